Context: an optimization exercise on an open-source flow, tuned for small area, a short achievable clock period and few clock cycles per item. The choices shown serve that exercise and are no tape-out recipe. In this exercise RTL edits were held to simulation tests only and were not proved equivalent to the original. Runs are listed by start time; runs that overlapped did not see each other's results, and the first one shown may already differ from the original design. Not every run is shown, and edits may drop behaviour that the tests do not exercise. Power is estimated from default activity; no workload was simulated.

$ cat run.sh
#!/bin/bash
# synth_recipe.tcl (not shown) runs the flow's synth.tcl, then flattens the netlist and writes it again
# the make line also repeats each setting of config.mk as NAME=value (left out here)
make -C /OpenROAD-flow-scripts/flow DESIGN_CONFIG=/design/flow/config.mk WORK_HOME=/design/flow/orfs CLKGATE_MAP_FILE= SYNTH_SCRIPT=/design/flow/synth_recipe.tcl finish
$ cat config.mk
export PLATFORM = sky130hd
export DESIGN_NAME = speck_rc4_keygen
export DESIGN_NICKNAME = speck_rc4_keygen
export VERILOG_FILES = /design/flow/design.v
export SDC_FILE = /design/flow/constraint.sdc
export NUM_CORES = 4
export LEC_CHECK = 0
export CAP_MARGIN = 20
export CORE_MARGIN = 2
export CORE_UTILIZATION = 40
export SLEW_MARGIN = 20
$ cat constraint.sdc
create_clock -name core_clock -period 7.0 [get_ports {clk}]
set_input_delay 1.4000 -clock core_clock [delete_from_list [all_inputs] [get_ports {clk}]]
set_output_delay 1.4000 -clock core_clock [all_outputs]
set_load 0.01 [all_outputs]
$ cat design.v
`timescale 1ns / 1ps
module adder_speck(ain1,
             ain2,
             add_out
    );
    input [63:0] ain1;
    input [63:0] ain2;
    output [63:0] add_out;
    assign add_out = ain1+ain2;
endmodule
`timescale 1ns / 1ps
module shift_right_speck(in,
                   out
    );
    input[63:0] in;
    output[63:0] out;
    assign out = (in>>7);
endmodule
`timescale 1ns / 1ps
module shift_left_speck(in,
                  out
    );
    input[63:0] in;
    output[63:0] out;
    assign out = (in<<2);
endmodule
`timescale 1ns / 1ps
module adder_rc4(input [3:0] in1,in2,
             output [4:0] out
    );
        assign out = in1+in2;
endmodule
`timescale 1ns / 1ps
module mod16_rc4(input  [4:0] in,
              output [3:0] out
    );
    assign out = (in % 16);
endmodule
`timescale 1ns / 1ps
module speck_rc4_keygen (
    input             clk,
    input             rst,
    input             start,
    input      [63:0] X,
    input      [63:0] Y1,
    input      [63:0] K1,
    input      [63:0] H1,
    input      [3:0]  add_to_read,
    output            ready,
    output     [3:0]  out,
    output     [31:0] final_out
);
    localparam ST_IDLE  = 3'd0,
               ST_SPECK = 3'd1,
               ST_HLOAD = 3'd2,
               ST_HASH  = 3'd3,
               ST_KSA   = 3'd4,
               ST_PRGA  = 3'd5;
    reg [2:0]  state;
    reg [3:0]  cnt;      
    reg [1:0]  ph;       
    reg [3:0]  j;
    reg [3:0]  n;        
    reg [63:0] xr, yr, kr, h1r, hr;
    reg [3:0]  S  [0:15];
    reg [3:0]  ks [0:15];
    wire [63:0] x_shr, x_add, x_new, y_shl, y_new;
    shift_right_speck sr  (.in(xr), .out(x_shr));              
    adder_speck       add (.ain1(x_shr), .ain2(yr), .add_out(x_add));
    assign x_new = x_add ^ kr;
    shift_left_speck  sl  (.in(yr), .out(y_shl));              
    assign y_new = x_new ^ y_shl;
    wire [63:0] h_shr, h_shl, h_add, h_new;
    shift_right_speck sr1  (.in(hr), .out(h_shr));
    shift_left_speck  sl1  (.in(hr), .out(h_shl));
    adder_speck       add1 (.ain1(h_shr), .ain2(kr), .add_out(h_add));
    assign h_new = h_add ^ h_shl;
    wire [3:0] key_i = hr[63 - 4*cnt -: 4];
    wire [3:0] s_i   = S[cnt];
    wire [4:0] a1, a2, a3, a4;
    wire [3:0] j_ksa, i_next, j_prga, t_idx;
    adder_rc4 ad1 (.in1(s_i), .in2(key_i), .out(a1));
    adder_rc4 ad2 (.in1(a1[3:0]), .in2(j), .out(a2));
    mod16_rc4 m1  (.in(a2), .out(j_ksa));
    assign i_next = cnt + 4'd1;
    adder_rc4 ad3 (.in1(j), .in2(S[i_next]), .out(a3));
    mod16_rc4 m2  (.in(a3), .out(j_prga));
    adder_rc4 ad4 (.in1(S[cnt]), .in2(S[j]), .out(a4));
    mod16_rc4 m3  (.in(a4), .out(t_idx));
    integer q;
    always @(posedge clk) begin
        if (rst) begin
            state <= ST_IDLE;
        end else begin
            case (state)
            ST_IDLE: begin
                if (start) begin
                    xr    <= X;
                    yr    <= Y1;
                    kr    <= K1;
                    h1r   <= H1;
                    cnt   <= 4'd0;
                    state <= ST_SPECK;
                end
            end
            ST_SPECK: begin
                xr  <= x_new;
                yr  <= y_new;
                cnt <= cnt + 4'd1;
                if (cnt == 4'd7)
                    state <= ST_HLOAD;
            end
            ST_HLOAD: begin
                hr    <= xr ^ yr ^ h1r;
                cnt   <= 4'd0;
                state <= ST_HASH;
            end
            ST_HASH: begin
                hr  <= h_new;
                cnt <= cnt + 4'd1;
                if (cnt == 4'd7) begin
                    cnt   <= 4'd0;
                    j     <= 4'd0;
                    ph    <= 2'd0;
                    for (q = 0; q < 16; q = q + 1)
                        S[q] <= q[3:0];
                    state <= ST_KSA;
                end
            end
            ST_KSA: begin
                if (ph == 2'd0) begin
                    j  <= j_ksa;
                    ph <= 2'd1;
                end else begin
                    S[cnt] <= S[j];
                    S[j]   <= S[cnt];
                    ph     <= 2'd0;
                    cnt    <= cnt + 4'd1;
                    if (cnt == 4'd15) begin
                        cnt   <= 4'd0;
                        j     <= 4'd0;
                        n     <= 4'd0;
                        state <= ST_PRGA;
                    end
                end
            end
            ST_PRGA: begin
                if (ph == 2'd0) begin
                    cnt <= i_next;
                    j   <= j_prga;
                    ph  <= 2'd1;
                end else if (ph == 2'd1) begin
                    S[cnt] <= S[j];
                    S[j]   <= S[cnt];
                    ph     <= 2'd2;
                end else begin
                    ks[n] <= S[t_idx];
                    n     <= n + 4'd1;
                    ph    <= 2'd0;
                    if (n == 4'd15)
                        state <= ST_IDLE;
                end
            end
            default: state <= ST_IDLE;
            endcase
        end
    end
    assign ready = (state == ST_IDLE);
    assign out   = ks[add_to_read];
    assign final_out = {ks[0] ^ ks[2],  ks[1] ^ ks[3],
                        ks[4] ^ ks[6],  ks[5] ^ ks[7],
                        ks[8] ^ ks[10], ks[9] ^ ks[11],
                        ks[12] ^ ks[14], ks[13] ^ ks[15]};
endmodule
==> flow_metrics.env, run 1 <==
export IMPL_run_status="timing/DRC/antenna clean"
export IMPL_p_clk_share_pct=28.3
export IMPL_tns_ns=0
export IMPL_maxCapViolations=0
export IMPL_die_y_um=282
export IMPL_cts_buffers=52
export IMPL_hold_violations=0
export IMPL_required_ns=5.60
export IMPL_worstHoldPathCells=1
export IMPL_area_growth_pct=18.8
export IMPL_slew_headroom_pct=34.0
export IMPL_period_needed_ns=5.14
export IMPL_cts_path_max_buffers=3
export IMPL_finalSetupViolCount=0
export IMPL_routed_via_density=5.72
export IMPL_post_cts_buffers=0
export IMPL_netSwitchingPower_uw=3320
export IMPL_syn_num_nets=3204
export IMPL_arrival_ns=3.74
export IMPL_ys_types=84
export IMPL_hpwlAfterDp_um=73900
export IMPL_antenna_found_initial=5
export IMPL_r2r_worst_path_cells=19
export IMPL_seq_area_mm2=0.0141
export IMPL_drt_wl_total_um=96400
export IMPL_first_pass_iters=6
export IMPL_hold_buffers=0
export IMPL_clock_sinks=473
export IMPL_cts_htree_levels=2
export IMPL_portBuffers=299
export IMPL_routed_via_count=23700
export IMPL_endpoint_kind="primary output"
export IMPL_seq_power_share_pct=38.3
export IMPL_dp_cells=4038
export IMPL_grt_usage_pct=24.0
export IMPL_place_congestion=0.965
export IMPL_final_nets=3453
export IMPL_avgRoutedWirePerCell_um=23.3
export IMPL_synth_avg_cell_area_um2=11.0
export IMPL_pwr_share_comb_pct=33.4
export IMPL_ios=300
export IMPL_multiInputGateArea_mm2=0.0162
export IMPL_ir_worst_vdd_uv=180
export IMPL_rows=102
export IMPL_coreArea_mm2=0.0771
export IMPL_min_path_type="flip-flop to flip-flop"
export IMPL_synthArstFlopShare_pct=0
export IMPL_cp_max_fo=16
export IMPL_cts_resized=0
export IMPL_die_area_mm2=0.0797
export IMPL_rsz0062_at_grt="false"
export IMPL_overflow=0
export IMPL_fill_cells=7098
export IMPL_drive_gt1_share_pct=8.89
export IMPL_stdcell_count=4136
export IMPL_clk_latency_ns=0.64
export IMPL_clock_root_buffer="clkbuf_16"
export IMPL_drt_iter0_drc=2290
export IMPL_worstSetupPathType="input pin to primary output"
export IMPL_drv_slew=0
export IMPL_worstMarginPinSlew_ns=0.987
export IMPL_cts_tree="yes"
export IMPL_leakage_uw=0.0132
export IMPL_synth_edf_count=462
export IMPL_fin_skew_ns=0.0317
export IMPL_start_kind="input pin"
export IMPL_swShare_pct=33.9
export IMPL_die_x_um=282
export IMPL_drc_errors=0
export IMPL_fin_crit_sh_pct=73.4
export IMPL_clk_pin_slew_worst_paths_ns=0.06
export IMPL_ys_seq_area_share_pct=45.5
export IMPL_grt_max_degree=232
export IMPL_synth_main_ff_cell="edfxtp_1"
export IMPL_start_util_pct=40.2
export IMPL_power_report_internal_total_uw=6460
export IMPL_grt_pass1_vias=24300
export IMPL_ys_seq_elements=473
export IMPL_yosysWarningCount=1
export IMPL_netlist_area_mm2=0.0310
export IMPL_powerDensity_mw_per_mm2=266
export IMPL_fmax_ghz=0.195
export IMPL_grt_first_pass_wirelength_um=147000
export IMPL_postRouteAntennaNets=0
export IMPL_synthCells=2804
[registers in the layout, summed over array words and instances, names as in the netlist, named ones only]
register and flops:
yr 64, kr 64, xr 64, n 4, ks 64, S 64, cnt 4, state 3
ph 2, hr 64, h1r 64, j 4
[cells in the mapped netlist (30+ instances only)]
library cell	n	share of area, %
ha_1	129	5.2
edfxtp_1	462	45
nor3_1	35	0.57
o21ai_0	235	3.8
mux4_2	100	7.3
clkbuf_1	123	1.5
nand3_1	46	0.74
a22oi_1	30	0.73
o22ai_1	32	0.65
nand2_1	322	3.9
nor2_1	140	1.7
a21o_1	82	2.0
a21oi_1	134	2.2
xnor2_1	322	9.1
inv_1	55	0.67
xor2_1	157	4.4
[stage by stage]
step / area, um^2 / setup slack [ns] / power [uW] / util, % / hold WS (ns)
final: 36800 / 1.86 / 9770 / 47.7 / 0.655
after global routing: 36800 / 1.56 / 10300 / 47.7 / 0.700
after CTS: 36800 / 1.41 / 9810 / 47.7 / 0.664
after detailed placement: 35100 / 1.41 / 7030 / 45.5 / 0.656
after floorplan: 31000 / 1.34 / 6010 / - / 0.608
after global placement: 35100 / 1.41 / 6990 / 45.5 / 0.635
[cell families (layout without fill, tap and decap cells)]
kind of cell,after synthesis,count (layout),share of synthesized area (%)
buf+inv,194,484,2.36
simple gates,678,678,9.76
other cells,0,2,0
fa+ha+maj,137,137,5.73
xor+xnor,482,482,13.8
mux,138,138,8.57
flops,473,473,45.5
compound gates,702,702,14.3
[power by group through the flow]
stage,Combinational (uW),Clock [uW],Sequential [uW]
after floorplan,2320,0,3700
after global placement,3190,0,3800
after detailed placement,3230,0,3800
after CTS,3260,2810,3740
after global routing,3600,2910,3760
final,3270,2770,3740
[worst max-delay path: stages]
cell and delay [ns]:
clkdlybuf4s50_1 0.95, mux4_2 0.42, mux4_2 0.47, clkdlybuf4s50_1 0.49
[placed cells by master, fill, tap and decap left out, types with 46 or more instances in the layout]
| master | instances |
|---|---|
| a21o_1 | 82 |
| a21oi_1 | 134 |
| clkbuf_16 | 52 |
| clkdlybuf4s50_1 | 298 |
| edfxtp_1 | 462 |
| ha_1 | 129 |
| inv_1 | 55 |
| mux4_2 | 100 |
| nand2_1 | 322 |
| nand3_1 | 46 |
| nor2_1 | 140 |
| o21ai_0 | 235 |
| xnor2_1 | 321 |
| xor2_1 | 157 |
[path summary, 6_finish.rpt]
kind                  start        end  slack, ns
max          add_to_read[1]     out[0]       1.86
min                    n[0]       n[0]       0.65
max reg2reg          cnt[1]  flip-flop       2.07
min reg2reg            n[0]       n[0]       0.65
[layout make-up]
| type | instances | share of cell area, % |
|---|---|---|
| Antenna cell | 2 | 0.0136 |
| Timing Repair Buffer | 334 | 8.95 |
| Clock buffer | 61 | 3.63 |
| Inverter | 55 | 0.561 |
| Sequential cell | 473 | 38.3 |
| Clock inverter | 34 | 0.979 |
| Multi-Input combinational cell | 2137 | 44.0 |
| Tap cell | 1040 | 3.54 |
[per-layer routing]
layer / part of all wire, % / wire, um / vias to the layer above / global-route usage [%]
li1: - / - / 10900 / -
met1: 43 / 41600 / 11500 / 33.0
met2: 47 / 45200 / 995 / 39.4
met3: 6.9 / 6640 / 176 / 3.58
met4: 3.0 / 2850 / 6 / 7.12
met5: 0.033 / 32 / - / 0
Testbench counts, summed over its fixed seeds: cycles 31,360, items 320.
==> inputs of run 2 (changes only) <==
==> design.v (replaced) <==
`timescale 1ns / 1ps
module adder_speck(ain1,
             ain2,
             add_out
    );
    input [63:0] ain1;
    input [63:0] ain2;
    output [63:0] add_out;
    assign add_out = ain1+ain2;
endmodule
`timescale 1ns / 1ps
module shift_right_speck(in,
                   out
    );
    input[63:0] in;
    output[63:0] out;
    assign out = (in>>7);
endmodule
`timescale 1ns / 1ps
module shift_left_speck(in,
                  out
    );
    input[63:0] in;
    output[63:0] out;
    assign out = (in<<2);
endmodule
`timescale 1ns / 1ps
module adder_rc4(input [3:0] in1,in2,
             output [4:0] out
    );
        assign out = in1+in2;
endmodule
`timescale 1ns / 1ps
module mod16_rc4(input  [4:0] in,
              output [3:0] out
    );
    assign out = (in % 16);
endmodule
`timescale 1ns / 1ps
module speck_rc4_keygen (
    input             clk,
    input             rst,
    input             start,
    input      [63:0] X,
    input      [63:0] Y1,
    input      [63:0] K1,
    input      [63:0] H1,
    input      [3:0]  add_to_read,
    output            ready,
    output     [3:0]  out,
    output     [31:0] final_out
);
    localparam ST_IDLE  = 3'd0,
               ST_SPECK = 3'd1,
               ST_HASH  = 3'd2,
               ST_KSA   = 3'd3,
               ST_PRGA  = 3'd4;
    reg [2:0]  state;
    reg [3:0]  cnt;
    reg [3:0]  j;
    reg [63:0] A, B, K, C;
    wire        is_hash = (state == ST_HASH);
    wire [63:0] sum     = (A >> 7) + (is_hash ? K : B);
    wire [63:0] r_new   = sum ^ (is_hash ? (A << 2) : K);   
    wire [63:0] y_new   = r_new ^ (B << 2);
    wire [63:0] h0      = (y_new << 2) ^ C;                 
    wire [3:0] S [0:15];
    genvar gi;
    generate
        for (gi = 0; gi < 16; gi = gi + 1) begin : g_s
            assign S[gi] = B[4*gi +: 4];
        end
    endgenerate
    wire [3:0] key = A[63:60];
    wire [3:0] si  = S[cnt];
    wire [3:0] jn  = j + si + ((state == ST_KSA) ? key : 4'd0);
    wire [3:0] sj  = S[jn];
    wire [3:0] t   = si + sj;
    wire [3:0] ks  = (t == cnt) ? sj : (t == jn) ? si : S[t];
    reg [63:0] B_swap;
    integer p;
    always @* begin
        for (p = 0; p < 16; p = p + 1)
            B_swap[4*p +: 4] = (p[3:0] == jn) ? si :
                               (p[3:0] == cnt) ? sj : S[p];
    end
    reg [63:0] S_init;
    always @* begin
        for (p = 0; p < 16; p = p + 1)
            S_init[4*p +: 4] = p[3:0];
    end
    always @(posedge clk) begin
        if (rst) begin
            state <= ST_IDLE;
        end else begin
            case (state)
            ST_IDLE: begin
                if (start) begin
                    cnt   <= 4'd0;
                    state <= ST_SPECK;
                end
            end
            ST_SPECK: begin
                cnt <= cnt + 4'd1;
                if (cnt == 4'd6) begin
                    cnt   <= 4'd0;
                    state <= ST_HASH;
                end
            end
            ST_HASH: begin
                cnt <= cnt + 4'd1;
                j   <= 4'd0;
                if (cnt == 4'd7) begin
                    cnt   <= 4'd0;
                    state <= ST_KSA;
                end
            end
            ST_KSA: begin
                cnt <= cnt + 4'd1;
                j   <= jn;
                if (cnt == 4'd15) begin
                    cnt   <= 4'd1;
                    j     <= 4'd0;
                    state <= ST_PRGA;
                end
            end
            ST_PRGA: begin
                cnt <= cnt + 4'd1;
                j   <= jn;
                if (cnt == 4'd0)
                    state <= ST_IDLE;
            end
            default: state <= ST_IDLE;
            endcase
        end
    end
    always @(posedge clk) begin
        case (state)
        ST_IDLE: begin
            if (start)
                A <= X;
            B <= Y1;
            K <= K1;
            C <= H1;
        end
        ST_SPECK: begin
            A <= (cnt == 4'd6) ? h0 : r_new;
            B <= y_new;
        end
        ST_HASH: begin
            A <= r_new;
            B <= S_init;
        end
        default: begin    
            A <= {A[59:0], ks};
            B <= B_swap;
        end
        endcase
    end
    assign ready = (state == ST_IDLE);
    wire [3:0] KS [0:15];
    generate
        for (gi = 0; gi < 16; gi = gi + 1) begin : g_ks
            assign KS[gi] = A[63 - 4*gi -: 4];
        end
    endgenerate
    assign out       = KS[add_to_read];
    assign final_out = {KS[0] ^ KS[2],  KS[1] ^ KS[3],
                        KS[4] ^ KS[6],  KS[5] ^ KS[7],
                        KS[8] ^ KS[10], KS[9] ^ KS[11],
                        KS[12] ^ KS[14], KS[13] ^ KS[15]};
endmodule
==> run 2 against run 1 <==
Compared with the run above: now fails the layout checks on setup timing; first-iteration DRC count up 24%; utilization up 4.0 points; via count down 2.2%; worst setup slack worse by 2.0 ns; critical endpoint is now A[0].
==> flow_metrics.env, run 2 <==
export IMPL_clock_root_buffer="clkbuf_16"
export IMPL_cts_buffers=36
export IMPL_synthArstFlopShare_pct=0
export IMPL_yosysMostFrequentCell="nand2_1"
export IMPL_ys_seq_elements=267
export IMPL_postRouteAntennaNets=0
export IMPL_hpwlAfterDp_um=90300
export IMPL_run_status="complete, but fails checks"
export IMPL_worstHoldPathCells=1
export IMPL_synthTopCellsByArea="edfxtp_1 (36%), xnor2_1 (8.0%), nand2_1 (6.3%), mux2i_1 (5.7%), xor2_1 (4.8%)"
export IMPL_synth_main_ff_cell="edfxtp_1"
export IMPL_overflow=0
export IMPL_synthAdderAreaFrac_pct=4.20
export IMPL_finalSetupViolCount=4
export IMPL_drt_iter0_drc=2836
export IMPL_area_growth_pct=28.2
export IMPL_path_depth=30
export IMPL_start_kind="flip-flop"
export IMPL_start_util_pct=40.4
export IMPL_grt_first_pass_wirelength_um=164000
export IMPL_hold_buffers=0
export IMPL_min_path_type="flip-flop to flip-flop"
export IMPL_final_common_cell="nand2_1"
export IMPL_clk_pin_slew_worst_paths_ns=0.06
export IMPL_synthDominantCellAreaShare_pct=35.7
export IMPL_ys_seq_area_share_pct=36.0
export IMPL_drc_errors=0
export IMPL_stdcell_count=3612
export IMPL_crit_family="compound AO/OA/AOI/OAI gates"
export IMPL_avgRoutedWirePerCell_um=32.5
export IMPL_fin_crit_sh_pct=102
export IMPL_drt_wl_total_um=118000
export IMPL_grt_pass1_vias=22200
export IMPL_synth_top_family_by_area="compound AO/OA/AOI/OAI gates"
export IMPL_synth_edf_count=264
export IMPL_dp_cells=3544
export IMPL_rsz0062_at_grt="true"
export IMPL_final_cell_mix="nand2_1 (368), clkdlybuf4s50_1 (299), edfxtp_1 (264)"
export IMPL_place_congestion=1.05
export IMPL_routed_via_density=6.41
export IMPL_slowest_delay_ns=0.54
export IMPL_netlist_area_mm2=0.0222
export IMPL_grt_usage_pct=40.2
export IMPL_cp_max_fo=19
export IMPL_cp_num_buf_inv=6
export IMPL_worstMarginPinSlew_ns=1.22
export IMPL_syn_num_nets=2798
export IMPL_hold_violations=0
export IMPL_ys_types=83
export IMPL_slowest_stage="mux4_2"
export IMPL_fmax_ghz=0.141
export IMPL_yosys_area_share_simple_pct=13.8
export IMPL_die_y_um=240
export IMPL_cts_path_max_buffers=3
export IMPL_ios=300
export IMPL_r2r_worst_path_cells=30
export IMPL_endpoint_kind="flip-flop"
export IMPL_drv_slew=0
export IMPL_arrival_ns=7.35
export IMPL_routed_via_count=23200
export IMPL_synthCells=2464
export IMPL_fin_ws_ns=-0.114
export IMPL_synthTopCellsByCount="nand2_1 (372), edfxtp_1 (264), xnor2_1 (202)"
export IMPL_fin_util_pct=51.7
export IMPL_yosysWarningCount=1
export IMPL_so_violations="setup timing"
export IMPL_grt_max_degree=125
export IMPL_cts_htree_levels=2
export IMPL_rows=86
export IMPL_diodes=0
export IMPL_clk_latency_ns=0.57
export IMPL_final_nets=3175
export IMPL_synth_mux_area_fraction_pct=7.20
export IMPL_antenna_found_initial=7
export IMPL_slew_headroom_pct=18.4
export IMPL_portBuffers=299
export IMPL_coreArea_mm2=0.0550
export IMPL_maxCapViolations=0
export IMPL_die_x_um=240
export IMPL_fill_cells=5188
export IMPL_drive_gt1_share_pct=11.6
export IMPL_first_pass_iters=6
export IMPL_required_ns=7.24
export IMPL_die_area_mm2=0.0574
export IMPL_synth_top_area_cell="edfxtp_1"
export IMPL_period_needed_ns=7.11
export IMPL_synth_xor_area_share_pct=13.3
export IMPL_synth_avg_cell_area_um2=9.01
export IMPL_fin_skew_ns=0.0246
export IMPL_clock_sinks=267
export IMPL_worstSetupPathType="flip-flop to flip-flop"
export IMPL_synth_compound_area_share_pct=21.8
export IMPL_cts_tree="yes"
[run 2: metal layers]
| metal | vias up | track usage [%] | share of wire (%) |
|---|---|---|---|
| met1 | 11300 | 53.1 | 40 |
| li1 | 9865 | - | - |
| met4 | 10 | 21.9 | 6.3 |
| met5 | - | 0 | 0.059 |
| met2 | 1687 | 61.3 | 43 |
| met3 | 343 | 8.59 | 11 |
[run 2: through the flow]
step	setup WS (ns)	hold slack (ns)	setup TNS, ns	area, um^2
4_1_cts	0.00179	0.602	0	28400
2_1_floorplan	-0.0230	0.554	-0.0511	22300
6_report	-0.114	0.599	-0.155	28400
3_3_place_gp	-0.0870	0.585	-0.300	27100
3_5_place_dp	-0.106	0.572	-0.402	27200
5_1_grt	-0.374	0.613	-1.34	28400
[run 2: worst register-to-register path, delay by kind of cell, from the launching register on]
kind	cells	cell delay [ns]
compound gates	8	1.56
xor+xnor	4	0.76
fa+ha+maj	5	1.51
buf+inv	6	0.68
flops	1	0.48
mux	3	1.34
simple gates	4	0.46
[run 2: final timing paths]
path,slack [ns],start,endpoint
worst max-delay path,-0.11,cnt[0],A[0]
worst min register to register,0.60,C[48],A[48]
worst max register to register,-0.11,cnt[0],A[0]
worst min-delay path,0.60,C[48],A[48]
[run 2: cell families (layout without fill, tap and decap cells)]
group	after synthesis	in the layout
compound gates	730	730
fa+ha+maj	71	71
mux	149	149
xor+xnor	329	329
buf+inv	208	608
flops	267	267
simple gates	710	710
[run 2: timing repair]
action                                  4_1_cts  5_1_grt
setup buffers                                 5        2
resized for setup                             6       15
pin swaps                                     5       10
endpoints found under the setup margin        4        4
[run 2: layout make-up]
class,instances,area [um^2],area share [%]
tap,748,936,3.29
inverter,46,179,0.629
multi-input combinational,1989,13600,47.8
clock inverter,20,204,0.717
clock buffer,41,941,3.31
sequential,267,7990,28.1
timing repair buffer,501,4600,16.2
Testbench counts for the RTL of run 2, summed over its fixed seeds: cycles 15,360, items 320.
Power of run 2 is not shown: the default activity estimate is doubtful for this run.
==> inputs of run 3 (changes only) <==
==> design.v (replaced) <==
`timescale 1ns / 1ps
module adder_speck(ain1,
             ain2,
             add_out
    );
    input [63:0] ain1;
    input [63:0] ain2;
    output [63:0] add_out;
    assign add_out = ain1+ain2;
endmodule
`timescale 1ns / 1ps
module shift_right_speck(in,
                   out
    );
    input[63:0] in;
    output[63:0] out;
    assign out = (in>>7);
endmodule
`timescale 1ns / 1ps
module shift_left_speck(in,
                  out
    );
    input[63:0] in;
    output[63:0] out;
    assign out = (in<<2);
endmodule
`timescale 1ns / 1ps
module adder_rc4(input [3:0] in1,in2,
             output [4:0] out
    );
        assign out = in1+in2;
endmodule
`timescale 1ns / 1ps
module mod16_rc4(input  [4:0] in,
              output [3:0] out
    );
    assign out = (in % 16);
endmodule
`timescale 1ns / 1ps
module speck_rc4_keygen (
    input             clk,
    input             rst,
    input             start,
    input      [63:0] X,
    input      [63:0] Y1,
    input      [63:0] K1,
    input      [63:0] H1,
    input      [3:0]  add_to_read,
    output            ready,
    output     [3:0]  out,
    output     [31:0] final_out
);
    reg        idle, speck, hash, ksa, prga, flush;
    reg [3:0]  cnt;
    reg [3:0]  jsa;
    reg [3:0]  sa, sb;
    reg [3:0]  tAr, tBr, aval;
    reg        asel;
    reg [63:0] A, B, K, C;
    wire [63:0] sum   = (A >> 7) + B;
    wire [63:0] r_new = sum ^ (hash ? (A << 2) : K);    
    wire [63:0] y_new = r_new ^ (B << 2);
    wire [63:0] h0    = (y_new << 2) ^ C;               
    function [3:0] rd(input [63:0] s, input [3:0] idx);
        rd = s[4*idx +: 4];
    endfunction
    wire [3:0] i0 = cnt;
    wire [3:0] i1 = cnt + 4'd1;
    wire [3:0] ka = A[63:60];         
    wire [3:0] kb = A[59:56];         
    wire [3:0] jA  = jsa + ka;
    wire [3:0] sjA = rd(B, jA);
    wire       c1  = (jA == i1);
    wire [3:0] sbA = c1 ? sa : sb;
    wire [3:0] jkk = jsa + ka + kb;
    wire [3:0] jB  = c1 ? jkk + sa : jkk + sb;
    wire [3:0] sjB = (jB == jA) ? sa : (jB == i0) ? sjA : rd(B, jB);
    wire [3:0] tA  = sa + sjA;
    wire [3:0] tB  = sbA + sjB;
    reg [63:0] B_rc4;
    integer p;
    always @* begin
        for (p = 0; p < 16; p = p + 1)
            B_rc4[4*p +: 4] = (p[3:0] == jB) ? sbA :
                              (p[3:0] == i1) ? sjB :
                              (p[3:0] == jA) ? sa  :
                              (p[3:0] == i0) ? sjA : B[4*p +: 4];
    end
    wire       ksa_last = ksa && (cnt == 4'd14);
    wire [3:0] n0 = ksa_last ? 4'd1 : cnt + 4'd2;
    wire [3:0] n1 = ksa_last ? 4'd2 : cnt + 4'd3;
    wire [3:0] sa_nx = (n0 == jB) ? sbA : (n0 == jA) ? sa : rd(B, n0);
    wire [3:0] sb_nx = (n1 == jB) ? sbA : (n1 == jA) ? sa : rd(B, n1);
    wire [3:0] ksA = asel ? aval : rd(B, tAr);
    wire [3:0] ksB = rd(B, tBr);
    reg [63:0] S_init;
    always @* begin
        for (p = 0; p < 16; p = p + 1)
            S_init[4*p +: 4] = p[3:0];
    end
    always @(posedge clk) begin
        if (rst) begin
            idle  <= 1'b1;
            speck <= 1'b0;
            hash  <= 1'b0;
            ksa   <= 1'b0;
            prga  <= 1'b0;
            flush <= 1'b0;
        end else begin
            if (idle && start) begin
                idle  <= 1'b0;
                speck <= 1'b1;
            end
            if (speck && cnt == 4'd6) begin
                speck <= 1'b0;
                hash  <= 1'b1;
            end
            if (hash && cnt == 4'd7) begin
                hash <= 1'b0;
                ksa  <= 1'b1;
            end
            if (ksa_last) begin
                ksa  <= 1'b0;
                prga <= 1'b1;
            end
            if (prga && cnt == 4'd15) begin
                prga  <= 1'b0;
                flush <= 1'b1;
            end
            if (flush) begin
                flush <= 1'b0;
                idle  <= 1'b1;
            end
        end
    end
    always @(posedge clk) begin
        if (idle || flush) begin
            cnt <= 4'd0;
        end else if (speck) begin
            cnt <= (cnt == 4'd6) ? 4'd0 : cnt + 4'd1;
        end else if (hash) begin
            cnt <= (cnt == 4'd7) ? 4'd0 : cnt + 4'd1;
            jsa <= 4'd0;
            sa  <= 4'd0;
            sb  <= 4'd1;
        end else begin
            cnt  <= n0;
            jsa  <= (ksa_last ? 4'd0 : jB) + sa_nx;
            sa   <= sa_nx;
            sb   <= sb_nx;
            tAr  <= tA;
            tBr  <= tB;
            asel <= (tA == i1) || (tA == jB);
            aval <= (tA == i1) ? sbA : sjB;
        end
    end
    always @(posedge clk) begin
        if (idle) begin
            if (start)
                A <= X;
            B <= Y1;
            K <= K1;
            C <= H1;
        end else if (speck) begin
            A <= (cnt == 4'd6) ? h0 : r_new;
            B <= (cnt == 4'd6) ? K : y_new;
        end else if (hash) begin
            A <= r_new;
            if (cnt == 4'd7)
                B <= S_init;
        end else begin    
            A <= {A[55:0], (ksa ? 8'd0 : {ksA, ksB})};
            B <= B_rc4;
        end
    end
    assign ready = idle;
    wire [3:0] KS [0:15];
    genvar gi;
    generate
        for (gi = 0; gi < 16; gi = gi + 1) begin : g_ks
            assign KS[gi] = A[63 - 4*gi -: 4];
        end
    endgenerate
    assign out       = KS[add_to_read];
    assign final_out = {KS[0] ^ KS[2],  KS[1] ^ KS[3],
                        KS[4] ^ KS[6],  KS[5] ^ KS[7],
                        KS[8] ^ KS[10], KS[9] ^ KS[11],
                        KS[12] ^ KS[14], KS[13] ^ KS[15]};
endmodule
--- a/config.mk
+++ b/config.mk
@@ -5,7 +5,9 @@
 export SDC_FILE = /design/flow/constraint.sdc
 export NUM_CORES = 4
 export LEC_CHECK = 0
+export ABC_CLOCK_PERIOD_IN_PS = 4000
 export CAP_MARGIN = 20
 export CORE_MARGIN = 2
 export CORE_UTILIZATION = 40
+export SETUP_SLACK_MARGIN = 2.5
 export SLEW_MARGIN = 20
==> run 3 against run 2 <==
Compared with the run above: hold slack worse by 0.13 ns; worst setup slack improved by 1.7 ns; highest routed layer unchanged; now clean on timing, DRC and antenna; clock skew is 0.0027 ns higher; final cell count is 18% higher; synthesized area increased by 23%; synthesized cell count increased by 21%; critical path depth decreased by 6; utilization up 1.7 points; largest cell class unchanged.
==> flow_metrics.env, run 3 <==
export IMPL_synth_top_area_cell="edfxtp_1"
export IMPL_synth_xor_area_share_pct=11.8
export IMPL_hpwlAfterDp_um=114000
export IMPL_drv_slew=0
export IMPL_cts_path_max_buffers=3
export IMPL_area_growth_pct=31.9
export IMPL_postRouteAntennaNets=0
export IMPL_netlist_area_mm2=0.0274
export IMPL_path_depth=24
export IMPL_hold_buffers=0
export IMPL_drt_wl_total_um=155000
export IMPL_maxCapViolations=0
export IMPL_synth_top_family_by_area="compound AO/OA/AOI/OAI gates"
export IMPL_avgRoutedWirePerCell_um=36.5
export IMPL_r2r_worst_path_cells=24
export IMPL_grt_max_degree=72
export IMPL_clock_sinks=291
export IMPL_drt_iter0_drc=4261
export IMPL_ios=300
export IMPL_min_path_type="flip-flop to flip-flop"
export IMPL_clk_latency_ns=0.59
export IMPL_die_area_mm2=0.0705
export IMPL_portBuffers=299
export IMPL_yosys_area_share_simple_pct=13.2
export IMPL_slew_headroom_pct=14.9
export IMPL_hold_violations=0
export IMPL_cts_htree_levels=2
export IMPL_drc_errors=0
export IMPL_clk_pin_slew_worst_paths_ns=0.06
export IMPL_slowest_stage="fa_2"
export IMPL_run_status="timing/DRC/antenna clean"
export IMPL_arrival_ns=5.72
export IMPL_grt_usage_pct=42.8
export IMPL_synth_main_ff_cell="edfxtp_1"
export IMPL_cp_max_fo=6
export IMPL_synthTopCellsByCount="nand2_1 (299), edfxtp_1 (281), nor2_1 (197)"
export IMPL_fmax_ghz=0.185
export IMPL_worstHoldPathCells=1
export IMPL_cts_buffers=38
export IMPL_synthCells=2975
export IMPL_synth_edf_count=281
export IMPL_grt_first_pass_wirelength_um=215000
export IMPL_period_needed_ns=5.41
export IMPL_worstSetupPathType="flip-flop to flip-flop"
export IMPL_synthArstFlopShare_pct=0
export IMPL_ys_seq_elements=291
export IMPL_required_ns=7.32
export IMPL_routed_via_density=6.87
export IMPL_synthTopCellsByArea="edfxtp_1 (31%), xnor2_1 (5.8%), mux2i_1 (5.1%), mux4_2 (4.9%), xor2_1 (4.4%)"
export IMPL_drive_gt1_share_pct=21.1
export IMPL_fin_crit_sh_pct=77.3
export IMPL_die_x_um=266
export IMPL_cp_common_cell="ha_4"
export IMPL_worstMarginPinSlew_ns=1.27
export IMPL_synthAdderAreaFrac_pct=4.07
export IMPL_die_y_um=266
export IMPL_first_pass_iters=7
export IMPL_cp_num_buf_inv=2
export IMPL_endpoint_kind="flip-flop"
export IMPL_antenna_found_initial=3
export IMPL_yosysMostFrequentCell="nand2_1"
export IMPL_slowest_delay_ns=0.62
export IMPL_clock_root_buffer="clkbuf_16"
export IMPL_cts_tree="yes"
export IMPL_tns_ns=0
export IMPL_overflow=0
export IMPL_rows=95
export IMPL_final_common_cell="clkdlybuf4s50_1"
export IMPL_finalSetupViolCount=0
export IMPL_start_kind="flip-flop"
export IMPL_fin_skew_ns=0.0273
export IMPL_crit_family="adder cells"
export IMPL_crit_chain="ha_4 -> fa_2 -> xor2_2 -> nor3_4 -> and2_4 -> mux2_4 -> ha_4 -> nand2_4 -> a221oi_4 -> a21oi_4 -> and2_4 -> xnor3_2 -> xnor2_2 -> nand4_1 -> buf_6 -> nor2_4 -> a21oi_4 -> inv_2 -> ha_4 -> a21o_1 -> a21oi_2 -> xnor2_2 -> xnor2_1 -> nor2_1"
export IMPL_ys_types=98
export IMPL_syn_num_nets=3324
export IMPL_grt_pass1_vias=28500
export IMPL_yosysWarningCount=1
export IMPL_synth_mux_area_fraction_pct=11.8
export IMPL_routed_via_count=29300
export IMPL_synth_compound_area_share_pct=23.5
export IMPL_synth_avg_cell_area_um2=9.20
export IMPL_synthDominantCellAreaShare_pct=30.8
export IMPL_place_congestion=1.05
export IMPL_ys_seq_area_share_pct=31.6
export IMPL_start_util_pct=40.5
export IMPL_rsz0062_at_grt="true"
export IMPL_final_cell_mix="clkdlybuf4s50_1 (291), nand2_1 (290), edfxtp_1 (281)"
export IMPL_coreArea_mm2=0.0675
export IMPL_final_nets=3710
==> run 3: cell types whose count changed in the layout (fill, tap and decap cells not counted), moves of 20 or more <==
cell / delta
a211oi_1: +41
mux4_2: +53
a21o_1: +39
nor2_4: +23
o211ai_1: +39
xnor2_1: -34
buf_6: +37
a22oi_1: -24
buf_4: +20
nand2_1: -78
mux2_2: +22
a222oi_1: -20
==> run 3: layout make-up <==
cell class              count  area, um^2
inverters                  54         208
flip-flops and latches    291        8650
clock buffers              44         973
fillers                  6130       31400
clock inverters            21         174
multi-input cells        2395       19300
repair buffers            581        5650
diodes                      2        5.00
well taps                 873        1090
==> run 3: cells by family after synthesis <==
family,after synthesis
AO/OA/AOI/OAI,941
adder cells (fa/ha/maj),86
multiplexers,242
flip-flops,291
AND/OR/NAND/NOR,788
XOR/XNOR,338
buffers and inverters,289
==> run 3: worst paths after layout <==
check | from | to | slack [ns]
worst max-delay path | A[60] | jsa[3] | 1.59
worst min-delay path | prga | prga | 0.47
worst max register to register | A[60] | jsa[3] | 1.59
worst min register to register | prga | prga | 0.47
==> run 3: metrics by stage <==
step	cell area (um^2)	util, %	setup WS (ns)	hold slack, ns	cells
final	36100	53.5	1.59	0.473	4261
after CTS	34900	51.7	1.73	0.467	4198
after floorplan	27900	-	1.59	0.423	2975
after global placement	32000	47.4	1.12	0.445	4044
after detailed placement	32000	47.4	1.08	0.455	4044
after global routing	36100	53.5	1.54	0.492	4259
==> run 3: routing by layer <==
metal / vias up / share of wire (%) / global-route usage (%)
li1: 12100 / - / -
met1: 14300 / 38 / 56.1
met2: 2337 / 42 / 63.3
met3: 524 / 13 / 12.3
met4: 2 / 7.1 / 24.1
met5: - / 0.0084 / 0
==> run 3: worst reg2reg max path, cell delays in order (launching register included) <==
cell,delay (ns)
edfxtp_1,0.46
ha_4,0.21
fa_2,0.62
xor2_2,0.11
nor3_4,0.30
and2_4,0.26
mux2_4,0.33
ha_4,0.32
nand2_4,0.08
a221oi_4,0.26
a21oi_4,0.06
and2_4,0.15
xnor3_2,0.29
xnor2_2,0.16
nand4_1,0.12
buf_6,0.17
nor2_4,0.12
a21oi_4,0.05
inv_2,0.08
ha_4,0.19
a21o_1,0.21
a21oi_2,0.21
xnor2_2,0.15
xnor2_1,0.17
nor2_1,0.07
==> run 3: what timing repair did <==
action                                  4_1_cts  5_1_grt
resized for setup                           230      151
gates cloned                                  6        0
buffers inserted                             83       61
endpoints found under the setup margin      180      171
pin swaps                                    74       68
Testbench counts for the RTL of run 3, summed over its fixed seeds: cycles 10,560, items 320.
Power of run 3 is not shown: default switching activity piles up to over one toggle a cycle in this logic, so the estimate is an artifact.
==> inputs of run 4 (changes only) <==
--- a/design.v
+++ b/design.v
@@ -51,10 +51,10 @@
     output     [31:0] final_out
 );
     reg        idle, speck, hash, ksa, prga, flush;
-    reg [3:0]  cnt;
-    reg [3:0]  jsa;
-    reg [3:0]  sa, sb;
-    reg [3:0]  tAr, tBr, aval;
+    reg        first;           
+    reg [3:0]  cnt;             
+    reg [3:0]  jAq, r2, r3;     
+    reg [3:0]  tAr, tBr, aval;  
     reg        asel;
     reg [63:0] A, B, K, C;
     wire [63:0] sum   = (A >> 7) + B;
@@ -64,33 +64,43 @@
     function [3:0] rd(input [63:0] s, input [3:0] idx);
         rd = s[4*idx +: 4];
     endfunction
-    wire [3:0] i0 = cnt;
-    wire [3:0] i1 = cnt + 4'd1;
-    wire [3:0] ka = A[63:60];         
-    wire [3:0] kb = A[59:56];         
-    wire [3:0] jA  = jsa + ka;
-    wire [3:0] sjA = rd(B, jA);
-    wire       c1  = (jA == i1);
+    wire [3:0] o0 = {3'd0, prga};           
+    wire [3:0] o1 = {2'd0, prga, ~prga};    
+    wire [3:0] ka = A[63:60];               
+    wire [3:0] kb = A[59:56];               
+    wire [3:0] sa = prga ? B[7:4]  : B[3:0];
+    wire [3:0] sb = prga ? B[11:8] : B[7:4];
+    wire [3:0] jAr = first ? ka : jAq;
+    wire [3:0] sjA = rd(B, jAr);
+    wire       c1  = (jAr == o1);
     wire [3:0] sbA = c1 ? sa : sb;
-    wire [3:0] jkk = jsa + ka + kb;
-    wire [3:0] jB  = c1 ? jkk + sa : jkk + sb;
-    wire [3:0] sjB = (jB == jA) ? sa : (jB == i0) ? sjA : rd(B, jB);
-    wire [3:0] tA  = sa + sjA;
-    wire [3:0] tB  = sbA + sjB;
-    reg [63:0] B_rc4;
+    wire [3:0] kab = ka + kb;
+    wire [3:0] jBr = first ? (c1 ? kab : kab + 4'd1) : (c1 ? r3 : r2);
+    wire [3:0] sjB = (jBr == jAr) ? sa : (jBr == o0) ? sjA : rd(B, jBr);
+    reg [63:0] Bn;
     integer p;
     always @* begin
         for (p = 0; p < 16; p = p + 1)
-            B_rc4[4*p +: 4] = (p[3:0] == jB) ? sbA :
-                              (p[3:0] == i1) ? sjB :
-                              (p[3:0] == jA) ? sa  :
-                              (p[3:0] == i0) ? sjA : B[4*p +: 4];
+            Bn[4*p +: 4] = (p[3:0] == jBr) ? sbA :
+                           (p[3:0] == o1)  ? sjB :
+                           (p[3:0] == jAr) ? sa  :
+                           (p[3:0] == o0)  ? sjA : B[4*p +: 4];
     end
+    wire [3:0] nb2 = 4'd14 - cnt;                   
+    wire [3:0] tA  = sa + sjA;
+    wire [3:0] tB  = sbA + sjB;
+    wire [3:0] tAs = tA - cnt;                      
+    wire [3:0] tAn = tA + nb2;                      
+    wire [3:0] tBn = tB + nb2;
     wire       ksa_last = ksa && (cnt == 4'd14);
-    wire [3:0] n0 = ksa_last ? 4'd1 : cnt + 4'd2;
-    wire [3:0] n1 = ksa_last ? 4'd2 : cnt + 4'd3;
-    wire [3:0] sa_nx = (n0 == jB) ? sbA : (n0 == jA) ? sa : rd(B, n0);
-    wire [3:0] sb_nx = (n1 == jB) ? sbA : (n1 == jA) ? sa : rd(B, n1);
+    wire       prga_nx  = prga || ksa_last;
+    wire [3:0] sa_nx = prga_nx ? Bn[15:12] : Bn[11:8];
+    wire [3:0] sb_nx = prga_nx ? Bn[19:16] : Bn[15:12];
+    wire [3:0] j_nx  = ksa_last ? 4'd0 : jBr - 4'd2;
+    wire [3:0] kab_nx = A[55:52] + A[51:48];
+    wire [3:0] jA_nx = j_nx + sa_nx + A[55:52];
+    wire [3:0] r2_nx = j_nx + sa_nx + sb_nx + kab_nx;
+    wire [3:0] r3_nx = j_nx + {sa_nx[2:0], 1'b0} + kab_nx;
     wire [3:0] ksA = asel ? aval : rd(B, tAr);
     wire [3:0] ksB = rd(B, tBr);
     reg [63:0] S_init;
@@ -123,7 +133,7 @@
                 ksa  <= 1'b0;
                 prga <= 1'b1;
             end
-            if (prga && cnt == 4'd15) begin
+            if (prga && cnt == 4'd14) begin
                 prga  <= 1'b0;
                 flush <= 1'b1;
             end
@@ -139,19 +149,18 @@
         end else if (speck) begin
             cnt <= (cnt == 4'd6) ? 4'd0 : cnt + 4'd1;
         end else if (hash) begin
-            cnt <= (cnt == 4'd7) ? 4'd0 : cnt + 4'd1;
-            jsa <= 4'd0;
-            sa  <= 4'd0;
-            sb  <= 4'd1;
+            cnt   <= (cnt == 4'd7) ? 4'd0 : cnt + 4'd1;
+            first <= (cnt == 4'd7);
         end else begin
-            cnt  <= n0;
-            jsa  <= (ksa_last ? 4'd0 : jB) + sa_nx;
-            sa   <= sa_nx;
-            sb   <= sb_nx;
-            tAr  <= tA;
-            tBr  <= tB;
-            asel <= (tA == i1) || (tA == jB);
-            aval <= (tA == i1) ? sbA : sjB;
+            cnt   <= cnt + 4'd2;
+            first <= 1'b0;
+            jAq   <= jA_nx;
+            r2    <= r2_nx;
+            r3    <= r3_nx;
+            tAr   <= tAn;
+            tBr   <= tBn;
+            asel  <= (tAs == o1) || (tAs == jBr);
+            aval  <= (tAs == o1) ? sbA : sjB;
         end
     end
     always @(posedge clk) begin
@@ -170,7 +179,7 @@
                 B <= S_init;
         end else begin    
             A <= {A[55:0], (ksa ? 8'd0 : {ksA, ksB})};
-            B <= B_rc4;
+            B <= {Bn[7:0], Bn[63:8]};
         end
     end
     assign ready = idle;
--- a/config.mk
+++ b/config.mk
@@ -9,5 +9,5 @@
 export CAP_MARGIN = 20
 export CORE_MARGIN = 2
 export CORE_UTILIZATION = 40
-export SETUP_SLACK_MARGIN = 2.5
+export SETUP_SLACK_MARGIN = 1.5
 export SLEW_MARGIN = 20
==> run 4 against run 3 <==
Compared with the run above: still clean on timing, DRC and antenna; worst setup slack lost 0.028 ns; utilization shrank 4.0 points; non-clock buffer count shrank 152; die area shrank 5.0%; cell area shrank 12%; fmax shrank 0.51%; critical path depth shrank 2; synthesized cell count shrank 6.4%; count of clock-buffer cells in the layout grew 6; sequential cell count grew 1; final cell count shrank 7.4%; critical path type unchanged.
==> flow_metrics.env, run 4 <==
export IMPL_fin_crit_sh_pct=77.7
export IMPL_slew_headroom_pct=19.3
export IMPL_crit_chain="buf_4 -> fa_2 -> ha_1 -> o21ai_2 -> xor2_2 -> a21oi_4 -> inv_2 -> o21ai_4 -> nor2_4 -> mux2i_4 -> nor2_1 -> a21oi_2 -> ha_4 -> xor2_2 -> fa_1 -> ha_1 -> inv_1 -> fa_1 -> xor2_1 -> xnor2_1 -> xnor2_1 -> xnor2_1"
export IMPL_synth_avg_cell_area_um2=9.33
export IMPL_cts_path_max_buffers=3
export IMPL_grt_pass1_vias=25100
export IMPL_ios=300
export IMPL_syn_num_nets=3153
export IMPL_dr_wl_met2_um=58300
export IMPL_placed_area_mm2=0.0300
export IMPL_worstMarginPinSlew_ns=1.21
export IMPL_antenna_found_initial=10
export IMPL_hold_violations=0
export IMPL_clk_latency_ns=0.58
export IMPL_finalSetupViolCount=0
export IMPL_ys_types=106
export IMPL_hpwlAfterDp_um=101000
export IMPL_drive_gt1_share_pct=11.8
export IMPL_r2r_end="r2[3]"
export IMPL_period_needed_ns=5.44
export IMPL_reg2reg_from="A[61]"
export IMPL_drt_iter0_drc=3640
export IMPL_worstHoldPathCells=2
export IMPL_synth_main_ff_cell="edfxtp_1"
export IMPL_final_common_cell="nand2_1"
export IMPL_clock_sinks=292
export IMPL_cp_common_cell="xnor2_1"
export IMPL_required_ns=7.30
export IMPL_rrSetupSlack_ns=1.56
export IMPL_final_cell_mix="nand2_1 (297), clkdlybuf4s50_1 (296), edfxtp_1 (282)"
export IMPL_synthTopCellsByArea="edfxtp_1 (33%), xnor2_1 (6.3%), mux2i_1 (5.4%), nand2_1 (4.4%), ha_1 (4.2%)"
export IMPL_die_y_um=259
export IMPL_cts_htree_levels=2
export IMPL_fin_skew_ns=0.0277
export IMPL_clk_pin_slew_worst_paths_ns=0.06
export IMPL_r2r_worst_path_cells=22
export IMPL_tns_ns=0
export IMPL_die_area_mm2=0.0670
export IMPL_yosysWarningCount=1
export IMPL_grt_max_degree=77
export IMPL_design_area_mm2=0.0318
export IMPL_ys_seq_area_share_pct=33.4
export IMPL_routed_via_density=6.54
export IMPL_grt_first_pass_wirelength_um=187000
export IMPL_maxCapViolations=0
export IMPL_slowest_stage="fa_2"
export IMPL_min_to="idle"
export IMPL_synthDominantCellAreaShare_pct=32.6
export IMPL_hold_buffers=0
export IMPL_fmax_ghz=0.184
export IMPL_overflow=0
export IMPL_final_nets=3431
export IMPL_coreArea_mm2=0.0643
export IMPL_endpoint_kind="flip-flop"
export IMPL_cp_max_fo=8
export IMPL_stdcell_count=3945
export IMPL_yosysMostFrequentCell="nand2_1"
export IMPL_powerDensity_mw_per_mm2=416
export IMPL_place_congestion=1.04
export IMPL_die_x_um=259
export IMPL_drt_met1_wl_um=53900
export IMPL_slowest_delay_ns=0.55
export IMPL_first_pass_iters=7
export IMPL_leakage_uw=0.0118
export IMPL_total_power_uw=13200
export IMPL_arrival_ns=5.74
export IMPL_cts_buffers=36
export IMPL_min_path_type="flip-flop to flip-flop"
export IMPL_dr_wl_met3_um=14800
export IMPL_synth_top_area_cell="edfxtp_1"
export IMPL_area_growth_pct=22.4
export IMPL_start_util_pct=40.4
export IMPL_postRouteAntennaNets=0
export IMPL_hold_ws_ns=0.611
export IMPL_netlist_area_mm2=0.0260
export IMPL_rsz0062_at_grt="true"
export IMPL_avgRoutedWirePerCell_um=34.1
export IMPL_cts_tree="yes"
export IMPL_top_layer_used="met5"
export IMPL_drt_wl_total_um=134000
export IMPL_portBuffers=299
export IMPL_rows=93
export IMPL_run_status="timing/DRC/antenna clean"
export IMPL_synthArstFlopShare_pct=0
export IMPL_synth_edf_count=282
export IMPL_drc_errors=0
export IMPL_start_kind="flip-flop"
export IMPL_synthCells=2784
export IMPL_dp_cells=3835
export IMPL_synthTopCellsByCount="nand2_1 (303), edfxtp_1 (282), a21oi_1 (219)"
export IMPL_clock_root_buffer="clkbuf_16"
export IMPL_drv_slew=0
export IMPL_routed_via_count=25800
export IMPL_worstSetupPathType="flip-flop to flip-flop"
export IMPL_ir_worst_vdd_uv=300
export IMPL_min_delay_start="flush"
export IMPL_ys_seq_elements=292
export IMPL_grt_usage_pct=38.9
[run 4: cell types whose count changed in the layout (fill, tap and decap cells not counted), sizes merged, moves of 25 or more]
cell,before,now
buf,283,130
a21o,77,40
a21oi,188,220
a211oi,63,33
nor3,60,32
inv,56,81
[run 4: per-layer routing]
layer,global-route usage [%],up-vias
li1,-,10900
met1,52.9,12600
met2,59.4,1858
met3,7.99,389
met4,18.1,10
met5,0,-
[run 4: cells by family (layout without fill, tap and decap cells)]
logic type	count (synthesis)	after routing	synth area share, %
other	0	3	0
buffers and inverters	273	575	4.35
adder cells (fa/ha/maj)	106	106	5.63
multiplexers	216	216	10.7
AND/OR/NAND/NOR	742	742	12.8
flip-flops	292	292	33.4
AO/OA/AOI/OAI	830	831	21.3
XOR/XNOR	325	325	11.8
[run 4: stage by stage]
step | util (%) | setup WS (ns)
2_1_floorplan | - | 1.69
3_3_place_gp | 46.5 | 0.865
3_5_place_dp | 46.5 | 0.897
4_1_cts | 48.6 | 1.46
5_1_grt | 49.4 | 1.43
6_report | 49.4 | 1.56
[run 4: worst max path at each step]
stage / start / end / slack (ns) / cells after the start
2_1_floorplan: A[56] / r2[3] / 1.69 / 22
3_3_place_gp: add_to_read[0] / out[2] / 0.87 / 7
3_5_place_dp: first / r2[3] / 0.90 / 19
4_1_cts: jAq[1] / r2[3] / 1.46 / 19
5_1_grt: A[61] / r2[3] / 1.43 / 20
6_report: A[61] / r2[3] / 1.56 / 22
[run 4: cell type report]
class / count / area [um^2]
inverter: 83 / 317
clock buffer: 50 / 996
timing repair buffer: 429 / 4030
antenna: 3 / 7.51
fill: 5992 / 32500
sequential: 292 / 8680
multi-input combinational: 2220 / 16600
tap: 855 / 1070
clock inverter: 13 / 153
[run 4: critical path: cells and delay by family (launching register included)]
family / cells / cell delay (ns)
buffers and inverters: 3 / 0.35
AO/OA/AOI/OAI: 4 / 0.64
AND/OR/NAND/NOR: 2 / 0.31
flip-flops: 1 / 0.52
adder cells (fa/ha/maj): 6 / 2.05
XOR/XNOR: 6 / 1.01
multiplexers: 1 / 0.28
[run 4: power by group]
| part | internal (uW) | switching, uW | leakage [uW] |
|---|---|---|---|
| Sequential | 2400 | 624 | 0.00293 |
| Clock | 1110 | 823 | 0.000554 |
| Combinational | 3420 | 4880 | 0.00827 |
[run 4: repair_timing]
action / 4_1_cts / 5_1_grt
buffers inserted: 14 / 29
endpoints found under the setup margin: 8 / 10
pin swaps: 2 / 13
resized for setup: 22 / 52
cloned: 0 / 1
Testbench counts for the RTL of run 4, summed over its fixed seeds: cycles 10,560, items 320.
==> inputs of run 5 (changes only) <==
==> flow/run.sh (new file) <==
#!/bin/bash
# Standard ORFS flow (standard.sh, standard synthesis unchanged);
# the only change is the cell used to buffer the ports: buf_1 instead of
# the default clkdlybuf4s50_1 (every port still gets its own buffer).
set -o pipefail
bash standard.sh BUFFER_PORTS_ARGS="-buffer_cell sky130_fd_sc_hd__buf_1" finish > flow_make.log 2>&1
==> standard.sh (new file) <==
#!/bin/bash
# synth_recipe.tcl (not shown) runs the flow's synth.tcl, then flattens the netlist and writes it again
# the make line also repeats each setting of config.mk as NAME=value (left out here)
make -C /OpenROAD-flow-scripts/flow DESIGN_CONFIG=/design/flow/config.mk WORK_HOME=/design/flow/orfs CLKGATE_MAP_FILE= SYNTH_SCRIPT=/design/flow/synth_recipe.tcl "${@:-finish}"
removed: run.sh
==> run 5 against run 4 <==
Compared with the run above: critical endpoint is now aval[1]; non-clock buffer count shrank 13; sequential cell count is the same; still clean; sequential share of layout area grew 1.8 points.
==> flow_metrics.env, run 5 <==
export IMPL_run_status="timing/DRC/antenna clean"
export IMPL_routed_via_density=6.48
export IMPL_ios=300
export IMPL_drive_gt1_share_pct=11.5
export IMPL_pwr_share_comb_pct=62.0
export IMPL_drt_wl_total_um=128000
export IMPL_period_needed_ns=5.37
export IMPL_final_nets=3418
export IMPL_seq_area_mm2=0.00868
export IMPL_tns_ns=0
export IMPL_first_pass_iters=5
export IMPL_routed_via_count=25500
export IMPL_netlist_area_mm2=0.0260
export IMPL_ys_types=106
export IMPL_hpwlAfterDp_um=96400
export IMPL_start_kind="flip-flop"
export IMPL_finalSetupViolCount=0
export IMPL_clock_root_buffer="clkbuf_16"
export IMPL_portBuffers=299
export IMPL_cts_path_max_buffers=3
export IMPL_fin_crit_sh_pct=76.6
export IMPL_rows=93
export IMPL_powerDensity_mw_per_mm2=435
export IMPL_final_common_cell="buf_1"
export IMPL_coreArea_mm2=0.0643
export IMPL_synth_main_ff_cell="edfxtp_1"
export IMPL_place_congestion=1.03
export IMPL_die_y_um=259
export IMPL_stdcell_count=3937
export IMPL_placed_area_mm2=0.0280
export IMPL_clock_sinks=292
export IMPL_synthTopCellsByArea="edfxtp_1 (33%), xnor2_1 (6.3%), mux2i_1 (5.4%), nand2_1 (4.4%), ha_1 (4.2%)"
export IMPL_slew_headroom_pct=18.4
export IMPL_ys_seq_area_share_pct=33.4
export IMPL_yosysMostFrequentCell="nand2_1"
export IMPL_hold_buffers=0
export IMPL_cts_htree_levels=2
export IMPL_swShare_pct=48.4
export IMPL_overflow=0
export IMPL_rsz0062_at_grt="true"
export IMPL_grt_first_pass_wirelength_um=180000
export IMPL_min_path_type="flip-flop to flip-flop"
export IMPL_final_cell_mix="buf_1 (298), nand2_1 (297), edfxtp_1 (282)"
export IMPL_grt_max_degree=132
export IMPL_synth_avg_cell_area_um2=9.33
export IMPL_leakage_uw=0.0109
export IMPL_postRouteAntennaNets=0
export IMPL_drc_errors=0
export IMPL_arrival_ns=5.69
export IMPL_die_x_um=259
export IMPL_fmax_ghz=0.186
export IMPL_cts_buffers=37
export IMPL_cp_max_fo=32
export IMPL_required_ns=7.32
export IMPL_drv_slew=0
export IMPL_fin_ws_ns=1.63
export IMPL_design_area_mm2=0.0298
export IMPL_worstMarginPinSlew_ns=1.22
export IMPL_synthArstFlopShare_pct=0
export IMPL_synthCells=2784
export IMPL_ys_seq_elements=292
export IMPL_syn_num_nets=3153
export IMPL_ir_worst_vdd_uv=217
export IMPL_synth_top_area_cell="edfxtp_1"
export IMPL_dp_cells=3825
export IMPL_cts_tree="yes"
export IMPL_synthDominantCellAreaShare_pct=32.6
export IMPL_seq_power_share_pct=23.3
export IMPL_drt_iter0_drc=3627
export IMPL_grt_pass1_vias=24600
export IMPL_post_place_ws_ns=0.889
export IMPL_avgRoutedWirePerCell_um=32.6
export IMPL_synthTopCellsByCount="nand2_1 (303), edfxtp_1 (282), a21oi_1 (219)"
export IMPL_fin_skew_ns=0.0360
export IMPL_clk_pin_slew_worst_paths_ns=0.06
export IMPL_yosysWarningCount=1
export IMPL_antenna_found_initial=6
export IMPL_endpoint_kind="flip-flop"
export IMPL_area_growth_pct=14.8
export IMPL_p_clk_share_pct=14.6
export IMPL_multiInputGateArea_mm2=0.0165
export IMPL_power_report_internal_total_uw=6680
export IMPL_maxCapViolations=0
export IMPL_netSwitchingPower_uw=6280
export IMPL_fill_cells=6161
export IMPL_grt_usage_pct=37.2
export IMPL_clk_latency_ns=0.60
export IMPL_hold_violations=0
export IMPL_total_power_uw=13000
export IMPL_start_util_pct=40.4
export IMPL_die_area_mm2=0.0670
export IMPL_synth_edf_count=282
export IMPL_worstSetupPathType="flip-flop to flip-flop"
==> run 5: cell type report <==
cell class | count | share of cell area, %
inverter | 83 | 1.07
clock buffer | 47 | 3.34
clock inverter | 21 | 0.550
timing repair buffer | 416 | 6.91
sequential | 292 | 29.1
multi-input combinational | 2219 | 55.4
antenna | 4 | 0.0336
tap | 855 | 3.59
==> run 5: critical path, stage by stage (launching register included) <==
cell and delay [ns]:
edfxtp_1 0.42, buf_6 0.23, nor2b_1 0.29, a21o_1 0.73
nand3_1 0.16, a21oi_1 0.36, nor4_2 0.10, buf_4 0.18
ha_1 0.23, fa_1 0.67, ha_1 0.28, a21o_1 0.16
a21oi_1 0.17, xor2_1 0.22, xnor2_1 0.22, nand3_1 0.32
mux2_2 0.38
==> run 5: power groups by stage <==
stage          registers (uW)  clock network (uW)  logic, uW
6_report                 3020                1900       8040
2_1_floorplan            2660                   0       5280
5_1_grt                  3030                1980       8500
4_1_cts                  3000                1920       7540
3_3_place_gp             3040                   0       7400
3_5_place_dp             3040                   0       7400
==> run 5: metal layers <==
metal	vias to the layer above	track usage (%)	wire [um]
met2	1748	58.1	57400
met3	330	7.23	13200
met5	-	0	75
li1	10900	-	-
met1	12500	50.4	51800
met4	10	15.2	5750
==> run 5: cells by family after synthesis <==
family	synth area share, %
AND/OR/NAND/NOR	12.8
adder cells (fa/ha/maj)	5.63
multiplexers	10.7
XOR/XNOR	11.8
AO/OA/AOI/OAI	21.3
flip-flops	33.4
buffers and inverters	4.35
==> run 5: final timing paths <==
kind / cells past startpoint / slack (ns) / to / start
worst min-delay path: 2 / 0.60 / idle / flush
worst min register to register: 2 / 0.60 / idle / flush
worst max register to register: 16 / 1.63 / aval[1] / first
worst max-delay path: 16 / 1.63 / aval[1] / first
==> run 5: through the flow <==
| stage | utilization, % | hold WS (ns) |
|---|---|---|
| after detailed placement | 43.5 | 0.589 |
| final | 46.3 | 0.596 |
| after global routing | 46.3 | 0.632 |
| after global placement | 43.5 | 0.586 |
| after floorplan | - | 0.464 |
| after CTS | 45.6 | 0.594 |
==> run 5: what timing repair did <==
action                                  in CTS  in global routing
resized for setup                           22                 47
endpoints found under the setup margin       4                  2
setup buffers                               10                 30
pin swaps                                    2                 14
==> inputs of run 6 (changes only) <==
--- a/design.v
+++ b/design.v
@@ -50,7 +50,7 @@
     output     [3:0]  out,
     output     [31:0] final_out
 );
-    reg        idle, speck, hash, ksa, prga, flush;
+    reg        idle, speck, hash, ksa, prga;
     reg        first;           
     reg [3:0]  cnt;             
     reg [3:0]  jAq, r2, r3;     
@@ -74,8 +74,9 @@
     wire [3:0] sjA = rd(B, jAr);
     wire       c1  = (jAr == o1);
     wire [3:0] sbA = c1 ? sa : sb;
-    wire [3:0] kab = ka + kb;
-    wire [3:0] jBr = first ? (c1 ? kab : kab + 4'd1) : (c1 ? r3 : r2);
+    wire [3:0] kab  = ka + kb;
+    wire [3:0] kab1 = ka + kb + 4'd1;
+    wire [3:0] jBr  = first ? (c1 ? kab : kab1) : (c1 ? r3 : r2);
     wire [3:0] sjB = (jBr == jAr) ? sa : (jBr == o0) ? sjA : rd(B, jBr);
     reg [63:0] Bn;
     integer p;
@@ -86,21 +87,27 @@
                            (p[3:0] == jAr) ? sa  :
                            (p[3:0] == o0)  ? sjA : B[4*p +: 4];
     end
-    wire [3:0] nb2 = 4'd14 - cnt;                   
-    wire [3:0] tA  = sa + sjA;
-    wire [3:0] tB  = sbA + sjB;
-    wire [3:0] tAs = tA - cnt;                      
-    wire [3:0] tAn = tA + nb2;                      
-    wire [3:0] tBn = tB + nb2;
+    wire [3:0] nb2  = 4'd14 - cnt;                  
+    wire [3:0] sa_n = sa + nb2;
+    wire [3:0] sb_n = sb + nb2;
+    wire [3:0] tAs  = (sa - cnt) + sjA;             
+    wire [3:0] tAn  = sa_n + sjA;                   
+    wire [3:0] tBn  = (c1 ? sa_n : sb_n) + sjB;     
     wire       ksa_last = ksa && (cnt == 4'd14);
     wire       prga_nx  = prga || ksa_last;
     wire [3:0] sa_nx = prga_nx ? Bn[15:12] : Bn[11:8];
     wire [3:0] sb_nx = prga_nx ? Bn[19:16] : Bn[15:12];
-    wire [3:0] j_nx  = ksa_last ? 4'd0 : jBr - 4'd2;
-    wire [3:0] kab_nx = A[55:52] + A[51:48];
-    wire [3:0] jA_nx = j_nx + sa_nx + A[55:52];
-    wire [3:0] r2_nx = j_nx + sa_nx + sb_nx + kab_nx;
-    wire [3:0] r3_nx = j_nx + {sa_nx[2:0], 1'b0} + kab_nx;
+    wire [3:0] kn2  = A[55:52] - 4'd2;
+    wire [3:0] kkn2 = A[55:52] + A[51:48] - 4'd2;
+    wire [3:0] qa   = first ? (c1 ? kab + kn2  : kab1 + kn2)
+                            : (c1 ? r3 + kn2   : r2 + kn2);
+    wire [3:0] qk   = first ? (c1 ? kab + kkn2 : kab1 + kkn2)
+                            : (c1 ? r3 + kkn2  : r2 + kkn2);
+    wire [3:0] qam  = ksa_last ? 4'd0 : qa;       
+    wire [3:0] qkm  = ksa_last ? 4'd0 : qk;       
+    wire [3:0] jA_nx = qam + sa_nx;
+    wire [3:0] r2_nx = qkm + sa_nx + sb_nx;
+    wire [3:0] r3_nx = qkm + {sa_nx[2:0], 1'b0};
     wire [3:0] ksA = asel ? aval : rd(B, tAr);
     wire [3:0] ksB = rd(B, tBr);
     reg [63:0] S_init;
@@ -115,7 +122,6 @@
             hash  <= 1'b0;
             ksa   <= 1'b0;
             prga  <= 1'b0;
-            flush <= 1'b0;
         end else begin
             if (idle && start) begin
                 idle  <= 1'b0;
@@ -134,17 +140,13 @@
                 prga <= 1'b1;
             end
             if (prga && cnt == 4'd14) begin
-                prga  <= 1'b0;
-                flush <= 1'b1;
-            end
-            if (flush) begin
-                flush <= 1'b0;
-                idle  <= 1'b1;
+                prga <= 1'b0;
+                idle <= 1'b1;
             end
         end
     end
     always @(posedge clk) begin
-        if (idle || flush) begin
+        if (idle) begin
             cnt <= 4'd0;
         end else if (speck) begin
             cnt <= (cnt == 4'd6) ? 4'd0 : cnt + 4'd1;
@@ -165,9 +167,10 @@
     end
     always @(posedge clk) begin
         if (idle) begin
-            if (start)
+            if (start) begin
                 A <= X;
-            B <= Y1;
+                B <= Y1;
+            end
             K <= K1;
             C <= H1;
         end else if (speck) begin
@@ -187,9 +190,13 @@
     genvar gi;
     generate
         for (gi = 0; gi < 16; gi = gi + 1) begin : g_ks
-            assign KS[gi] = A[63 - 4*gi -: 4];
+            if (gi < 14) begin : g_a
+                assign KS[gi] = A[55 - 4*gi -: 4];
+            end
         end
     endgenerate
+    assign KS[14] = ksA;
+    assign KS[15] = ksB;
     assign out       = KS[add_to_read];
     assign final_out = {KS[0] ^ KS[2],  KS[1] ^ KS[3],
                         KS[4] ^ KS[6],  KS[5] ^ KS[7],
--- a/config.mk
+++ b/config.mk
@@ -9,5 +9,5 @@
 export CAP_MARGIN = 20
 export CORE_MARGIN = 2
 export CORE_UTILIZATION = 40
-export SETUP_SLACK_MARGIN = 1.5
+export SETUP_SLACK_MARGIN = 2.2
 export SLEW_MARGIN = 20
==> run 6 against run 5 <==
Compared with the run above: clock skew is 0.016 ns lower; highest routed layer unchanged; final cell count hardly changed; sequential cell count is 1 lower; clock power hardly changed; fmax is 3.9% lower; hold slack worse by 0.0019 ns; utilization is 0.96 points higher; wire length is 1.0% lower; critical endpoint is now r2[3]; sequential share of layout area is 0.19 points lower; largest power group unchanged; still clean.
==> flow_metrics.env, run 6 <==
export IMPL_run_status="timing/DRC/antenna clean"
export IMPL_cts_htree_levels=2
export IMPL_final_cell_mix="buf_1 (295), nand2_1 (290), edfxtp_1 (282)"
export IMPL_start_util_pct=40.6
export IMPL_drt_iter0_drc=3737
export IMPL_synth_main_ff_cell="edfxtp_1"
export IMPL_cts_buffers=36
export IMPL_grt_max_degree=174
export IMPL_synth_top_area_cell="edfxtp_1"
export IMPL_yosysWarningCount=1
export IMPL_synthCells=2777
export IMPL_grt_pass1_vias=24800
export IMPL_synth_mux_area_fraction_pct=9.40
export IMPL_worstHoldPathCells=2
export IMPL_p_clk_share_pct=15.0
export IMPL_period_needed_ns=5.59
export IMPL_final_common_cell="buf_1"
export IMPL_power_report_internal_total_uw=6670
export IMPL_leakage_uw=0.0110
export IMPL_die_x_um=257
export IMPL_r2r_worst_path_cells=23
export IMPL_clock_root_buffer="clkbuf_16"
export IMPL_tns_ns=0
export IMPL_synthAdderAreaFrac_pct=5.96
export IMPL_fmax_ghz=0.179
export IMPL_grt_usage_pct=37.2
export IMPL_rrSetupSlack_ns=1.41
export IMPL_clk_latency_ns=0.57
export IMPL_area_growth_pct=16.5
export IMPL_synth_top_family_by_area="compound AO/OA/AOI/OAI gates"
export IMPL_cts_tree="yes"
export IMPL_routed_via_count=25700
export IMPL_design_area_mm2=0.0299
export IMPL_avgRoutedWirePerCell_um=32.2
export IMPL_rsz0062_at_grt="true"
export IMPL_synth_edf_count=282
export IMPL_endpoint_kind="flip-flop"
export IMPL_drt_wl_total_um=127000
export IMPL_post_place_ws_ns=0.734
export IMPL_cts_path_max_buffers=3
export IMPL_slew_headroom_pct=13.9
export IMPL_ys_seq_elements=291
export IMPL_swShare_pct=48.0
export IMPL_ys_types=90
export IMPL_worstMarginPinSlew_ns=1.29
export IMPL_netSwitchingPower_uw=6160
export IMPL_first_pass_iters=6
export IMPL_routed_via_density=6.52
export IMPL_synthTopCellsByCount="nand2_1 (294), edfxtp_1 (282), o21ai_0 (216)"
export IMPL_hold_buffers=0
export IMPL_synthArstFlopShare_pct=0
export IMPL_fin_ws_ns=1.41
export IMPL_placed_area_mm2=0.0279
export IMPL_start_kind="flip-flop"
export IMPL_yosysMostFrequentCell="nand2_1"
export IMPL_dp_cells=3810
export IMPL_overflow=0
export IMPL_fin_skew_ns=0.0204
export IMPL_powerDensity_mw_per_mm2=428
export IMPL_yosys_area_share_simple_pct=11.9
export IMPL_required_ns=7.31
export IMPL_grt_first_pass_wirelength_um=179000
export IMPL_die_y_um=257
export IMPL_place_congestion=1.04
export IMPL_syn_num_nets=3152
export IMPL_stdcell_count=3940
export IMPL_netlist_area_mm2=0.0257
export IMPL_hpwlAfterDp_um=95400
export IMPL_coreArea_mm2=0.0633
export IMPL_synthTopCellsByArea="edfxtp_1 (33%), xnor2_1 (6.9%), ha_1 (4.7%), mux2i_1 (4.5%), nand2_1 (4.3%)"
export IMPL_clock_sinks=291
export IMPL_synth_avg_cell_area_um2=9.25
export IMPL_finalSetupViolCount=0
export IMPL_final_nets=3442
export IMPL_drive_gt1_share_pct=11.6
export IMPL_ir_worst_vdd_uv=233
export IMPL_postRouteAntennaNets=0
export IMPL_antenna_found_initial=4
export IMPL_clk_pin_slew_worst_paths_ns=0.06
export IMPL_cp_max_fo=9
export IMPL_synthDominantCellAreaShare_pct=33.0
export IMPL_synth_compound_area_share_pct=23.0
export IMPL_drc_errors=0
export IMPL_seq_power_share_pct=22.9
export IMPL_worstSetupPathType="flip-flop to flip-flop"
export IMPL_maxCapViolations=0
export IMPL_min_path_type="flip-flop to flip-flop"
export IMPL_die_area_mm2=0.0663
export IMPL_ios=300
export IMPL_arrival_ns=5.89
export IMPL_rows=92
export IMPL_hold_violations=0
export IMPL_ys_seq_area_share_pct=33.7
export IMPL_synth_xor_area_share_pct=12.0
export IMPL_drv_slew=0
export IMPL_pwr_share_comb_pct=62.1
export IMPL_fin_crit_sh_pct=79.8
export IMPL_portBuffers=299
-- run 6: cell count changes after synthesis, moves of 14 or more --
cell      change
mux2i_1      -23
clkbuf_1     +30
nor2_1       -34
a21o_1       +31
buf_2        -14
o21ai_0      +44
o21a_1       +14
-- run 6: stage by stage --
step                      hold slack [ns]  util (%)  power [uW]
after detailed placement            0.585      44.0       10100
after global routing                0.626      47.3       13300
after floorplan                     0.515         -        7580
after CTS                           0.594      46.8       12400
after global placement              0.565      44.0       10100
final                               0.595      47.3       12800
-- run 6: worst max-delay path: stages, from the launching register on --
cell and delay (ns):
edfxtp_1 0.49, buf_4 0.19, nor2b_4 0.12, mux4_2 0.59, nand2_1 0.21, mux2i_4 0.34
o22ai_1 0.11, buf_4 0.19, nand2_2 0.22, o22ai_1 0.17, nor4_4 0.36, o22ai_2 0.15
a31oi_2 0.24, nor2_1 0.06, or2_1 0.27, fa_1 0.43, inv_1 0.07, ha_1 0.13
inv_1 0.05, fa_2 0.35, xnor2_2 0.15, xnor2_1 0.13, xnor2_1 0.16, xnor2_1 0.13
-- run 6: per-layer routing --
layer | vias to the layer above | GRT usage, % | share of wire (%) | wire (um)
met5 | - | 0 | 0.039 | 49
met4 | 8 | 17.2 | 5.3 | 6730
met3 | 358 | 7.67 | 11 | 13900
met2 | 1783 | 58.3 | 45 | 56900
met1 | 12500 | 49.2 | 39 | 49300
li1 | 11000 | - | - | -
-- run 6: final timing paths --
check           to  start
max          r2[3]  A[60]
min            ksa    ksa
max reg2reg  r2[3]  A[60]
min reg2reg    ksa    ksa
-- run 6: kinds of logic (layout without fill, tap and decap cells) --
kind of cell             count (synthesis)  count (layout)
XOR/XNOR                               330             330
buffers and inverters                  274             590
flip-flops                             291             291
other                                    0               1
AO/OA/AOI/OAI                          902             902
multiplexers                           182             182
AND/OR/NAND/NOR                        685             685
adder cells (fa/ha/maj)                113             113
-- run 6: final cells by class --
cell class / count / area (um^2)
Tap cell: 846 / 1060
Sequential cell: 291 / 8660
Inverter: 87 / 342
Timing Repair Buffer: 439 / 2240
Antenna cell: 1 / 2.50
Clock inverter: 21 / 211
Clock buffer: 43 / 948
Multi-Input combinational cell: 2212 / 16500
Fill cell: 6215 / 33400
-- run 6: power by group through the flow --
stage / registers [uW] / clock network, uW / logic, uW
finish: 2940 / 1920 / 7960
global placement: 3000 / 0 / 7120
floorplan: 2610 / 0 / 4970
CTS: 2930 / 1940 / 7560
global route: 2940 / 2010 / 8350
detailed placement: 3000 / 0 / 7140
-- run 6: repair_timing --
item | 4_1_cts | 5_1_grt
pin swaps | 16 | 5
buffers inserted | 47 | 18
resized for setup | 60 | 46
cloned | 0 | 0
setup endpoints to repair | 50 | 50
Testbench counts for the RTL of run 6, summed over its fixed seeds: cycles 10,240, items 320.
==> inputs of run 7 (changes only) <==
--- a/design.v
+++ b/design.v
@@ -1,12 +1,34 @@
 `timescale 1ns / 1ps
 module adder_speck(ain1,
              ain2,
-             add_out
+             add_out,
+             c56
     );
     input [63:0] ain1;
     input [63:0] ain2;
     output [63:0] add_out;
-    assign add_out = ain1+ain2;
+    output c56;                  
+    wire [63:0] G [0:6];
+    wire [63:0] P [0:6];
+    assign G[0] = ain1 & ain2;
+    assign P[0] = ain1 ^ ain2;
+    genvar l, i;
+    generate
+        for (l = 0; l < 6; l = l + 1) begin : lv
+            for (i = 0; i < 64; i = i + 1) begin : bt
+                if (i & (1 << l)) begin : c
+                    localparam integer J = ((i >> l) << l) - 1;
+                    assign G[l+1][i] = G[l][i] | (P[l][i] & G[l][J]);
+                    assign P[l+1][i] = P[l][i] & P[l][J];
+                end else begin : p
+                    assign G[l+1][i] = G[l][i];
+                    assign P[l+1][i] = P[l][i];
+                end
+            end
+        end
+    endgenerate
+    assign add_out = P[0] ^ {G[6][62:0], 1'b0};
+    assign c56 = G[6][55];
 endmodule
 `timescale 1ns / 1ps
 module shift_right_speck(in,
@@ -51,16 +73,26 @@
     output     [31:0] final_out
 );
     reg        idle, speck, hash, ksa, prga;
-    reg        first;           
     reg [3:0]  cnt;             
     reg [3:0]  jAq, r2, r3;     
     reg [3:0]  tAr, tBr, aval;  
     reg        asel;
     reg [63:0] A, B, K, C;
-    wire [63:0] sum   = (A >> 7) + B;
-    wire [63:0] r_new = sum ^ (hash ? (A << 2) : K);    
-    wire [63:0] y_new = r_new ^ (B << 2);
-    wire [63:0] h0    = (y_new << 2) ^ C;               
+    wire [63:0] sum;
+    wire        c56;
+    adder_speck add (.ain1(A >> 7), .ain2(B), .add_out(sum), .c56(c56));
+    wire [63:0] r_new = sum ^ (hash ? (A << 2) : K);           
+    wire [63:0] ky    = K ^ (B << 2);
+    wire [63:0] y_new = sum ^ ky;
+    wire [63:0] h0    = (sum << 2) ^ ((ky << 2) ^ C);          
+    wire [7:0] htop0 = ({7'd0, A[63]} + B[63:56])        ^ A[61:54];
+    wire [7:0] htop1 = ({7'd0, A[63]} + B[63:56] + 8'd1) ^ A[61:54];
+    wire [7:0] htop  = c56 ? htop1 : htop0;
+    wire [3:0] k0_0  = htop0[7:4];
+    wire [3:0] k0_1  = htop1[7:4];
+    wire [3:0] kk_0  = htop0[7:4] + htop0[3:0];
+    wire [3:0] kk_1  = htop1[7:4] + htop1[3:0];
+    wire [3:0] kk    = c56 ? kk_1 : kk_0;
     function [3:0] rd(input [63:0] s, input [3:0] idx);
         rd = s[4*idx +: 4];
     endfunction
@@ -70,13 +102,11 @@
     wire [3:0] kb = A[59:56];               
     wire [3:0] sa = prga ? B[7:4]  : B[3:0];
     wire [3:0] sb = prga ? B[11:8] : B[7:4];
-    wire [3:0] jAr = first ? ka : jAq;
+    wire [3:0] jAr = jAq;
     wire [3:0] sjA = rd(B, jAr);
     wire       c1  = (jAr == o1);
     wire [3:0] sbA = c1 ? sa : sb;
-    wire [3:0] kab  = ka + kb;
-    wire [3:0] kab1 = ka + kb + 4'd1;
-    wire [3:0] jBr  = first ? (c1 ? kab : kab1) : (c1 ? r3 : r2);
+    wire [3:0] jBr = c1 ? r3 : r2;
     wire [3:0] sjB = (jBr == jAr) ? sa : (jBr == o0) ? sjA : rd(B, jBr);
     reg [63:0] Bn;
     integer p;
@@ -99,10 +129,8 @@
     wire [3:0] sb_nx = prga_nx ? Bn[19:16] : Bn[15:12];
     wire [3:0] kn2  = A[55:52] - 4'd2;
     wire [3:0] kkn2 = A[55:52] + A[51:48] - 4'd2;
-    wire [3:0] qa   = first ? (c1 ? kab + kn2  : kab1 + kn2)
-                            : (c1 ? r3 + kn2   : r2 + kn2);
-    wire [3:0] qk   = first ? (c1 ? kab + kkn2 : kab1 + kkn2)
-                            : (c1 ? r3 + kkn2  : r2 + kkn2);
+    wire [3:0] qa   = c1 ? r3 + kn2  : r2 + kn2;
+    wire [3:0] qk   = c1 ? r3 + kkn2 : r2 + kkn2;
     wire [3:0] qam  = ksa_last ? 4'd0 : qa;       
     wire [3:0] qkm  = ksa_last ? 4'd0 : qk;       
     wire [3:0] jA_nx = qam + sa_nx;
@@ -152,10 +180,11 @@
             cnt <= (cnt == 4'd6) ? 4'd0 : cnt + 4'd1;
         end else if (hash) begin
             cnt   <= (cnt == 4'd7) ? 4'd0 : cnt + 4'd1;
-            first <= (cnt == 4'd7);
+            jAq <= c56 ? k0_1 : k0_0;      
+            r2  <= kk + 4'd1;              
+            r3  <= kk;                     
         end else begin
             cnt   <= cnt + 4'd2;
-            first <= 1'b0;
             jAq   <= jA_nx;
             r2    <= r2_nx;
             r3    <= r3_nx;
==> run 7 against run 6 <==
Compared with the run above: still clean; non-clock buffer count fell by 32; sequential cell count down 1; first-iteration DRC count down 12%; critical path type unchanged.
==> flow_metrics.env, run 7 <==
export IMPL_syn_num_nets=3052
export IMPL_place_congestion=1.01
export IMPL_synthTopCellsByCount="edfxtp_1 (281), xnor2_1 (260), nand2_1 (253)"
export IMPL_portBuffers=299
export IMPL_clk_latency_ns=0.58
export IMPL_required_ns=7.31
export IMPL_cp_max_fo=24
export IMPL_fin_crit_sh_pct=71.8
export IMPL_start_kind="flip-flop"
export IMPL_maxCapViolations=0
export IMPL_synth_top_area_cell="edfxtp_1"
export IMPL_cts_path_max_buffers=3
export IMPL_powerDensity_mw_per_mm2=485
export IMPL_clock_root_buffer="clkbuf_16"
export IMPL_clk_pin_slew_worst_paths_ns=0.06
export IMPL_overflow=0
export IMPL_drv_slew=0
export IMPL_fmax_ghz=0.199
export IMPL_synth_edf_count=281
export IMPL_ir_worst_vdd_uv=218
export IMPL_grt_pass1_vias=23700
export IMPL_slowest_delay_ns=0.65
export IMPL_die_area_mm2=0.0671
export IMPL_drc_errors=0
export IMPL_period_needed_ns=5.02
export IMPL_drive_gt1_share_pct=10.9
export IMPL_yosysMostFrequentCell="edfxtp_1"
export IMPL_min_path_type="flip-flop to flip-flop"
export IMPL_antenna_found_initial=2
export IMPL_cts_buffers=39
export IMPL_worstMarginPinSlew_ns=1.21
export IMPL_startpoint="jAq[1]"
export IMPL_synthDominantCellAreaShare_pct=32.5
export IMPL_finalSetupViolCount=0
export IMPL_ios=300
export IMPL_path_depth=19
export IMPL_placed_area_mm2=0.0282
export IMPL_clock_sinks=290
export IMPL_worstSetupPathType="flip-flop to flip-flop"
export IMPL_ys_types=86
export IMPL_routed_via_count=24300
export IMPL_cp_common_cell="xnor2_1"
export IMPL_synth_avg_cell_area_um2=9.76
export IMPL_crit_chain="buf_4 -> buf_4 -> mux4_2 -> mux4_2 -> o21ai_1 -> o22ai_4 -> o211a_1 -> or3_4 -> o21ai_4 -> fa_1 -> inv_1 -> ha_2 -> fa_2 -> xor2_1 -> xnor2_1 -> xnor2_1 -> xnor2_1 -> nor2_1 -> a21oi_1"
export IMPL_tns_ns=0
export IMPL_start_util_pct=40.4
export IMPL_grt_usage_pct=34.4
export IMPL_die_x_um=259
export IMPL_first_pass_iters=6
export IMPL_slowest_stage="mux4_2"
export IMPL_ys_seq_elements=290
export IMPL_avgRoutedWirePerCell_um=30.8
export IMPL_routed_via_density=6.32
export IMPL_synthArstFlopShare_pct=0
export IMPL_yosysWarningCount=2
export IMPL_leakage_uw=0.0110
export IMPL_final_common_cell="buf_1"
export IMPL_endpoint_kind="flip-flop"
export IMPL_rsz0062_at_grt="true"
export IMPL_drt_iter0_drc=3292
export IMPL_grtUsageMet2_pct=54.3
export IMPL_arrival_ns=5.33
export IMPL_total_power_uw=14600
export IMPL_grt_max_degree=72
export IMPL_r2r_worst_path_cells=19
export IMPL_run_status="timing/DRC/antenna clean"
export IMPL_reg2reg_from="jAq[1]"
export IMPL_cts_htree_levels=2
export IMPL_fin_skew_ns=0.0244
export IMPL_synthCells=2663
export IMPL_synthTopCellsByArea="edfxtp_1 (32%), xnor2_1 (8.8%), xor2_1 (5.4%), mux4_2 (5.2%), ha_1 (4.9%)"
export IMPL_grt_first_pass_wirelength_um=167000
export IMPL_ys_seq_area_share_pct=33.1
export IMPL_min_delay_start="cnt[1]"
export IMPL_cts_tree="yes"
export IMPL_coreArea_mm2=0.0643
export IMPL_use_met1_pct=45.4
export IMPL_area_growth_pct=15.8
export IMPL_final_nets=3342
export IMPL_postRouteAntennaNets=0
export IMPL_cp_num_buf_inv=3
export IMPL_slew_headroom_pct=19.4
export IMPL_die_y_um=259
export IMPL_hold_buffers=0
export IMPL_grt_use_met3_pct=6.76
export IMPL_hpwlAfterDp_um=88600
export IMPL_crit_family="multiplexers"
export IMPL_final_cell_mix="buf_1 (297), edfxtp_1 (281), xnor2_1 (260)"
export IMPL_drt_wl_total_um=118000
export IMPL_rows=93
export IMPL_netlist_area_mm2=0.0260
export IMPL_synth_main_ff_cell="edfxtp_1"
export IMPL_worstHoldPathCells=1
export IMPL_busiest_layer="met2"
export IMPL_design_area_mm2=0.0301
export IMPL_hold_violations=0
-- run 7: stage by stage --
step	utilization, %	cells	setup WS (ns)	hold slack [ns]
floorplan	-	2663	2.21	0.513
global placement	43.8	3735	1.34	0.535
detailed placement	43.9	3735	1.30	0.556
CTS	46.6	3830	1.96	0.570
global route	46.8	3837	1.74	0.623
finish	46.8	3838	1.98	0.565
-- run 7: logic make-up (layout without fill, tap and decap cells) --
logic type      count (synthesis)  count (layout)  share of synthesized area (%)
buf+inv                       243             562                           3.59
simple gates                  666             666                           11.5
mux                           209             209                           11.0
other cells                     0               1                              0
xor+xnor                      444             444                           16.2
fa+ha+maj                     126             126                           6.76
flops                         290             290                           33.1
compound gates                685             685                           17.8
-- run 7: cell type report --
cell class                      count  area, um^2
Timing Repair Buffer              407        2030
Antenna cell                        1        2.50
Tap cell                          855        1070
Inverter                           85         323
Clock inverter                     26         297
Clock buffer                       44        1040
Fill cell                        6101       34200
Sequential cell                   290        8630
Multi-Input combinational cell   2130       16700
-- run 7: what timing repair did --
item	CTS	global route
setup buffers	25	7
setup endpoints to repair	30	30
gates cloned	0	0
pin swaps	14	10
endpoints found under the hold margin	0	0
resized for setup	47	18
-- run 7: routing by layer --
layer  part of all wire (%)  vias to the layer above
met5                      0                        -
met4                    5.2                        0
met3                     10                      302
met2                     45                     1648
met1                     39                    11800
li1                       -                    10500
-- run 7: worst register-to-register path, delay by kind of cell, from the launching register on --
kind,cells,cell delay [ns]
XOR/XNOR,4,0.60
buffers and inverters,3,0.59
flip-flops,1,0.54
AO/OA/AOI/OAI,5,0.76
adder cells (fa/ha/maj),3,0.79
AND/OR/NAND/NOR,2,0.46
multiplexers,2,1.03
-- run 7: power breakdown --
part | internal [uW] | switching, uW
Clock | 1290 | 864
Sequential | 2400 | 578
Combinational | 3940 | 5530
Total | 7640 | 6970
-- run 7: path summary, 6_finish.rpt --
path                                to  slack (ns)
worst max-delay path             r2[3]        1.98
worst min register to register  cnt[1]        0.56
worst min-delay path            cnt[1]        0.56
worst max register to register   r2[3]        1.98
Testbench counts for the RTL of run 7, summed over its fixed seeds: cycles 10,240, items 320.
==> inputs of run 8 (changes only) <==
--- a/config.mk
+++ b/config.mk
@@ -8,6 +8,7 @@
 export ABC_CLOCK_PERIOD_IN_PS = 4000
 export CAP_MARGIN = 20
 export CORE_MARGIN = 2
-export CORE_UTILIZATION = 40
+export CORE_UTILIZATION = 52
+export CTS_BUF_LIST = sky130_fd_sc_hd__clkbuf_4 sky130_fd_sc_hd__clkbuf_8
 export SETUP_SLACK_MARGIN = 2.2
 export SLEW_MARGIN = 20
==> run 8 against run 7 <==
Compared with the run above: wire length down 5.9%; count of clock-buffer cells in the layout is 28 higher; sequential share of layout area up 0.31 points; global-route usage increased by 8.2 points; power decreased by 2.6%; utilization increased by 14 points; fmax down 0.45%; clock skew increased by 0.021 ns; final cell count fell by 4.2%; register-to-register slack got worse by 0.02 ns; combinational power shrank 1%; synthesized area stayed put; largest cell class unchanged.
==> flow_metrics.env, run 8 <==
export IMPL_final_common_cell="buf_1"
export IMPL_coreArea_mm2=0.0492
export IMPL_netlist_area_mm2=0.0260
export IMPL_crit_family="buffers and inverters"
export IMPL_slowest_delay_ns=0.44
export IMPL_endpoint_kind="flip-flop"
export IMPL_die_area_mm2=0.0518
export IMPL_postRouteAntennaNets=0
export IMPL_grt_max_degree=164
export IMPL_power_report_internal_total_uw=7440
export IMPL_min_to="cnt[1]"
export IMPL_slowest_stage="edfxtp_1"
export IMPL_final_cell_mix="buf_1 (296), edfxtp_1 (281), xnor2_1 (260)"
export IMPL_yosysMostFrequentCell="edfxtp_1"
export IMPL_post_place_ws_ns=0.971
export IMPL_synthArstFlopShare_pct=0
export IMPL_fmax_ghz=0.198
export IMPL_period_needed_ns=5.05
export IMPL_busiest_layer="met2"
export IMPL_drv_slew=0
export IMPL_worstSetupPathType="flip-flop to flip-flop"
export IMPL_reg2reg_from="jAq[0]"
export IMPL_synthDominantCellAreaShare_pct=32.5
export IMPL_drt_iter0_drc=3794
export IMPL_fin_ws_ns=1.95
export IMPL_drt_wl_total_um=111000
export IMPL_tns_ns=0
export IMPL_rsz0062_at_grt="true"
export IMPL_p_clk_share_pct=13.2
export IMPL_cts_htree_levels=2
export IMPL_cp_common_cell="buf_4"
export IMPL_synth_main_ff_cell="edfxtp_1"
export IMPL_overflow=0
export IMPL_fin_skew_ns=0.0459
export IMPL_drive_gt1_share_pct=11.5
export IMPL_r2r_worst_path_cells=23
export IMPL_routed_via_density=6.72
export IMPL_synthCells=2663
export IMPL_routed_via_count=24700
export IMPL_ys_types=86
export IMPL_cp_num_buf_inv=6
export IMPL_ios=300
export IMPL_clk_pin_slew_worst_paths_ns=0.07
export IMPL_fin_crit_sh_pct=72.1
export IMPL_avgRoutedWirePerCell_um=30.3
export IMPL_leakage_uw=0.0111
export IMPL_use_met1_pct=57.2
export IMPL_hold_violations=0
export IMPL_yosysWarningCount=2
export IMPL_grt_usage_pct=42.5
export IMPL_min_delay_start="cnt[1]"
export IMPL_portBuffers=299
export IMPL_ys_seq_area_share_pct=33.1
export IMPL_start_kind="flip-flop"
export IMPL_seq_power_share_pct=21.2
export IMPL_r2r_end="r2[3]"
export IMPL_crit_chain="buf_4 -> buf_4 -> nor3b_2 -> o21ai_4 -> buf_4 -> buf_4 -> mux2_2 -> a222oi_1 -> buf_4 -> o22ai_4 -> o211a_1 -> or3_4 -> o21ai_4 -> fa_1 -> inv_1 -> ha_2 -> fa_2 -> xor2_1 -> xnor2_1 -> xnor2_1 -> xnor2_1 -> nor2_1 -> a21oi_1"
export IMPL_cts_tree="yes"
export IMPL_worstHoldPathCells=1
export IMPL_antenna_found_initial=5
export IMPL_synthTopCellsByCount="edfxtp_1 (281), xnor2_1 (260), nand2_1 (253)"
export IMPL_clock_root_buffer="clkbuf_8"
export IMPL_synth_avg_cell_area_um2=9.76
export IMPL_clk_latency_ns=0.71
export IMPL_synth_top_area_cell="edfxtp_1"
export IMPL_grt_first_pass_wirelength_um=158000
export IMPL_clock_sinks=290
export IMPL_synth_edf_count=281
export IMPL_rrSetupSlack_ns=1.95
export IMPL_place_congestion=1.05
export IMPL_drc_errors=0
export IMPL_worstMarginPinSlew_ns=1.23
export IMPL_hold_buffers=0
export IMPL_synthTopCellsByArea="edfxtp_1 (32%), xnor2_1 (8.8%), xor2_1 (5.4%), mux4_2 (5.2%), ha_1 (4.9%)"
export IMPL_grt_use_met3_pct=9.46
export IMPL_grt_pass1_vias=23800
export IMPL_finalSetupViolCount=0
export IMPL_cts_buffers=55
export IMPL_die_y_um=228
export IMPL_grtUsageMet2_pct=63.4
export IMPL_required_ns=7.39
export IMPL_pwr_share_comb_pct=65.6
export IMPL_start_util_pct=52.9
export IMPL_area_growth_pct=14.6
export IMPL_powerDensity_mw_per_mm2=477
export IMPL_min_path_type="flip-flop to flip-flop"
export IMPL_final_nets=3359
export IMPL_arrival_ns=5.43
export IMPL_netSwitchingPower_uw=6790
export IMPL_ir_worst_vdd_uv=338
export IMPL_cts_path_max_buffers=3
export IMPL_maxCapViolations=0
export IMPL_swShare_pct=47.7
export IMPL_first_pass_iters=6
export IMPL_cp_max_fo=17
export IMPL_ys_seq_elements=290
export IMPL_die_x_um=228
export IMPL_syn_num_nets=3052
export IMPL_slew_headroom_pct=17.6
export IMPL_run_status="timing/DRC/antenna clean"
export IMPL_rows=81
export IMPL_hpwlAfterDp_um=80900
run 8: layout make-up:
| cell class | count | area, um^2 |
|---|---|---|
| Fill cell | 4271 | 19400 |
| Multi-Input combinational cell | 2130 | 16700 |
| Sequential cell | 290 | 8630 |
| Timing Repair Buffer | 408 | 2120 |
| Clock buffer | 72 | 910 |
| Tap cell | 664 | 831 |
| Inverter | 85 | 322 |
| Clock inverter | 28 | 270 |
| Antenna cell | 1 | 2.50 |
run 8: metrics by stage:
stage	power, uW	std cells	util (%)	hold slack (ns)	cell area [um^2]
2_1_floorplan	8830	2663	-	0.513	26000
3_3_place_gp	11400	3529	56.7	0.536	27900
3_5_place_dp	11500	3529	56.7	0.551	27900
4_1_cts	13900	3675	60.4	0.563	29700
5_1_grt	14800	3677	60.6	0.573	29800
6_report	14200	3678	60.6	0.558	29800
run 8: cells by family after synthesis:
kind of cell	Yosys count	synth area share, %
xor gates and xnor gates	444	16.2
muxes	209	11.0
AOI/OAI and AO/OA	685	17.8
buffers and inverters	243	3.59
and+or+nand+nor	666	11.5
adders and majority gates	126	6.76
DFF	290	33.1
run 8: routing by layer:
metal  part of all wire, %  wire length (um)  vias to the layer above
li1                      -                 -                    10500
met1                    38             42600                    11900
met2                    43             48200                     1884
met5                 0.038                42                        -
met3                    12             13700                      370
met4                   6.2              6930                        6
run 8: how the worst max path moves through the flow:
| stage | start | endpoint | slack, ns | depth (start not counted) |
|---|---|---|---|---|
| floorplan | jAq[0] | r2[3] | 2.21 | 23 |
| global placement | prga | r2[3] | 1.03 | 22 |
| detailed placement | prga | r2[3] | 0.97 | 22 |
| CTS | jAq[1] | r2[3] | 1.95 | 23 |
| global route | jAq[0] | r2[3] | 1.75 | 23 |
| finish | jAq[0] | r2[3] | 1.95 | 23 |
run 8: timing repair:
action	CTS	global route
endpoints found under the setup margin	35	18
cloned	2	0
resized for setup	48	22
pin swaps	15	7
setup buffers	44	2
run 8: power groups by stage:
stage / logic, uW / clock network, uW / registers [uW]
5_1_grt: 9870 / 1950 / 3020
6_report: 9330 / 1880 / 3020
3_5_place_dp: 8410 / 0 / 3080
3_3_place_gp: 8350 / 0 / 3080
4_1_cts: 9010 / 1870 / 2980
2_1_floorplan: 6160 / 0 / 2670
==> inputs of run 9 (changes only) <==
--- a/design.v
+++ b/design.v
@@ -125,8 +125,11 @@
     wire [3:0] tBn  = (c1 ? sa_n : sb_n) + sjB;     
     wire       ksa_last = ksa && (cnt == 4'd14);
     wire       prga_nx  = prga || ksa_last;
-    wire [3:0] sa_nx = prga_nx ? Bn[15:12] : Bn[11:8];
-    wire [3:0] sb_nx = prga_nx ? Bn[19:16] : Bn[15:12];
+    wire [3:0] s2_nx = (jBr == 4'd2) ? sbA : (jAr == 4'd2) ? sa : B[11:8];
+    wire [3:0] s3_nx = (jBr == 4'd3) ? sbA : (jAr == 4'd3) ? sa : B[15:12];
+    wire [3:0] s4_nx = (jBr == 4'd4) ? sbA : (jAr == 4'd4) ? sa : B[19:16];
+    wire [3:0] sa_nx = prga_nx ? s3_nx : s2_nx;
+    wire [3:0] sb_nx = prga_nx ? s4_nx : s3_nx;
     wire [3:0] kn2  = A[55:52] - 4'd2;
     wire [3:0] kkn2 = A[55:52] + A[51:48] - 4'd2;
     wire [3:0] qa   = c1 ? r3 + kn2  : r2 + kn2;
--- a/config.mk
+++ b/config.mk
@@ -8,7 +8,6 @@
 export ABC_CLOCK_PERIOD_IN_PS = 4000
 export CAP_MARGIN = 20
 export CORE_MARGIN = 2
-export CORE_UTILIZATION = 52
-export CTS_BUF_LIST = sky130_fd_sc_hd__clkbuf_4 sky130_fd_sc_hd__clkbuf_8
-export SETUP_SLACK_MARGIN = 2.2
+export CORE_UTILIZATION = 40
+export SETUP_SLACK_MARGIN = 2.6
 export SLEW_MARGIN = 20
==> run 9 against run 8 <==
Compared with the run above: critical endpoint is now out[0]; cell area is 4.1% higher; synthesized area fell by 0.29%; sequential cell count did not move; non-clock buffer count increased by 96; global-route usage shrank 6.5 points; synthesized cell count decreased by 2.5%; clock power is 7% higher.
==> flow_metrics.env, run 9 <==
export IMPL_synth_top_area_cell="edfxtp_1"
export IMPL_drc_errors=0
export IMPL_total_power_uw=15100
export IMPL_synthDominantCellAreaShare_pct=32.5
export IMPL_area_growth_pct=19.7
export IMPL_yosysMostFrequentCell="edfxtp_1"
export IMPL_clock_sinks=290
export IMPL_fill_cells=6106
export IMPL_hold_violations=0
export IMPL_die_x_um=259
export IMPL_antenna_found_initial=5
export IMPL_min_path_type="flip-flop to flip-flop"
export IMPL_clk_pin_slew_worst_paths_ns=0.06
export IMPL_place_congestion=1.02
export IMPL_leakage_uw=0.0116
export IMPL_drv_slew=0
export IMPL_rsz0062_at_grt="true"
export IMPL_grt_pass1_vias=23700
export IMPL_slew_headroom_pct=22.1
export IMPL_routed_via_density=6.43
export IMPL_start_kind="flip-flop"
export IMPL_postRouteAntennaNets=0
export IMPL_ys_types=95
export IMPL_routed_via_count=24900
export IMPL_final_common_cell="buf_1"
export IMPL_cts_buffers=38
export IMPL_grt_usage_pct=36.0
export IMPL_yosysWarningCount=2
export IMPL_overflow=0
export IMPL_netlist_area_mm2=0.0259
export IMPL_cts_htree_levels=2
export IMPL_tns_ns=0
export IMPL_run_status="timing/DRC/antenna clean"
export IMPL_synthCells=2597
export IMPL_final_nets=3369
export IMPL_seq_power_share_pct=19.0
export IMPL_hold_buffers=0
export IMPL_power_report_internal_total_uw=7820
export IMPL_slowest_stage="mux4_2"
export IMPL_final_cell_mix="buf_1 (288), edfxtp_1 (281), xnor2_1 (251)"
export IMPL_ys_seq_area_share_pct=33.2
export IMPL_ios=300
export IMPL_drive_gt1_share_pct=15.7
export IMPL_maxCapViolations=0
export IMPL_arrival_ns=3.68
export IMPL_netSwitchingPower_uw=7290
export IMPL_finalSetupViolCount=0
export IMPL_slowest_delay_ns=0.56
export IMPL_placed_area_mm2=0.0281
export IMPL_die_y_um=259
export IMPL_clock_root_buffer="clkbuf_16"
export IMPL_fin_crit_sh_pct=72.5
export IMPL_synthArstFlopShare_pct=0
export IMPL_ys_seq_elements=290
export IMPL_hpwlAfterDp_um=89200
export IMPL_cp_common_cell="mux4_2"
export IMPL_seq_area_mm2=0.00863
export IMPL_design_area_mm2=0.0310
export IMPL_crit_chain="mux4_2 -> mux4_2 -> mux2_4 -> mux4_2 -> mux4_2 -> buf_6"
export IMPL_ir_worst_vdd_uv=222
export IMPL_multiInputGateArea_mm2=0.0168
export IMPL_worstSetupPathType="flip-flop to primary output"
export IMPL_worstMarginPinSlew_ns=1.17
export IMPL_syn_num_nets=2985
export IMPL_period_needed_ns=5.08
export IMPL_cts_path_max_buffers=3
export IMPL_endpoint_kind="primary output"
export IMPL_cts_tree="yes"
export IMPL_cp_max_fo=3
export IMPL_first_pass_iters=6
export IMPL_required_ns=5.60
export IMPL_clk_latency_ns=0.59
export IMPL_grt_first_pass_wirelength_um=173000
export IMPL_coreArea_mm2=0.0642
export IMPL_fmax_ghz=0.197
export IMPL_synth_main_ff_cell="edfxtp_1"
export IMPL_drt_iter0_drc=3682
export IMPL_portBuffers=299
export IMPL_synth_avg_cell_area_um2=9.98
export IMPL_drt_wl_total_um=124000
export IMPL_rows=93
export IMPL_die_area_mm2=0.0669
export IMPL_powerDensity_mw_per_mm2=487
export IMPL_rrSetupSlack_ns=2.39
export IMPL_synthTopCellsByCount="edfxtp_1 (281), xnor2_1 (258), nand2_1 (234)"
export IMPL_start_util_pct=40.4
export IMPL_pwr_share_comb_pct=67.7
export IMPL_avgRoutedWirePerCell_um=32.1
export IMPL_synthTopCellsByArea="edfxtp_1 (33%), xnor2_1 (8.7%), xor2_1 (5.9%), mux4_2 (5.9%), ha_1 (4.9%)"
export IMPL_swShare_pct=48.2
export IMPL_grt_max_degree=94
export IMPL_fin_skew_ns=0.0347
export IMPL_synth_edf_count=281
export IMPL_p_clk_share_pct=13.3
## run 9: changes by cell type after synthesis, moves of 14 or more
cell and delta:
a211oi_1 -29, o21ai_1 +18, mux2i_1 -16, o21ai_0 -30
nand2_1 -19, a21oi_1 +16, nor2_1 -15, xor2_1 +14
## run 9: metal layers
layer / global-route usage (%) / routed length [um] / vias up
met4: 14.4 / 5790 / 4
met2: 52.8 / 52500 / 1874
met1: 49.7 / 48800 / 12200
met5: 0 / 27 / -
li1: - / - / 10400
met3: 10.8 / 17000 / 333
## run 9: layout make-up
type | count | share of cell area (%)
Antenna cell | 3 | 0.0242
Clock buffer | 43 | 3.13
Clock inverter | 25 | 0.815
Inverter | 86 | 1.14
Multi-Input combinational cell | 2059 | 54.2
Sequential cell | 290 | 27.8
Tap cell | 855 | 3.45
Timing Repair Buffer | 504 | 9.36
Timing Repair inverter | 2 | 0.0403
## run 9: stage by stage
| stage | setup WS [ns] | utilization (%) | std cells | hold WS, ns |
|---|---|---|---|---|
| 2_1_floorplan | 2.46 | - | 2597 | 0.575 |
| 3_3_place_gp | 1.68 | 43.7 | 3661 | 0.625 |
| 3_5_place_dp | 1.59 | 43.8 | 3663 | 0.640 |
| 4_1_cts | 1.97 | 47.8 | 3848 | 0.647 |
| 5_1_grt | 1.92 | 48.3 | 3865 | 0.672 |
| 6_report | 1.92 | 48.3 | 3867 | 0.644 |
## run 9: kinds of logic after synthesis
group,after synthesis,synth area share [%]
buffers and inverters,249,3.86
DFF,290,33.2
xor gates and xnor gates,453,16.4
and+or+nand+nor,612,10.4
AOI/OAI and AO/OA,659,17.3
adders and majority gates,125,6.73
muxes,209,12.1
## run 9: timing repair
action | CTS | global route
endpoints found under the hold margin | 0 | 0
endpoints found under the setup margin | 47 | 51
pin swaps | 12 | 14
cloned | 5 | 0
gates resized for setup | 87 | 36
setup buffers | 112 | 16
## run 9: power by group through the flow
stage               Sequential, uW  Clock (uW)  Combinational [uW]
floorplan                     2670           0                6170
CTS                           2840        2010                9660
global route                  2870        2080               10700
global placement              3070           0                8630
detailed placement            3070           0                8660
finish                        2870        2010               10200
## run 9: final timing paths
| path | start | endpoint | cells after the start |
|---|---|---|---|
| setup reg to reg | prga | r2[3] | 16 |
| setup / recovery | B[16] | out[0] | 6 |
| hold / removal | cnt[0] | cnt[0] | 2 |
| hold reg to reg | cnt[0] | cnt[0] | 2 |
## run 9: critical path: cells and delay by family (launching register included)
family,cells,cell delay (ns)
buf+inv,1,0.16
flops,1,0.55
mux,5,2.37
Testbench counts for the RTL of run 9, summed over its fixed seeds: cycles 10,240, items 320.
==> inputs of run 10 (changes only) <==
--- a/design.v
+++ b/design.v
@@ -72,7 +72,7 @@
     output     [3:0]  out,
     output     [31:0] final_out
 );
-    reg        idle, speck, hash, ksa, prga;
+    reg        idle, speck, hash, ksa, prga, flush;
     reg [3:0]  cnt;             
     reg [3:0]  jAq, r2, r3;     
     reg [3:0]  tAr, tBr, aval;  
@@ -153,6 +153,7 @@
             hash  <= 1'b0;
             ksa   <= 1'b0;
             prga  <= 1'b0;
+            flush <= 1'b0;
         end else begin
             if (idle && start) begin
                 idle  <= 1'b0;
@@ -171,13 +172,17 @@
                 prga <= 1'b1;
             end
             if (prga && cnt == 4'd14) begin
-                prga <= 1'b0;
-                idle <= 1'b1;
+                prga  <= 1'b0;
+                flush <= 1'b1;
+            end
+            if (flush) begin
+                flush <= 1'b0;
+                idle  <= 1'b1;
             end
         end
     end
     always @(posedge clk) begin
-        if (idle) begin
+        if (idle || flush) begin
             cnt <= 4'd0;
         end else if (speck) begin
             cnt <= (cnt == 4'd6) ? 4'd0 : cnt + 4'd1;
@@ -199,10 +204,9 @@
     end
     always @(posedge clk) begin
         if (idle) begin
-            if (start) begin
+            if (start)
                 A <= X;
-                B <= Y1;
-            end
+            B <= Y1;
             K <= K1;
             C <= H1;
         end else if (speck) begin
@@ -222,13 +226,9 @@
     genvar gi;
     generate
         for (gi = 0; gi < 16; gi = gi + 1) begin : g_ks
-            if (gi < 14) begin : g_a
-                assign KS[gi] = A[55 - 4*gi -: 4];
-            end
+            assign KS[gi] = A[63 - 4*gi -: 4];
         end
     endgenerate
-    assign KS[14] = ksA;
-    assign KS[15] = ksB;
     assign out       = KS[add_to_read];
     assign final_out = {KS[0] ^ KS[2],  KS[1] ^ KS[3],
                         KS[4] ^ KS[6],  KS[5] ^ KS[7],
==> run 10 against run 9 <==
Compared with the run above: cell area shrank 1.1%; non-clock buffer count shrank 47; hold slack lost 0.011 ns; first-iteration DRC count shrank 12%; combinational power is essentially flat; power grew 3.3%; clock power grew 5%; clock skew grew 0.0020 ns; worst setup slack gained 0.70 ns; register-to-register slack gained 0.24 ns; count of clock-buffer cells in the layout shrank 1; critical path type is now flip-flop to flip-flop; largest power group unchanged; highest routed layer unchanged.
==> flow_metrics.env, run 10 <==
export IMPL_die_area_mm2=0.0673
export IMPL_synth_edf_count=281
export IMPL_slew_headroom_pct=25.8
export IMPL_place_congestion=1.03
export IMPL_ys_seq_elements=291
export IMPL_crit_family="compound AO/OA/AOI/OAI gates"
export IMPL_worstHoldPathCells=2
export IMPL_final_nets=3363
export IMPL_ys_seq_area_share_pct=33.1
export IMPL_endpoint_kind="flip-flop"
export IMPL_synthTopCellsByArea="edfxtp_1 (32%), xnor2_1 (8.4%), mux4_2 (5.7%), xor2_1 (5.5%), ha_1 (4.8%)"
export IMPL_worstMarginPinSlew_ns=1.11
export IMPL_ys_types=97
export IMPL_netlist_area_mm2=0.0261
export IMPL_final_cell_mix="buf_1 (294), edfxtp_1 (281), xnor2_1 (249)"
export IMPL_arrival_ns=4.69
export IMPL_drt_iter0_drc=3246
export IMPL_design_area_mm2=0.0307
export IMPL_cp_num_buf_inv=0
export IMPL_synth_avg_cell_area_um2=9.89
export IMPL_cts_buffers=38
export IMPL_portBuffers=299
export IMPL_synthCells=2638
export IMPL_synth_top_area_cell="edfxtp_1"
export IMPL_placed_area_mm2=0.0282
export IMPL_start_kind="flip-flop"
export IMPL_synth_top_family_by_area="compound AO/OA/AOI/OAI gates"
export IMPL_yosysMostFrequentCell="edfxtp_1"
export IMPL_worstSetupPathType="flip-flop to flip-flop"
export IMPL_min_path_type="flip-flop to flip-flop"
export IMPL_tns_ns=0
export IMPL_min_delay_start="cnt[0]"
export IMPL_cts_htree_levels=2
export IMPL_r2r_worst_path_cells=11
export IMPL_seq_area_mm2=0.00865
export IMPL_slowest_delay_ns=0.64
export IMPL_die_x_um=259
export IMPL_clk_pin_slew_worst_paths_ns=0.06
export IMPL_area_growth_pct=17.5
export IMPL_yosysWarningCount=2
export IMPL_period_needed_ns=4.37
export IMPL_maxCapViolations=0
export IMPL_cp_max_fo=8
export IMPL_overflow=0
export IMPL_rsz0062_at_grt="true"
export IMPL_routed_via_count=24300
export IMPL_fmax_ghz=0.229
export IMPL_run_status="timing/DRC/antenna clean"
export IMPL_path_depth=11
export IMPL_die_y_um=259
export IMPL_ios=300
export IMPL_reg2reg_from="B[34]"
export IMPL_clock_sinks=291
export IMPL_clock_root_buffer="clkbuf_16"
export IMPL_drv_slew=0
export IMPL_synthArstFlopShare_pct=0
export IMPL_grt_max_degree=83
export IMPL_synth_main_ff_cell="edfxtp_1"
export IMPL_synthTopCellsByCount="edfxtp_1 (281), xnor2_1 (250), nand2_1 (228)"
export IMPL_crit_chain="ha_1 -> nand4_1 -> or4_4 -> nor3_4 -> a41oi_4 -> a2111o_4 -> a31oi_4 -> nor2_2 -> xnor3_1 -> and3_1 -> o41a_1"
export IMPL_coreArea_mm2=0.0645
export IMPL_multiInputGateArea_mm2=0.0168
export IMPL_grt_pass1_vias=23400
export IMPL_finalSetupViolCount=0
export IMPL_synth_mux_area_fraction_pct=11.5
export IMPL_synthDominantCellAreaShare_pct=32.3
export IMPL_synth_compound_area_share_pct=17.7
export IMPL_fin_crit_sh_pct=62.5
export IMPL_drc_errors=0
export IMPL_yosys_area_share_simple_pct=10.9
export IMPL_fin_skew_ns=0.0367
export IMPL_avgRoutedWirePerCell_um=29.8
export IMPL_powerDensity_mw_per_mm2=509
export IMPL_synth_xor_area_share_pct=16.4
export IMPL_antenna_found_initial=6
export IMPL_min_to="cnt[0]"
export IMPL_slowest_stage="a2111o_4"
export IMPL_post_place_ws_ns=1.64
export IMPL_first_pass_iters=6
export IMPL_drt_wl_total_um=115000
export IMPL_start_util_pct=40.5
export IMPL_rows=93
export IMPL_hpwlAfterDp_um=84100
export IMPL_drive_gt1_share_pct=13.3
export IMPL_grt_usage_pct=33.1
export IMPL_grt_first_pass_wirelength_um=163000
export IMPL_synthAdderAreaFrac_pct=6.68
export IMPL_fill_cells=6120
export IMPL_syn_num_nets=3026
export IMPL_routed_via_density=6.30
export IMPL_ir_worst_vdd_uv=253
export IMPL_r2r_end="A[59]"
export IMPL_cts_path_max_buffers=3
export IMPL_postRouteAntennaNets=0
export IMPL_fin_ws_ns=2.63
export IMPL_rrSetupSlack_ns=2.63
export IMPL_cts_tree="yes"
export IMPL_final_common_cell="buf_1"
export IMPL_clk_latency_ns=0.60
export IMPL_hold_violations=0
export IMPL_required_ns=7.32
export IMPL_leakage_uw=0.0116
run 10: tightest hold or removal path: stages (launching register included):
cell,delay [ns]
dfxtp_1,0.42
nand2_1,0.10
o31ai_1,0.06
run 10: cells by family (layout without fill, tap and decap cells):
logic type               Yosys count  count (layout)
AO/OA/AOI/OAI                    682             682
XOR/XNOR                         442             442
adder cells (fa/ha/maj)          125             125
buffers and inverters            257             623
flip-flops                       291             291
multiplexers                     212             212
other                              0               3
AND/OR/NAND/NOR                  629             629
run 10: worst max-delay path by stage:
stage / start / to / slack, ns
after floorplan: jAq[1] / r2[3] / 2.64
after global placement: jAq[2] / r2[3] / 1.77
after detailed placement: jAq[2] / r2[3] / 1.64
after CTS: jAq[0] / aval[2] / 2.52
after global routing: jAq[1] / r2[3] / 2.55
final: B[34] / A[59] / 2.63
run 10: power breakdown:
group          internal (uW)  total [uW]  leakage (uW)  switching [uW]
Combinational           4580       10400       0.00801            5790
Clock                   1260        2110      0.000636             850
Sequential              2450        3140       0.00293             691
run 10: cell type report:
type | count | area share [%]
antenna | 3 | 0.0245
multi-input combinational | 2090 | 54.7
clock inverter | 27 | 1.06
sequential | 291 | 28.2
clock buffer | 42 | 3.15
timing repair buffer | 457 | 8.17
inverter | 97 | 1.21
tap | 855 | 3.49
run 10: through the flow:
step / hold WS, ns / total power, uW / cells / utilization (%)
after floorplan: 0.463 / 9740 / 2638 / -
after global placement: 0.631 / 12500 / 3687 / 43.7
after detailed placement: 0.629 / 12600 / 3687 / 43.7
after CTS: 0.639 / 14900 / 3782 / 46.2
after global routing: 0.686 / 16400 / 3859 / 47.6
final: 0.633 / 15600 / 3862 / 47.6
run 10: timing repair:
action / 4_1_cts / 5_1_grt
endpoints found under the setup margin: 52 / 44
buffers inserted: 25 / 72
hold buffers: 0 / 0
gates cloned: 1 / 3
gates resized for setup: 49 / 52
pin swaps: 5 / 20
run 10: routing by layer:
metal / part of all wire, % / track usage, % / up-vias
li1: - / - / 10500
met1: 38 / 43.1 / 12000
met2: 46 / 52.6 / 1570
met3: 10 / 5.95 / 328
met4: 5.5 / 17.1 / 8
met5: 0.054 / 0 / -
Testbench counts for the RTL of run 10, summed over its fixed seeds: cycles 10,560, items 320.
==> inputs of run 11 (changes only) <==
==> flow/run.sh (replaced) <==
#!/bin/bash
# Standard ORFS flow (standard.sh, standard synthesis unchanged) with
# two layout settings changed:
#  - ports are buffered with buf_1 instead of clkdlybuf4s50_1 (every port
#    still gets its own buffer);
#  - timing repair may resize a cell to any footprint (MATCH_CELL_FOOTPRINT=0),
#    not only to cells of the same width.
set -o pipefail
bash standard.sh BUFFER_PORTS_ARGS="-buffer_cell sky130_fd_sc_hd__buf_1" MATCH_CELL_FOOTPRINT=0 finish > flow_make.log 2>&1
==> run 11 against run 10 <==
Compared with the run above: still clean; first-iteration DRC count fell by 9.7%; clock power is 11% lower; sequential power barely moved; synthesized cell count unchanged; worst setup slack worse by 0.043 ns; largest power group unchanged.
==> flow_metrics.env, run 11 <==
export IMPL_powerDensity_mw_per_mm2=504
export IMPL_ys_seq_elements=291
export IMPL_die_y_um=259
export IMPL_hold_buffers=0
export IMPL_worstMarginPinSlew_ns=1.06
export IMPL_postRouteAntennaNets=0
export IMPL_cts_path_max_buffers=3
export IMPL_area_growth_pct=17.6
export IMPL_die_x_um=259
export IMPL_endpoint_kind="primary output"
export IMPL_fin_skew_ns=0.0152
export IMPL_dp_cells=3685
export IMPL_seq_power_share_pct=20.3
export IMPL_startpoint="add_to_read[0]"
export IMPL_maxCapViolations=0
export IMPL_run_status="timing/DRC/antenna clean"
export IMPL_diodes=0
export IMPL_start_util_pct=40.5
export IMPL_rows=93
export IMPL_cts_buffers=36
export IMPL_finalSetupViolCount=0
export IMPL_period_needed_ns=4.42
export IMPL_synthCells=2638
export IMPL_start_kind="input pin"
export IMPL_syn_num_nets=3026
export IMPL_seq_area_mm2=0.00865
export IMPL_rsz0062_at_grt="true"
export IMPL_netlist_area_mm2=0.0261
export IMPL_p_clk_share_pct=12.1
export IMPL_antenna_found_initial=2
export IMPL_clk_pin_slew_worst_paths_ns=0.06
export IMPL_netSwitchingPower_uw=7360
export IMPL_synthTopCellsByArea="edfxtp_1 (32%), xnor2_1 (8.4%), mux4_2 (5.7%), xor2_1 (5.5%), ha_1 (4.8%)"
export IMPL_yosysMostFrequentCell="edfxtp_1"
export IMPL_drive_gt1_share_pct=14.2
export IMPL_first_pass_iters=8
export IMPL_overflow=0
export IMPL_r2r_worst_path_cells=12
export IMPL_crit_end="out[2]"
export IMPL_ys_seq_area_share_pct=33.1
export IMPL_die_area_mm2=0.0673
export IMPL_drt_iter0_drc=2932
export IMPL_pwr_share_comb_pct=67.5
export IMPL_design_area_mm2=0.0307
export IMPL_place_congestion=1.02
export IMPL_yosysWarningCount=2
export IMPL_final_common_cell="buf_1"
export IMPL_ir_worst_vdd_uv=286
export IMPL_swShare_pct=47.5
export IMPL_clock_root_buffer="clkbuf_16"
export IMPL_routed_via_count=24400
export IMPL_fin_util_pct=47.6
export IMPL_cts_htree_levels=2
export IMPL_synthDominantCellAreaShare_pct=32.3
export IMPL_routed_via_density=6.28
export IMPL_cts_tree="yes"
export IMPL_min_path_type="flip-flop to flip-flop"
export IMPL_drv_slew=0
export IMPL_grt_first_pass_wirelength_um=162000
export IMPL_placed_area_mm2=0.0282
export IMPL_reg2reg_from="B[17]"
export IMPL_stdcell_count=3877
export IMPL_synth_main_ff_cell="edfxtp_1"
export IMPL_fill_cells=6116
export IMPL_coreArea_mm2=0.0645
export IMPL_synthTopCellsByCount="edfxtp_1 (281), xnor2_1 (250), nand2_1 (228)"
export IMPL_synth_avg_cell_area_um2=9.89
export IMPL_fmax_ghz=0.226
export IMPL_grt_max_degree=75
export IMPL_cp_max_fo=14
export IMPL_multiInputGateArea_mm2=0.0168
export IMPL_worstSetupPathType="input pin to primary output"
export IMPL_synth_edf_count=281
export IMPL_final_cell_mix="buf_1 (294), edfxtp_1 (281), xnor2_1 (249)"
export IMPL_required_ns=5.60
export IMPL_avgRoutedWirePerCell_um=29.9
export IMPL_drt_wl_total_um=116000
export IMPL_arrival_ns=3.02
export IMPL_ys_types=97
export IMPL_clk_latency_ns=0.56
export IMPL_power_report_internal_total_uw=8120
export IMPL_r2r_end="B[43]"
export IMPL_grt_usage_pct=33.1
export IMPL_synthArstFlopShare_pct=0
export IMPL_ios=300
export IMPL_clock_sinks=291
export IMPL_leakage_uw=0.0116
export IMPL_fin_crit_sh_pct=63.1
export IMPL_hold_violations=0
export IMPL_final_nets=3386
export IMPL_portBuffers=299
export IMPL_tns_ns=0
export IMPL_grt_pass1_vias=23400
export IMPL_hpwlAfterDp_um=84300
export IMPL_synth_top_area_cell="edfxtp_1"
export IMPL_rrSetupSlack_ns=2.63
export IMPL_drc_errors=0
export IMPL_slew_headroom_pct=29.2
## run 11: cell counts after synthesis
Identical to the previous run, type by type.
## run 11: how the worst min path moves through the flow
stage / start / slack, ns / to / cells past startpoint
6_report: flush / 0.61 / idle / 2
5_1_grt: flush / 0.64 / idle / 2
4_1_cts: flush / 0.59 / idle / 2
3_5_place_dp: flush / 0.58 / idle / 2
3_3_place_gp: flush / 0.57 / idle / 2
2_1_floorplan: flush / 0.46 / idle / 2
## run 11: power by group through the flow
stage                     Sequential, uW  Clock [uW]  Combinational (uW)
final                               3150        1880               10500
after global routing                3150        1970               11100
after CTS                           3230        1900                9670
after detailed placement            3320           0                9330
after global placement              3320           0                9280
after floorplan                     2760           0                6990
## run 11: cell families after synthesis
logic type,count (synthesis),share of synthesized area [%]
flip-flops,291,33.1
multiplexers,212,11.5
AO/OA/AOI/OAI,682,17.7
XOR/XNOR,442,16.4
AND/OR/NAND/NOR,629,10.9
buffers and inverters,257,3.75
adder cells (fa/ha/maj),125,6.68
## run 11: critical path: stages
cell,delay [ns]
clkbuf_4,0.19
buf_12,0.18
mux2i_2,0.40
o221ai_1,0.25
o21ai_0,0.13
o221ai_1,0.15
o21a_1,0.17
buf_1,0.14
## run 11: final cells by class
type,count,area share (%)
multi-input cells,2090,54.9
flip-flops and latches,291,28.2
repair buffers,482,8.61
well taps,855,3.48
clock buffers,43,3.09
inverters,97,1.21
clock inverters,19,0.583
## run 11: timing repair
action                     in CTS  in global routing
buffers inserted               26                 99
cloned                          2                  2
pin swaps                       3                 16
hold endpoints to repair        0                  0
setup endpoints to repair      56                 50
resized for setup              41                 63
## run 11: metrics by stage
step | worst slack (ns) | hold slack, ns | total power, uW
3_5_place_dp | 1.66 | 0.580 | 12700
4_1_cts | 2.54 | 0.594 | 14800
3_3_place_gp | 1.75 | 0.571 | 12600
5_1_grt | 2.53 | 0.640 | 16200
6_report | 2.58 | 0.608 | 15500
2_1_floorplan | 2.64 | 0.463 | 9740
## run 11: metal layers
layer / up-vias / routed length (um) / global-route usage (%)
met3: 314 / 11200 / 5.94
li1: 10500 / - / -
met2: 1586 / 53400 / 53.1
met4: 2 / 6580 / 16.8
met1: 11900 / 44700 / 42.9
met5: - / 12 / 0
==> inputs of run 12 (changes only) <==
==> flow/run.sh (replaced) <==
#!/bin/bash
# Standard ORFS flow (standard.sh, standard synthesis unchanged);
# the only change is the cell used to buffer the ports: buf_1 instead of
# the default clkdlybuf4s50_1 (every port still gets its own buffer).
set -o pipefail
bash standard.sh BUFFER_PORTS_ARGS="-buffer_cell sky130_fd_sc_hd__buf_1" finish > flow_make.log 2>&1
--- a/config.mk
+++ b/config.mk
@@ -9,5 +9,7 @@
 export CAP_MARGIN = 20
 export CORE_MARGIN = 2
 export CORE_UTILIZATION = 40
+export CTS_CLUSTER_DIAMETER = 100
+export CTS_CLUSTER_SIZE = 16
 export SETUP_SLACK_MARGIN = 2.6
 export SLEW_MARGIN = 20
==> run 12 against run 11 <==
Compared with the run above: still clean on timing, DRC and antenna; sequential cell count did not move; fmax grew 0.31%; die area is the same; non-clock buffer count shrank 38; sequential share of layout area grew 0.69 points; clock power is 23% lower; synthesized cell count did not move; critical endpoint is now A[42].
==> flow_metrics.env, run 12 <==
export IMPL_fill_cells=6194
export IMPL_grt_use_met3_pct=4.48
export IMPL_synthArstFlopShare_pct=0
export IMPL_worstSetupPathType="flip-flop to flip-flop"
export IMPL_grt_max_degree=83
export IMPL_ios=300
export IMPL_cp_num_buf_inv=4
export IMPL_swShare_pct=48.6
export IMPL_seq_power_share_pct=21.1
export IMPL_fin_skew_ns=0.0393
export IMPL_area_growth_pct=14.8
export IMPL_final_cell_mix="buf_1 (294), edfxtp_1 (281), xnor2_1 (247)"
export IMPL_place_congestion=1.03
export IMPL_rsz0062_at_grt="true"
export IMPL_yosysMostFrequentCell="edfxtp_1"
export IMPL_synthCells=2638
export IMPL_run_status="timing/DRC/antenna clean"
export IMPL_total_power_uw=14800
export IMPL_avgRoutedWirePerCell_um=30.1
export IMPL_synthAdderAreaFrac_pct=6.68
export IMPL_die_area_mm2=0.0673
export IMPL_drc_errors=0
export IMPL_clock_sinks=291
export IMPL_post_place_ws_ns=1.64
export IMPL_yosys_area_share_simple_pct=10.9
export IMPL_die_y_um=259
export IMPL_antenna_found_initial=4
export IMPL_final_nets=3336
export IMPL_powerDensity_mw_per_mm2=495
export IMPL_hold_buffers=0
export IMPL_slew_headroom_pct=22.3
export IMPL_diodes=0
export IMPL_portBuffers=299
export IMPL_tns_ns=0
export IMPL_synthTopCellsByCount="edfxtp_1 (281), xnor2_1 (250), nand2_1 (228)"
export IMPL_synth_compound_area_share_pct=17.7
export IMPL_coreArea_mm2=0.0645
export IMPL_syn_num_nets=3026
export IMPL_start_kind="flip-flop"
export IMPL_drive_gt1_share_pct=12.1
export IMPL_use_met1_pct=43.5
export IMPL_grt_usage_pct=32.9
export IMPL_clk_pin_slew_worst_paths_ns=0.07
export IMPL_overflow=0
export IMPL_crit_family="simple AND/OR/NAND/NOR gates"
export IMPL_synth_main_ff_cell="edfxtp_1"
export IMPL_fin_crit_sh_pct=62.9
export IMPL_die_x_um=259
export IMPL_period_needed_ns=4.40
export IMPL_rrSetupSlack_ns=2.60
export IMPL_synth_mux_area_fraction_pct=11.5
export IMPL_netlist_area_mm2=0.0261
export IMPL_synthTopCellsByArea="edfxtp_1 (32%), xnor2_1 (8.4%), mux4_2 (5.7%), xor2_1 (5.5%), ha_1 (4.8%)"
export IMPL_synth_top_area_cell="edfxtp_1"
export IMPL_postRouteAntennaNets=0
export IMPL_synth_avg_cell_area_um2=9.89
export IMPL_cts_path_max_buffers=3
export IMPL_clock_root_buffer="clkbuf_16"
export IMPL_maxCapViolations=0
export IMPL_leakage_uw=0.0112
export IMPL_cp_max_fo=38
export IMPL_fmax_ghz=0.227
export IMPL_clk_latency_ns=0.61
export IMPL_cts_tree="yes"
export IMPL_drt_wl_total_um=115000
export IMPL_rows=93
export IMPL_synthDominantCellAreaShare_pct=32.3
export IMPL_slowest_delay_ns=0.90
export IMPL_ir_worst_vdd_uv=226
export IMPL_busiest_layer="met2"
export IMPL_netSwitchingPower_uw=7210
export IMPL_routed_via_density=6.32
export IMPL_start_util_pct=40.5
export IMPL_ys_types=97
export IMPL_power_report_internal_total_uw=7630
export IMPL_arrival_ns=4.82
export IMPL_endpoint_kind="flip-flop"
export IMPL_drt_iter0_drc=3180
export IMPL_hpwlAfterDp_um=84100
export IMPL_cts_htree_levels=1
export IMPL_required_ns=7.42
export IMPL_worstMarginPinSlew_ns=1.16
export IMPL_drv_slew=0
export IMPL_grt_pass1_vias=23200
export IMPL_grtUsageMet2_pct=52.5
export IMPL_fin_ws_ns=2.60
export IMPL_crit_chain="inv_1 -> ha_1 -> nand2_1 -> nor2_2 -> buf_4 -> nand2_1 -> buf_4 -> nand2_1 -> buf_4 -> nor2_1 -> a22oi_1 -> o21ai_0"
export IMPL_routed_via_count=24100
export IMPL_multiInputGateArea_mm2=0.0168
export IMPL_p_clk_share_pct=9.8
export IMPL_synth_top_family_by_area="compound AO/OA/AOI/OAI gates"
export IMPL_synth_edf_count=281
export IMPL_hold_ws_ns=0.642
export IMPL_pwr_share_comb_pct=69.1
export IMPL_finalSetupViolCount=0
export IMPL_seq_area_mm2=0.00865
export IMPL_hold_violations=0
export IMPL_yosysWarningCount=2
export IMPL_ys_seq_elements=291
export IMPL_grt_first_pass_wirelength_um=162000
export IMPL_cts_buffers=24
export IMPL_final_common_cell="buf_1"
export IMPL_first_pass_iters=8
export IMPL_synth_xor_area_share_pct=16.4
export IMPL_ys_seq_area_share_pct=33.1
export IMPL_min_path_type="flip-flop to flip-flop"
export IMPL_slowest_stage="nand2_1"
[run 12: cell counts after synthesis]
Identical to the previous run, type by type.
[run 12: layout make-up]
class | count | share of cell area (%)
clock buffers | 33 | 2.22
repair buffers | 444 | 7.86
clock inverters | 7 | 0.280
flip-flops and latches | 291 | 28.9
multi-input cells | 2090 | 56.0
well taps | 855 | 3.57
inverters | 97 | 1.24
[run 12: final timing paths]
path,startpoint,endpoint,depth (start not counted)
worst min-delay path,cnt[0],cnt[0],2
worst max register to register,cnt[0],A[42],12
worst max-delay path,cnt[0],A[42],12
worst min register to register,cnt[0],cnt[0],2
[run 12: cell families after synthesis]
group,Yosys count
AO/OA/AOI/OAI,682
XOR/XNOR,442
adder cells (fa/ha/maj),125
buffers and inverters,257
flip-flops,291
multiplexers,212
AND/OR/NAND/NOR,629
[run 12: worst min-delay path: stages (launching register included)]
cell	delay, ns
dfxtp_1	0.43
nand2_1	0.10
o31ai_1	0.06
[run 12: per-layer routing]
metal | routed length [um] | share of wire (%) | vias up
met5 | 33 | 0.029 | -
met4 | 6610 | 5.8 | 4
met3 | 11200 | 9.7 | 307
met2 | 52700 | 46 | 1584
met1 | 44200 | 39 | 11900
li1 | - | - | 10400
[run 12: power by group through the flow]
stage | Clock [uW] | Sequential [uW] | Combinational, uW
3_5_place_dp | 0 | 3290 | 9280
2_1_floorplan | 0 | 2760 | 6990
3_3_place_gp | 0 | 3280 | 9230
5_1_grt | 1520 | 3150 | 10900
6_report | 1450 | 3130 | 10300
4_1_cts | 1460 | 3200 | 9590
[run 12: per-stage QoR]
step                      std cells  utilization, %  instance area, um^2
after detailed placement       3687            43.7                28200
final                          3817            46.5                30000
after CTS                      3747            45.3                29200
after global routing           3817            46.5                30000
after floorplan                2638               -                26100
after global placement         3687            43.7                28200
[run 12: what timing repair did]
item                       4_1_cts  5_1_grt
gates cloned                     0        3
pin swaps                        4       13
setup endpoints to repair       56       45
resized for setup               49       46
setup buffers                   20       65
==> inputs of run 13 (changes only) <==
--- a/config.mk
+++ b/config.mk
@@ -13,3 +13,4 @@
 export CTS_CLUSTER_SIZE = 16
 export SETUP_SLACK_MARGIN = 2.6
 export SLEW_MARGIN = 20
+export TNS_END_PERCENT = 10
==> run 13 against run 12 <==
Compared with the run above: still clean on timing, DRC and antenna; register-to-register slack hardly changed; final cell count grew 0.73%; count of clock-buffer cells in the layout fell by 1; sequential share of layout area decreased by 0.14 points; combinational power about the same; sequential power about the same; largest power group unchanged.
==> flow_metrics.env, run 13 <==
export IMPL_total_power_uw=14900
export IMPL_cts_path_max_buffers=3
export IMPL_final_cell_mix="buf_1 (296), edfxtp_1 (281), xnor2_1 (248)"
export IMPL_grt_first_pass_wirelength_um=160000
export IMPL_crit_chain="buf_1 -> buf_6 -> inv_1 -> nor2_1 -> a31oi_1 -> o221ai_1 -> o21ai_0 -> a21oi_1 -> buf_1"
export IMPL_worstMarginPinSlew_ns=1.19
export IMPL_slowest_delay_ns=0.36
export IMPL_synth_main_ff_cell="edfxtp_1"
export IMPL_cp_common_cell="buf_1"
export IMPL_ios=300
export IMPL_avgRoutedWirePerCell_um=29.6
export IMPL_fmax_ghz=0.222
export IMPL_synthDominantCellAreaShare_pct=32.3
export IMPL_clock_root_buffer="clkbuf_16"
export IMPL_yosysWarningCount=2
export IMPL_place_congestion=0.990
export IMPL_netlist_area_mm2=0.0261
export IMPL_slew_headroom_pct=20.5
export IMPL_hold_ws_ns=0.651
export IMPL_fill_cells=6208
export IMPL_synthTopCellsByArea="edfxtp_1 (32%), xnor2_1 (8.4%), mux4_2 (5.7%), xor2_1 (5.5%), ha_1 (4.8%)"
export IMPL_overflow=0
export IMPL_first_pass_iters=6
export IMPL_arrival_ns=3.11
export IMPL_fin_ws_ns=2.49
export IMPL_hold_violations=0
export IMPL_crit_family="buffers and inverters"
export IMPL_ys_seq_area_share_pct=33.1
export IMPL_coreArea_mm2=0.0645
export IMPL_area_growth_pct=15.4
export IMPL_ys_types=97
export IMPL_run_status="timing/DRC/antenna clean"
export IMPL_routed_via_density=6.25
export IMPL_synthCells=2638
export IMPL_ys_seq_elements=291
export IMPL_leakage_uw=0.0113
export IMPL_placed_area_mm2=0.0281
export IMPL_design_area_mm2=0.0301
export IMPL_grt_usage_pct=32.7
export IMPL_cp_max_fo=28
export IMPL_start_kind="input pin"
export IMPL_routed_via_count=24000
export IMPL_cts_tree="yes"
export IMPL_syn_num_nets=3026
export IMPL_cp_num_buf_inv=4
export IMPL_tns_ns=0
export IMPL_required_ns=5.60
export IMPL_fin_crit_sh_pct=64.5
export IMPL_die_y_um=259
export IMPL_synthTopCellsByCount="edfxtp_1 (281), xnor2_1 (250), nand2_1 (228)"
export IMPL_postRouteAntennaNets=0
export IMPL_period_needed_ns=4.51
export IMPL_drv_slew=0
export IMPL_die_area_mm2=0.0673
export IMPL_synth_top_area_cell="edfxtp_1"
export IMPL_synthArstFlopShare_pct=0
export IMPL_synth_edf_count=281
export IMPL_worstSetupPathType="input pin to primary output"
export IMPL_final_common_cell="buf_1"
export IMPL_hpwlAfterDp_um=83300
export IMPL_hold_buffers=0
export IMPL_post_place_ws_ns=1.45
export IMPL_clock_sinks=291
export IMPL_slowest_stage="a21oi_1"
export IMPL_start_util_pct=40.5
export IMPL_clk_pin_slew_worst_paths_ns=0.07
export IMPL_die_x_um=259
export IMPL_drc_errors=0
export IMPL_endpoint_kind="primary output"
export IMPL_maxCapViolations=0
export IMPL_grt_max_degree=76
export IMPL_cts_buffers=24
export IMPL_drt_iter0_drc=3012
export IMPL_final_nets=3362
export IMPL_rows=93
export IMPL_rsz0062_at_grt="true"
export IMPL_grt_pass1_vias=23200
export IMPL_clk_latency_ns=0.61
export IMPL_yosysMostFrequentCell="edfxtp_1"
export IMPL_drive_gt1_share_pct=12.6
export IMPL_finalSetupViolCount=0
export IMPL_fin_skew_ns=0.0402
export IMPL_drt_wl_total_um=114000
export IMPL_antenna_found_initial=4
export IMPL_cts_htree_levels=1
export IMPL_powerDensity_mw_per_mm2=495
export IMPL_min_path_type="flip-flop to flip-flop"
export IMPL_portBuffers=299
export IMPL_ir_worst_vdd_uv=296
export IMPL_synth_avg_cell_area_um2=9.89
-- run 13: cell type report --
| class | count | area (um^2) | area share [%] |
|---|---|---|---|
| diodes | 2 | 5.00 | 0.0166 |
| clock buffers | 32 | 652 | 2.16 |
| clock inverters | 8 | 61.3 | 0.204 |
| inverters | 97 | 378 | 1.25 |
| multi-input cells | 2090 | 16800 | 55.7 |
| flip-flops and latches | 291 | 8650 | 28.7 |
| well taps | 855 | 1070 | 3.55 |
| repair buffers | 470 | 2520 | 8.37 |
-- run 13: logic make-up after synthesis --
group / count (synthesis) / share of synthesized area [%]
buffers and inverters: 257 / 3.75
AOI/OAI and AO/OA: 682 / 17.7
and+or+nand+nor: 629 / 10.9
muxes: 212 / 11.5
DFF: 291 / 33.1
xor gates and xnor gates: 442 / 16.4
adders and majority gates: 125 / 6.68
-- run 13: where the power goes --
part / leakage (uW) / switching (uW) / internal [uW] / total [uW]
logic: 0.00805 / 5790 / 4590 / 10400
clock network: 0.000345 / 732 / 661 / 1390
registers: 0.00293 / 689 / 2440 / 3130
-- run 13: worst min-delay path: stages, from the launching register on --
cell	delay (ns)
dfxtp_1	0.44
nand2_1	0.11
o31ai_1	0.06
-- run 13: final timing paths --
kind	startpoint	to	slack [ns]	cells after the start
max	add_to_read[0]	out[1]	2.49	9
min	cnt[0]	cnt[0]	0.65	2
max reg2reg	B[34]	A[59]	2.61	11
min reg2reg	cnt[0]	cnt[0]	0.65	2
-- run 13: timing repair --
action	CTS	global route
setup endpoints to repair	74	62
hold endpoints to repair	0	0
pin swaps	3	17
gates resized for setup	45	40
cloned	2	0
buffers inserted	27	89
-- run 13: through the flow --
stage,cells,util (%)
6_report,3845,46.7
5_1_grt,3844,46.7
4_1_cts,3754,45.4
3_5_place_dp,3685,43.6
3_3_place_gp,3684,43.6
2_1_floorplan,2638,-
-- run 13: layer usage --
metal	part of all wire (%)	wire, um	track usage (%)	up-vias
li1	-	-	-	10500
met4	5.6	6410	16.0	6
met2	46	52200	52.5	1473
met5	0.031	35	0	-
met1	39	44600	43.0	11800
met3	9.2	10500	5.17	305
==> inputs of run 14 (changes only) <==
--- a/design.v
+++ b/design.v
@@ -125,17 +125,19 @@
     wire [3:0] tBn  = (c1 ? sa_n : sb_n) + sjB;     
     wire       ksa_last = ksa && (cnt == 4'd14);
     wire       prga_nx  = prga || ksa_last;
+    reg        nxp;        
+    reg        nlast;      
     wire [3:0] s2_nx = (jBr == 4'd2) ? sbA : (jAr == 4'd2) ? sa : B[11:8];
     wire [3:0] s3_nx = (jBr == 4'd3) ? sbA : (jAr == 4'd3) ? sa : B[15:12];
     wire [3:0] s4_nx = (jBr == 4'd4) ? sbA : (jAr == 4'd4) ? sa : B[19:16];
-    wire [3:0] sa_nx = prga_nx ? s3_nx : s2_nx;
-    wire [3:0] sb_nx = prga_nx ? s4_nx : s3_nx;
+    wire [3:0] sa_nx = nxp ? s3_nx : s2_nx;
+    wire [3:0] sb_nx = nxp ? s4_nx : s3_nx;
     wire [3:0] kn2  = A[55:52] - 4'd2;
     wire [3:0] kkn2 = A[55:52] + A[51:48] - 4'd2;
     wire [3:0] qa   = c1 ? r3 + kn2  : r2 + kn2;
     wire [3:0] qk   = c1 ? r3 + kkn2 : r2 + kkn2;
-    wire [3:0] qam  = ksa_last ? 4'd0 : qa;       
-    wire [3:0] qkm  = ksa_last ? 4'd0 : qk;       
+    wire [3:0] qam  = nlast ? 4'd0 : qa;          
+    wire [3:0] qkm  = nlast ? 4'd0 : qk;          
     wire [3:0] jA_nx = qam + sa_nx;
     wire [3:0] r2_nx = qkm + sa_nx + sb_nx;
     wire [3:0] r3_nx = qkm + {sa_nx[2:0], 1'b0};
@@ -182,25 +184,24 @@
         end
     end
     always @(posedge clk) begin
+        nxp   <= prga || ksa_last || (ksa && cnt == 4'd12);
+        nlast <= ksa && (cnt == 4'd12);
         if (idle || flush) begin
             cnt <= 4'd0;
         end else if (speck) begin
             cnt <= (cnt == 4'd6) ? 4'd0 : cnt + 4'd1;
         end else if (hash) begin
             cnt   <= (cnt == 4'd7) ? 4'd0 : cnt + 4'd1;
-            jAq <= c56 ? k0_1 : k0_0;      
-            r2  <= kk + 4'd1;              
-            r3  <= kk;                     
         end else begin
             cnt   <= cnt + 4'd2;
-            jAq   <= jA_nx;
-            r2    <= r2_nx;
-            r3    <= r3_nx;
-            tAr   <= tAn;
-            tBr   <= tBn;
-            asel  <= (tAs == o1) || (tAs == jBr);
-            aval  <= (tAs == o1) ? sbA : sjB;
-        end
+        end
+        jAq  <= hash ? (c56 ? k0_1 : k0_0) : jA_nx;     
+        r2   <= hash ? kk + 4'd1 : r2_nx;               
+        r3   <= hash ? kk : r3_nx;                      
+        tAr  <= tAn;
+        tBr  <= tBn;
+        asel <= (tAs == o1) || (tAs == jBr);
+        aval <= (tAs == o1) ? sbA : sjB;
     end
     always @(posedge clk) begin
         if (idle) begin
@@ -214,8 +215,7 @@
             B <= (cnt == 4'd6) ? K : y_new;
         end else if (hash) begin
             A <= r_new;
-            if (cnt == 4'd7)
-                B <= S_init;
+            B <= (cnt == 4'd7) ? S_init : K;
         end else begin    
             A <= {A[55:0], (ksa ? 8'd0 : {ksA, ksB})};
             B <= {Bn[7:0], Bn[63:8]};
--- a/config.mk
+++ b/config.mk
@@ -13,4 +13,3 @@
 export CTS_CLUSTER_SIZE = 16
 export SETUP_SLACK_MARGIN = 2.6
 export SLEW_MARGIN = 20
-export TNS_END_PERCENT = 10
==> run 14 against run 13 <==
Compared with the run above: utilization decreased by 0.17 points; count of clock-buffer cells in the layout grew 5; sequential share of layout area shrank 1.4 points; synthesized area down 5.0%; die area decreased by 4.9%; final cell count is 3.9% lower; global-route usage rose by 2.7 points; register-to-register slack worse by 0.04 ns; synthesized cell count down 1.5%; fmax increased by 1.8%; largest cell class unchanged.
==> flow_metrics.env, run 14 <==
export IMPL_run_status="timing/DRC/antenna clean"
export IMPL_place_congestion=0.975
export IMPL_slew_headroom_pct=28.6
export IMPL_r2r_end="r2[3]"
export IMPL_hpwlAfterDp_um=86200
export IMPL_fin_ws_ns=2.57
export IMPL_start_kind="flip-flop"
export IMPL_r2r_worst_path_cells=21
export IMPL_final_nets=3273
export IMPL_netlist_area_mm2=0.0248
export IMPL_total_power_uw=13700
export IMPL_rows=91
export IMPL_dr_wl_met2_um=52100
export IMPL_design_area_mm2=0.0286
export IMPL_first_pass_iters=9
export IMPL_crit_end="r2[3]"
export IMPL_ios=300
export IMPL_synthDominantCellAreaShare_pct=23.2
export IMPL_fin_skew_ns=0.0277
export IMPL_synth_edf_count=192
export IMPL_grt_pass1_vias=23100
export IMPL_ys_types=86
export IMPL_endpoint_kind="flip-flop"
export IMPL_fin_crit_sh_pct=63.4
export IMPL_die_x_um=253
export IMPL_cts_buffers=26
export IMPL_yosysMostFrequentCell="xnor2_1"
export IMPL_clock_root_buffer="clkbuf_16"
export IMPL_cp_max_fo=14
export IMPL_drt_met1_wl_um=45300
export IMPL_avgRoutedWirePerCell_um=31.5
export IMPL_min_path_type="flip-flop to flip-flop"
export IMPL_synthTopCellsByCount="xnor2_1 (253), nand2_1 (237), edfxtp_1 (192)"
export IMPL_cts_path_max_buffers=3
export IMPL_final_common_cell="buf_1"
export IMPL_rsz0062_at_grt="true"
export IMPL_routed_via_density=6.47
export IMPL_overflow=0
export IMPL_synthTopCellsByArea="edfxtp_1 (23%), xnor2_1 (8.9%), dfxtp_1 (8.2%), mux4_2 (5.8%), xor2_1 (5.5%)"
export IMPL_synth_main_ff_cell="edfxtp_1"
export IMPL_die_area_mm2=0.0640
export IMPL_coreArea_mm2=0.0615
export IMPL_rrSetupSlack_ns=2.57
export IMPL_maxCapViolations=0
export IMPL_grt_usage_pct=35.4
export IMPL_drt_iter0_drc=3035
export IMPL_fmax_ghz=0.226
export IMPL_hold_buffers=0
export IMPL_required_ns=7.53
export IMPL_cts_htree_levels=1
export IMPL_leakage_uw=0.0104
export IMPL_worstMarginPinSlew_ns=1.07
export IMPL_hold_violations=0
export IMPL_ys_seq_elements=293
export IMPL_portBuffers=299
export IMPL_top_layer_used="met5"
export IMPL_area_growth_pct=15.4
export IMPL_fin_util_pct=46.5
export IMPL_clock_sinks=293
export IMPL_syn_num_nets=2988
export IMPL_final_cell_mix="buf_1 (293), xnor2_1 (248), nand2_1 (236)"
export IMPL_routed_via_count=23900
export IMPL_die_y_um=253
export IMPL_synth_top_area_cell="edfxtp_1"
export IMPL_finalSetupViolCount=0
export IMPL_start_util_pct=40.3
export IMPL_drt_wl_total_um=116000
export IMPL_powerDensity_mw_per_mm2=479
export IMPL_startpoint="jAq[0]"
export IMPL_drc_errors=0
export IMPL_tns_ns=0
export IMPL_drv_slew=0
export IMPL_slowest_delay_ns=0.45
export IMPL_clk_pin_slew_worst_paths_ns=0.08
export IMPL_placed_area_mm2=0.0269
export IMPL_cts_tree="yes"
export IMPL_grt_first_pass_wirelength_um=163000
export IMPL_period_needed_ns=4.43
export IMPL_dr_wl_met3_um=11700
export IMPL_drive_gt1_share_pct=12.3
export IMPL_worstSetupPathType="flip-flop to flip-flop"
export IMPL_grt_max_degree=94
export IMPL_post_place_ws_ns=1.65
export IMPL_crit_chain="buf_12 -> nor3b_4 -> o21ai_4 -> buf_12 -> mux2i_4 -> buf_6 -> inv_1 -> buf_6 -> ha_1 -> inv_1 -> fa_1 -> nor2_2 -> fa_1 -> ha_1 -> fa_1 -> xor2_1 -> xnor2_1 -> xnor2_1 -> xnor2_1 -> nor2_1 -> a21oi_1"
export IMPL_fill_cells=5875
export IMPL_reg2reg_from="jAq[0]"
export IMPL_antenna_found_initial=9
export IMPL_synthCells=2599
export IMPL_ir_worst_vdd_uv=281
export IMPL_yosysWarningCount=2
export IMPL_slowest_stage="fa_1"
export IMPL_synthArstFlopShare_pct=0
export IMPL_ys_seq_area_share_pct=31.4
export IMPL_synth_avg_cell_area_um2=9.54
export IMPL_clk_latency_ns=0.60
export IMPL_postRouteAntennaNets=0
export IMPL_arrival_ns=4.96
[run 14: through the flow]
step                      instances  hold slack (ns)
after floorplan                2599            0.483
after global placement         3593            0.550
after detailed placement       3593            0.569
after CTS                      3661            0.578
after global routing           3693            0.602
final                          3695            0.601
[run 14: worst min-delay path by stage]
stage	cells after the start	start	endpoint	slack, ns
after floorplan	1	flush	cnt[0]	0.48
after global placement	1	flush	cnt[0]	0.55
after detailed placement	1	flush	cnt[0]	0.57
after CTS	1	flush	cnt[0]	0.58
after global routing	2	flush	idle	0.60
final	2	flush	idle	0.60
[run 14: power by group]
group / total (uW) / internal, uW / switching, uW
combinational: 9250 / 3900 / 5340
sequential: 2930 / 2210 / 723
clock: 1530 / 765 / 764
[run 14: area by class of cell]
cell class | instances | area [um^2] | area share (%)
repair buffers | 417 | 2240 | 7.84
multi-input cells | 2063 | 16400 | 57.4
well taps | 790 | 988 | 3.45
clock inverters | 10 | 118 | 0.411
inverters | 83 | 314 | 1.10
diodes | 2 | 5.00 | 0.0175
clock buffers | 37 | 713 | 2.49
flip-flops and latches | 293 | 7820 | 27.3
[run 14: repair_timing]
| action | in CTS | in global routing |
|---|---|---|
| pin swaps | 7 | 10 |
| cloned | 4 | 2 |
| resized for setup | 60 | 54 |
| buffers inserted | 17 | 29 |
| setup endpoints to repair | 42 | 34 |
[run 14: critical path: cells and delay by family (launching register included)]
kind / cells / cell delay, ns
compound gates: 2 / 0.22
mux: 1 / 0.18
flops: 1 / 0.39
xor+xnor: 4 / 0.64
buf+inv: 6 / 0.74
fa+ha+maj: 5 / 1.69
simple gates: 3 / 0.49
[run 14: kinds of logic after synthesis]
| logic type | synth area share [%] |
|---|---|
| AO/OA/AOI/OAI | 20.2 |
| buffers and inverters | 3.85 |
| adder cells (fa/ha/maj) | 7.08 |
| multiplexers | 11.4 |
| XOR/XNOR | 15.6 |
| flip-flops | 31.4 |
| AND/OR/NAND/NOR | 10.5 |
[run 14: routing by layer]
layer	vias to the layer above	track usage (%)
li1	10200	-
met1	11800	46.4
met2	1591	55.6
met3	365	6.32
met4	10	18.9
met5	-	0
Testbench counts for the RTL of run 14, summed over its fixed seeds: cycles 10,560, items 320.
==> inputs of run 15 (changes only) <==
--- a/config.mk
+++ b/config.mk
@@ -11,5 +11,5 @@
 export CORE_UTILIZATION = 40
 export CTS_CLUSTER_DIAMETER = 100
 export CTS_CLUSTER_SIZE = 16
-export SETUP_SLACK_MARGIN = 2.6
+export SETUP_SLACK_MARGIN = 2.4
 export SLEW_MARGIN = 20
==> run 15 against run 14 <==
Compared with the run above: worst setup slack got worse by 0.13 ns; sequential power about the same; utilization shrank 1.1 points; sequential cell count stayed put; critical path type is now input pin to primary output; highest routed layer unchanged.
==> flow_metrics.env, run 15 <==
export IMPL_hold_buffers=0
export IMPL_clk_latency_ns=0.58
export IMPL_synth_top_area_cell="edfxtp_1"
export IMPL_fin_skew_ns=0.0249
export IMPL_portBuffers=299
export IMPL_grt_pass1_vias=22800
export IMPL_fin_crit_sh_pct=65.3
export IMPL_maxCapViolations=0
export IMPL_grt_usage_pct=33.9
export IMPL_area_growth_pct=12.5
export IMPL_drv_slew=0
export IMPL_final_nets=3227
export IMPL_design_area_mm2=0.0279
export IMPL_synth_avg_cell_area_um2=9.54
export IMPL_clk_pin_slew_worst_paths_ns=0.07
export IMPL_overflow=0
export IMPL_rsz0062_at_grt="true"
export IMPL_hpwlAfterDp_um=84200
export IMPL_worstSetupPathType="input pin to primary output"
export IMPL_powerDensity_mw_per_mm2=478
export IMPL_final_cell_mix="buf_1 (297), xnor2_1 (249), nand2_1 (236)"
export IMPL_start_util_pct=40.3
export IMPL_clock_sinks=293
export IMPL_run_status="timing/DRC/antenna clean"
export IMPL_rows=91
export IMPL_die_x_um=253
export IMPL_start_kind="input pin"
export IMPL_cts_tree="yes"
export IMPL_netlist_area_mm2=0.0248
export IMPL_synth_main_ff_cell="edfxtp_1"
export IMPL_cts_htree_levels=1
export IMPL_fmax_ghz=0.219
export IMPL_stdcell_count=3647
export IMPL_die_y_um=253
export IMPL_drive_gt1_share_pct=9.98
export IMPL_leakage_uw=0.0100
export IMPL_synthCells=2599
export IMPL_endpoint_kind="primary output"
export IMPL_postRouteAntennaNets=0
export IMPL_ys_seq_area_share_pct=31.4
export IMPL_drt_wl_total_um=112000
export IMPL_syn_num_nets=2988
export IMPL_drt_iter0_drc=2830
export IMPL_tns_ns=0
export IMPL_antenna_found_initial=3
export IMPL_ys_types=86
export IMPL_ir_worst_vdd_uv=258
export IMPL_synthTopCellsByArea="edfxtp_1 (23%), xnor2_1 (8.9%), dfxtp_1 (8.2%), mux4_2 (5.8%), xor2_1 (5.5%)"
export IMPL_period_needed_ns=4.57
export IMPL_hold_violations=0
export IMPL_first_pass_iters=7
export IMPL_worstMarginPinSlew_ns=1.07
export IMPL_cp_max_fo=23
export IMPL_cts_buffers=24
export IMPL_arrival_ns=3.17
export IMPL_ios=300
export IMPL_finalSetupViolCount=0
export IMPL_grt_first_pass_wirelength_um=158000
export IMPL_final_common_cell="buf_1"
export IMPL_min_path_type="flip-flop to flip-flop"
export IMPL_grt_max_degree=99
export IMPL_slew_headroom_pct=28.4
export IMPL_synthTopCellsByCount="xnor2_1 (253), nand2_1 (237), edfxtp_1 (192)"
export IMPL_yosysMostFrequentCell="xnor2_1"
export IMPL_die_area_mm2=0.0640
export IMPL_cts_path_max_buffers=3
export IMPL_place_congestion=0.976
export IMPL_placed_area_mm2=0.0268
export IMPL_routed_via_count=23400
export IMPL_fin_util_pct=45.4
export IMPL_drc_errors=0
export IMPL_clock_root_buffer="clkbuf_16"
export IMPL_synthArstFlopShare_pct=0
export IMPL_dp_cells=3594
export IMPL_coreArea_mm2=0.0615
export IMPL_ys_seq_elements=293
export IMPL_avgRoutedWirePerCell_um=30.6
export IMPL_routed_via_density=6.42
export IMPL_yosysWarningCount=2
export IMPL_synthDominantCellAreaShare_pct=23.2
export IMPL_synth_edf_count=192
export IMPL_required_ns=5.60
run 15: cell types whose count changed in the layout (fill, tap and decap cells not counted), sizes merged:
cell,change
inv,-2
buf,-37
diode,-1
bufbuf,-2
clkbuf,-5
clkinv,-1
run 15: path summary, 6_finish.rpt:
| check | endpoint | slack [ns] | cells after the start | startpoint |
|---|---|---|---|---|
| hold / removal | cnt[0] | 0.57 | 1 | flush |
| setup / recovery | out[2] | 2.43 | 8 | add_to_read[1] |
| hold reg to reg | cnt[0] | 0.57 | 1 | flush |
| setup reg to reg | r2[3] | 2.44 | 20 | jAq[1] |
run 15: cells by family after synthesis:
logic type | synth area share [%]
fa+ha+maj | 7.08
compound gates | 20.2
flops | 31.4
mux | 11.4
simple gates | 10.5
buf+inv | 3.85
xor+xnor | 15.6
run 15: stage by stage:
step	setup slack, ns	hold WS [ns]	power [uW]
2_1_floorplan	2.42	0.483	8780
3_3_place_gp	1.59	0.540	11500
3_5_place_dp	1.53	0.548	11500
4_1_cts	2.33	0.559	13000
5_1_grt	2.24	0.590	14000
6_report	2.43	0.567	13300
run 15: where the power goes:
group	internal (uW)	total [uW]	switching (uW)
logic	3750	8990	5230
clock network	717	1440	723
registers	2210	2910	701
run 15: area by class of cell:
| cell class | instances | area [um^2] |
|---|---|---|
| Inverter | 83 | 317 |
| Multi-Input combinational cell | 2063 | 16300 |
| Timing Repair Buffer | 373 | 1750 |
| Clock buffer | 37 | 681 |
| Clock inverter | 7 | 77.6 |
| Sequential cell | 293 | 7800 |
| Tap cell | 790 | 988 |
| Fill cell | 5962 | 33600 |
| Antenna cell | 1 | 2.50 |
run 15: critical path: stages:
cell	delay [ns]
buf_2	0.19
buf_8	0.20
nor2_1	0.30
nand2_1	0.11
o22ai_1	0.28
a222oi_1	0.19
a31oi_2	0.29
buf_1	0.19
run 15: per-layer routing:
layer	wire length (um)	global-route usage, %	vias to the layer above
met4	5380	14.0	4
met5	27	0	-
met2	51900	55.2	1497
met3	10700	6.26	273
met1	43700	44.2	11500
li1	-	-	10100
run 15: repair_timing:
| item | CTS | global route |
|---|---|---|
| setup endpoints to repair | 18 | 21 |
| setup buffers | 4 | 3 |
| pin swaps | 3 | 2 |
| cloned | 1 | 0 |
| gates resized for setup | 27 | 39 |
==> inputs of run 16 (changes only) <==
--- a/config.mk
+++ b/config.mk
@@ -11,5 +11,5 @@
 export CORE_UTILIZATION = 40
 export CTS_CLUSTER_DIAMETER = 100
 export CTS_CLUSTER_SIZE = 16
-export SETUP_SLACK_MARGIN = 2.4
+export SETUP_SLACK_MARGIN = 2.8
 export SLEW_MARGIN = 20
==> run 16 against run 15 <==
Compared with the run above: critical endpoint unchanged; register-to-register slack improved by 0.30 ns; utilization is 1.9 points higher; critical path type unchanged; non-clock buffer count rose by 80; power rose by 3.8%; largest power group unchanged.
==> flow_metrics.env, run 16 <==
export IMPL_run_status="timing/DRC/antenna clean"
export IMPL_final_common_cell="buf_1"
export IMPL_overflow=0
export IMPL_slew_headroom_pct=24.3
export IMPL_drive_gt1_share_pct=14.4
export IMPL_powerDensity_mw_per_mm2=477
export IMPL_synthDominantCellAreaShare_pct=23.2
export IMPL_place_congestion=1.00
export IMPL_cts_buffers=24
export IMPL_required_ns=5.60
export IMPL_die_y_um=253
export IMPL_avgRoutedWirePerCell_um=30.0
export IMPL_ys_seq_elements=293
export IMPL_ios=300
export IMPL_cts_path_max_buffers=3
export IMPL_drc_errors=0
export IMPL_cts_tree="yes"
export IMPL_grt_max_degree=93
export IMPL_multiInputGateArea_mm2=0.0166
export IMPL_final_nets=3309
export IMPL_yosysWarningCount=2
export IMPL_fin_skew_ns=0.0299
export IMPL_tns_ns=0
export IMPL_first_pass_iters=6
export IMPL_routed_via_count=23800
export IMPL_synthArstFlopShare_pct=0
export IMPL_grt_first_pass_wirelength_um=158000
export IMPL_portBuffers=299
export IMPL_die_area_mm2=0.0640
export IMPL_clock_root_buffer="clkbuf_16"
export IMPL_fin_crit_sh_pct=63.0
export IMPL_grt_usage_pct=33.6
export IMPL_synth_avg_cell_area_um2=9.54
export IMPL_drt_iter0_drc=3057
export IMPL_coreArea_mm2=0.0615
export IMPL_postRouteAntennaNets=0
export IMPL_drt_wl_total_um=112000
export IMPL_worstSetupPathType="input pin to primary output"
export IMPL_start_kind="input pin"
export IMPL_fill_cells=5821
export IMPL_synthCells=2599
export IMPL_synth_top_area_cell="edfxtp_1"
export IMPL_maxCapViolations=0
export IMPL_rsz0062_at_grt="true"
export IMPL_synthTopCellsByCount="xnor2_1 (253), nand2_1 (237), edfxtp_1 (192)"
export IMPL_ys_types=86
export IMPL_worstMarginPinSlew_ns=1.14
export IMPL_syn_num_nets=2988
export IMPL_synthTopCellsByArea="edfxtp_1 (23%), xnor2_1 (8.9%), dfxtp_1 (8.2%), mux4_2 (5.8%), xor2_1 (5.5%)"
export IMPL_routed_via_density=6.37
export IMPL_design_area_mm2=0.0291
export IMPL_clk_pin_slew_worst_paths_ns=0.08
export IMPL_synth_edf_count=192
export IMPL_ir_worst_vdd_uv=252
export IMPL_antenna_found_initial=3
export IMPL_endpoint_kind="primary output"
export IMPL_clk_latency_ns=0.59
export IMPL_cts_htree_levels=1
export IMPL_hpwlAfterDp_um=80800
export IMPL_netlist_area_mm2=0.0248
export IMPL_ys_seq_area_share_pct=31.4
export IMPL_yosysMostFrequentCell="xnor2_1"
export IMPL_cp_max_fo=8
export IMPL_area_growth_pct=17.2
export IMPL_finalSetupViolCount=0
export IMPL_seq_area_mm2=0.00783
export IMPL_placed_area_mm2=0.0268
export IMPL_die_x_um=253
export IMPL_drv_slew=0
export IMPL_fin_ws_ns=2.59
export IMPL_start_util_pct=40.3
export IMPL_post_place_ws_ns=1.58
export IMPL_synth_main_ff_cell="edfxtp_1"
export IMPL_hold_violations=0
export IMPL_final_cell_mix="buf_1 (291), xnor2_1 (247), nand2_1 (234)"
export IMPL_rows=91
export IMPL_leakage_uw=0.0106
export IMPL_min_path_type="flip-flop to flip-flop"
export IMPL_fmax_ghz=0.227
export IMPL_clock_sinks=293
export IMPL_grt_pass1_vias=22900
export IMPL_hold_buffers=0
export IMPL_period_needed_ns=4.41
export IMPL_arrival_ns=3.01
[run 16: cell counts after synthesis]
Identical to the previous run, type by type.
[run 16: path summary, 6_finish.rpt]
path                  startpoint  slack, ns  depth (start not counted)  endpoint
setup reg to reg          jAq[1]       2.74                         19     r2[3]
hold reg to reg            flush       0.60                          1    cnt[0]
hold / removal             flush       0.60                          1    cnt[0]
setup / recovery  add_to_read[0]       2.59                          9    out[2]
[run 16: critical path, stage by stage]
cell and delay (ns):
buf_12 0.11, buf_12 0.13, nor2b_4 0.14, nand2_1 0.06, nor2_1 0.04, a311o_1 0.28
a222oi_1 0.45, a31oi_2 0.20, buf_2 0.18
[run 16: per-stage QoR]
stage	utilization [%]	std cells	power (uW)	hold WS (ns)
2_1_floorplan	-	2599	8830	0.483
3_3_place_gp	43.6	3586	11400	0.546
3_5_place_dp	43.6	3586	11400	0.566
4_1_cts	46.1	3682	13200	0.578
5_1_grt	47.3	3728	14500	0.604
6_report	47.3	3729	13800	0.597
[run 16: layout make-up]
type,instances,area share [%]
antenna,1,0.00861
multi-input combinational,2064,57.0
timing repair buffer,453,8.93
sequential,293,27.0
inverter,83,1.11
clock buffer,38,2.39
tap,790,3.40
timing repair inverter,1,0.0172
clock inverter,6,0.177
[run 16: repair_timing]
item | in CTS | in global routing
buffers inserted | 49 | 40
gates resized for setup | 77 | 82
pin swaps | 15 | 19
gates cloned | 3 | 6
endpoints found under the setup margin | 68 | 44
[run 16: cells by family after synthesis]
| logic type | synth area share (%) |
|---|---|
| flip-flops | 31.4 |
| adder cells (fa/ha/maj) | 7.08 |
| XOR/XNOR | 15.6 |
| buffers and inverters | 3.85 |
| AND/OR/NAND/NOR | 10.5 |
| multiplexers | 11.4 |
| AO/OA/AOI/OAI | 20.2 |
[run 16: metal layers]
metal | track usage (%) | up-vias | share of wire [%]
met4 | 18.1 | 6 | 6.2
met5 | 0 | - | 0.038
met3 | 6.20 | 368 | 9.7
li1 | - | 10300 | -
met1 | 43.3 | 11600 | 39
met2 | 53.3 | 1517 | 45
[run 16: where the power goes]
group	internal, uW	total [uW]	switching [uW]
logic	4090	9560	5470
clock network	695	1420	726
registers	2210	2870	656
==> inputs of run 17 (changes only) <==
--- a/config.mk
+++ b/config.mk
@@ -11,5 +11,6 @@
 export CORE_UTILIZATION = 40
 export CTS_CLUSTER_DIAMETER = 100
 export CTS_CLUSTER_SIZE = 16
-export SETUP_SLACK_MARGIN = 2.8
+export PLACE_DENSITY = 0.75
+export SETUP_SLACK_MARGIN = 2.6
 export SLEW_MARGIN = 20
==> run 17 against run 16 <==
Compared with the run above: synthesized area did not move; clock skew barely moved; sequential cell count did not move; critical path type unchanged; highest routed layer unchanged.
==> flow_metrics.env, run 17 <==
export IMPL_cp_num_buf_inv=3
export IMPL_grt_use_met3_pct=8.66
export IMPL_synthCells=2599
export IMPL_rsz0062_at_grt="true"
export IMPL_start_kind="input pin"
export IMPL_ir_worst_vdd_uv=272
export IMPL_grt_max_degree=70
export IMPL_worstSetupPathType="input pin to primary output"
export IMPL_crit_family="compound AO/OA/AOI/OAI gates"
export IMPL_rrSetupSlack_ns=2.67
export IMPL_crit_end="out[2]"
export IMPL_hpwlAfterDp_um=80300
export IMPL_syn_num_nets=2988
export IMPL_grt_usage_pct=33.6
export IMPL_first_pass_iters=9
export IMPL_leakage_uw=0.0105
export IMPL_final_nets=3304
export IMPL_portBuffers=299
export IMPL_grt_pass1_vias=22700
export IMPL_ios=300
export IMPL_die_x_um=253
export IMPL_arrival_ns=3.03
export IMPL_clock_sinks=293
export IMPL_busiest_layer="met2"
export IMPL_yosysMostFrequentCell="xnor2_1"
export IMPL_clk_pin_slew_worst_paths_ns=0.08
export IMPL_slowest_delay_ns=0.41
export IMPL_reg2reg_from="B[38]"
export IMPL_slew_headroom_pct=30.3
export IMPL_drt_iter0_drc=3783
export IMPL_fmax_ghz=0.226
export IMPL_startpoint="add_to_read[0]"
export IMPL_synth_main_ff_cell="edfxtp_1"
export IMPL_overflow=0
export IMPL_hold_ws_ns=0.619
export IMPL_clock_root_buffer="clkbuf_16"
export IMPL_die_area_mm2=0.0640
export IMPL_area_growth_pct=16.2
export IMPL_grt_first_pass_wirelength_um=157000
export IMPL_rows=91
export IMPL_r2r_worst_path_cells=13
export IMPL_synthDominantCellAreaShare_pct=23.2
export IMPL_min_path_type="flip-flop to flip-flop"
export IMPL_routed_via_count=24300
export IMPL_grtUsageMet2_pct=50.6
export IMPL_cp_max_fo=5
export IMPL_path_depth=9
export IMPL_ys_types=86
export IMPL_r2r_end="A[56]"
export IMPL_synthTopCellsByCount="xnor2_1 (253), nand2_1 (237), edfxtp_1 (192)"
export IMPL_clk_latency_ns=0.59
export IMPL_drive_gt1_share_pct=13.5
export IMPL_netlist_area_mm2=0.0248
export IMPL_run_status="timing/DRC/antenna clean"
export IMPL_drv_slew=0
export IMPL_ys_seq_area_share_pct=31.4
export IMPL_crit_chain="buf_12 -> buf_12 -> nor2b_4 -> nand2_2 -> nor2_2 -> a311o_1 -> a222oi_1 -> a31oi_2 -> buf_2"
export IMPL_start_util_pct=40.3
export IMPL_avgRoutedWirePerCell_um=30.1
export IMPL_tns_ns=0
export IMPL_fin_skew_ns=0.0303
export IMPL_slowest_stage="a222oi_1"
export IMPL_place_congestion=1.06
export IMPL_maxCapViolations=0
export IMPL_cts_path_max_buffers=3
export IMPL_cts_htree_levels=1
export IMPL_fill_cells=5816
export IMPL_worstMarginPinSlew_ns=1.04
export IMPL_antenna_found_initial=4
export IMPL_cts_tree="yes"
export IMPL_drc_errors=0
export IMPL_hold_buffers=0
export IMPL_final_cell_mix="buf_1 (293), xnor2_1 (246), nand2_1 (233)"
export IMPL_period_needed_ns=4.43
export IMPL_synth_avg_cell_area_um2=9.54
export IMPL_drt_wl_total_um=112000
export IMPL_die_y_um=253
export IMPL_routed_via_density=6.53
export IMPL_postRouteAntennaNets=0
export IMPL_use_met1_pct=42.6
export IMPL_yosysWarningCount=2
export IMPL_final_common_cell="buf_1"
export IMPL_synthArstFlopShare_pct=0
export IMPL_endpoint_kind="primary output"
export IMPL_synth_edf_count=192
export IMPL_coreArea_mm2=0.0615
export IMPL_powerDensity_mw_per_mm2=475
export IMPL_synth_top_area_cell="edfxtp_1"
export IMPL_synthTopCellsByArea="edfxtp_1 (23%), xnor2_1 (8.9%), dfxtp_1 (8.2%), mux4_2 (5.8%), xor2_1 (5.5%)"
export IMPL_fin_crit_sh_pct=63.2
export IMPL_required_ns=5.60
export IMPL_ys_seq_elements=293
export IMPL_finalSetupViolCount=0
export IMPL_cts_buffers=22
export IMPL_cp_common_cell="buf_12"
export IMPL_hold_violations=0
-- run 17: timing repair --
item / in CTS / in global routing
buffers inserted: 22 / 55
gates cloned: 3 / 6
gates resized for setup: 63 / 76
setup endpoints to repair: 34 / 26
pin swaps: 7 / 19
-- run 17: worst min-delay path by stage --
stage,from,to,depth (start not counted)
finish,ksa,ksa,2
global route,ksa,ksa,2
CTS,ksa,ksa,2
detailed placement,ksa,ksa,2
global placement,ksa,ksa,2
floorplan,flush,cnt[0],1
-- run 17: through the flow --
stage	util [%]	total power (uW)	area (um^2)	instances	worst slack [ns]
finish	46.9	13700	28800	3722	2.57
global route	46.8	14200	28800	3720	2.53
CTS	45.6	12900	28000	3659	2.52
detailed placement	43.7	11300	26800	3595	1.47
global placement	43.7	11300	26800	3595	1.53
floorplan	-	8790	24800	2599	2.64
-- run 17: layout make-up --
class                           instances  area [um^2]  share of cell area [%]
Timing Repair Buffer                  450         2500                    8.69
Tap cell                              790          988                    3.43
Timing Repair inverter                  1         5.00                  0.0174
Multi-Input combinational cell       2064        16500                    57.4
Sequential cell                       293         7820                    27.1
Antenna cell                            2         5.00                  0.0174
Clock buffer                           37          628                    2.18
Inverter                               83          327                    1.13
Clock inverter                          2         13.8                  0.0478
-- run 17: routing by layer --
metal / up-vias / wire length [um]
li1: 10300 / -
met1: 11500 / 40200
met2: 2102 / 47400
met3: 497 / 15300
met4: 2 / 8980
met5: - / 13
-- run 17: cells by family (layout without fill, tap and decap cells) --
logic type	after synthesis	after routing	share of synthesized area [%]
buffers and inverters	244	573	3.85
adders and majority gates	126	126	7.08
xor gates and xnor gates	423	423	15.6
AOI/OAI and AO/OA	736	738	20.2
and+or+nand+nor	581	581	10.5
other	0	2	0
DFF	293	293	31.4
muxes	196	196	11.4
-- run 17: worst min-delay path, stage by stage, from the launching register on --
cell     delay, ns
dfxtp_1       0.42
nand2_1       0.10
a21oi_1       0.06
-- run 17: power breakdown --
part | leakage (uW) | switching [uW] | internal [uW]
registers | 0.00278 | 698 | 2210
clock network | 0.000308 | 701 | 615
logic | 0.00739 | 5410 | 4040
total | 0.0105 | 6810 | 6870
==> inputs of run 18 (changes only) <==
--- a/config.mk
+++ b/config.mk
@@ -10,7 +10,6 @@
 export CORE_MARGIN = 2
 export CORE_UTILIZATION = 40
 export CTS_CLUSTER_DIAMETER = 100
-export CTS_CLUSTER_SIZE = 16
-export PLACE_DENSITY = 0.75
+export CTS_CLUSTER_SIZE = 22
 export SETUP_SLACK_MARGIN = 2.6
 export SLEW_MARGIN = 20
==> run 18 against run 17 <==
Compared with the run above: still clean; synthesized cell count unchanged; power about the same; sequential power about the same; critical path type is now flip-flop to flip-flop; largest power group unchanged.
==> flow_metrics.env, run 18 <==
export IMPL_synthCells=2599
export IMPL_synth_edf_count=192
export IMPL_hold_violations=0
export IMPL_hold_buffers=0
export IMPL_clk_pin_slew_worst_paths_ns=0.09
export IMPL_fmax_ghz=0.226
export IMPL_synthArstFlopShare_pct=0
export IMPL_syn_num_nets=2988
export IMPL_dp_cells=3593
export IMPL_place_congestion=0.975
export IMPL_fin_ws_ns=2.58
export IMPL_clock_sinks=293
export IMPL_die_x_um=253
export IMPL_netlist_area_mm2=0.0248
export IMPL_period_needed_ns=4.42
export IMPL_total_power_uw=13700
export IMPL_synth_top_area_cell="edfxtp_1"
export IMPL_worstSetupPathType="flip-flop to flip-flop"
export IMPL_leakage_uw=0.0104
export IMPL_synthTopCellsByCount="xnor2_1 (253), nand2_1 (237), edfxtp_1 (192)"
export IMPL_first_pass_iters=9
export IMPL_endpoint_kind="flip-flop"
export IMPL_required_ns=7.51
export IMPL_run_status="timing/DRC/antenna clean"
export IMPL_min_path_type="flip-flop to flip-flop"
export IMPL_drive_gt1_share_pct=12.4
export IMPL_hold_ws_ns=0.594
export IMPL_rsz0062_at_grt="true"
export IMPL_synth_mux_area_fraction_pct=11.4
export IMPL_fin_skew_ns=0.0351
export IMPL_antenna_found_initial=7
export IMPL_cts_path_max_buffers=3
export IMPL_r2r_worst_path_cells=20
export IMPL_yosys_area_share_simple_pct=10.5
export IMPL_drc_errors=0
export IMPL_overflow=0
export IMPL_ys_types=86
export IMPL_fin_crit_sh_pct=63.2
export IMPL_synthAdderAreaFrac_pct=7.08
export IMPL_drt_iter0_drc=3021
export IMPL_final_common_cell="buf_1"
export IMPL_die_area_mm2=0.0640
export IMPL_arrival_ns=4.94
export IMPL_synth_main_ff_cell="edfxtp_1"
export IMPL_synthTopCellsByArea="edfxtp_1 (23%), xnor2_1 (8.9%), dfxtp_1 (8.2%), mux4_2 (5.8%), xor2_1 (5.5%)"
export IMPL_area_growth_pct=15.4
export IMPL_grt_first_pass_wirelength_um=163000
export IMPL_start_kind="flip-flop"
export IMPL_die_y_um=253
export IMPL_avgRoutedWirePerCell_um=31.4
export IMPL_ys_seq_area_share_pct=31.4
export IMPL_tns_ns=0
export IMPL_final_cell_mix="buf_1 (292), xnor2_1 (248), nand2_1 (236)"
export IMPL_grt_pass1_vias=23000
export IMPL_postRouteAntennaNets=0
export IMPL_synth_top_family_by_area="compound AO/OA/AOI/OAI gates"
export IMPL_ir_worst_vdd_uv=286
export IMPL_coreArea_mm2=0.0615
export IMPL_synthDominantCellAreaShare_pct=23.2
export IMPL_powerDensity_mw_per_mm2=477
export IMPL_yosysWarningCount=2
export IMPL_clock_root_buffer="clkbuf_16"
export IMPL_ios=300
export IMPL_drt_wl_total_um=116000
export IMPL_start_util_pct=40.3
export IMPL_drv_slew=0
export IMPL_post_place_ws_ns=1.65
export IMPL_cts_buffers=22
export IMPL_worstHoldPathCells=1
export IMPL_routed_via_density=6.44
export IMPL_cts_tree="yes"
export IMPL_finalSetupViolCount=0
export IMPL_final_nets=3273
export IMPL_hpwlAfterDp_um=86200
export IMPL_cts_htree_levels=1
export IMPL_synth_xor_area_share_pct=15.6
export IMPL_grt_usage_pct=35.3
export IMPL_synth_compound_area_share_pct=20.2
export IMPL_yosysMostFrequentCell="xnor2_1"
export IMPL_stdcell_count=3693
export IMPL_maxCapViolations=0
export IMPL_synth_avg_cell_area_um2=9.54
export IMPL_portBuffers=299
export IMPL_ys_seq_elements=293
export IMPL_clk_latency_ns=0.59
export IMPL_cp_max_fo=14
export IMPL_slew_headroom_pct=30.6
export IMPL_routed_via_count=23800
export IMPL_grt_max_degree=94
export IMPL_rows=91
export IMPL_worstMarginPinSlew_ns=1.04
[run 18: where the power goes]
group | internal [uW] | switching (uW)
Sequential | 2210 | 719
Combinational | 3920 | 5340
Clock | 685 | 777
Total | 6820 | 6840
[run 18: critical path, stage by stage, from the launching register on]
cell and delay (ns):
dfxtp_4 0.38, buf_12 0.16, nor3b_4 0.17, o21ai_4 0.32, mux2i_4 0.31, buf_6 0.13
inv_1 0.05, buf_6 0.15, ha_1 0.22, inv_1 0.08, fa_1 0.46, nor2_4 0.14
fa_1 0.41, ha_1 0.23, fa_2 0.34, xor2_1 0.16, xnor2_1 0.13, xnor2_1 0.20
xnor2_1 0.15, nor2_1 0.06, a21oi_1 0.13
[run 18: layer usage]
metal / routed length [um] / up-vias / global-route usage, %
met4: 6690 / 8 / 16.9
met1: 45500 / 11700 / 46.4
met2: 52500 / 1541 / 56.5
met3: 11200 / 349 / 5.89
met5: 50 / - / 0
li1: - / 10200 / -
[run 18: final timing paths]
path	startpoint	slack, ns	to
max	jAq[0]	2.58	r2[3]
min	flush	0.59	cnt[0]
max reg2reg	jAq[0]	2.58	r2[3]
min reg2reg	flush	0.59	cnt[0]
[run 18: cell families after synthesis]
group | after synthesis
compound gates | 736
xor+xnor | 423
buf+inv | 244
flops | 293
fa+ha+maj | 126
simple gates | 581
mux | 196
[run 18: stage by stage]
stage,instance area [um^2],utilization (%)
detailed placement,26900,43.7
global route,28600,46.5
CTS,28100,45.6
finish,28600,46.6
floorplan,24800,-
global placement,26900,43.7
[run 18: cell type report]
class / count / area (um^2)
fill: 5870 / 32900
multi-input combinational: 2063 / 16400
sequential: 293 / 7820
timing repair buffer: 421 / 2290
tap: 790 / 988
clock buffer: 28 / 594
inverter: 83 / 314
clock inverter: 12 / 176
antenna: 3 / 7.51
[run 18: what timing repair did]
action                     CTS  global route
gates cloned                 4             4
gates resized for setup     65            54
pin swaps                    7            16
setup endpoints to repair   42            36
buffers inserted            16            32
==> inputs of run 19 (changes only) <==
--- a/config.mk
+++ b/config.mk
@@ -10,6 +10,7 @@
 export CORE_MARGIN = 2
 export CORE_UTILIZATION = 40
 export CTS_CLUSTER_DIAMETER = 100
-export CTS_CLUSTER_SIZE = 22
+export CTS_CLUSTER_SIZE = 16
+export PLACE_DENSITY = 0.88
 export SETUP_SLACK_MARGIN = 2.6
 export SLEW_MARGIN = 20
==> run 19 against run 18 <==
Compared with the run above: clock skew is 0.013 ns lower; synthesized area stayed put; clock power is 9.6% lower; wire length is 5.1% lower; cell area is 0.72% lower; combinational power is 1% lower; first-iteration DRC count is 34% higher; critical endpoint is now out[2].
==> flow_metrics.env, run 19 <==
export IMPL_arrival_ns=3.06
export IMPL_ios=300
export IMPL_synthCells=2599
export IMPL_coreArea_mm2=0.0615
export IMPL_ys_types=86
export IMPL_reg2reg_from="jAq[0]"
export IMPL_crit_family="compound AO/OA/AOI/OAI gates"
export IMPL_period_needed_ns=4.46
export IMPL_die_x_um=253
export IMPL_rrSetupSlack_ns=2.59
export IMPL_ir_worst_vdd_uv=277
export IMPL_synth_main_ff_cell="edfxtp_1"
export IMPL_cp_common_cell="a22oi_1"
export IMPL_min_path_type="flip-flop to flip-flop"
export IMPL_drv_slew=0
export IMPL_synthTopCellsByCount="xnor2_1 (253), nand2_1 (237), edfxtp_1 (192)"
export IMPL_synth_top_family_by_area="compound AO/OA/AOI/OAI gates"
export IMPL_drc_errors=0
export IMPL_routed_via_density=6.66
export IMPL_die_area_mm2=0.0640
export IMPL_cts_tree="yes"
export IMPL_synth_edf_count=192
export IMPL_cts_path_max_buffers=3
export IMPL_start_util_pct=40.3
export IMPL_synthArstFlopShare_pct=0
export IMPL_grt_use_met3_pct=10.0
export IMPL_powerDensity_mw_per_mm2=473
export IMPL_fmax_ghz=0.224
export IMPL_cts_htree_levels=1
export IMPL_clk_latency_ns=0.58
export IMPL_avgRoutedWirePerCell_um=29.9
export IMPL_tns_ns=0
export IMPL_rows=91
export IMPL_grtUsageMet2_pct=50.6
export IMPL_synth_avg_cell_area_um2=9.54
export IMPL_first_pass_iters=9
export IMPL_drive_gt1_share_pct=12.2
export IMPL_synthTopCellsByArea="edfxtp_1 (23%), xnor2_1 (8.9%), dfxtp_1 (8.2%), mux4_2 (5.8%), xor2_1 (5.5%)"
export IMPL_yosysMostFrequentCell="xnor2_1"
export IMPL_drt_wl_total_um=110000
export IMPL_run_status="timing/DRC/antenna clean"
export IMPL_crit_chain="buf_4 -> buf_6 -> nor2b_2 -> a22oi_1 -> o22ai_1 -> a22oi_1 -> a31oi_2 -> buf_2"
export IMPL_area_growth_pct=14.6
export IMPL_clock_root_buffer="clkbuf_16"
export IMPL_place_congestion=1.04
export IMPL_start_kind="input pin"
export IMPL_cts_buffers=22
export IMPL_slowest_stage="a31oi_2"
export IMPL_routed_via_count=24600
export IMPL_drt_iter0_drc=4041
export IMPL_netlist_area_mm2=0.0248
export IMPL_clk_pin_slew_worst_paths_ns=0.09
export IMPL_rsz0062_at_grt="true"
export IMPL_finalSetupViolCount=0
export IMPL_ys_seq_elements=293
export IMPL_ys_seq_area_share_pct=31.4
export IMPL_required_ns=5.60
export IMPL_fin_skew_ns=0.0225
export IMPL_synthAdderAreaFrac_pct=7.08
export IMPL_grt_usage_pct=33.1
export IMPL_worstSetupPathType="input pin to primary output"
export IMPL_min_to="ksa"
export IMPL_leakage_uw=0.0102
export IMPL_worstHoldPathCells=2
export IMPL_hold_ws_ns=0.571
export IMPL_clock_sinks=293
export IMPL_final_common_cell="buf_1"
export IMPL_grt_first_pass_wirelength_um=156000
export IMPL_hold_violations=0
export IMPL_synth_xor_area_share_pct=15.6
export IMPL_worstMarginPinSlew_ns=1.22
export IMPL_slew_headroom_pct=18.4
export IMPL_die_y_um=253
export IMPL_overflow=0
export IMPL_hold_buffers=0
export IMPL_busiest_layer="met2"
export IMPL_cp_max_fo=17
export IMPL_synthDominantCellAreaShare_pct=23.2
export IMPL_synth_top_area_cell="edfxtp_1"
export IMPL_antenna_found_initial=5
export IMPL_syn_num_nets=2988
export IMPL_grt_pass1_vias=23300
export IMPL_portBuffers=299
export IMPL_use_met1_pct=40.0
export IMPL_slowest_delay_ns=0.31
export IMPL_r2r_worst_path_cells=17
export IMPL_maxCapViolations=0
export IMPL_r2r_end="tBr[3]"
export IMPL_fin_crit_sh_pct=63.8
export IMPL_grt_max_degree=103
export IMPL_min_delay_start="ksa"
export IMPL_synth_mux_area_fraction_pct=11.4
export IMPL_postRouteAntennaNets=0
export IMPL_endpoint_kind="primary output"
export IMPL_final_cell_mix="buf_1 (293), xnor2_1 (249), nand2_1 (235)"
export IMPL_synth_compound_area_share_pct=20.2
export IMPL_yosys_area_share_simple_pct=10.5
export IMPL_cp_num_buf_inv=3
export IMPL_final_nets=3266
export IMPL_yosysWarningCount=2
export IMPL_hpwlAfterDp_um=79600
-- run 19: per-layer routing --
layer  wire, um  up-vias
li1           -    10200
met1      37400    11400
met2      46600     2311
met3      16300      671
met4       9760        4
met5         27        -
-- run 19: report_power, final --
| part | total, uW | internal, uW | switching, uW | leakage [uW] |
|---|---|---|---|---|
| Sequential | 2990 | 2210 | 776 | 0.00277 |
| Combinational | 9140 | 3910 | 5220 | 0.00715 |
| Clock | 1320 | 629 | 690 | 0.000314 |
| Total | 13400 | 6760 | 6690 | 0.0102 |
-- run 19: layout make-up --
class / count / area, um^2
Inverter: 83 / 328
Sequential cell: 293 / 7820
Tap cell: 790 / 988
Clock buffer: 39 / 646
Multi-Input combinational cell: 2063 / 16500
Antenna cell: 4 / 10.0
Clock inverter: 1 / 11.3
Fill cell: 5654 / 33100
Timing Repair Buffer: 414 / 2150
-- run 19: what timing repair did --
action	CTS	global route
resized for setup	71	64
setup endpoints to repair	38	31
pin swaps	6	18
cloned	1	1
buffers inserted	14	45
-- run 19: logic make-up after synthesis --
logic type      count (synthesis)
buf+inv                       244
mux                           196
compound gates                736
fa+ha+maj                     126
xor+xnor                      423
simple gates                  581
flops                         293
-- run 19: worst max path at each step --
stage | from | endpoint | slack [ns] | depth (start not counted)
2_1_floorplan | prga | r2[3] | 2.64 | 21
3_3_place_gp | jAq[0] | r2[3] | 1.72 | 19
3_5_place_dp | jAq[0] | r2[3] | 1.61 | 19
4_1_cts | jAq[0] | r2[3] | 2.58 | 19
5_1_grt | jAq[0] | r2[3] | 2.49 | 19
6_report | add_to_read[2] | out[2] | 2.54 | 8
-- run 19: worst min-delay path, delay by kind of cell (launching register included) --
kind / cells / cell delay [ns]
AND/OR/NAND/NOR: 1 / 0.09
flip-flops: 1 / 0.39
AO/OA/AOI/OAI: 1 / 0.06
-- run 19: through the flow --
stage	std cells	utilization, %	setup WS [ns]	total power [uW]	instance area, um^2
3_3_place_gp	3582	43.5	1.72	11100	26700
3_5_place_dp	3582	43.5	1.61	11200	26700
6_report	3687	46.2	2.54	13400	28400
2_1_floorplan	2599	-	2.64	8790	24800
5_1_grt	3683	46.2	2.49	14000	28400
4_1_cts	3637	45.2	2.58	12700	27800
==> inputs of run 20 (changes only) <==
--- a/config.mk
+++ b/config.mk
@@ -10,7 +10,7 @@
 export CORE_MARGIN = 2
 export CORE_UTILIZATION = 40
 export CTS_CLUSTER_DIAMETER = 100
-export CTS_CLUSTER_SIZE = 16
-export PLACE_DENSITY = 0.88
-export SETUP_SLACK_MARGIN = 2.6
+export CTS_CLUSTER_SIZE = 22
+export PLACE_DENSITY = 0.75
+export SETUP_SLACK_MARGIN = 2.5
 export SLEW_MARGIN = 20
==> run 20 against run 19 <==
Compared with the run above: still clean; final cell count down 1.3%; power decreased by 1.1%; register-to-register slack worse by 0.11 ns; utilization shrank 0.94 points; sequential cell count is the same; sequential share of layout area grew 0.52 points; wire length down 0.41%; critical path type is now flip-flop to flip-flop; critical endpoint is now r2[3]; highest routed layer unchanged.
==> flow_metrics.env, run 20 <==
export IMPL_dp_cells=3589
export IMPL_finalSetupViolCount=0
export IMPL_avgRoutedWirePerCell_um=30.1
export IMPL_ys_seq_area_share_pct=31.4
export IMPL_clk_latency_ns=0.59
export IMPL_die_area_mm2=0.0640
export IMPL_die_x_um=253
export IMPL_slowest_stage="a21o_1"
export IMPL_start_util_pct=40.3
export IMPL_antenna_found_initial=8
export IMPL_arrival_ns=5.01
export IMPL_rsz0062_at_grt="true"
export IMPL_fmax_ghz=0.221
export IMPL_min_delay_start="ksa"
export IMPL_synth_edf_count=192
export IMPL_cp_max_fo=31
export IMPL_synthAdderAreaFrac_pct=7.08
export IMPL_synthDominantCellAreaShare_pct=23.2
export IMPL_first_pass_iters=9
export IMPL_crit_chain="buf_6 -> mux2i_1 -> buf_4 -> inv_1 -> nor2_1 -> a21o_1 -> o21ai_0 -> mux2i_1 -> fa_1 -> inv_1 -> ha_1 -> fa_1 -> xor2_1 -> xnor2_1 -> xnor2_1 -> xnor2_1 -> nor2_1 -> a21oi_1"
export IMPL_synth_main_ff_cell="edfxtp_1"
export IMPL_maxCapViolations=0
export IMPL_hpwlAfterDp_um=80200
export IMPL_final_cell_mix="buf_1 (297), xnor2_1 (248), nand2_1 (235)"
export IMPL_cts_path_max_buffers=3
export IMPL_synth_mux_area_fraction_pct=11.4
export IMPL_slowest_delay_ns=0.46
export IMPL_synth_top_family_by_area="compound AO/OA/AOI/OAI gates"
export IMPL_coreArea_mm2=0.0615
export IMPL_cts_buffers=18
export IMPL_cp_common_cell="xnor2_1"
export IMPL_syn_num_nets=2988
export IMPL_ys_seq_elements=293
export IMPL_r2r_worst_path_cells=18
export IMPL_worstMarginPinSlew_ns=1.18
export IMPL_area_growth_pct=12.2
export IMPL_required_ns=7.50
export IMPL_slew_headroom_pct=21.4
export IMPL_run_status="timing/DRC/antenna clean"
export IMPL_rows=91
export IMPL_postRouteAntennaNets=0
export IMPL_drive_gt1_share_pct=9.91
export IMPL_die_y_um=253
export IMPL_synthCells=2599
export IMPL_period_needed_ns=4.52
export IMPL_cts_tree="yes"
export IMPL_drc_errors=0
export IMPL_fin_util_pct=45.3
export IMPL_fin_crit_sh_pct=64.5
export IMPL_synthTopCellsByCount="xnor2_1 (253), nand2_1 (237), edfxtp_1 (192)"
export IMPL_worstHoldPathCells=2
export IMPL_worstSetupPathType="flip-flop to flip-flop"
export IMPL_place_congestion=1.05
export IMPL_overflow=0
export IMPL_synth_top_area_cell="edfxtp_1"
export IMPL_stdcell_count=3638
export IMPL_synth_xor_area_share_pct=15.6
export IMPL_clk_pin_slew_worst_paths_ns=0.10
export IMPL_routed_via_density=6.63
export IMPL_routed_via_count=24100
export IMPL_netlist_area_mm2=0.0248
export IMPL_ir_worst_vdd_uv=269
export IMPL_synthArstFlopShare_pct=0
export IMPL_endpoint_kind="flip-flop"
export IMPL_powerDensity_mw_per_mm2=478
export IMPL_drv_slew=0
export IMPL_yosysWarningCount=2
export IMPL_start_kind="flip-flop"
export IMPL_portBuffers=299
export IMPL_clock_root_buffer="clkbuf_16"
export IMPL_rrSetupSlack_ns=2.48
export IMPL_grt_usage_pct=33.1
export IMPL_final_nets=3222
export IMPL_synthTopCellsByArea="edfxtp_1 (23%), xnor2_1 (8.9%), dfxtp_1 (8.2%), mux4_2 (5.8%), xor2_1 (5.5%)"
export IMPL_min_to="ksa"
export IMPL_reg2reg_from="prga"
export IMPL_r2r_end="r2[3]"
export IMPL_synth_compound_area_share_pct=20.2
export IMPL_drt_wl_total_um=110000
export IMPL_synth_avg_cell_area_um2=9.54
export IMPL_tns_ns=0
export IMPL_grt_first_pass_wirelength_um=155000
export IMPL_leakage_uw=0.00997
export IMPL_fill_cells=5908
export IMPL_cts_htree_levels=1
export IMPL_clock_sinks=293
export IMPL_hold_buffers=0
export IMPL_hold_violations=0
export IMPL_grt_max_degree=149
export IMPL_drt_iter0_drc=3634
export IMPL_min_path_type="flip-flop to flip-flop"
export IMPL_fin_skew_ns=0.0382
export IMPL_ios=300
export IMPL_yosys_area_share_simple_pct=10.5
export IMPL_yosysMostFrequentCell="xnor2_1"
export IMPL_grt_pass1_vias=22500
export IMPL_ys_types=86
export IMPL_final_common_cell="buf_1"
-- run 20: final cells by class --
class | instances | area, um^2 | share of cell area, %
clock buffer | 27 | 505 | 1.82
inverter | 83 | 314 | 1.13
timing repair buffer | 374 | 1780 | 6.40
antenna | 3 | 7.51 | 0.0270
clock inverter | 5 | 47.5 | 0.171
tap | 790 | 988 | 3.55
multi-input combinational | 2063 | 16400 | 58.9
sequential | 293 | 7810 | 28.0
-- run 20: kinds of logic after synthesis --
family | after synthesis
flip-flops | 293
adder cells (fa/ha/maj) | 126
AO/OA/AOI/OAI | 736
buffers and inverters | 244
XOR/XNOR | 423
multiplexers | 196
AND/OR/NAND/NOR | 581
-- run 20: through the flow --
| stage | power [uW] | setup WS [ns] | cell area (um^2) | hold slack, ns |
|---|---|---|---|---|
| after floorplan | 8780 | 2.60 | 24800 | 0.483 |
| after global placement | 11300 | 1.89 | 26800 | 0.545 |
| after detailed placement | 11400 | 1.88 | 26800 | 0.556 |
| after CTS | 12600 | 2.32 | 27500 | 0.577 |
| after global routing | 13800 | 2.40 | 27800 | 0.619 |
| final | 13300 | 2.48 | 27800 | 0.585 |
-- run 20: how the worst max path moves through the flow --
| stage | from | end | slack [ns] | depth (start not counted) |
|---|---|---|---|---|
| finish | prga | r2[3] | 2.48 | 18 |
| global route | prga | r2[3] | 2.40 | 18 |
| CTS | jAq[0] | r2[3] | 2.32 | 18 |
| detailed placement | jAq[0] | r2[3] | 1.88 | 18 |
| global placement | jAq[0] | r2[3] | 1.89 | 18 |
| floorplan | prga | r2[3] | 2.60 | 21 |
-- run 20: repair_timing --
item | 4_1_cts | 5_1_grt
buffers inserted | 2 | 9
cloned | 1 | 1
endpoints found under the setup margin | 20 | 35
pin swaps | 2 | 3
gates resized for setup | 20 | 51
-- run 20: where the power goes --
part | internal, uW | total [uW] | switching [uW]
registers | 2210 | 2990 | 780
clock network | 519 | 1220 | 697
logic | 3790 | 9100 | 5310
-- run 20: layer usage --
metal	part of all wire (%)	wire length (um)	vias up	track usage, %
li1	-	-	10100	-
met1	36	39400	11500	41.6
met2	43	46700	2056	49.7
met3	14	15300	501	10.4
met4	7.4	8100	10	20.1
met5	0.063	69	-	0
-- run 20: critical path: cells and delay by family, from the launching register on --
family,cells,cell delay [ns]
mux,2,0.51
xor+xnor,4,0.64
fa+ha+maj,3,0.77
simple gates,2,0.32
flops,1,0.43
buf+inv,4,0.83
compound gates,3,0.90

==> port drivers added, routing unchanged <==
No port has a modelled driver above. Below, the same layouts with a new extraction and two added sets of constraints. Step 1 (the two cells are an assumption about what drives the block):
set clk [get_ports {clk}]
set_driving_cell -lib_cell sky130_fd_sc_hd__clkbuf_16 $clk
set_driving_cell -lib_cell sky130_fd_sc_hd__buf_2 [delete_from_list [all_inputs] $clk]
Step 2 moves the port delays by t, midway between the first and last clock arrival at a register: inputs arrive t later, outputs are due t later. That takes back most of the time a late clock gives input paths. Three values: no drivers, after step 1, after step 2; two values: the first two.
run	t (ns)	setup slack, ns	worst setup path after step 2
run 1	0.688	1.863 / 1.835 / 1.835	input to output
run 2	0.618	-0.114 / -0.114 / -0.114	register to register
run 3	0.648	1.591 / 1.591 / 1.591	register to register
run 4	0.636	1.564 / 1.484 / 1.484	input to output
run 5	0.644	1.635 / 1.635 / 1.635	register to register
run 6	0.631	1.414 / 1.414 / 1.414	register to register
run 7	0.629	1.977 / 1.977 / 1.977	register to register
run 8	0.750	1.954 / 1.954 / 1.954	register to register
run 9	0.637	1.924 / 1.861 / 2.389	register to register
run 10	0.643	2.626 / 2.619 / 2.619	input to output
run 11	0.619	2.584 / 2.548 / 2.548	input to output
run 12	0.655	2.597 / 2.597 / 2.597	register to register
run 13	0.651	2.487 / 2.457 / 2.457	input to output
run 14	0.652	2.565 / 2.565 / 2.565	register to register
run 15	0.635	2.431 / 2.368 / 2.368	input to output
run 16	0.634	2.591 / 2.543 / 2.543	input to output
run 17	0.635	2.574 / 2.508 / 2.508	input to output
run 18	0.629	2.576 / 2.563 / 2.563	input to output
run 19	0.623	2.537 / 2.506 / 2.506	input to output
run 20	0.623	2.484 / 2.484 / 2.484	register to register
The setup slack of run 4, which loses most, moves by -0.080 ns with the drivers and by -0.080 ns with both steps.
